Source: an optimization exercise on an open RTL-to-GDS flow (aim: small area and a short achievable clock period). Production flows keep margins and buffers that such runs may drop. RTL that was checked went through simulation tests only; none was proved equivalent to the original. Runs are listed by start time; runs that overlapped did not see each other's results, and the first one shown may already differ from the original design. The series may have gaps, and a smaller design here may also do less where the tests do not look. Function not checked in runs 5 to 13, 18, 19, 23, 34 and 35: the RTL went through the layout flow alone. The clock cells of runs 9 and 11 to 35 come from the design's own scripts or RTL, not from TritonCTS. No driver is modelled on the clock port, so clock power and skew are understated where the tree is cut down; a real chip needs a root buffer or a tree. No activity file was given, so power comes from the tool's default toggle rates.

==> design/flow/design.v <==
module fifo(input [8-1:0]  data_in,
            input write_enb,
            input read,
            output [8-1:0] data_out,
            output reg full,
            output reg empty,
            input clock,
            input reset
           );
    function integer log2;
      input integer n;
      begin
       log2 = 0;
       while(2**log2 < n)
        begin
         log2=log2+1;
        end
      end
    endfunction
    parameter ADDR_WIDTH = log2(32);
    reg   [ADDR_WIDTH : 0]     rd_ptr;  
    reg   [ADDR_WIDTH : 0]     wr_ptr;  
    wire  [ADDR_WIDTH-1 : 0]  wr_loc;
    wire  [ADDR_WIDTH-1 : 0]  rd_loc;
    reg   [8-1 : 0]  mem[32-1 : 0];
    assign wr_loc = wr_ptr[ADDR_WIDTH-1 : 0];
    assign rd_loc = rd_ptr[ADDR_WIDTH-1 : 0];
    always @(posedge clock)
     begin
      if(~reset)
       begin
        wr_ptr <= 'h0;
        rd_ptr <= 'h0;
       end 
      else
       begin
        if(write_enb & (~full))
         begin
          wr_ptr <= wr_ptr+1;
         end
        if(read & (~empty))
          rd_ptr <= rd_ptr+1;
       end 
     end
    always @(rd_ptr or wr_ptr)
     begin
     empty <= 1'b0;
     full  <= 1'b0;
     if(rd_ptr[ADDR_WIDTH-1:0]==wr_ptr[ADDR_WIDTH-1:0])
      begin
        if(rd_ptr[ADDR_WIDTH]==wr_ptr[ADDR_WIDTH])
          empty <= 1'b1;
        else
          full  <= 1'b1;
      end
     end
    always @(posedge clock)
     begin
      if (write_enb & (~full))
       mem[wr_loc] <= data_in;
     end 
    assign data_out = read ? mem[rd_loc]:'h0;
endmodule
==> design/flow/run.sh <==
#!/bin/bash
# synth_recipe.tcl (not shown) runs the flow's synth.tcl, then flattens the netlist and writes it again
# the make line also repeats each setting of config.mk as NAME=value (left out here)
make -C /OpenROAD-flow-scripts/flow DESIGN_CONFIG=/design/flow/config.mk WORK_HOME=/design/flow/orfs CLKGATE_MAP_FILE= SYNTH_SCRIPT=/design/flow/synth_recipe.tcl finish
==> design/flow/config.mk <==
export PLATFORM = sky130hd
export DESIGN_NAME = fifo
export DESIGN_NICKNAME = fifo
export VERILOG_FILES = /design/flow/design.v
export SDC_FILE = /design/flow/constraint.sdc
export NUM_CORES = 4
export LEC_CHECK = 0
export CAP_MARGIN = 20
export CORE_MARGIN = 2
export CORE_UTILIZATION = 40
export SLEW_MARGIN = 20
==> design/flow/constraint.sdc <==
create_clock -name core_clock -period 3.5 [get_ports {clock}]
set_input_delay 0.7000 -clock core_clock [delete_from_list [all_inputs] [get_ports {clock}]]
set_output_delay 0.7000 -clock core_clock [all_outputs]
set_load 0.01 [all_outputs]
==> qor.yml, run 1 <==
power_and_ir_drop:
  powerDensity_nw_per_um2: 569
  pwr-share-comb_pct: 11.5
  ir_drop_uv: 446
  intPower_uw: 5660
  leakagePower_uw: 0.00406
  seqPwrFrac_pct: 49.8
  swShare_pct: 22.4
  switchingPower_uw: 1630
  power_frac_clock_pct: 38.6
yosys:
  syn_inst: 540
  synth_ff_type: "edfxtp_1"
  ys_ff_latch: 273
  avgSynthCellArea_um2: 20.1
  yosysSeqAreaShare_pct: 74.0
  synth_nets: 557
  synth_area_um2: 10800
  synth_edf_count: 256
  synth_cell_types: 45
  ys_warn_count: 1
  async_reset_ff_share_pct: 0
drt:
  routed-wl-met2_um: 11600
  wl_met1_um: 10400
  wire_per_inst_um: 24.3
  drt-initial-drc-count: 502
  drt-vias-per-instance: 5.55
  firstDrtPassIters: 5
  drc: 0
  highest_layer: "met4"
  wl_met3_um: 1680
  antenna_left: 0
  num_vias: 5459
  route.final.wire_length_um: 23900
timing:
  timing.setup.tns_ps: 0
  setup_viol: 0
  slew_headroom_pct: 41.2
  post-route-period-util_pct: 96.8
  skew_ps: 11.6
  worst_hold_slack_ps: 531
  worstMarginPinSlew_ps: 878
  finalMaxSlewViolations: 0
  finalHoldViolations: 0
  rsz0062_at_grt: "no"
  timing.fmax_mhz: 295
  fin_crit_ps: 3390
worst_setup_path:
  critPathKind: "reg -> out"
  crit_path_max_fanout: 8
  critical_path_required_ps: 2800
  rr_worst_depth: 7
  r2r_setup_slack_ps: 960
  cp-start-kind: "flop"
  worstPathArrival_ps: 2690
  r2r_end: "mem[24][7]$_DFFE_PP_"
  r2r-start: "wr_ptr[2]$_SDFFE_PN0P_"
  endpoint_kind: "output pin"
global_route:
  grt_antenna_before_repair: 0
  grt_pass1_wl_um: 36300
  grt_usage_pct: 17.4
  grt_max_degree: 33
  globalRouteOverflowTotal: 0
  grt_pass1_vias: 5656
layout:
  regArea_um2: 8040
  syn2layout_area_growth_pct: 18.0
  drive_above_1_share_pct: 30.6
  n_antenna_cell: 0
  multi_input_area_um2: 2670
  layout_commonest_cell: "edfxtp_1"
  fin_nets: 640
  nFillCells: 2196
  final_cell_mix: "edfxtp_1 (256), mux4_2 (61), buf_4 (50), nor2_1 (49), clkbuf_16 (29)"
die:
  core_area_um2: 26800
  dieArea_um2: 28400
  initial_utilization_pct: 40.5
  rows: 60
  ioPinCount: 22
  dieWidth_um: 169
  die_h_um: 169
min_path:
  hp-class: "reg -> reg"
  min_delay_path_depth: 2
  hold_path_end: "rd_ptr[5]$_SDFFE_PN0P_"
  min_from: "rd_ptr[5]$_SDFFE_PN0P_"
clock_network:
  clkLatencyLatePin_ps: 530
  path_clk_slew_ps: 60
  cts_buffers: 28
  cts_max_path_buffers: 3
  cts.sinks: 273
  root_buffer: "clkbuf_16"
  cts_hold_buf: 0
  htree_num_levels: 1
  cts_tree: "built"
placement:
  dp_hpwl_um: 14800
  place_congestion: 0.788
  port_buffers: 21
job:
  maxCapViolations: 0
outcome:
  status: "timing/DRC/antenna clean"
[sequential cells by signal, indices dropped and copies added (netlist names), named ones only]
| signal | count |
|---|---|
| wr_ptr | 6 |
| rd_ptr | 6 |
| mem | 256 |
[cell families after synthesis]
logic type	after synthesis	share of synthesized area, %
AO/OA/AOI/OAI	39	3.03
multiplexers	89	15.9
AND/OR/NAND/NOR	90	3.68
buffers and inverters	32	1.79
flip-flops	273	74.0
adder cells (fa/ha/maj)	5	0.577
XOR/XNOR	12	0.969
[per-stage QoR]
stage | cells | cell area (µm²) | util (%) | total power (µW) | setup slack, ps
after floorplan | 540 | 10800 | - | 4160 | 1080
after global placement | 923 | 11700 | 43.7 | 4420 | 243
after detailed placement | 923 | 11700 | 43.7 | 4430 | 212
after CTS | 984 | 12800 | 47.7 | 7360 | 11.7
after global routing | 984 | 12800 | 47.8 | 7530 | 13.4
final | 984 | 12800 | 47.8 | 7290 | 111
[worst max path at each step]
stage	start	endpoint	slack (ps)	cells after the start
3_3_place_gp	read	data_out[4]	240	4
6_report	flop	data_out[2]	110	7
3_5_place_dp	flop	data_out[6]	210	6
2_1_floorplan	flop	data_out[1]	1080	5
5_1_grt	flop	data_out[4]	10	7
4_1_cts	flop	data_out[6]	10	7
[layout make-up]
class                      count  share of cell area, %
clock buffer                  33                   5.79
sequential                   273                   62.8
timing repair buffer          81                   6.06
multi-input combinational    235                   20.9
tap                          341                   3.33
inverter                       4                  0.117
clock inverter                17                   1.01
[Yosys cell counts, types with 2 or more instances]
master	n	share of area, %
ha_1	5	0.58
a21oi_1	7	0.32
a22oi_1	3	0.21
buf_1	2	0.069
inv_1	4	0.14
or3b_2	2	0.16
or4_1	2	0.14
mux4_2	61	13
nand2_1	17	0.59
nand2b_1	2	0.12
buf_6	5	0.52
o21ai_0	2	0.092
mux4_1	3	0.73
nand3b_1	2	0.14
nor2b_1	2	0.12
dfxtp_1	17	3.1
clkbuf_1	8	0.28
edfxtp_1	256	71
a31oi_1	4	0.23
buf_2	10	0.46
o221ai_1	6	0.48
mux2i_1	6	0.55
a221oi_1	5	0.40
o31ai_1	2	0.14
nor2_1	49	1.7
and2_1	2	0.12
xnor2_1	9	0.73
o21a_1	2	0.14
o221ai_2	2	0.28
or2_2	2	0.12
xor2_1	3	0.24
mux2_2	19	2.0
nand3_1	6	0.28
buf_4	2	0.14
[power groups by stage]
stage / Sequential [µW] / Combinational (µW) / Clock [µW]
finish: 3630 / 842 / 2820
detailed placement: 3710 / 729 / 0
global route: 3630 / 895 / 3010
CTS: 3630 / 854 / 2880
global placement: 3700 / 717 / 0
floorplan: 3680 / 476 / 0
[worst max-delay path: stages, from the launching register on]
cell and delay [ps]:
dfxtp_4 390, bufbuf_16 300, buf_4 120, mux4_2 470
mux2_2 340, o221ai_2 180, a21oi_1 90, clkdlybuf4s15_1 270
[routing by layer]
metal	vias to the layer above	track usage, %
met3	31	3.11
met2	192	28.3
met1	2862	25.0
met4	0	3.45
met5	-	0
li1	2374	-
[timing repair]
| action | in CTS | in global routing |
|---|---|---|
| endpoints found under the hold margin | 0 | 0 |
| endpoints found under the setup margin | 8 | 2 |
| resized for setup | 21 | 3 |
| setup buffers | 9 | 0 |
| gates cloned | 2 | 0 |
==> run 2: changes to the inputs <==
==> design/flow/design.v (replaced) <==
module fifo(input [8-1:0]  data_in,
            input write_enb,
            input read,
            output [8-1:0] data_out,
            output reg full,
            output reg empty,
            input clock,
            input reset
           );
    localparam W    = 8;
    localparam ROWS = 32 - 1;            
    localparam AW   = 5;                      
    localparam CW   = 6;                      
    reg  [W-1:0]    head;                    
    reg  [W-1:0]    mem [0:ROWS-1];
    reg  [ROWS-1:0] rsel;                    
    reg  [AW-1:0]   wptr;                    
    reg  [CW-1:0]   count;                   
    wire one  = (count == 1);
    wire le1  = empty | one;                 
    wire w    = write_enb & ~full;
    wire r    = read & ~empty;
    wire w_buf = w & ~empty & ~(one & read);
    wire r_buf = read & ~le1;
    assign data_out = head;
    reg [W-1:0] memout;
    integer i;
    always @* begin
      memout = {W{1'b0}};
      for (i = 0; i < ROWS; i = i + 1)
        memout = memout | (mem[i] & {W{rsel[i]}});
    end
    always @(posedge clock)
      if (read | empty)
        head <= le1 ? data_in : memout;
    always @(posedge clock)
      if (w)
        mem[wptr] <= data_in;
    always @(posedge clock)
     begin
      if (~reset)
       begin
        wptr  <= {AW{1'b0}};
        rsel  <= {{(ROWS-1){1'b0}}, 1'b1};
        count <= {CW{1'b0}};
        empty <= 1'b1;
        full  <= 1'b0;
       end
      else
       begin
        if (w_buf)
          wptr <= (wptr == ROWS-1) ? {AW{1'b0}} : wptr + 1'b1;
        if (r_buf)
          rsel <= {rsel[ROWS-2:0], rsel[ROWS-1]};
        if (w & ~r)
         begin
          count <= count + 1'b1;
          empty <= 1'b0;
          full  <= (count == 32-1);
         end
        else if (r & ~w)
         begin
          count <= count - 1'b1;
          empty <= one;
          full  <= 1'b0;
         end
       end
     end
endmodule
==> run 2 against run 1 <==
Net effect:
- highest routed layer unchanged
- sequential power is 9.6% higher
- first-iteration DRC count is 100% higher
- utilization is 0.80 points lower
- sequential share of layout area is 4.7 points higher
- non-clock buffer count is 34 lower
- combinational power is about 50% lower
- flip-flop and latch count is 27 higher
- area after synthesis is 2.0% higher
- global-route usage is 6.5 points higher
- clock power is 9.6% higher
- synthesized cell count is 35% higher
- worst setup slack better by 990 ps
==> qor.yml, run 2 <==
timing:
  timing.fmax_mhz: 416
  skew_ps: 14.2
  timing.setup.tns_ps: 0
  slew_headroom_pct: 31.8
  setup_viol: 0
  rsz0062_at_grt: "no"
  post-route-period-util_pct: 68.6
  fin_ws_ps: 1100
  finalHoldViolations: 0
  finalMaxSlewViolations: 0
  fin_crit_ps: 2400
  worstMarginPinSlew_ps: 1020
layout:
  multi_input_area_um2: 2300
  final_cell_mix: "edfxtp_1 (256), a22oi_1 (98), nand2_1 (75), nor2_1 (45), dfxtp_1 (44)"
  regMostFlops: "mem"
  layout_commonest_cell: "edfxtp_1"
  nFillCells: 2306
  regArea_um2: 8570
  fin_nets: 783
  drive_above_1_share_pct: 9.41
  n_antenna_cell: 0
  largest_reg_flops: 248
  syn2layout_area_growth_pct: 14.7
  top_regs: "mem x248, rsel x31, head x8"
min_path:
  hp-class: "reg -> reg"
worst_setup_path:
  crit_path_max_fanout: 14
  endpoint_kind: "flop"
  cp-start-kind: "flop"
  worstPathArrival_ps: 2580
  critical_path_required_ps: 3680
  critPathKind: "reg -> reg"
yosys:
  syn_inst: 731
  synth_cell_types: 38
  ys_ff_latch: 300
  yosys.area.top_type_share_pct: 69.5
  yosysMostFrequentCell: "edfxtp_1"
  synth_nets: 751
  ys_top_cells_by_area: "edfxtp_1 (69%), dfxtp_1 (8.0%), a22oi_1 (6.6%)"
  synth_area_um2: 11100
  synth_edf_count: 256
  synth.largest_area_cell: "edfxtp_1"
  avgSynthCellArea_um2: 15.1
  yosysSeqAreaShare_pct: 77.4
  synth_ff_type: "edfxtp_1"
  async_reset_ff_share_pct: 0
  ys_warn_count: 1
  synthTopCellsByCount: "edfxtp_1 (256), a22oi_1 (98), nand2_1 (75)"
global_route:
  grt_max_degree: 32
  grt_pass1_vias: 6813
  grt_antenna_before_repair: 0
  globalRouteOverflowTotal: 0
  grt_usage_pct: 23.8
  grt_pass1_wl_um: 49100
die:
  core_area_um2: 27000
  die_h_um: 170
  dieArea_um2: 29000
  ioPinCount: 22
  rows: 60
  initial_utilization_pct: 40.9
  dieWidth_um: 170
drt:
  antenna_left: 0
  firstDrtPassIters: 6
  drt-vias-per-instance: 6.38
  drc: 0
  wire_per_inst_um: 30.2
  drt-initial-drc-count: 1027
  route.final.wire_length_um: 34100
  num_vias: 7185
clock_network:
  cts_resized: 0
  cts_max_path_buffers: 3
  root_buffer: "clkbuf_16"
  cts_setup_buffers: 0
  clkLatencyLatePin_ps: 550
  path_clk_slew_ps: 60
  cts.sinks: 300
  htree_num_levels: 1
  cts_hold_buf: 0
  cts_buffers: 30
  cts_tree: "built"
placement:
  pre_cts_slack_ps: 636
  dp_hpwl_um: 23300
  place_congestion: 1.04
  port_buffers: 21
outcome:
  status: "timing/DRC/antenna clean"
job:
  maxCapViolations: 0
power_and_ir_drop:
  ir_drop_uv: 453
  leakagePower_uw: 0.00391
  powerDensity_nw_per_um2: 590
==> run 2: layer usage <==
layer / share of wire, % / up-vias / global-route usage, %
met5: 0 / - / 0
met3: 12 / 90 / 4.14
met2: 46 / 557 / 37.8
met1: 38 / 3585 / 33.3
li1: - / 2953 / -
met4: 3.9 / 0 / 8.29
==> run 2: final timing paths <==
check / depth (start not counted) / to / from / slack [ps]
worst min-delay path: 2 / full$_SDFFE_PN0P_ / full$_SDFFE_PN0P_ / 500
worst max-delay path: 2 / mem[16][6]$_DFFE_PP_ / wptr[4]$_SDFFE_PN0P_ / 1100
worst max register to register: 2 / mem[16][6]$_DFFE_PP_ / wptr[4]$_SDFFE_PN0P_ / 1100
worst min register to register: 2 / full$_SDFFE_PN0P_ / full$_SDFFE_PN0P_ / 500
==> run 2: layout make-up <==
class | count | share of cell area, %
sequential | 300 | 67.5
clock inverter | 13 | 0.917
timing repair buffer | 47 | 3.39
inverter | 6 | 0.177
tap | 341 | 3.36
multi-input combinational | 378 | 18.1
clock buffer | 42 | 6.52
==> run 2: cells by family after synthesis <==
family,count (synthesis),share of synthesized area (%)
xor gates and xnor gates,4,0.317
and+or+nand+nor,183,7.79
buffers and inverters,53,1.83
muxes,1,0.0905
adders and majority gates,8,0.905
DFF,300,77.4
AOI/OAI and AO/OA,182,11.6
==> run 2: worst max-delay path, cell delays in order, from the launching register on <==
cell     delay [ps]
dfxtp_1         770
or3b_2          590
nor2_1          670
==> run 2: where the power goes <==
group	internal, µW	switching, µW
Sequential	3930	50.0
Combinational	151	268
Clock	1790	1300
Total	5870	1620
==> run 2: through the flow <==
step / hold slack [ps] / util [%] / power, µW / std cells / instance area (µm²)
floorplan: 490 / - / 4240 / 731 / 11100
global placement: 479 / 43.5 / 4460 / 1072 / 11700
detailed placement: 485 / 43.5 / 4470 / 1072 / 11700
CTS: 496 / 47.0 / 7510 / 1127 / 12700
global route: 518 / 47.0 / 7690 / 1127 / 12700
finish: 496 / 47.0 / 7490 / 1127 / 12700
==> run 3: changes to the inputs <==
--- a/design/flow/config.mk
+++ b/design/flow/config.mk
@@ -5,7 +5,9 @@
 export SDC_FILE = /design/flow/constraint.sdc
 export NUM_CORES = 4
 export LEC_CHECK = 0
+export ABC_CLOCK_PERIOD_IN_PS = 1600
 export CAP_MARGIN = 20
 export CORE_MARGIN = 2
 export CORE_UTILIZATION = 40
+export SETUP_SLACK_MARGIN = 1.9
 export SLEW_MARGIN = 20
==> run 3 against run 2 <==
Net effect:
- highest routed layer unchanged
- critical endpoint is now count[5]$_SDFFE_PN0P_
- worst setup slack improved by 580 ps
- combinational power rose by 55%
- fmax is 32% higher
- sequential power about the same
==> qor.yml, run 3 <==
power_and_ir_drop:
  pwr-share-comb_pct: 8.4
  powerDensity_nw_per_um2: 550
  power_frac_clock_pct: 39.9
  leakagePower_uw: 0.00432
  ir_drop_uv: 378
  fin_total_pwr_uw: 7690
  intPower_uw: 5950
  seqPwrFrac_pct: 51.7
  swShare_pct: 22.6
  switchingPower_uw: 1740
die:
  dieWidth_um: 170
  core_area_um2: 27000
  ioPinCount: 22
  rows: 60
  die_h_um: 170
  initial_utilization_pct: 40.9
  dieArea_um2: 29000
yosys:
  synthTopCellsByCount: "edfxtp_1 (256), a22oi_1 (98), nand2_1 (75)"
  synth_ff_type: "edfxtp_1"
  ys_warn_count: 1
  yosysMostFrequentCell: "edfxtp_1"
  ys_top_cells_by_area: "edfxtp_1 (69%), dfxtp_1 (8.0%), a22oi_1 (6.6%)"
  synth_nets: 751
  synth_area_um2: 11100
  yosysSeqAreaShare_pct: 77.4
  synth_edf_count: 256
  async_reset_ff_share_pct: 0
  avgSynthCellArea_um2: 15.1
  synth.largest_area_cell: "edfxtp_1"
  ys_ff_latch: 300
  yosys.area.top_type_share_pct: 69.5
  synth_cell_types: 38
  syn_inst: 731
layout:
  largest_reg_flops: 248
  n_antenna_cell: 0
  syn2layout_area_growth_pct: 26.5
  fin_nets: 830
  top_regs: "mem x248, rsel x31, head x8"
  layout_commonest_cell: "edfxtp_1"
  final_cell_mix: "edfxtp_1 (256), nand2_1 (69), a22oi_1 (58), buf_4 (41), a22oi_2 (40)"
  regMostFlops: "mem"
  drive_above_1_share_pct: 32.9
clock_network:
  path_clk_slew_ps: 60
  htree_num_levels: 1
  cts_buffers: 29
  cts_max_path_buffers: 3
  root_buffer: "clkbuf_16"
  cts.sinks: 300
  clkLatencyLatePin_ps: 570
  cts_tree: "built"
drt:
  drt-vias-per-instance: 6.24
  antenna_left: 0
  drt-initial-drc-count: 1034
  route.final.wire_length_um: 35900
  wire_per_inst_um: 30.6
  firstDrtPassIters: 5
  drc: 0
  num_vias: 7329
placement:
  dp_hpwl_um: 23000
  port_buffers: 21
  place_congestion: 0.968
timing:
  post-route-period-util_pct: 52.0
  worstMarginPinSlew_ps: 925
  fin_crit_ps: 1820
  rsz0062_at_grt: "yes"
  finalHoldViolations: 0
  timing.setup.tns_ps: 0
  setup_viol: 0
  slew_headroom_pct: 38.4
  timing.fmax_mhz: 549
  worst_hold_slack_ps: 489
  finalMaxSlewViolations: 0
  skew_ps: 11.5
global_route:
  grt_antenna_before_repair: 0
  grt_pass1_vias: 7171
  grt_max_degree: 34
  grt_pass1_wl_um: 50900
  grt_usage_pct: 24.8
  globalRouteOverflowTotal: 0
worst_setup_path:
  cp-start-kind: "flop"
  crit_path_end: "count[5]$_SDFFE_PN0P_"
  critPathLaunch: "full$_SDFFE_PN0P_"
  rr_worst_depth: 9
  critical_path_required_ps: 3950
  r2r_setup_slack_ps: 1680
  crit_path_max_fanout: 3
  worstPathArrival_ps: 2270
  r2r_end: "count[5]$_SDFFE_PN0P_"
  critPathKind: "reg -> reg"
  r2r-start: "full$_SDFFE_PN0P_"
  endpoint_kind: "flop"
job:
  maxCapViolations: 0
outcome:
  status: "timing/DRC/antenna clean"
min_path:
  hp-class: "reg -> reg"
run 3: cell type report:
type	count	area (µm²)
Clock buffer	49	863
Clock inverter	5	53.8
Fill cell	2143	13000
Inverter	6	30.0
Multi-Input combinational cell	379	3020
Sequential cell	300	8650
Tap cell	341	427
Timing Repair Buffer	94	958
run 3: metal layers:
layer  share of wire, %  global-route usage (%)
met5                  0                       0
met4                3.6                    9.22
met3                 11                    4.33
met2                 47                    40.3
met1                 38                    33.6
run 3: through the flow:
stage / cells / instance area [µm²] / utilization (%) / worst slack (ps)
after floorplan: 731 / 11300 / - / 1510
after global placement: 1070 / 12000 / 44.3 / 749
after detailed placement: 1070 / 12000 / 44.3 / 703
after CTS: 1159 / 13600 / 50.5 / 1680
after global routing: 1174 / 14000 / 51.8 / 1640
final: 1174 / 14000 / 51.8 / 1680
run 3: timing repair:
action,CTS,global route
buffers inserted,34,13
pin swaps,44,38
endpoints found under the hold margin,0,0
gates cloned,1,2
gates resized for setup,183,45
setup endpoints to repair,347,291
hold buffers,0,0
run 3: how the worst min path moves through the flow:
stage	from	to	slack, ps	cells past startpoint
after floorplan	wptr[1]$_SDFFE_PN0P_	wptr[1]$_SDFFE_PN0P_	490	2
after global placement	full$_SDFFE_PN0P_	full$_SDFFE_PN0P_	490	2
after detailed placement	full$_SDFFE_PN0P_	full$_SDFFE_PN0P_	490	2
after CTS	full$_SDFFE_PN0P_	full$_SDFFE_PN0P_	490	2
after global routing	full$_SDFFE_PN0P_	full$_SDFFE_PN0P_	520	2
final	full$_SDFFE_PN0P_	full$_SDFFE_PN0P_	490	2
run 3: logic make-up (layout without fill, tap and decap cells):
logic type	after synthesis	count (layout)	share of synthesized area [%]
flops	300	300	77.4
simple gates	183	183	7.79
buf+inv	53	154	1.83
compound gates	182	183	11.6
xor+xnor	4	4	0.317
mux	1	1	0.0905
fa+ha+maj	8	8	0.905
run 3: power groups by stage:
| stage | registers (µW) | logic (µW) | clock network, µW |
|---|---|---|---|
| after floorplan | 4060 | 217 | 0 |
| after global placement | 4060 | 430 | 0 |
| after detailed placement | 4060 | 438 | 0 |
| after CTS | 3970 | 581 | 3070 |
| after global routing | 3980 | 681 | 3220 |
| final | 3970 | 650 | 3070 |
run 3: critical path, stage by stage (launching register included):
cell and delay (ps):
dfxtp_2 330, nand2b_4 170, inv_8 70, ha_4 150, buf_6 100, buf_4 110
nand4_1 160, nor3_1 370, o21a_1 190, nor3_1 50
==> run 4: changes to the inputs <==
--- a/design/flow/config.mk
+++ b/design/flow/config.mk
@@ -9,5 +9,5 @@
 export CAP_MARGIN = 20
 export CORE_MARGIN = 2
 export CORE_UTILIZATION = 40
-export SETUP_SLACK_MARGIN = 1.9
+export SETUP_SLACK_MARGIN = 1.5
 export SLEW_MARGIN = 20
==> run 4 against run 3 <==
Net effect:
- utilization shrank 3.0 points
- via count shrank 2.4%
- sequential share of layout area grew 3.3 points
- final area shrank 5.9%
- synthesized cell count is the same
==> qor.yml, run 4 <==
yosys:
  synth_nets: 751
  synthTopCellsByCount: "edfxtp_1 (256), a22oi_1 (98), nand2_1 (75)"
  async_reset_ff_share_pct: 0
  yosys.area.top_type_share_pct: 69.5
  synth_cell_types: 38
  ys_top_cells_by_area: "edfxtp_1 (69%), dfxtp_1 (8.0%), a22oi_1 (6.6%)"
  syn_inst: 731
  synth_ff_type: "edfxtp_1"
  avgSynthCellArea_um2: 15.1
  synth.largest_area_cell: "edfxtp_1"
  yosysMostFrequentCell: "edfxtp_1"
  ys_warn_count: 1
  synth_edf_count: 256
  ys_ff_latch: 300
  yosysSeqAreaShare_pct: 77.4
  synth_area_um2: 11100
global_route:
  grt_usage_pct: 24.1
  use_met3_pct: 7.02
  use_met2_pct: 37.0
  met1_usage_pct: 32.9
  grt_antenna_before_repair: 1
  grt_pass1_vias: 6838
  globalRouteOverflowTotal: 0
  grt-busiest-layer: "met2"
  grt_pass1_wl_um: 49400
  grt_max_degree: 33
clock_network:
  cts_max_path_buffers: 3
  path_clk_slew_ps: 60
  clkLatencyLatePin_ps: 580
  root_buffer: "clkbuf_16"
  cts_tree: "built"
  cts.sinks: 300
  cts_buffers: 31
  htree_num_levels: 1
  cts_hold_buf: 0
drt:
  num_vias: 7156
  drc: 0
  drt-vias-per-instance: 6.33
  route.final.wire_length_um: 34600
  firstDrtPassIters: 6
  antenna_left: 0
  drt-initial-drc-count: 1179
  wire_per_inst_um: 30.6
die:
  ioPinCount: 22
  dieWidth_um: 170
  rows: 60
  die_h_um: 170
  initial_utilization_pct: 40.9
  core_area_um2: 27000
  dieArea_um2: 29000
layout:
  fin_nets: 784
  top_regs: "mem x248, rsel x31, head x8"
  final_cell_mix: "edfxtp_1 (256), a22oi_1 (97), nand2_1 (73), dfxtp_1 (42), a21oi_1 (37)"
  regMostFlops: "mem"
  syn2layout_area_growth_pct: 19.1
  layout_commonest_cell: "edfxtp_1"
  final_cells: 1130
  n_antenna_cell: 0
  drive_above_1_share_pct: 17.5
  largest_reg_flops: 248
timing:
  rsz0062_at_grt: "yes"
  setup_viol: 0
  finalHoldViolations: 0
  finalMaxSlewViolations: 0
  worstMarginPinSlew_ps: 832
  post-route-period-util_pct: 62.6
  slew_headroom_pct: 44.3
  timing.setup.tns_ps: 0
  timing.fmax_mhz: 457
  skew_ps: 15.1
  fin_crit_ps: 2190
placement:
  numPlacedInstances: 1067
  port_buffers: 21
  dp_hpwl_um: 23100
  place_congestion: 0.988
min_path:
  hp-class: "reg -> reg"
worst_setup_path:
  endpoint_kind: "flop"
  cp-start-kind: "input pin"
  worstPathCellList: "clkdlybuf4s50_1 -> nand2b_4 -> inv_2 -> nand2_1 -> nor2_2"
  critPathKind: "in -> reg"
  slowest_stage: "nor2_2"
  max_stage_delay_ps: 580
  crit_path_max_fanout: 8
  critical_path_required_ps: 3720
  worstPathArrival_ps: 2410
outcome:
  status: "timing/DRC/antenna clean"
power_and_ir_drop:
  fin_total_pwr_uw: 8120
  powerDensity_nw_per_um2: 616
  leakagePower_uw: 0.00403
  ir_drop_uv: 525
job:
  maxCapViolations: 0
-- run 4: cell count changes in the layout (fill, tap and decap cells not counted), moves of 12 or more --
cell / change
dfxtp_2: -29
dfxtp_1: +39
buf_6: -17
clkbuf_1: -14
a22oi_1: +39
a22oi_2: -39
buf_4: -15
buf_12: -12
-- run 4: worst paths after layout --
kind	from	endpoint	slack [ps]	cells after the start
setup / recovery	write_enb	mem[28][2]$_DFFE_PP_	1310	5
hold / removal	full$_SDFFE_PN0P_	full$_SDFFE_PN0P_	500	2
setup reg to reg	wptr[0]$_SDFFE_PN0P_	mem[15][5]$_DFFE_PP_	1450	4
hold reg to reg	full$_SDFFE_PN0P_	full$_SDFFE_PN0P_	500	2
-- run 4: worst max-delay path: cells and delay by family --
family	cells	cell delay (ps)
buffers and inverters	2	610
AND/OR/NAND/NOR	3	1090
-- run 4: timing repair --
item / CTS / global route
endpoints found under the setup margin: 277 / 267
buffers inserted: 2 / 3
pin swaps: 1 / 3
resized for setup: 42 / 36
-- run 4: kinds of logic after synthesis --
kind of cell               after synthesis  synth area share [%]
AOI/OAI and AO/OA                      182                  11.6
xor gates and xnor gates                 4                 0.317
adders and majority gates                8                 0.905
buffers and inverters                   53                  1.83
DFF                                    300                  77.4
muxes                                    1                0.0905
and+or+nand+nor                        183                  7.79
-- run 4: area by class of cell --
type	count	area [µm²]
Fill cell	2242	13800
Sequential cell	300	8570
Multi-Input combinational cell	378	2620
Clock buffer	33	783
Tap cell	341	427
Timing Repair Buffer	47	394
Clock inverter	25	360
Inverter	6	22.5
-- run 4: stage by stage --
stage / setup WS, ps / util (%) / hold WS (ps) / cell area, µm²
finish: 1310 / 48.8 / 496 / 13200
global route: 1240 / 48.8 / 529 / 13200
CTS: 1280 / 48.1 / 490 / 13000
detailed placement: 650 / 43.4 / 479 / 11700
global placement: 766 / 43.4 / 472 / 11700
floorplan: 1500 / - / 490 / 11100
-- run 4: power breakdown --
group          internal [µW]  switching [µW]  leakage [µW]
logic                    179             303      0.000806
registers               3930            53.8       0.00267
clock network           2180            1470      0.000552
total                   6290            1830       0.00403
-- run 4: routing by layer --
metal,share of wire (%),up-vias
met4,3.6,2
li1,-,2964
met3,13,90
met1,38,3585
met2,46,515
met5,0.038,-
==> run 5: changes to the inputs <==
--- a/design/flow/design.v
+++ b/design/flow/design.v
@@ -9,17 +9,24 @@
            );
     localparam W    = 8;
     localparam ROWS = 32 - 1;            
-    localparam AW   = 5;                      
-    localparam CW   = 6;                      
+    localparam AW   = 5;                     
+    localparam CW   = 6;                     
     reg  [W-1:0]    head;                    
     reg  [W-1:0]    mem [0:ROWS-1];
     reg  [ROWS-1:0] rsel;                    
     reg  [AW-1:0]   wptr;                    
     reg  [CW-1:0]   count;                   
-    wire one  = (count == 1);
-    wire le1  = empty | one;                 
+    reg             one;                     
+    wire two    = (count == 2);
+    wire near   = (count == 32-1);
+    wire le1    = empty | one;               
+    wire [CW-1:0] count_up = count + 1'b1;
+    wire [CW-1:0] count_dn = count - 1'b1;
+    wire [AW-1:0] wptr_up  = (wptr == ROWS-1) ? {AW{1'b0}} : wptr + 1'b1;
     wire w    = write_enb & ~full;
     wire r    = read & ~empty;
+    wire up   = w & ~r;
+    wire dn   = r & ~w;
     wire w_buf = w & ~empty & ~(one & read);
     wire r_buf = read & ~le1;
     assign data_out = head;
@@ -44,26 +51,22 @@
         rsel  <= {{(ROWS-1){1'b0}}, 1'b1};
         count <= {CW{1'b0}};
         empty <= 1'b1;
+        one   <= 1'b0;
         full  <= 1'b0;
        end
       else
        begin
         if (w_buf)
-          wptr <= (wptr == ROWS-1) ? {AW{1'b0}} : wptr + 1'b1;
+          wptr <= wptr_up;
         if (r_buf)
           rsel <= {rsel[ROWS-2:0], rsel[ROWS-1]};
-        if (w & ~r)
-         begin
-          count <= count + 1'b1;
-          empty <= 1'b0;
-          full  <= (count == 32-1);
-         end
-        else if (r & ~w)
-         begin
-          count <= count - 1'b1;
-          empty <= one;
-          full  <= 1'b0;
-         end
+        if (up)
+          count <= count_up;
+        else if (dn)
+          count <= count_dn;
+        empty <= (empty & ~write_enb) | (one & read & ~write_enb);
+        one   <= (empty & write_enb) | (one & ~(read ^ write_enb)) | (two & read & ~write_enb);
+        full  <= (full & ~read) | (near & write_enb & ~read);
        end
      end
 endmodule
==> design/flow/config.mk (replaced) <==
export PLATFORM = sky130hd
export DESIGN_NAME = fifo
export DESIGN_NICKNAME = fifo
export VERILOG_FILES = /design/flow/design.v
export SDC_FILE = /design/flow/constraint.sdc
export NUM_CORES = 4
export LEC_CHECK = 0
export CAP_MARGIN = 20
export CORE_MARGIN = 2
export CORE_UTILIZATION = 40
export SETUP_SLACK_MARGIN = 1.9
export SLEW_MARGIN = 20
==> run 5 against run 4 <==
Net effect:
- still clean
- utilization increased by 2.5 points
- fmax increased by 11%
- final area increased by 11%
- hold slack worse by 26 ps
- clock skew shrank 0.71 ps
- flip-flop and latch count grew 1
- register-to-register slack better by 80 ps
- largest cell class unchanged
==> qor.yml, run 5 <==
power_and_ir_drop:
  fin_total_pwr_uw: 7600
  powerDensity_nw_per_um2: 520
  leakagePower_uw: 0.00464
  ir_drop_uv: 398
layout:
  nFillCells: 2330
  largest_reg_flops: 248
  layout_commonest_cell: "edfxtp_1"
  drive_above_1_share_pct: 33.3
  regMostFlops: "mem"
  syn2layout_area_growth_pct: 26.9
  fin_nets: 850
  top_regs: "mem x248, rsel x31, head x8"
  n_antenna_cell: 0
  final_cell_mix: "edfxtp_1 (256), nand2_1 (78), buf_4 (48), a22o_1 (39), a22oi_1 (38)"
clock_network:
  clkLatencyLatePin_ps: 570
  cts.sinks: 301
  cts_tree: "built"
  cts_max_path_buffers: 3
  cts_hold_buf: 0
  root_buffer: "clkbuf_16"
  htree_num_levels: 1
  cts_buffers: 30
  path_clk_slew_ps: 60
worst_setup_path:
  cp-start-kind: "flop"
  critPathLaunch: "rsel[19]$_SDFFE_PN0P_"
  slowest_stage: "o32a_1"
  crit_path_max_fanout: 5
  worstPathCellList: "a22o_1 -> a221oi_2 -> nand4_1 -> o32a_1"
  critPathKind: "reg -> reg"
  worstPathArrival_ps: 2270
  critical_path_required_ps: 3790
  endpoint_kind: "flop"
  max_stage_delay_ps: 430
  r2r-start: "rsel[19]$_SDFFE_PN0P_"
yosys:
  synth_area_um2: 11500
  ys_ff_latch: 301
  yosys.area.top_type_share_pct: 66.7
  synth_edf_count: 256
  synth_nets: 753
  synthTopCellsByCount: "edfxtp_1 (256), nand2_1 (82), dfxtp_1 (45)"
  synth.largest_area_cell: "edfxtp_1"
  ys_top_cells_by_area: "edfxtp_1 (67%), dfxtp_1 (7.8%), buf_6 (3.1%)"
  synth_cell_types: 46
  ys_warn_count: 1
  yosysSeqAreaShare_pct: 74.5
  avgSynthCellArea_um2: 15.8
  yosysMostFrequentCell: "edfxtp_1"
  synth_ff_type: "edfxtp_1"
  syn_inst: 731
  async_reset_ff_share_pct: 0
die:
  dieArea_um2: 30200
  core_area_um2: 28500
  dieWidth_um: 174
  rows: 62
  die_h_um: 174
  initial_utilization_pct: 40.4
  ioPinCount: 22
placement:
  port_buffers: 21
  place_congestion: 0.939
  dp_hpwl_um: 21500
timing:
  finalMaxSlewViolations: 0
  rsz0062_at_grt: "yes"
  skew_ps: 14.4
  worstMarginPinSlew_ps: 1120
  timing.setup.tns_ps: 0
  slew_headroom_pct: 25.3
  post-route-period-util_pct: 56.4
  fin_crit_ps: 1970
  finalHoldViolations: 0
  timing.fmax_mhz: 507
  setup_viol: 0
global_route:
  globalRouteOverflowTotal: 0
  grt_antenna_before_repair: 0
  grt_usage_pct: 23.1
  grt_max_degree: 33
  grt_pass1_vias: 7305
  grt_pass1_wl_um: 50700
job:
  maxCapViolations: 0
min_path:
  hp-class: "in -> reg"
  min_from: "read"
drt:
  num_vias: 7428
  antenna_left: 0
  firstDrtPassIters: 5
  drt-vias-per-instance: 6.01
  drt-initial-drc-count: 899
  drc: 0
  wire_per_inst_um: 28.3
  route.final.wire_length_um: 34900
outcome:
  status: "timing/DRC/antenna clean"
-- run 5: cell count changes in the layout (fill, tap and decap cells not counted), sizes merged, moves of 9 or more --
| cell | delta |
|---|---|
| buf | +76 |
| a22oi | -60 |
| a22o | +34 |
| clkbuf | +9 |
| a221oi | +34 |
| nand2 | +9 |
-- run 5: power breakdown --
part	switching (µW)	internal (µW)	total, µW
Combinational	267	190	457
Clock	1340	1850	3190
Sequential	43.6	3910	3950
Total	1650	5950	7600
-- run 5: cell families after synthesis --
kind of cell / count (synthesis) / synth area share (%)
compound gates: 179 / 12.5
fa+ha+maj: 10 / 1.15
xor+xnor: 5 / 0.380
mux: 2 / 0.174
simple gates: 180 / 7.28
buf+inv: 54 / 3.99
flops: 301 / 74.5
-- run 5: area by class of cell --
class                      count  area, µm²  area share (%)
clock buffer                  42        857            5.86
timing repair buffer         112       1260            8.64
multi-input combinational    377       3170            21.7
inverter                       6       33.8           0.231
tap                          384        480            3.29
sequential                   301       8700            59.5
clock inverter                14        124           0.847
-- run 5: per-stage QoR --
step / instances / instance area (µm²) / hold slack, ps / setup slack [ps] / util, %
final: 1236 / 14600 / 470 / 1530 / 51.2
after global routing: 1236 / 14600 / 484 / 1540 / 51.2
after CTS: 1226 / 14400 / 464 / 1620 / 50.3
after detailed placement: 1104 / 12200 / 475 / 588 / 42.8
after global placement: 1104 / 12200 / 471 / 661 / 42.8
after floorplan: 731 / 11800 / 443 / 1300 / -
-- run 5: path summary, 6_finish.rpt --
kind	depth (start not counted)	endpoint	slack, ps
setup / recovery	4	head[3]$_DFFE_PP_	1530
hold / removal	2	full$_SDFF_PN0_	470
setup reg to reg	4	head[3]$_DFFE_PP_	1530
hold reg to reg	2	count[5]$_SDFFE_PN0P_	480
-- run 5: critical path, delay by kind of cell, from the launching register on --
kind / cells / cell delay [ps]
AO/OA/AOI/OAI: 3 / 1010
flip-flops: 1 / 370
AND/OR/NAND/NOR: 1 / 330
-- run 5: timing repair --
action,CTS,global route
setup buffers,65,10
endpoints found under the setup margin,407,282
hold endpoints to repair,0,0
gates resized for setup,163,44
cloned,1,0
pin swaps,56,45
-- run 5: metal layers --
layer | track usage [%] | share of wire [%] | up-vias
met1 | 31.1 | 39 | 3769
met2 | 37.7 | 48 | 448
li1 | - | - | 3105
met5 | 0 | 0 | -
met4 | 8.54 | 4.3 | 0
met3 | 3.88 | 9.3 | 106
==> run 6: changes to the inputs <==
--- a/design/flow/config.mk
+++ b/design/flow/config.mk
@@ -8,5 +8,7 @@
 export CAP_MARGIN = 20
 export CORE_MARGIN = 2
 export CORE_UTILIZATION = 40
+export CTS_CLUSTER_DIAMETER = 100
+export CTS_CLUSTER_SIZE = 30
 export SETUP_SLACK_MARGIN = 1.9
 export SLEW_MARGIN = 20
==> run 6 against run 5 <==
Net effect:
- final area down 3.9%
- worst setup slack improved by 33 ps
- clock-buffer cell count fell by 21
- sequential share of layout area is 2.5 points higher
- critical path depth is the same
- fmax grew 1.7%
- global-route usage fell by 0.39 points
- hold slack got worse by 5.6 ps
- clock power is about 40% lower
- flip-flop and latch count stayed put
- power is 17% lower
- utilization decreased by 2.0 points
- largest power group unchanged
==> qor.yml, run 6 <==
worst_setup_path:
  critPathKind: "reg -> reg"
  critical_path.top_delay_family: "compound AO/OA/AOI/OAI gates"
  worstPathArrival_ps: 2180
  cp-start-kind: "flop"
  r2r_setup_slack_ps: 1560
  endpoint_kind: "flop"
  worstPathCellList: "a22o_1 -> a221oi_2 -> nand4_1 -> o32a_1"
  critical_path_required_ps: 3740
  max_stage_delay_ps: 420
  crit_path_max_fanout: 1
  slowest_stage: "o32a_1"
  critical_path_buf_inv_count: 0
timing:
  post-route-period-util_pct: 55.5
  timing.fmax_mhz: 515
  timing.setup.tns_ps: 0
  fin_ws_ps: 1560
  finalHoldViolations: 0
  skew_ps: 22.8
  worstMarginPinSlew_ps: 954
  worst_hold_slack_ps: 465
  slew_headroom_pct: 36.4
  finalMaxSlewViolations: 0
  rsz0062_at_grt: "yes"
  fin_crit_ps: 1940
  setup_viol: 0
yosys:
  synth_ff_type: "edfxtp_1"
  ys_top_cells_by_area: "edfxtp_1 (67%), dfxtp_1 (7.8%), buf_6 (3.1%)"
  async_reset_ff_share_pct: 0
  ys_ff_latch: 301
  synth_edf_count: 256
  yosys.area.top_type_share_pct: 66.7
  synth_cell_types: 46
  avgSynthCellArea_um2: 15.8
  yosysSeqAreaShare_pct: 74.5
  ys_warn_count: 1
  synth.largest_area_cell: "edfxtp_1"
  synth_area_um2: 11500
  yosysMostFrequentCell: "edfxtp_1"
  synthTopCellsByCount: "edfxtp_1 (256), nand2_1 (82), dfxtp_1 (45)"
  syn_inst: 731
  synth_nets: 753
layout:
  utilization_pct: 49.2
  syn2layout_area_growth_pct: 21.9
  drive_above_1_share_pct: 31.0
  largest_reg_flops: 248
  regMostFlops: "mem"
  final_cell_mix: "edfxtp_1 (256), nand2_1 (79), buf_4 (46), a22o_1 (40), a22oi_1 (36)"
  top_regs: "mem x248, rsel x31, head x8"
  layout_commonest_cell: "edfxtp_1"
  fin_nets: 834
drt:
  drc: 0
  firstDrtPassIters: 6
  wire_per_inst_um: 28.7
  drt-initial-drc-count: 916
  drt-vias-per-instance: 6.06
  antenna_left: 0
  num_vias: 7296
  route.final.wire_length_um: 34500
power_and_ir_drop:
  ir_drop_uv: 283
  leakagePower_uw: 0.00436
  fin_total_pwr_uw: 6320
  powerDensity_nw_per_um2: 450
placement:
  port_buffers: 21
  pre_cts_slack_ps: 588
  dp_hpwl_um: 21500
  place_congestion: 0.939
clock_network:
  htree_num_levels: 1
  cts_hold_buf: 0
  root_buffer: "clkbuf_16"
  clkLatencyLatePin_ps: 510
  cts_max_path_buffers: 3
  cts.sinks: 301
  path_clk_slew_ps: 110
  cts_tree: "built"
  cts_buffers: 14
job:
  maxCapViolations: 0
global_route:
  grt_pass1_wl_um: 49900
  grt_max_degree: 33
  grt_usage_pct: 22.7
  globalRouteOverflowTotal: 0
  grt_pass1_vias: 7144
  grt_antenna_before_repair: 0
outcome:
  status: "timing/DRC/antenna clean"
die:
  rows: 62
  die_h_um: 174
  initial_utilization_pct: 40.4
  dieWidth_um: 174
  dieArea_um2: 30200
  core_area_um2: 28500
  ioPinCount: 22
min_path:
  hp-class: "in -> reg"
## run 6: cell counts after synthesis
No cell type changed its count.
## run 6: kinds of logic (layout without fill, tap and decap cells)
group	Yosys count	after routing	share of synthesized area, %
XOR/XNOR	5	5	0.380
flip-flops	301	301	74.5
other	0	1	0
buffers and inverters	54	141	3.99
AND/OR/NAND/NOR	180	181	7.28
adder cells (fa/ha/maj)	10	10	1.15
AO/OA/AOI/OAI	179	179	12.5
multiplexers	2	2	0.174
## run 6: where the power goes
part	switching [µW]	internal, µW	total (µW)
clock	1090	823	1910
sequential	41.6	3900	3940
combinational	269	191	460
total	1400	4920	6320
## run 6: path summary, 6_finish.rpt
path | from | endpoint | cells after the start
worst max-delay path | mem[19][3]$_DFFE_PP_ | head[3]$_DFFE_PP_ | 4
worst max register to register | mem[19][3]$_DFFE_PP_ | head[3]$_DFFE_PP_ | 4
worst min-delay path | write_enb | one$_SDFF_PN0_ | 2
worst min register to register | count[5]$_SDFFE_PN0P_ | count[5]$_SDFFE_PN0P_ | 2
## run 6: layer usage
metal  wire length (µm)  part of all wire [%]  vias up  global-route usage, %
met2              16500                    48      484                   37.2
met4               1570                   4.5        0                   7.91
met1              12900                    37     3654                   30.2
met5                  0                     0        -                      0
li1                   -                     -     3069                      -
met3               3520                    10       89                   4.47
## run 6: through the flow
| step | instance area [µm²] | instances |
|---|---|---|
| detailed placement | 12200 | 1104 |
| global route | 14000 | 1203 |
| floorplan | 11800 | 731 |
| CTS | 13700 | 1183 |
| global placement | 12200 | 1104 |
| finish | 14000 | 1204 |
## run 6: layout make-up
| class | instances | area [µm²] |
|---|---|---|
| clock buffer | 21 | 398 |
| antenna | 1 | 2.50 |
| clock inverter | 2 | 32.5 |
| sequential | 301 | 8710 |
| timing repair buffer | 112 | 1250 |
| fill | 2398 | 14500 |
| inverter | 6 | 33.8 |
| multi-input combinational | 377 | 3140 |
| tap | 384 | 480 |
## run 6: what timing repair did
action,4_1_cts,5_1_grt
pin swaps,49,40
gates cloned,1,0
resized for setup,165,43
setup buffers,55,20
setup endpoints to repair,420,265
==> run 7: changes to the inputs <==
--- a/design/flow/design.v
+++ b/design/flow/design.v
@@ -17,17 +17,29 @@
     reg  [AW-1:0]   wptr;                    
     reg  [CW-1:0]   count;                   
     reg             one;                     
-    wire two    = (count == 2);
-    wire near   = (count == 32-1);
-    wire le1    = empty | one;               
-    wire [CW-1:0] count_up = count + 1'b1;
-    wire [CW-1:0] count_dn = count - 1'b1;
-    wire [AW-1:0] wptr_up  = (wptr == ROWS-1) ? {AW{1'b0}} : wptr + 1'b1;
-    wire w    = write_enb & ~full;
-    wire r    = read & ~empty;
-    wire up   = w & ~r;
-    wire dn   = r & ~w;
-    wire w_buf = w & ~empty & ~(one & read);
+    wire le1  = empty | one;                 
+    wire two  = (count == 2);
+    wire near = (count == 32-1);
+    wire mid  = ~le1 & ~full;                
+    wire [CW-1:0] cu = count + 1'b1;
+    wire [CW-1:0] cd = count - 1'b1;
+    wire [CW-1:0] c_w  = full  ? count : cu;
+    wire [CW-1:0] c_r  = empty ? count : cd;
+    wire [CW-1:0] c_wr = empty ? cu : full ? cd : count;
+    wire [AW-1:0] wptr_up = (wptr == ROWS-1) ? {AW{1'b0}} : wptr + 1'b1;
+    reg [CW-1:0] count_n;
+    reg          one_n;
+    always @* begin
+      case ({write_enb, read})
+        2'b10:   begin count_n = c_w;  one_n = empty; end
+        2'b01:   begin count_n = c_r;  one_n = two;   end
+        2'b11:   begin count_n = c_wr; one_n = le1;   end
+        default: begin count_n = count; one_n = one;  end
+      endcase
+    end
+    wire empty_n = ~write_enb & (empty | (read & one));
+    wire full_n  = ~read & (full | (write_enb & near));
+    wire w_buf = write_enb & (mid | (one & ~read));
     wire r_buf = read & ~le1;
     assign data_out = head;
     reg [W-1:0] memout;
@@ -41,7 +53,7 @@
       if (read | empty)
         head <= le1 ? data_in : memout;
     always @(posedge clock)
-      if (w)
+      if (write_enb & ~full)
         mem[wptr] <= data_in;
     always @(posedge clock)
      begin
@@ -60,13 +72,10 @@
           wptr <= wptr_up;
         if (r_buf)
           rsel <= {rsel[ROWS-2:0], rsel[ROWS-1]};
-        if (up)
-          count <= count_up;
-        else if (dn)
-          count <= count_dn;
-        empty <= (empty & ~write_enb) | (one & read & ~write_enb);
-        one   <= (empty & write_enb) | (one & ~(read ^ write_enb)) | (two & read & ~write_enb);
-        full  <= (full & ~read) | (near & write_enb & ~read);
+        count <= count_n;
+        empty <= empty_n;
+        one   <= one_n;
+        full  <= full_n;
        end
      end
 endmodule
--- a/design/flow/config.mk
+++ b/design/flow/config.mk
@@ -8,7 +8,7 @@
 export CAP_MARGIN = 20
 export CORE_MARGIN = 2
 export CORE_UTILIZATION = 40
-export CTS_CLUSTER_DIAMETER = 100
-export CTS_CLUSTER_SIZE = 30
-export SETUP_SLACK_MARGIN = 1.9
+export CTS_CLUSTER_DIAMETER = 60
+export CTS_CLUSTER_SIZE = 20
+export SETUP_SLACK_MARGIN = 1.7
 export SLEW_MARGIN = 20
==> run 7 against run 6 <==
Net effect:
- clock-buffer cell count grew 9
- hold slack gained 54 ps
- clock power grew 37%
- die area shrank 2.1%
- first-iteration DRC count grew 21%
- non-clock buffer count shrank 58
- largest cell class unchanged
- largest power group unchanged
==> qor.yml, run 7 <==
outcome:
  status: "timing/DRC/antenna clean"
placement:
  numPlacedInstances: 1106
  dp_hpwl_um: 23200
  pre_cts_slack_ps: 883
  placed_area_um2: 12100
  port_buffers: 21
  place_congestion: 0.953
layout:
  final_cell_mix: "edfxtp_1 (256), nand2_1 (78), a22o_1 (38), a21oi_1 (38), a22oi_1 (37)"
  regArea_um2: 8660
  layout_commonest_cell: "edfxtp_1"
  regMostFlops: "mem"
  largest_reg_flops: 248
  syn2layout_area_growth_pct: 18.8
  utilization_pct: 48.2
  multi_input_area_um2: 3000
  fin_nets: 788
  top_regs: "mem x248, rsel x31, head x8"
  n_antenna_cell: 0
  final_cells: 1164
  drive_above_1_share_pct: 23.7
  fin_area_um2: 13400
  nFillCells: 2345
yosys:
  ys_ff_latch: 301
  avgSynthCellArea_um2: 15.2
  yosys.area.top_type_share_pct: 68.2
  async_reset_ff_share_pct: 0
  synth_cell_types: 50
  synth_edf_count: 256
  syn_inst: 742
  synth_area_um2: 11300
  synth_ff_type: "edfxtp_1"
  yosysSeqAreaShare_pct: 76.2
  synth.largest_area_cell: "edfxtp_1"
  synth_nets: 761
  ys_warn_count: 1
  ys_top_cells_by_area: "edfxtp_1 (68%), dfxtp_1 (8.0%), a221oi_1 (3.2%)"
  yosysMostFrequentCell: "edfxtp_1"
  synthTopCellsByCount: "edfxtp_1 (256), nand2_1 (83), dfxtp_1 (45)"
timing:
  fin_crit_ps: 1930
  fin_ws_ps: 1570
  finalMaxSlewViolations: 0
  timing.setup.tns_ps: 0
  finalHoldViolations: 0
  post-route-period-util_pct: 55.1
  skew_ps: 31.2
  slew_headroom_pct: 30.3
  rsz0062_at_grt: "yes"
  worstMarginPinSlew_ps: 1040
  setup_viol: 0
  timing.fmax_mhz: 518
drt:
  antenna_left: 0
  route.final.wire_length_um: 34100
  num_vias: 7141
  firstDrtPassIters: 5
  drc: 0
  drt-vias-per-instance: 6.13
  wire_per_inst_um: 29.3
  drt-initial-drc-count: 1110
clock_network:
  cts_buffers: 23
  clkLatencyLatePin_ps: 540
  cts_tree: "built"
  path_clk_slew_ps: 80
  cts_max_path_buffers: 3
  cts.sinks: 301
  htree_num_levels: 1
  root_buffer: "clkbuf_16"
  cts_hold_buf: 0
global_route:
  grt_antenna_before_repair: 0
  grt_pass1_vias: 6858
  grt_max_degree: 33
  grt_pass1_wl_um: 49200
  grt_usage_pct: 23.5
  globalRouteOverflowTotal: 0
worst_setup_path:
  slowest_stage: "dfxtp_4"
  max_stage_delay_ps: 370
  worstPathCellList: "buf_8 -> a22o_4 -> a221oi_4 -> nand4_1 -> o32a_1"
  critPathKind: "reg -> reg"
  endpoint_kind: "flop"
  crit_path_max_fanout: 7
  cp-start-kind: "flop"
  critical_path_required_ps: 3780
  worstPathArrival_ps: 2210
die:
  ioPinCount: 22
  die_h_um: 172
  dieWidth_um: 172
  core_area_um2: 27800
  dieArea_um2: 29500
  rows: 61
  initial_utilization_pct: 40.6
min_path:
  hp-class: "reg -> reg"
power_and_ir_drop:
  leakagePower_uw: 0.00407
  ir_drop_uv: 249
  powerDensity_nw_per_um2: 513
job:
  maxCapViolations: 0
==> run 7: cell types whose count changed after synthesis, moves of 4 or more <==
cell,delta
clkbuf_1,+39
buf_6,-31
xor2_1,-5
nor3_1,+6
o31ai_1,-4
a221oi_2,-10
a221oi_1,+10
==> run 7: kinds of logic after synthesis <==
kind of cell / count (synthesis) / share of synthesized area [%]
flip-flops: 301 / 76.2
AO/OA/AOI/OAI: 185 / 12.8
AND/OR/NAND/NOR: 182 / 7.48
buffers and inverters: 60 / 2.16
adder cells (fa/ha/maj): 7 / 0.777
multiplexers: 4 / 0.355
XOR/XNOR: 3 / 0.233
==> run 7: layout make-up <==
class | count | area share (%)
Tap cell | 378 | 3.53
Inverter | 8 | 0.224
Clock buffer | 30 | 4.49
Timing Repair Buffer | 54 | 3.67
Clock inverter | 12 | 1.05
Sequential cell | 301 | 64.6
Multi-Input combinational cell | 381 | 22.4
==> run 7: stage by stage <==
| stage | total power, µW | hold slack (ps) |
|---|---|---|
| 3_3_place_gp | 4340 | 491 |
| 5_1_grt | 7070 | 539 |
| 6_report | 6870 | 518 |
| 4_1_cts | 6900 | 513 |
| 2_1_floorplan | 4170 | 456 |
| 3_5_place_dp | 4340 | 504 |
==> run 7: metal layers <==
layer  part of all wire (%)  up-vias  global-route usage (%)
met4                    2.5        0                    6.43
met3                     10       46                    3.62
met1                     40     3634                    33.9
li1                       -     3000                       -
met5                      0        -                       0
met2                     47      461                    37.1
==> run 7: power breakdown <==
part	internal, µW	switching (µW)
Sequential	3910	36.7
Combinational	110	208
Clock	1280	1330
==> run 7: timing repair <==
item                                    in CTS  in global routing
pin swaps                                    8                  6
endpoints found under the setup margin     314                 30
resized for setup                          103                 33
gates cloned                                 0                  0
setup buffers                               10                  6
==> run 7: final timing paths <==
kind	startpoint	endpoint	slack, ps	depth (start not counted)
max	rsel[21]$_SDFFE_PN0P_	head[3]$_DFFE_PP_	1570	5
min	count[5]$_SDFFE_PN0P_	count[5]$_SDFFE_PN0P_	520	2
max reg2reg	rsel[21]$_SDFFE_PN0P_	head[3]$_DFFE_PP_	1570	5
min reg2reg	count[5]$_SDFFE_PN0P_	count[5]$_SDFFE_PN0P_	520	2
==> run 7: critical path, delay by kind of cell, from the launching register on <==
family | cells | cell delay [ps]
flip-flops | 1 | 370
buffers and inverters | 1 | 140
AO/OA/AOI/OAI | 3 | 870
AND/OR/NAND/NOR | 1 | 290
==> run 8: changes to the inputs <==
--- a/design/flow/config.mk
+++ b/design/flow/config.mk
@@ -7,7 +7,7 @@
 export LEC_CHECK = 0
 export CAP_MARGIN = 20
 export CORE_MARGIN = 2
-export CORE_UTILIZATION = 40
+export CORE_UTILIZATION = 60
 export CTS_CLUSTER_DIAMETER = 60
 export CTS_CLUSTER_SIZE = 20
 export SETUP_SLACK_MARGIN = 1.7
==> run 8 against run 7 <==
Net effect:
- clock-buffer cell count fell by 3
- worst setup slack better by 69 ps
- die area down 33%
- routed wire length is 0.25% higher
- critical path type unchanged
- global-route usage is 11 points higher
- combinational power about the same
- first-iteration DRC count increased by 2.4%
==> qor.yml, run 8 <==
timing:
  setup_viol: 0
  timing.fmax_mhz: 538
  worstMarginPinSlew_ps: 1050
  post-route-period-util_pct: 53.1
  slew_headroom_pct: 30.1
  finalMaxSlewViolations: 0
  timing.setup.tns_ps: 0
  finalHoldViolations: 0
  skew_ps: 28.1
  fin_crit_ps: 1860
  rsz0062_at_grt: "yes"
clock_network:
  clkLatencyLatePin_ps: 530
  htree_num_levels: 1
  root_buffer: "clkbuf_16"
  cts.sinks: 301
  path_clk_slew_ps: 80
  cts_buffers: 22
  cts_max_path_buffers: 3
  cts_tree: "built"
power_and_ir_drop:
  leakagePower_uw: 0.00422
  powerDensity_nw_per_um2: 513
  ir_drop_uv: 479
drt:
  route.final.wire_length_um: 34100
  wl_met3_um: 4540
  drt-initial-drc-count: 1137
  routed-wl-met2_um: 15700
  wire_per_inst_um: 32.8
  drc: 0
  firstDrtPassIters: 7
  num_vias: 7382
  drt-vias-per-instance: 7.10
  wl_met1_um: 12400
  highest_layer: "met4"
  antenna_left: 0
layout:
  largest_reg_flops: 248
  n_antenna_cell: 0
  final_cell_mix: "edfxtp_1 (256), nand2_1 (77), buf_4 (44), a22o_1 (39)"
  layout_commonest_cell: "edfxtp_1"
  top_regs: "mem x248, rsel x31, head x8"
  syn2layout_area_growth_pct: 19.2
  nFillCells: 1156
  fin_nets: 812
  drive_above_1_share_pct: 26.2
  final_cells: 1040
  regMostFlops: "mem"
placement:
  place_congestion: 0.972
  port_buffers: 21
  dp_hpwl_um: 22700
  numPlacedInstances: 964
worst_setup_path:
  slowest_stage: "o32a_1"
  crit_path_max_fanout: 4
  r2r_setup_slack_ps: 1640
  worstPathArrival_ps: 2120
  max_stage_delay_ps: 360
  worstPathCellList: "buf_6 -> a22o_1 -> a221oi_2 -> nand4_1 -> o32a_1"
  rr_worst_depth: 5
  r2r-start: "rsel[21]$_SDFFE_PN0P_"
  r2r_end: "head[3]$_DFFE_PP_"
  critPathKind: "reg -> reg"
  endpoint_kind: "flop"
  critical_path_required_ps: 3760
  cp-start-kind: "flop"
global_route:
  grt_pass1_wl_um: 48600
  grt_max_degree: 36
  grt_pass1_vias: 6957
  grt_usage_pct: 34.5
  grt_antenna_before_repair: 0
  globalRouteOverflowTotal: 0
die:
  dieWidth_um: 141
  dieArea_um2: 19900
  initial_utilization_pct: 60.7
  rows: 50
  ioPinCount: 22
  die_h_um: 141
  core_area_um2: 18600
yosys:
  synthAdderAreaFrac_pct: 0.777
  avgSynthCellArea_um2: 15.2
  synth_ff_type: "edfxtp_1"
  synth-simple-area-share_pct: 7.48
  synth.area.mux_share_pct: 0.355
  async_reset_ff_share_pct: 0
  synth-xor-area-share_pct: 0.233
  ys_top_cells_by_area: "edfxtp_1 (68%), dfxtp_1 (8.0%), a221oi_1 (3.2%)"
  syn_inst: 742
  synth_top_family_by_area: "compound AO/OA/AOI/OAI gates"
  yosys.area.top_type_share_pct: 68.2
  synth_edf_count: 256
  synth_area_um2: 11300
  synth_compound_area_share_pct: 12.8
  synth_nets: 761
  synth.largest_area_cell: "edfxtp_1"
  yosysSeqAreaShare_pct: 76.2
  ys_ff_latch: 301
  yosysMostFrequentCell: "edfxtp_1"
  synthTopCellsByCount: "edfxtp_1 (256), nand2_1 (83), dfxtp_1 (45)"
  ys_warn_count: 1
  synth_cell_types: 50
min_path:
  hp-class: "reg -> reg"
  min_delay_path_depth: 2
  min_from: "count[5]$_SDFFE_PN0P_"
  hold_path_end: "count[5]$_SDFFE_PN0P_"
outcome:
  status: "timing/DRC/antenna clean"
job:
  maxCapViolations: 0
[run 8: layout make-up]
type	count	area, µm²	share of cell area, %
timing repair buffer	79	704	5.24
clock buffer	27	612	4.55
sequential	301	8670	64.5
tap	234	293	2.18
clock inverter	10	119	0.884
multi-input combinational	381	3010	22.4
inverter	8	30.0	0.223
[run 8: cells by family (layout without fill, tap and decap cells)]
| group | after synthesis | after routing |
|---|---|---|
| buffers and inverters | 60 | 124 |
| adder cells (fa/ha/maj) | 7 | 7 |
| AND/OR/NAND/NOR | 182 | 182 |
| flip-flops | 301 | 301 |
| XOR/XNOR | 3 | 3 |
| multiplexers | 4 | 4 |
| AO/OA/AOI/OAI | 185 | 185 |
[run 8: per-stage QoR]
| stage | total power [µW] | hold WS, ps | instance area (µm²) | setup WS [ps] | util [%] |
|---|---|---|---|---|---|
| final | 6890 | 493 | 13400 | 1640 | 72.4 |
| after floorplan | 4170 | 456 | 11500 | 1620 | - |
| after CTS | 6890 | 498 | 13200 | 1600 | 71.1 |
| after global placement | 4330 | 473 | 12000 | 835 | 64.4 |
| after detailed placement | 4330 | 486 | 12000 | 760 | 64.4 |
| after global routing | 7050 | 552 | 13400 | 1620 | 72.4 |
[run 8: power breakdown]
part / leakage [µW] / total [µW] / internal, µW / switching (µW)
combinational: 0.00116 / 315 / 107 / 208
clock: 0.000356 / 2640 / 1360 / 1280
sequential: 0.00270 / 3940 / 3910 / 31.8
total: 0.00422 / 6890 / 5370 / 1520
[run 8: how the worst max path moves through the flow]
stage / end / slack (ps) / from / depth (start not counted)
2_1_floorplan: mem[13][0]$_DFFE_PP_ / 1620 / write_enb / 4
3_3_place_gp: mem[14][2]$_DFFE_PP_ / 840 / write_enb / 5
3_5_place_dp: mem[14][0]$_DFFE_PP_ / 760 / write_enb / 5
4_1_cts: empty / 1600 / empty$_SDFF_PN1_ / 1
5_1_grt: head[2]$_DFFE_PP_ / 1620 / rsel[3]$_SDFFE_PN0P_ / 5
6_report: head[3]$_DFFE_PP_ / 1640 / rsel[21]$_SDFFE_PN0P_ / 5
[run 8: metal layers]
layer  global-route usage (%)  vias up
li1                         -     3044
met2                     53.9      594
met5                        0        -
met3                     8.22       92
met4                     11.9        0
met1                     48.5     3652
[run 8: worst max-delay path, delay by kind of cell, from the launching register on]
family | cells | cell delay (ps)
AOI/OAI and AO/OA | 3 | 900
buffers and inverters | 1 | 130
DFF | 1 | 320
and+or+nand+nor | 1 | 260
[run 8: repair_timing]
item | 4_1_cts | 5_1_grt
setup buffers | 24 | 15
cloned | 0 | 0
hold endpoints to repair | 0 | 0
hold buffers | 0 | 0
resized for setup | 121 | 28
pin swaps | 18 | 19
endpoints found under the setup margin | 355 | 104
==> run 9: changes to the inputs <==
==> design/flow/design.v (replaced) <==
module fifo(input [8-1:0]  data_in,
            input write_enb,
            input read,
            output [8-1:0] data_out,
            output reg full,
            output reg empty,
            input clock,
            input reset
           );
    localparam W    = 8;
    localparam ROWS = 32 - 1;            
    localparam AW   = 5;                     
    localparam CW   = 6;                     
    localparam G3   = ROWS / 3;              
    reg  [W-1:0]    head;                    
    reg  [W-1:0]    mem [0:ROWS-1];
    reg  [3:0]      ran;                     
    reg  [7:0]      rbn;                     
    reg  [AW-1:0]   wptr;                    
    reg  [CW-1:0]   count;                   
    reg             one;                     
    reg             two;                     
    wire le1   = empty | one;                
    wire three = (count == 3);
    wire near  = (count == 32-1);
    wire mid   = ~le1 & ~full;               
    wire [CW-1:0] cu = count + 1'b1;
    wire [CW-1:0] cd = count - 1'b1;
    wire [CW-1:0] c_w  = full  ? 32     : cu;
    wire [CW-1:0] c_r  = empty ? 0          : cd;
    wire [CW-1:0] c_wr = empty ? 1 : full ? 32 - 1 : count;
    wire [AW-1:0] wptr_up = (wptr == ROWS-1) ? {AW{1'b0}} : wptr + 1'b1;
    wire [3:0] wa = 4'b0001 << wptr[1:0];
    wire [7:0] wb = 8'b00000001 << wptr[4:2];
    wire [ROWS-1:0] wdec;
    genvar g;
    generate
      for (g = 0; g < ROWS; g = g + 1) begin : dec
        assign wdec[g] = wa[g % 4] & wb[g / 4];
      end
    endgenerate
    wire [3:0] ra = ~ran;
    wire [7:0] rb = ~rbn;
    wire       rwrap = ra[2] & rb[7];
    wire [3:0] ra_up = rwrap ? 4'b0001 : {ra[2:0], ra[3]};
    wire [7:0] rb_up = rwrap ? 8'b00000001 : ra[3] ? {rb[6:0], rb[7]} : rb;
    wire [ROWS-1:0] rsel;
    generate
      for (g = 0; g < ROWS; g = g + 1) begin : rs
        assign rsel[g] = ~(ran[g % 4] | rbn[g / 4]);
      end
    endgenerate
    wire [CW-1:0] count_n;
    wire          one_n, two_n;
    fifo_sel4 #(.W(CW+2)) u_cnt_n (
      .d00({count, one,   two}),
      .d10({c_w,   empty, one}),
      .d01({c_r,   two,   three}),
      .d11({c_wr,  le1,   two}),
      .s1(write_enb), .s0(read),
      .y({count_n, one_n, two_n}));
    wire empty_n = ~write_enb & (empty | (read & one));
    wire full_n  = ~read & (full | (write_enb & near));
    wire w_buf = write_enb & (mid | (one & ~read));
    wire rs_hold  = reset & ~read & ~le1;
    wire rs_shift = reset & read & ~le1 & (~two | write_enb);
    wire rs_load  = reset & one & write_enb & ~read;
    wire [3:0] ran_n = ~(({4{rs_hold}} & ra) | ({4{rs_shift}} & ra_up) | ({4{rs_load}} & wa));
    wire [7:0] rbn_n = rs_shift ? ~rb_up : rs_load ? ~wb : rbn;
    assign data_out = head;
    wire [W-1:0] grp_n [0:G3];
    generate
      for (g = 0; g < G3; g = g + 1) begin : grp
        fifo_aoi3 #(.W(W)) u_aoi (
          .a0(mem[3*g]),   .s0(rsel[3*g]),
          .a1(mem[3*g+1]), .s1(rsel[3*g+1]),
          .a2(mem[3*g+2]), .s2(rsel[3*g+2]),
          .y(grp_n[g]));
      end
    endgenerate
    fifo_aoi2 #(.W(W)) u_aoi_last (
      .a0(mem[ROWS-1]), .s0(rsel[ROWS-1]),
      .a1(data_in),     .s1(le1),
      .y(grp_n[G3]));
    reg [W-1:0] head_d;
    integer k;
    always @* begin
      head_d = {W{1'b0}};
      for (k = 0; k <= G3; k = k + 1)
        head_d = head_d | ~grp_n[k];
    end
    always @(posedge clock)
      if (read | empty)
        head <= head_d;
    always @(posedge clock)
      if (write_enb & ~full)
        mem[wptr] <= data_in;
    always @(posedge clock)
     begin
      ran <= ran_n;
      rbn <= rbn_n;
     end
    always @(posedge clock)
     begin
      if (~reset)
       begin
        wptr  <= {AW{1'b0}};
        count <= {CW{1'b0}};
        empty <= 1'b1;
        one   <= 1'b0;
        two   <= 1'b0;
        full  <= 1'b0;
       end
      else
       begin
        if (w_buf)
          wptr <= wptr_up;
        count <= count_n;
        empty <= empty_n;
        one   <= one_n;
        two   <= two_n;
        full  <= full_n;
       end
     end
endmodule
module fifo_aoi3 #(parameter W = 8)
  (input [W-1:0] a0, input [W-1:0] a1, input [W-1:0] a2,
   input s0, input s1, input s2, output [W-1:0] y);
    assign y = ~((a0 & {W{s0}}) | (a1 & {W{s1}}) | (a2 & {W{s2}}));
endmodule
module fifo_aoi2 #(parameter W = 8)
  (input [W-1:0] a0, input [W-1:0] a1,
   input s0, input s1, output [W-1:0] y);
    assign y = ~((a0 & {W{s0}}) | (a1 & {W{s1}}));
endmodule
module fifo_sel4 #(parameter W = 8)
  (input [W-1:0] d00, input [W-1:0] d01, input [W-1:0] d10, input [W-1:0] d11,
   input s1, input s0, output [W-1:0] y);
    assign y = s1 ? (s0 ? d11 : d10) : (s0 ? d01 : d00);
endmodule
==> design/flow/flow/run.sh (new file) <==
#!/bin/bash
# Standard layout except the clock tree: synthesis, floorplan and placement
# by standard.sh, the clock tree by flow/my_cts.tcl (a two-level tree of
# leaf buffers over register clusters), then standard.sh again for routing
# and finishing. Each step's full output goes to its own log here.
set -euo pipefail
here=$(pwd)
res=$here/orfs/results/sky130hd/fifo/base
bash standard.sh place > place.log 2>&1
bash standard.sh run RUN_SCRIPT=$here/flow/my_cts.tcl RUN_LOG_NAME_STEM=4_1_cts_custom > cts.log 2>&1
test -f $res/4_1_cts.odb
cp $res/4_1_cts.odb $res/4_cts.odb
touch $res/4_cts.sdc
bash standard.sh finish > finish.log 2>&1
==> design/flow/flow/my_cts.tcl (new file) <==
# Clock tree built here instead of TritonCTS: the clock port drives one root
# buffer in the middle of the registers, which drives one leaf buffer per
# cluster of registers (clusters from k-means on the clock-pin locations).
# Two buffer levels, balanced by construction. The rest follows ORFS cts.tcl.
source $::env(SCRIPTS_DIR)/load.tcl
erase_non_stage_variables cts
load_design 3_place.odb 3_place.sdc

set K        [expr {[info exists ::env(MY_CTS_K)] ? $::env(MY_CTS_K) : 12}]
set LEAF     [expr {[info exists ::env(MY_CTS_LEAF)] ? $::env(MY_CTS_LEAF) : "sky130_fd_sc_hd__clkbuf_16"}]
set ROOT     [expr {[info exists ::env(MY_CTS_ROOT)] ? $::env(MY_CTS_ROOT) : "sky130_fd_sc_hd__clkbuf_16"}]

set block [ord::get_db_block]
set clk_net [$block findNet clock]

# register clock pins on the clock net
set sinks {}
foreach it [$clk_net getITerms] {
  set inst [$it getInst]
  set box [$inst getBBox]
  set x [expr {([$box xMin] + [$box xMax]) / 2.0}]
  set y [expr {([$box yMin] + [$box yMax]) / 2.0}]
  lappend sinks [list $it $x $y]
}
set n [llength $sinks]
puts "my_cts: $n sinks, $K clusters"

# k-means, seeded with sinks spread along the sorted-by-x order
set sorted [lsort -real -index 1 $sinks]
set cent {}
for {set k 0} {$k < $K} {incr k} {
  set s [lindex $sorted [expr {int(($k + 0.5) * $n / $K)}]]
  lappend cent [list [lindex $s 1] [lindex $s 2]]
}
set cap [expr {int(ceil(1.15 * $n / $K))}]
for {set iter 0} {$iter < 40} {incr iter} {
  # capacity-limited assignment: sinks in order of best distance
  set cand {}
  set si 0
  foreach s $sinks {
    set k 0
    foreach c $cent {
      set d [expr {abs([lindex $s 1] - [lindex $c 0]) + abs([lindex $s 2] - [lindex $c 1])}]
      lappend cand [list $d $si $k]
      incr k
    }
    incr si
  }
  set cand [lsort -real -index 0 $cand]
  array unset asg
  array unset cnt
  for {set k 0} {$k < $K} {incr k} { set cnt($k) 0 }
  foreach c $cand {
    lassign $c d si k
    if {[info exists asg($si)]} continue
    if {$cnt($k) >= $cap} continue
    set asg($si) $k
    incr cnt($k)
  }
  set newc {}
  for {set k 0} {$k < $K} {incr k} { set sx($k) 0.0; set sy($k) 0.0 }
  for {set si 0} {$si < $n} {incr si} {
    set k $asg($si)
    set s [lindex $sinks $si]
    set sx($k) [expr {$sx($k) + [lindex $s 1]}]
    set sy($k) [expr {$sy($k) + [lindex $s 2]}]
  }
  for {set k 0} {$k < $K} {incr k} {
    if {$cnt($k) > 0} {
      lappend newc [list [expr {$sx($k) / $cnt($k)}] [expr {$sy($k) / $cnt($k)}]]
    } else {
      lappend newc [lindex $cent $k]
    }
  }
  set cent $newc
}

set lib_root [get_lib_cells $ROOT]
set lib_leaf [get_lib_cells $LEAF]
set db [ord::get_db]
set m_root [$db findMaster $ROOT]
set m_leaf [$db findMaster $LEAF]

# root buffer at the centre of the leaf buffers
set rx 0.0; set ry 0.0
foreach c $cent { set rx [expr {$rx + [lindex $c 0]}]; set ry [expr {$ry + [lindex $c 1]}] }
set rx [expr {int($rx / $K)}]; set ry [expr {int($ry / $K)}]

set root [odb::dbInst_create $block $m_root clkbuf_root]
$root setLocation $rx $ry
$root setPlacementStatus PLACED
set root_net [odb::dbNet_create $block clknet_root]
$root_net setSigType CLOCK
[$root findITerm A] connect $clk_net
[$root findITerm X] connect $root_net

for {set k 0} {$k < $K} {incr k} {
  set c [lindex $cent $k]
  set leaf [odb::dbInst_create $block $m_leaf clkbuf_leaf_$k]
  $leaf setLocation [expr {int([lindex $c 0])}] [expr {int([lindex $c 1])}]
  $leaf setPlacementStatus PLACED
  set net [odb::dbNet_create $block clknet_leaf_$k]
  $net setSigType CLOCK
  [$leaf findITerm A] connect $root_net
  [$leaf findITerm X] connect $net
  set leafnet($k) $net
}
for {set si 0} {$si < $n} {incr si} {
  set it [lindex [lindex $sinks $si] 0]
  $it disconnect
  $it connect $leafnet($asg($si))
}
for {set k 0} {$k < $K} {incr k} { puts "my_cts: leaf $k: $cnt($k) sinks at [lindex $cent $k]" }

set_propagated_clock [all_clocks]
estimate_parasitics -placement
report_clock_skew
report_clock_latency

set_placement_padding -global \
  -left $::env(CELL_PAD_IN_SITES_DETAIL_PLACEMENT) \
  -right $::env(CELL_PAD_IN_SITES_DETAIL_PLACEMENT)
detailed_placement
estimate_parasitics -placement

if { !$::env(SKIP_CTS_REPAIR_TIMING) } {
  repair_timing_helper
  detailed_placement
  check_placement -verbose
}
estimate_parasitics -placement
report_clock_skew
report_clock_latency
report_worst_slack

orfs_write_db $::env(RESULTS_DIR)/4_1_cts.odb
orfs_write_sdc $::env(RESULTS_DIR)/4_cts.sdc
==> design/flow/standard.sh (new file) <==
#!/bin/bash
# synth_recipe.tcl (not shown) runs the flow's synth.tcl, then flattens the netlist and writes it again
# the make line also repeats each setting of config.mk as NAME=value (left out here)
make -C /OpenROAD-flow-scripts/flow DESIGN_CONFIG=/design/flow/config.mk WORK_HOME=/design/flow/orfs CLKGATE_MAP_FILE= SYNTH_SCRIPT=/design/flow/synth_recipe.tcl "${@:-finish}"
--- a/design/flow/config.mk
+++ b/design/flow/config.mk
@@ -7,8 +7,10 @@
 export LEC_CHECK = 0
 export CAP_MARGIN = 20
 export CORE_MARGIN = 2
-export CORE_UTILIZATION = 60
+export CORE_UTILIZATION = 50
 export CTS_CLUSTER_DIAMETER = 60
 export CTS_CLUSTER_SIZE = 20
-export SETUP_SLACK_MARGIN = 1.7
+export SETUP_SLACK_MARGIN = 1.95
 export SLEW_MARGIN = 20
+export SYNTH_HIERARCHICAL = 1
+export TNS_END_PERCENT = 0
removed: design/flow/run.sh
==> run 9 against run 8 <==
Net effect:
- register-to-register slack got worse by 160 ps
- global-route usage fell by 12 points
- via count is 13% lower
- final area shrank 8.1%
- utilization down 15 points
- routed wire length down 24%
- hold slack improved by 31 ps
- final cell count shrank 6.6%
- largest cell class unchanged
- highest routed layer unchanged
==> qor.yml, run 9 <==
outcome:
  status: "timing/DRC/antenna clean"
timing:
  worstMarginPinSlew_ps: 670
  timing.fmax_mhz: 496
  post-route-period-util_pct: 57.6
  fin_crit_ps: 2020
  slew_headroom_pct: 55.3
  finalMaxSlewViolations: 0
  finalHoldViolations: 0
  setup_viol: 0
  skew_ps: 27.1
  timing.setup.tns_ps: 0
  rsz0062_at_grt: "yes"
worst_setup_path:
  endpoint_kind: "flop"
  max_stage_delay_ps: 500
  worstPathCellList: "nor2_4 -> a222oi_1 -> nand4_1 -> nor2_2 -> nand4_1"
  slowest_stage: "a222oi_1"
  crit_path_max_fanout: 8
  worstPathArrival_ps: 2200
  path_common_cell: "nand4_1"
  cp-start-kind: "flop"
  critPathKind: "reg -> reg"
  critical_path_required_ps: 3680
yosys:
  avgSynthCellArea_um2: 16.7
  synth_ff_type: "edfxtp_1"
  ys_warn_count: 7
  ys_top_cells_by_area: "edfxtp_1 (72%), a222oi_1 (7.3%), dfxtp_1 (3.5%)"
  synthTopCellsByCount: "edfxtp_1 (264), nor2_1 (89), a222oi_1 (80)"
  ys_ff_latch: 283
  synth.largest_area_cell: "edfxtp_1"
  syn_inst: 658
  yosysSeqAreaShare_pct: 75.6
  synth_edf_count: 264
  yosysMostFrequentCell: "edfxtp_1"
  async_reset_ff_share_pct: 0
  synth_nets: 676
  synth_cell_types: 51
  yosys.area.top_type_share_pct: 72.2
  synth_area_um2: 11000
global_route:
  grt_max_degree: 32
  grt_pass1_wl_um: 39900
  grt_usage_pct: 22.2
  grt_antenna_before_repair: 0
  grt_pass1_vias: 6395
  globalRouteOverflowTotal: 0
power_and_ir_drop:
  leakagePower_uw: 0.00373
  pwr-share-comb_pct: 5.0
  power_frac_clock_pct: 28.3
  seqPwrFrac_pct: 66.7
  intPower_uw: 4480
  ir_drop_uv: 316
  swShare_pct: 20.2
  switchingPower_uw: 1130
  powerDensity_nw_per_um2: 454
layout:
  final_cell_mix: "edfxtp_1 (264), a222oi_1 (80), nor2_1 (36), nor2_4 (33), buf_4 (33)"
  syn2layout_area_growth_pct: 12.5
  fin_nets: 711
  n_antenna_cell: 0
  layout_commonest_cell: "edfxtp_1"
  regMostFlops: "mem"
  top_regs: "mem x248, head x8, rbn x8"
  largest_reg_flops: 248
  fin_area_um2: 12400
  drive_above_1_share_pct: 21.1
die:
  dieArea_um2: 23200
  core_area_um2: 21700
  die_h_um: 152
  rows: 54
  dieWidth_um: 152
  initial_utilization_pct: 50.6
  ioPinCount: 22
min_path:
  hp-class: "reg -> reg"
drt:
  firstDrtPassIters: 9
  num_vias: 6401
  drc: 0
  wire_per_inst_um: 26.9
  drt-vias-per-instance: 6.59
  antenna_left: 0
  route.final.wire_length_um: 26100
  drt-initial-drc-count: 1038
placement:
  dp_hpwl_um: 17100
  place_congestion: 0.823
  port_buffers: 21
  placed_area_um2: 11700
job:
  maxCapViolations: 0
clock_network:
  path_clk_slew_ps: 100
  clkLatencyLatePin_ps: 450
-- run 9: changes by cell type in the layout (fill, tap and decap cells not counted), moves of 15 or more --
cell,before,now
a222oi_1,0,80
nand2_1,77,5
a22o_1,39,0
a22oi_1,38,0
a21oi_1,38,4
nor2_1,9,36
a221oi_2,21,1
nor2_2,1,20
dfxtp_2,15,0
-- run 9: final cells by class --
class | count | area, µm²
Multi-Input combinational cell | 326 | 2780
Timing Repair Buffer | 59 | 534
Inverter | 10 | 40.0
Sequential cell | 283 | 8330
Tap cell | 280 | 350
Buffer | 13 | 325
Fill cell | 1631 | 9330
-- run 9: worst paths after layout --
check | start | endpoint | slack (ps) | depth (start not counted)
setup / recovery | ran[1]$_DFF_P_ | head[7]$_DFFE_PP_ | 1480 | 5
hold / removal | wptr[1]$_SDFFE_PN0P_ | wptr[1]$_SDFFE_PN0P_ | 520 | 2
setup reg to reg | ran[1]$_DFF_P_ | head[7]$_DFFE_PP_ | 1480 | 5
hold reg to reg | wptr[1]$_SDFFE_PN0P_ | wptr[1]$_SDFFE_PN0P_ | 520 | 2
-- run 9: worst max-delay path: cells and delay by family (launching register included) --
| kind | cells | cell delay [ps] |
|---|---|---|
| AOI/OAI and AO/OA | 1 | 500 |
| DFF | 1 | 450 |
| and+or+nand+nor | 4 | 810 |
-- run 9: through the flow --
| stage | util (%) | total power, µW | setup WS (ps) | cells | hold slack, ps |
|---|---|---|---|---|---|
| floorplan | - | 3950 | 1720 | 658 | 485 |
| global placement | 54.0 | 4090 | 865 | 933 | 507 |
| detailed placement | 54.0 | 4100 | 806 | 933 | 518 |
| global route | 57.0 | 5800 | 1440 | 971 | 543 |
| finish | 57.0 | 5610 | 1480 | 971 | 524 |
-- run 9: routing by layer --
metal,track usage [%],up-vias,share of wire (%)
li1,-,2813,-
met1,32.8,3274,43
met2,36.9,275,48
met3,1.99,39,6.6
met4,4.23,0,2.4
met5,0,-,0
-- run 9: power groups by stage --
stage	Sequential (µW)	Combinational, µW	Clock (µW)
floorplan	3820	130	0
finish	3740	280	1590
global placement	3820	266	0
detailed placement	3830	271	0
global route	3750	301	1750
-- run 9: kinds of logic after synthesis --
logic type | after synthesis | share of synthesized area (%)
and+or+nand+nor | 177 | 7.97
DFF | 283 | 75.6
xor gates and xnor gates | 6 | 0.478
buffers and inverters | 49 | 2.28
adders and majority gates | 6 | 0.683
AOI/OAI and AO/OA | 120 | 10.4
muxes | 17 | 2.55
==> run 10: changes to the inputs <==
==> design/flow/run.sh (new file) <==
#!/bin/bash
# synth_recipe.tcl (not shown) runs the flow's synth.tcl, then flattens the netlist and writes it again
# the make line also repeats each setting of config.mk as NAME=value (left out here)
make -C /OpenROAD-flow-scripts/flow DESIGN_CONFIG=/design/flow/config.mk WORK_HOME=/design/flow/orfs CLKGATE_MAP_FILE= SYNTH_SCRIPT=/design/flow/synth_recipe.tcl finish
removed: design/flow/flow/run.sh
removed: design/flow/flow/my_cts.tcl
removed: design/flow/standard.sh
==> run 10 against run 9 <==
Net effect:
- still clean
- via count increased by 0.95%
- critical path depth did not move
- first-iteration DRC count is 0.67% higher
==> qor.yml, run 10 <==
layout:
  top_regs: "mem x248, head x8, rbn x8"
  regMostFlops: "mem"
  largest_reg_flops: 248
  syn2layout_area_growth_pct: 15.6
  layout_commonest_cell: "edfxtp_1"
  nFillCells: 1607
  final_cell_mix: "edfxtp_1 (264), a222oi_1 (80), nor2_1 (39), nor2_4 (35), buf_4 (29)"
  utilization_pct: 58.5
  drive_above_1_share_pct: 22.4
  fin_nets: 717
  n_antenna_cell: 0
yosys:
  ys_warn_count: 7
  synth_top_family_by_area: "compound AO/OA/AOI/OAI gates"
  synthAdderAreaFrac_pct: 0.683
  synth-simple-area-share_pct: 7.97
  synthTopCellsByCount: "edfxtp_1 (264), nor2_1 (89), a222oi_1 (80)"
  synth_ff_type: "edfxtp_1"
  ys_ff_latch: 283
  async_reset_ff_share_pct: 0
  yosys.area.top_type_share_pct: 72.2
  synth_compound_area_share_pct: 10.4
  ys_top_cells_by_area: "edfxtp_1 (72%), a222oi_1 (7.3%), dfxtp_1 (3.5%)"
  avgSynthCellArea_um2: 16.7
  synth_cell_types: 51
  synth_nets: 676
  synth.area.mux_share_pct: 2.55
  yosysSeqAreaShare_pct: 75.6
  yosysMostFrequentCell: "edfxtp_1"
  synth-xor-area-share_pct: 0.478
  synth.largest_area_cell: "edfxtp_1"
  synth_edf_count: 264
  synth_area_um2: 11000
  syn_inst: 658
die:
  dieArea_um2: 23200
  rows: 54
  dieWidth_um: 152
  initial_utilization_pct: 50.6
  die_h_um: 152
  ioPinCount: 22
  core_area_um2: 21700
job:
  maxCapViolations: 0
drt:
  drc: 0
  wire_per_inst_um: 26.8
  firstDrtPassIters: 6
  num_vias: 6462
  drt-initial-drc-count: 1045
  drt-vias-per-instance: 6.53
  route.final.wire_length_um: 26600
  antenna_left: 0
worst_setup_path:
  slowest_stage: "dfxtp_4"
  endpoint_kind: "flop"
  max_stage_delay_ps: 480
  worstPathCellList: "nor2_2 -> a222oi_1 -> nand4_1 -> nor2_2 -> nand4_1"
  crit_path_max_fanout: 17
  critPathKind: "reg -> reg"
  critical_path_required_ps: 3750
  worstPathArrival_ps: 2280
  r2r-start: "ran[3]$_DFF_P_"
  cp-start-kind: "flop"
  critical_path_buf_inv_count: 0
  critical_path.top_delay_family: "simple AND/OR/NAND/NOR gates"
  critPathLaunch: "ran[3]$_DFF_P_"
timing:
  skew_ps: 27.4
  post-route-period-util_pct: 58.0
  timing.fmax_mhz: 492
  finalHoldViolations: 0
  rsz0062_at_grt: "yes"
  fin_crit_ps: 2030
  worstMarginPinSlew_ps: 670
  finalMaxSlewViolations: 0
  setup_viol: 0
  timing.setup.tns_ps: 0
  slew_headroom_pct: 55.3
clock_network:
  cts_tree: "built"
  cts_max_path_buffers: 3
  path_clk_slew_ps: 80
  root_buffer: "clkbuf_16"
  cts_buffers: 21
  cts.sinks: 283
  htree_num_levels: 1
  clkLatencyLatePin_ps: 530
  cts_hold_buf: 0
global_route:
  grt_usage_pct: 22.9
  globalRouteOverflowTotal: 0
  grt_pass1_wl_um: 40300
  grt_max_degree: 32
  grt_antenna_before_repair: 0
  grt_pass1_vias: 6434
min_path:
  hp-class: "reg -> reg"
  min_from: "wptr[1]$_SDFFE_PN0P_"
placement:
  place_congestion: 0.823
  port_buffers: 21
  dp_hpwl_um: 17100
power_and_ir_drop:
  leakagePower_uw: 0.00388
  powerDensity_nw_per_um2: 507
  ir_drop_uv: 362
outcome:
  status: "timing/DRC/antenna clean"
-- run 10: cell counts after synthesis --
Identical to the previous run, type by type.
-- run 10: layout make-up --
class                           count  area (µm²)  share of cell area, %
Multi-Input combinational cell    326        2780                   21.9
Clock buffer                       23         533                   4.20
Sequential cell                   283        8330                   65.6
Timing Repair Buffer               57         538                   4.24
Tap cell                          280         350                   2.76
Inverter                           10        37.5                  0.296
Clock inverter                     11         126                  0.996
-- run 10: where the power goes --
| part | internal, µW | switching [µW] | total, µW |
|---|---|---|---|
| sequential | 3720 | 21.3 | 3740 |
| combinational | 102 | 181 | 283 |
| clock | 1220 | 1190 | 2410 |
-- run 10: worst min-delay path: stages (launching register included) --
cell     delay, ps
dfxtp_1        340
nand3_1         80
a21oi_1         60
-- run 10: logic make-up after synthesis --
logic type      count (synthesis)
flops                         283
compound gates                120
buf+inv                        49
fa+ha+maj                       6
simple gates                  177
xor+xnor                        6
mux                            17
-- run 10: timing repair --
action,in CTS,in global routing
gates resized for setup,47,4
setup buffers,21,2
cloned,0,0
pin swaps,24,10
endpoints found under the setup margin,309,333
-- run 10: metrics by stage --
step | cells | hold slack [ps] | instance area (µm²) | setup WS [ps] | total power, µW
6_report | 990 | 523 | 12700 | 1470 | 6430
5_1_grt | 990 | 541 | 12700 | 1440 | 6620
4_1_cts | 988 | 528 | 12700 | 1520 | 6470
3_5_place_dp | 933 | 518 | 11700 | 806 | 4100
3_3_place_gp | 933 | 507 | 11700 | 865 | 4090
2_1_floorplan | 658 | 485 | 11300 | 1720 | 3950
-- run 10: final timing paths --
path,to,slack (ps),cells after the start
setup / recovery,head[4]$_DFFE_PP_,1470,5
hold / removal,wptr[1]$_SDFFE_PN0P_,520,2
setup reg to reg,head[4]$_DFFE_PP_,1470,5
hold reg to reg,wptr[1]$_SDFFE_PN0P_,520,2
-- run 10: per-layer routing --
layer  track usage [%]  part of all wire (%)
met3              2.53                   6.0
met5                 0                     0
met1              33.7                    43
met4              6.76                   2.6
met2              36.7                    48
==> run 11: changes to the inputs <==
==> design/flow/flow/run.sh (new file) <==
#!/bin/bash
# Standard layout except the clock tree: synthesis, floorplan and placement
# by standard.sh, the clock tree by flow/my_cts.tcl (a two-level tree of
# leaf buffers over register clusters), then standard.sh again for routing
# and finishing. Each step's full output goes to its own log here.
set -euo pipefail
here=$(pwd)
res=$here/orfs/results/sky130hd/fifo/base
bash standard.sh place > place.log 2>&1
bash standard.sh run RUN_SCRIPT=$here/flow/my_cts.tcl RUN_LOG_NAME_STEM=4_1_cts_custom > cts.log 2>&1
test -f $res/4_1_cts.odb
cp $res/4_1_cts.odb $res/4_cts.odb
touch $res/4_cts.sdc
bash standard.sh finish > finish.log 2>&1
==> design/flow/flow/my_cts.tcl (new file) <==
source $::env(SCRIPTS_DIR)/load.tcl
erase_non_stage_variables cts
load_design 3_place.odb 3_place.sdc

set K        [expr {[info exists ::env(MY_CTS_K)] ? $::env(MY_CTS_K) : 12}]
set LEAF     [expr {[info exists ::env(MY_CTS_LEAF)] ? $::env(MY_CTS_LEAF) : "sky130_fd_sc_hd__clkbuf_16"}]
set R        [expr {[info exists ::env(MY_CTS_R)] ? $::env(MY_CTS_R) : 4}]
set ROOT     [expr {[info exists ::env(MY_CTS_ROOT)] ? $::env(MY_CTS_ROOT) : "sky130_fd_sc_hd__clkbuf_16"}]

set block [ord::get_db_block]
set clk_net [$block findNet clock]

# register clock pins on the clock net
set sinks {}
foreach it [$clk_net getITerms] {
  set inst [$it getInst]
  set box [$inst getBBox]
  set x [expr {([$box xMin] + [$box xMax]) / 2.0}]
  set y [expr {([$box yMin] + [$box yMax]) / 2.0}]
  lappend sinks [list $it $x $y]
}
set n [llength $sinks]
puts "my_cts: $n sinks, $K clusters"

# k-means, seeded with sinks spread along the sorted-by-x order
set sorted [lsort -real -index 1 $sinks]
set cent {}
for {set k 0} {$k < $K} {incr k} {
  set s [lindex $sorted [expr {int(($k + 0.5) * $n / $K)}]]
  lappend cent [list [lindex $s 1] [lindex $s 2]]
}
set cap [expr {int(ceil(1.15 * $n / $K))}]
for {set iter 0} {$iter < 40} {incr iter} {
  # capacity-limited assignment: sinks in order of best distance
  set cand {}
  set si 0
  foreach s $sinks {
    set k 0
    foreach c $cent {
      set d [expr {abs([lindex $s 1] - [lindex $c 0]) + abs([lindex $s 2] - [lindex $c 1])}]
      lappend cand [list $d $si $k]
      incr k
    }
    incr si
  }
  set cand [lsort -real -index 0 $cand]
  array unset asg
  array unset cnt
  for {set k 0} {$k < $K} {incr k} { set cnt($k) 0 }
  foreach c $cand {
    lassign $c d si k
    if {[info exists asg($si)]} continue
    if {$cnt($k) >= $cap} continue
    set asg($si) $k
    incr cnt($k)
  }
  set newc {}
  for {set k 0} {$k < $K} {incr k} { set sx($k) 0.0; set sy($k) 0.0 }
  for {set si 0} {$si < $n} {incr si} {
    set k $asg($si)
    set s [lindex $sinks $si]
    set sx($k) [expr {$sx($k) + [lindex $s 1]}]
    set sy($k) [expr {$sy($k) + [lindex $s 2]}]
  }
  for {set k 0} {$k < $K} {incr k} {
    if {$cnt($k) > 0} {
      lappend newc [list [expr {$sx($k) / $cnt($k)}] [expr {$sy($k) / $cnt($k)}]]
    } else {
      lappend newc [lindex $cent $k]
    }
  }
  set cent $newc
}

set lib_root [get_lib_cells $ROOT]
set lib_leaf [get_lib_cells $LEAF]
set db [ord::get_db]
set m_root [$db findMaster $ROOT]
set m_leaf [$db findMaster $LEAF]

# group the leaf buffers: k-means on the leaf positions, R groups
set lsorted {}
for {set k 0} {$k < $K} {incr k} { lappend lsorted [list $k {*}[lindex $cent $k]] }
set lsorted [lsort -real -index 1 $lsorted]
set rcent {}
for {set r 0} {$r < $R} {incr r} {
  set s [lindex $lsorted [expr {int(($r + 0.5) * $K / $R)}]]
  lappend rcent [list [lindex $s 1] [lindex $s 2]]
}
set rcap [expr {int(ceil(1.0 * $K / $R))}]
for {set iter 0} {$iter < 30} {incr iter} {
  set cand {}
  for {set k 0} {$k < $K} {incr k} {
    set c [lindex $cent $k]
    set r 0
    foreach rc $rcent {
      lappend cand [list [expr {abs([lindex $c 0] - [lindex $rc 0]) + abs([lindex $c 1] - [lindex $rc 1])}] $k $r]
      incr r
    }
  }
  set cand [lsort -real -index 0 $cand]
  array unset rasg
  array unset rcnt
  for {set r 0} {$r < $R} {incr r} { set rcnt($r) 0; set rsx($r) 0.0; set rsy($r) 0.0 }
  foreach c $cand {
    lassign $c d k r
    if {[info exists rasg($k)]} continue
    if {$rcnt($r) >= $rcap} continue
    set rasg($k) $r
    incr rcnt($r)
  }
  for {set k 0} {$k < $K} {incr k} {
    set r $rasg($k)
    set rsx($r) [expr {$rsx($r) + [lindex [lindex $cent $k] 0]}]
    set rsy($r) [expr {$rsy($r) + [lindex [lindex $cent $k] 1]}]
  }
  set newr {}
  for {set r 0} {$r < $R} {incr r} {
    if {$rcnt($r) > 0} {
      lappend newr [list [expr {$rsx($r) / $rcnt($r)}] [expr {$rsy($r) / $rcnt($r)}]]
    } else {
      lappend newr [lindex $rcent $r]
    }
  }
  set rcent $newr
}

for {set r 0} {$r < $R} {incr r} {
  set rc [lindex $rcent $r]
  set root [odb::dbInst_create $block $m_root clkbuf_root_$r]
  $root setLocation [expr {int([lindex $rc 0])}] [expr {int([lindex $rc 1])}]
  $root setPlacementStatus PLACED
  set rnet [odb::dbNet_create $block clknet_root_$r]
  $rnet setSigType CLOCK
  [$root findITerm A] connect $clk_net
  [$root findITerm X] connect $rnet
  set rootnet($r) $rnet
  puts "my_cts: root $r: $rcnt($r) leaves at $rc"
}

for {set k 0} {$k < $K} {incr k} {
  set c [lindex $cent $k]
  set leaf [odb::dbInst_create $block $m_leaf clkbuf_leaf_$k]
  $leaf setLocation [expr {int([lindex $c 0])}] [expr {int([lindex $c 1])}]
  $leaf setPlacementStatus PLACED
  set net [odb::dbNet_create $block clknet_leaf_$k]
  $net setSigType CLOCK
  [$leaf findITerm A] connect $rootnet($rasg($k))
  [$leaf findITerm X] connect $net
  set leafnet($k) $net
}
for {set si 0} {$si < $n} {incr si} {
  set it [lindex [lindex $sinks $si] 0]
  $it disconnect
  $it connect $leafnet($asg($si))
}
for {set k 0} {$k < $K} {incr k} { puts "my_cts: leaf $k: $cnt($k) sinks at [lindex $cent $k]" }

set_propagated_clock [all_clocks]
estimate_parasitics -placement
report_clock_skew
report_clock_latency

set_placement_padding -global \
  -left $::env(CELL_PAD_IN_SITES_DETAIL_PLACEMENT) \
  -right $::env(CELL_PAD_IN_SITES_DETAIL_PLACEMENT)
detailed_placement
estimate_parasitics -placement

if { !$::env(SKIP_CTS_REPAIR_TIMING) } {
  repair_timing_helper
  detailed_placement
  check_placement -verbose
}
estimate_parasitics -placement
report_clock_skew
report_clock_latency
report_worst_slack

orfs_write_db $::env(RESULTS_DIR)/4_1_cts.odb
orfs_write_sdc $::env(RESULTS_DIR)/4_cts.sdc
==> design/flow/standard.sh (new file) <==
#!/bin/bash
# synth_recipe.tcl (not shown) runs the flow's synth.tcl, then flattens the netlist and writes it again
# the make line also repeats each setting of config.mk as NAME=value (left out here)
make -C /OpenROAD-flow-scripts/flow DESIGN_CONFIG=/design/flow/config.mk WORK_HOME=/design/flow/orfs CLKGATE_MAP_FILE= SYNTH_SCRIPT=/design/flow/synth_recipe.tcl "${@:-finish}"
removed: design/flow/run.sh
==> run 11 against run 10 <==
Net effect:
- final cell count down 1.4%
- via count up 0.68%
- fmax about the same
- sequential share of layout area up 1.2 points
- critical path depth up 1
- global-route usage down 0.50 points
- worst setup slack better by 0.90 ps
- clock skew up 0.59 ps
- final area down 1.8%
==> qor.yml, run 11 <==
placement:
  place_congestion: 0.823
  port_buffers: 21
  dp_hpwl_um: 17100
  pre_cts_slack_ps: 806
  numPlacedInstances: 933
layout:
  regArea_um2: 8330
  regMostFlops: "mem"
  multi_input_area_um2: 2790
  final_cells: 976
  nFillCells: 1613
  top_regs: "mem x248, head x8, rbn x8"
  syn2layout_area_growth_pct: 13.5
  fin_nets: 716
  layout_commonest_cell: "edfxtp_1"
  largest_reg_flops: 248
  final_cell_mix: "edfxtp_1 (264), a222oi_1 (80), nor2_1 (36), nor2_4 (33), buf_4 (32)"
  n_antenna_cell: 0
  drive_above_1_share_pct: 21.8
worst_setup_path:
  worstPathArrival_ps: 2060
  path_common_cell: "nand4_1"
  worstPathCellList: "buf_6 -> nor2_4 -> a222oi_1 -> nand4_1 -> nor2_2 -> nand4_1"
  critical_path_required_ps: 3530
  crit_path_max_fanout: 8
  endpoint_kind: "flop"
  max_stage_delay_ps: 470
  critPathKind: "reg -> reg"
  critical_path.top_delay_family: "simple AND/OR/NAND/NOR gates"
  critical_path_buf_inv_count: 1
  slowest_stage: "a222oi_1"
  cp-start-kind: "flop"
drt:
  drt-initial-drc-count: 985
  drt-vias-per-instance: 6.67
  wire_per_inst_um: 27.0
  num_vias: 6506
  route.final.wire_length_um: 26400
  antenna_left: 0
  drc: 0
  firstDrtPassIters: 7
global_route:
  grt_pass1_wl_um: 40300
  grt_usage_pct: 22.4
  grt_antenna_before_repair: 0
  globalRouteOverflowTotal: 0
  grt_pass1_vias: 6462
  grt_max_degree: 32
yosys:
  synth_edf_count: 264
  ys_ff_latch: 283
  synthTopCellsByCount: "edfxtp_1 (264), nor2_1 (89), a222oi_1 (80)"
  ys_top_cells_by_area: "edfxtp_1 (72%), a222oi_1 (7.3%), dfxtp_1 (3.5%)"
  yosys.area.top_type_share_pct: 72.2
  yosysMostFrequentCell: "edfxtp_1"
  async_reset_ff_share_pct: 0
  synth_area_um2: 11000
  yosysSeqAreaShare_pct: 75.6
  synth_nets: 676
  syn_inst: 658
  ys_warn_count: 7
  synth_ff_type: "edfxtp_1"
  avgSynthCellArea_um2: 16.7
  synth.largest_area_cell: "edfxtp_1"
  synth_cell_types: 51
timing:
  fin_crit_ps: 2030
  rsz0062_at_grt: "yes"
  fin_ws_ps: 1470
  skew_ps: 28.0
  finalHoldViolations: 0
  worst_hold_slack_ps: 524
  slew_headroom_pct: 53.5
  post-route-period-util_pct: 58.0
  timing.setup.tns_ps: 0
  setup_viol: 0
  timing.fmax_mhz: 492
  finalMaxSlewViolations: 0
  worstMarginPinSlew_ps: 697
power_and_ir_drop:
  powerDensity_nw_per_um2: 463
  ir_drop_uv: 316
  fin_total_pwr_uw: 5770
  leakagePower_uw: 0.00376
die:
  core_area_um2: 21700
  dieArea_um2: 23200
  rows: 54
  dieWidth_um: 152
  ioPinCount: 22
  initial_utilization_pct: 50.6
  die_h_um: 152
min_path:
  hp-class: "reg -> reg"
job:
  maxCapViolations: 0
clock_network:
  path_clk_slew_ps: 100
  clkLatencyLatePin_ps: 310
outcome:
  status: "timing/DRC/antenna clean"
==> run 11: cell counts after synthesis <==
No cell type changed its count.
==> run 11: where the power goes <==
part | switching (µW) | internal (µW) | total [µW]
Sequential | 23.4 | 3720 | 3740
Combinational | 182 | 107 | 289
Clock | 913 | 823 | 1740
Total | 1120 | 4650 | 5770
==> run 11: layer usage <==
layer	GRT usage (%)	share of wire, %	vias up
met5	0	0	-
met4	4.36	2.3	0
met3	2.56	7.3	40
met2	37.0	47	309
met1	33.0	43	3332
li1	-	-	2825
==> run 11: per-stage QoR <==
| stage | cell area (µm²) | utilization [%] |
|---|---|---|
| floorplan | 11300 | - |
| finish | 12500 | 57.5 |
| global route | 12500 | 57.5 |
| detailed placement | 11700 | 54.0 |
| global placement | 11700 | 54.0 |
==> run 11: final cells by class <==
class,instances,share of cell area (%)
inverter,10,0.301
timing repair buffer,60,4.50
sequential,283,66.8
tap,280,2.81
multi-input combinational,327,22.4
buffer,16,3.21
==> run 11: worst min-delay path, stage by stage (launching register included) <==
cell and delay (ps):
dfxtp_1 350, nand3_1 80, a21oi_1 60
==> run 11: path summary, 6_finish.rpt <==
| check | startpoint | cells after the start | endpoint | slack [ps] |
|---|---|---|---|---|
| hold reg to reg | wptr[1]$_SDFFE_PN0P_ | 2 | wptr[1]$_SDFFE_PN0P_ | 520 |
| setup reg to reg | rbn[2]$_DFFE_PP_ | 6 | head[4]$_DFFE_PP_ | 1470 |
| setup / recovery | rbn[2]$_DFFE_PP_ | 6 | head[4]$_DFFE_PP_ | 1470 |
| hold / removal | wptr[1]$_SDFFE_PN0P_ | 2 | wptr[1]$_SDFFE_PN0P_ | 520 |
==> run 11: cell families (layout without fill, tap and decap cells) <==
family | Yosys count | in the layout | share of synthesized area (%)
AOI/OAI and AO/OA | 120 | 120 | 10.4
xor gates and xnor gates | 6 | 6 | 0.478
adders and majority gates | 6 | 6 | 0.683
buffers and inverters | 49 | 86 | 2.28
DFF | 283 | 283 | 75.6
muxes | 17 | 17 | 2.55
and+or+nand+nor | 177 | 178 | 7.97
==> run 12: changes to the inputs <==
--- a/design/flow/design.v
+++ b/design/flow/design.v
@@ -11,7 +11,7 @@
     localparam ROWS = 32 - 1;            
     localparam AW   = 5;                     
     localparam CW   = 6;                     
-    localparam G3   = ROWS / 3;              
+    localparam G2   = (ROWS + 1) / 2;        
     reg  [W-1:0]    head;                    
     reg  [W-1:0]    mem [0:ROWS-1];
     reg  [3:0]      ran;                     
@@ -68,26 +68,25 @@
     wire [3:0] ran_n = ~(({4{rs_hold}} & ra) | ({4{rs_shift}} & ra_up) | ({4{rs_load}} & wa));
     wire [7:0] rbn_n = rs_shift ? ~rb_up : rs_load ? ~wb : rbn;
     assign data_out = head;
-    wire [W-1:0] grp_n [0:G3];
+    wire [W-1:0] pair_n [0:G2-1];
     generate
-      for (g = 0; g < G3; g = g + 1) begin : grp
-        fifo_aoi3 #(.W(W)) u_aoi (
-          .a0(mem[3*g]),   .s0(rsel[3*g]),
-          .a1(mem[3*g+1]), .s1(rsel[3*g+1]),
-          .a2(mem[3*g+2]), .s2(rsel[3*g+2]),
-          .y(grp_n[g]));
+      for (g = 0; g < G2 - 1; g = g + 1) begin : grp
+        fifo_aoi2 #(.W(W)) u_aoi (
+          .a0(mem[2*g]),   .s0(rsel[2*g]),
+          .a1(mem[2*g+1]), .s1(rsel[2*g+1]),
+          .y(pair_n[g]));
       end
     endgenerate
     fifo_aoi2 #(.W(W)) u_aoi_last (
       .a0(mem[ROWS-1]), .s0(rsel[ROWS-1]),
       .a1(data_in),     .s1(le1),
-      .y(grp_n[G3]));
+      .y(pair_n[G2-1]));
     reg [W-1:0] head_d;
     integer k;
     always @* begin
       head_d = {W{1'b0}};
-      for (k = 0; k <= G3; k = k + 1)
-        head_d = head_d | ~grp_n[k];
+      for (k = 0; k < G2; k = k + 1)
+        head_d = head_d | ~pair_n[k];
     end
     always @(posedge clock)
       if (read | empty)
@@ -123,11 +122,6 @@
        end
      end
 endmodule
-module fifo_aoi3 #(parameter W = 8)
-  (input [W-1:0] a0, input [W-1:0] a1, input [W-1:0] a2,
-   input s0, input s1, input s2, output [W-1:0] y);
-    assign y = ~((a0 & {W{s0}}) | (a1 & {W{s1}}) | (a2 & {W{s2}}));
-endmodule
 module fifo_aoi2 #(parameter W = 8)
   (input [W-1:0] a0, input [W-1:0] a1,
    input s0, input s1, output [W-1:0] y);
==> run 12 against run 11 <==
Net effect:
- flip-flop and latch count is the same
- critical endpoint is now head[2]$_DFFE_PP_
- via count grew 1.1%
- final area up 8.2%
- routed wire length increased by 6.1%
- still clean on timing, DRC and antenna
- combinational power about the same
- register-to-register slack better by 40 ps
- clock power hardly changed
- critical path depth is the same
- first-iteration DRC count fell by 39%
==> qor.yml, run 12 <==
timing:
  timing.setup.tns_ps: 0
  setup_viol: 0
  finalMaxSlewViolations: 0
  skew_ps: 23.1
  timing.fmax_mhz: 504
  worstMarginPinSlew_ps: 792
  slew_headroom_pct: 47.0
  fin_crit_ps: 1990
  finalHoldViolations: 0
  post-route-period-util_pct: 56.7
  rsz0062_at_grt: "yes"
  fin_ws_ps: 1510
layout:
  regMostFlops: "mem"
  final_cell_mix: "edfxtp_1 (264), a22oi_2 (128), nor2_4 (46), nand4_1 (34), buf_4 (33)"
  top_regs: "mem x248, head x8, rbn x8"
  layout_commonest_cell: "edfxtp_1"
  n_antenna_cell: 0
  largest_reg_flops: 248
  fin_nets: 771
  final_cells: 1070
  fin_area_um2: 13500
  drive_above_1_share_pct: 38.9
  syn2layout_area_growth_pct: 12.4
die:
  ioPinCount: 22
  rows: 56
  die_h_um: 159
  initial_utilization_pct: 51.0
  core_area_um2: 23500
  dieArea_um2: 25300
  dieWidth_um: 159
global_route:
  grt_antenna_before_repair: 1
  grt_usage_pct: 22.0
  grt_pass1_wl_um: 42300
  grt_pass1_vias: 6453
  globalRouteOverflowTotal: 0
  grt_max_degree: 32
clock_network:
  clkLatencyLatePin_ps: 310
  path_clk_slew_ps: 90
yosys:
  synthTopCellsByCount: "edfxtp_1 (264), a22oi_2 (128), nor2_1 (81)"
  synth.largest_area_cell: "edfxtp_1"
  async_reset_ff_share_pct: 0
  ys_warn_count: 7
  synth_nets: 734
  yosysSeqAreaShare_pct: 69.2
  ys_ff_latch: 283
  avgSynthCellArea_um2: 16.8
  ys_top_cells_by_area: "edfxtp_1 (66%), a22oi_2 (13%), buf_6 (3.3%)"
  synth_edf_count: 264
  syn_inst: 716
  yosys.area.top_type_share_pct: 66.0
  synth_ff_type: "edfxtp_1"
  synth_area_um2: 12000
  synth_cell_types: 50
  yosysMostFrequentCell: "edfxtp_1"
placement:
  placed_area_um2: 12500
  place_congestion: 0.866
  dp_hpwl_um: 18500
  numPlacedInstances: 1021
  port_buffers: 21
  pre_cts_slack_ps: 698
worst_setup_path:
  critical_path_required_ps: 3530
  endpoint_kind: "flop"
  cp-start-kind: "flop"
  crit_path_max_fanout: 6
  critPathKind: "reg -> reg"
  worstPathArrival_ps: 2010
drt:
  firstDrtPassIters: 5
  antenna_left: 0
  route.final.wire_length_um: 28000
  num_vias: 6580
  wire_per_inst_um: 26.2
  drc: 0
  drt-vias-per-instance: 6.15
  drt-initial-drc-count: 600
power_and_ir_drop:
  ir_drop_uv: 350
  leakagePower_uw: 0.00392
  powerDensity_nw_per_um2: 430
min_path:
  hp-class: "reg -> reg"
job:
  maxCapViolations: 0
outcome:
  status: "timing/DRC/antenna clean"
run 12: changes by cell type in the layout (fill, tap and decap cells not counted), sizes merged:
cell	previous run	this run
a222oi	80	0
a22oi	8	128
buf	39	46
clkdlybuf4s15	0	1
clkdlybuf4s50	18	8
dlygate4sd2	3	12
nand4	26	34
nor2	89	81
or4	1	9
run 12: cell families (layout without fill, tap and decap cells):
logic type,after synthesis,count (layout),synth area share (%)
flops,283,283,69.2
simple gates,185,186,7.96
compound gates,160,160,15.4
mux,17,17,2.34
buf+inv,59,93,4.07
fa+ha+maj,6,6,0.625
xor+xnor,6,6,0.438
run 12: metrics by stage:
step	total power (µW)	utilization [%]	hold WS, ps
3_5_place_dp	4100	53.3	522
6_report	5790	57.3	539
5_1_grt	5970	57.3	587
2_1_floorplan	3950	-	485
3_3_place_gp	4100	53.3	513
run 12: final cells by class:
class	instances	area, µm²
Buffer	16	400
Fill cell	1830	10100
Inverter	10	40.0
Multi-Input combinational cell	375	3670
Sequential cell	283	8330
Tap cell	319	399
Timing Repair Buffer	67	651
run 12: final timing paths:
check	to	cells after the start	from	slack, ps
max	head[2]$_DFFE_PP_	6	ran[2]$_DFF_P_	1510
min	wptr[1]$_SDFFE_PN0P_	2	wptr[1]$_SDFFE_PN0P_	540
max reg2reg	head[2]$_DFFE_PP_	6	ran[2]$_DFF_P_	1510
min reg2reg	wptr[1]$_SDFFE_PN0P_	2	wptr[1]$_SDFFE_PN0P_	540
run 12: worst max-delay path: stages, from the launching register on:
cell,delay (ps)
dfxtp_2,340
buf_8,110
nor2_2,70
buf_6,150
a22oi_2,200
nand4_1,280
or4_4,570
run 12: routing by layer:
metal  up-vias  routed length, µm  track usage, %
li1       2934                  -               -
met1      3422              12700            32.6
met2       179              13000            35.2
met3        43               1430            3.18
met4         2                771            4.88
met5         -                 10               0
run 12: where the power goes:
group	internal (µW)	leakage, µW	total, µW	switching [µW]
combinational	108	0.00120	291	183
sequential	3720	0.00253	3750	27.8
clock	824	0.000197	1750	931
==> run 13: changes to the inputs <==
--- a/design/flow/design.v
+++ b/design/flow/design.v
@@ -14,8 +14,7 @@
     localparam G2   = (ROWS + 1) / 2;        
     reg  [W-1:0]    head;                    
     reg  [W-1:0]    mem [0:ROWS-1];
-    reg  [3:0]      ran;                     
-    reg  [7:0]      rbn;                     
+    reg  [ROWS-1:0] rsel;                    
     reg  [AW-1:0]   wptr;                    
     reg  [CW-1:0]   count;                   
     reg             one;                     
@@ -39,17 +38,6 @@
         assign wdec[g] = wa[g % 4] & wb[g / 4];
       end
     endgenerate
-    wire [3:0] ra = ~ran;
-    wire [7:0] rb = ~rbn;
-    wire       rwrap = ra[2] & rb[7];
-    wire [3:0] ra_up = rwrap ? 4'b0001 : {ra[2:0], ra[3]};
-    wire [7:0] rb_up = rwrap ? 8'b00000001 : ra[3] ? {rb[6:0], rb[7]} : rb;
-    wire [ROWS-1:0] rsel;
-    generate
-      for (g = 0; g < ROWS; g = g + 1) begin : rs
-        assign rsel[g] = ~(ran[g % 4] | rbn[g / 4]);
-      end
-    endgenerate
     wire [CW-1:0] count_n;
     wire          one_n, two_n;
     fifo_sel4 #(.W(CW+2)) u_cnt_n (
@@ -65,8 +53,12 @@
     wire rs_hold  = reset & ~read & ~le1;
     wire rs_shift = reset & read & ~le1 & (~two | write_enb);
     wire rs_load  = reset & one & write_enb & ~read;
-    wire [3:0] ran_n = ~(({4{rs_hold}} & ra) | ({4{rs_shift}} & ra_up) | ({4{rs_load}} & wa));
-    wire [7:0] rbn_n = rs_shift ? ~rb_up : rs_load ? ~wb : rbn;
+    wire [ROWS-1:0] rsel_n;
+    fifo_ao3 #(.W(ROWS)) u_rsel_n (
+      .a0(rsel), .s0(rs_hold),
+      .a1({rsel[ROWS-2:0], rsel[ROWS-1]}), .s1(rs_shift),
+      .a2(wdec), .s2(rs_load),
+      .y(rsel_n));
     assign data_out = head;
     wire [W-1:0] pair_n [0:G2-1];
     generate
@@ -81,13 +73,19 @@
       .a0(mem[ROWS-1]), .s0(rsel[ROWS-1]),
       .a1(data_in),     .s1(le1),
       .y(pair_n[G2-1]));
-    reg [W-1:0] head_d;
-    integer k;
-    always @* begin
-      head_d = {W{1'b0}};
-      for (k = 0; k < G2; k = k + 1)
-        head_d = head_d | ~pair_n[k];
-    end
+    wire [W-1:0] quad [0:3];
+    wire [W-1:0] half_n [0:1];
+    wire [W-1:0] head_d;
+    generate
+      for (g = 0; g < 4; g = g + 1) begin : q4
+        fifo_nand4 #(.W(W)) u_q (.a(pair_n[4*g]), .b(pair_n[4*g+1]),
+          .c(pair_n[4*g+2]), .d(pair_n[4*g+3]), .y(quad[g]));
+      end
+      for (g = 0; g < 2; g = g + 1) begin : h2
+        fifo_nor2 #(.W(W)) u_h (.a(quad[2*g]), .b(quad[2*g+1]), .y(half_n[g]));
+      end
+    endgenerate
+    fifo_nand2 #(.W(W)) u_or (.a(half_n[0]), .b(half_n[1]), .y(head_d));
     always @(posedge clock)
       if (read | empty)
         head <= head_d;
@@ -96,8 +94,7 @@
         mem[wptr] <= data_in;
     always @(posedge clock)
      begin
-      ran <= ran_n;
-      rbn <= rbn_n;
+      rsel <= rsel_n;
      end
     always @(posedge clock)
      begin
@@ -132,3 +129,21 @@
    input s1, input s0, output [W-1:0] y);
     assign y = s1 ? (s0 ? d11 : d10) : (s0 ? d01 : d00);
 endmodule
+module fifo_nand4 #(parameter W = 8)
+  (input [W-1:0] a, input [W-1:0] b, input [W-1:0] c, input [W-1:0] d,
+   output [W-1:0] y);
+    assign y = ~(a & b & c & d);
+endmodule
+module fifo_nor2 #(parameter W = 8)
+  (input [W-1:0] a, input [W-1:0] b, output [W-1:0] y);
+    assign y = ~(a | b);
+endmodule
+module fifo_nand2 #(parameter W = 8)
+  (input [W-1:0] a, input [W-1:0] b, output [W-1:0] y);
+    assign y = ~(a & b);
+endmodule
+module fifo_ao3 #(parameter W = 8)
+  (input [W-1:0] a0, input [W-1:0] a1, input [W-1:0] a2,
+   input s0, input s1, input s2, output [W-1:0] y);
+    assign y = (a0 & {W{s0}}) | (a1 & {W{s1}}) | (a2 & {W{s2}});
+endmodule
==> design/flow/flow/run.sh (replaced) <==
#!/bin/bash
set -euo pipefail
here=$(pwd)
res=$here/orfs/results/sky130hd/fifo/base
export BUFFER_PORTS_ARGS="-buffer_cell sky130_fd_sc_hd__buf_2"
bash standard.sh place > place.log 2>&1
bash standard.sh run RUN_SCRIPT=$here/flow/my_cts.tcl RUN_LOG_NAME_STEM=4_1_cts_custom > cts.log 2>&1
test -f $res/4_1_cts.odb
cp $res/4_1_cts.odb $res/4_cts.odb
touch $res/4_cts.sdc
bash standard.sh finish > finish.log 2>&1
--- a/design/flow/config.mk
+++ b/design/flow/config.mk
@@ -8,9 +8,7 @@
 export CAP_MARGIN = 20
 export CORE_MARGIN = 2
 export CORE_UTILIZATION = 50
-export CTS_CLUSTER_DIAMETER = 60
-export CTS_CLUSTER_SIZE = 20
 export SETUP_SLACK_MARGIN = 1.95
 export SLEW_MARGIN = 20
 export SYNTH_HIERARCHICAL = 1
-export TNS_END_PERCENT = 0
+export TNS_END_PERCENT = 10
==> run 13 against run 12 <==
Net effect:
- final area is 4.5% higher
- die area is 5.0% higher
- global-route usage is 0.33 points lower
- largest cell class unchanged
- still clean on timing, DRC and antenna
- highest routed layer is now met4
- critical endpoint is now head[1]$_DFFE_PP_
- critical path depth down 1
- critical path type is now in -> reg
- via count up 7.7%
- first-iteration DRC count is 47% higher
==> qor.yml, run 13 <==
outcome:
  status: "timing/DRC/antenna clean"
global_route:
  globalRouteOverflowTotal: 0
  grt_pass1_vias: 6935
  grt_pass1_wl_um: 43200
  grt_usage_pct: 21.7
  grt_max_degree: 33
  grt_antenna_before_repair: 0
min_path:
  hp-class: "reg -> reg"
  min_from: "wptr[1]$_SDFFE_PN0P_"
  hold_path_end: "wptr[1]$_SDFFE_PN0P_"
  min_delay_path_depth: 2
yosys:
  ys_top_cells_by_area: "edfxtp_1 (61%), a22oi_2 (13%), dfxtp_1 (7.3%)"
  synth_edf_count: 256
  syn_inst: 795
  synth_nets: 813
  synthTopCellsByCount: "edfxtp_1 (256), a22oi_2 (128), nor2_1 (81)"
  ys_ff_latch: 302
  synthAdderAreaFrac_pct: 0.595
  avgSynthCellArea_um2: 15.9
  synth-simple-area-share_pct: 7.85
  async_reset_ff_share_pct: 0
  yosysSeqAreaShare_pct: 68.2
  yosysMostFrequentCell: "edfxtp_1"
  synth_top_family_by_area: "compound AO/OA/AOI/OAI gates"
  synth-xor-area-share_pct: 0.416
  synth_cell_types: 43
  synth_compound_area_share_pct: 16.3
  synth.area.mux_share_pct: 1.43
  synth.largest_area_cell: "edfxtp_1"
  yosys.area.top_type_share_pct: 60.9
  ys_warn_count: 7
  synth_area_um2: 12600
  synth_ff_type: "edfxtp_1"
die:
  ioPinCount: 22
  initial_utilization_pct: 50.6
  dieArea_um2: 26500
  dieWidth_um: 163
  die_h_um: 163
  rows: 58
  core_area_um2: 25000
timing:
  setup_viol: 0
  skew_ps: 30.0
  slew_headroom_pct: 52.7
  finalMaxSlewViolations: 0
  fin_crit_ps: 1750
  finalHoldViolations: 0
  post-route-period-util_pct: 49.9
  worstMarginPinSlew_ps: 709
  timing.fmax_mhz: 572
  rsz0062_at_grt: "yes"
  worst_hold_slack_ps: 553
  timing.setup.tns_ps: 0
clock_network:
  clkLatencyLatePin_ps: 320
  path_clk_slew_ps: 90
layout:
  layout_commonest_cell: "edfxtp_1"
  top_regs: "mem x248, rsel x31, head x8"
  syn2layout_area_growth_pct: 11.6
  regMostFlops: "mem"
  final_cells: 1153
  final_cell_mix: "edfxtp_1 (256), a22oi_2 (128), nor2_1 (41), inv_1 (36), buf_4 (35)"
  largest_reg_flops: 248
  drive_above_1_share_pct: 37.8
  fin_nets: 843
  n_antenna_cell: 0
placement:
  port_buffers: 21
  dp_hpwl_um: 18700
  numPlacedInstances: 1093
  place_congestion: 0.846
power_and_ir_drop:
  leakagePower_uw: 0.00449
  powerDensity_nw_per_um2: 434
  ir_drop_uv: 329
  fin_total_pwr_uw: 6120
drt:
  num_vias: 7088
  drt-vias-per-instance: 6.15
  wire_per_inst_um: 25.3
  route.final.wire_length_um: 29200
  antenna_left: 0
  drc: 0
  drt-initial-drc-count: 883
  firstDrtPassIters: 8
worst_setup_path:
  critPathKind: "in -> reg"
  worstPathArrival_ps: 1810
  critical_path_required_ps: 3560
  cp-start-kind: "input pin"
  rr_worst_depth: 7
  r2r_end: "count[4]$_SDFF_PN0_"
  r2r-start: "count[1]$_SDFF_PN0_"
  crit_path_max_fanout: 32
  r2r_setup_slack_ps: 1790
  endpoint_kind: "flop"
job:
  maxCapViolations: 0
run 13: cell type report:
class | count | area [µm²]
Fill cell | 1923 | 10900
Sequential cell | 302 | 8650
Multi-Input combinational cell | 395 | 3830
Timing Repair Buffer | 69 | 643
Tap cell | 330 | 413
Buffer | 16 | 400
Inverter | 41 | 159
run 13: kinds of logic after synthesis:
logic type,count (synthesis)
flip-flops,302
AND/OR/NAND/NOR,196
AO/OA/AOI/OAI,177
buffers and inverters,100
multiplexers,8
XOR/XNOR,6
adder cells (fa/ha/maj),6
run 13: how the worst max path moves through the flow:
| stage | from | end | slack [ps] | depth (start not counted) |
|---|---|---|---|---|
| after global routing | count[0]$_SDFF_PN0_ | count[3]$_SDFF_PN0_ | 1720 | 6 |
| after floorplan | write_enb | wptr[3]$_SDFFE_PN0P_ | 1710 | 4 |
| after global placement | read | rsel[29]$_DFF_P_ | 1010 | 5 |
| final | data_in[1] | head[1]$_DFFE_PP_ | 1750 | 5 |
| after detailed placement | write_enb | mem[12][3]$_DFFE_PP_ | 1130 | 4 |
run 13: critical path, cell delays in order:
cell	delay (ps)
buf_2	300
a22oi_2	220
nand4_1	240
nor2_2	240
nand2_1	100
run 13: through the flow:
step	worst slack (ps)	instance area (µm²)	utilization, %
6_report	1750	14100	56.4
3_3_place_gp	1010	13000	51.9
3_5_place_dp	1130	13000	52.0
2_1_floorplan	1710	12900	-
5_1_grt	1720	14100	56.4
run 13: report_power, final:
group          total [µW]  switching, µW  internal [µW]
sequential           3950           24.0           3920
clock                1820            995            827
combinational         349            220            130
run 13: metal layers:
layer  GRT usage (%)  vias up  wire (µm)
met1            29.8     3629      12100
li1                -     3172          -
met4            6.72        0       1070
met2            36.6      243      14400
met5               0        -          0
met3            2.44       44       1670
==> run 14: changes to the inputs <==
--- a/design/flow/design.v
+++ b/design/flow/design.v
@@ -14,7 +14,8 @@
     localparam G2   = (ROWS + 1) / 2;        
     reg  [W-1:0]    head;                    
     reg  [W-1:0]    mem [0:ROWS-1];
-    reg  [ROWS-1:0] rsel;                    
+    reg  [3:0]      ran;                     
+    reg  [7:0]      rbn;                     
     reg  [AW-1:0]   wptr;                    
     reg  [CW-1:0]   count;                   
     reg             one;                     
@@ -38,6 +39,17 @@
         assign wdec[g] = wa[g % 4] & wb[g / 4];
       end
     endgenerate
+    wire [3:0] ra = ~ran;
+    wire [7:0] rb = ~rbn;
+    wire       rwrap = ra[2] & rb[7];
+    wire [3:0] ra_up = rwrap ? 4'b0001 : {ra[2:0], ra[3]};
+    wire [7:0] rb_up = rwrap ? 8'b00000001 : ra[3] ? {rb[6:0], rb[7]} : rb;
+    wire [ROWS-1:0] rsel;
+    generate
+      for (g = 0; g < ROWS; g = g + 1) begin : rs
+        assign rsel[g] = ~(ran[g % 4] | rbn[g / 4]);
+      end
+    endgenerate
     wire [CW-1:0] count_n;
     wire          one_n, two_n;
     fifo_sel4 #(.W(CW+2)) u_cnt_n (
@@ -53,12 +65,8 @@
     wire rs_hold  = reset & ~read & ~le1;
     wire rs_shift = reset & read & ~le1 & (~two | write_enb);
     wire rs_load  = reset & one & write_enb & ~read;
-    wire [ROWS-1:0] rsel_n;
-    fifo_ao3 #(.W(ROWS)) u_rsel_n (
-      .a0(rsel), .s0(rs_hold),
-      .a1({rsel[ROWS-2:0], rsel[ROWS-1]}), .s1(rs_shift),
-      .a2(wdec), .s2(rs_load),
-      .y(rsel_n));
+    wire [3:0] ran_n = ~(({4{rs_hold}} & ra) | ({4{rs_shift}} & ra_up) | ({4{rs_load}} & wa));
+    wire [7:0] rbn_n = rs_shift ? ~rb_up : rs_load ? ~wb : rbn;
     assign data_out = head;
     wire [W-1:0] pair_n [0:G2-1];
     generate
@@ -94,7 +102,8 @@
         mem[wptr] <= data_in;
     always @(posedge clock)
      begin
-      rsel <= rsel_n;
+      ran <= ran_n;
+      rbn <= rbn_n;
      end
     always @(posedge clock)
      begin
@@ -142,8 +151,3 @@
   (input [W-1:0] a, input [W-1:0] b, output [W-1:0] y);
     assign y = ~(a & b);
 endmodule
-module fifo_ao3 #(parameter W = 8)
-  (input [W-1:0] a0, input [W-1:0] a1, input [W-1:0] a2,
-   input s0, input s1, input s2, output [W-1:0] y);
-    assign y = (a0 & {W{s0}}) | (a1 & {W{s1}}) | (a2 & {W{s2}});
-endmodule
==> run 14 against run 13 <==
Net effect:
- combinational power decreased by 8.0%
- highest routed layer unchanged
- still clean
- critical path depth did not move
- power fell by 4.8%
- synthesized cell count is 7.5% lower
- flip-flop and latch count is 19 lower
- fmax grew 1.2%
- final cell count down 4.1%
==> qor.yml, run 14 <==
yosys:
  syn_inst: 735
  synth-simple-area-share_pct: 8.03
  ys_ff_latch: 283
  yosys.area.top_type_share_pct: 65.7
  synth_edf_count: 264
  synth_ff_type: "edfxtp_1"
  ys_top_cells_by_area: "edfxtp_1 (66%), a22oi_2 (13%), buf_6 (3.3%)"
  synthTopCellsByCount: "edfxtp_1 (264), a22oi_2 (128), nor2_1 (100)"
  synth_cell_types: 49
  yosysSeqAreaShare_pct: 68.9
  synth_area_um2: 12100
  synth_top_family_by_area: "compound AO/OA/AOI/OAI gates"
  ys_warn_count: 7
  async_reset_ff_share_pct: 0
  synth_nets: 753
  synth_compound_area_share_pct: 15.6
  synth.largest_area_cell: "edfxtp_1"
  yosysMostFrequentCell: "edfxtp_1"
  synthAdderAreaFrac_pct: 0.623
  synth.area.mux_share_pct: 2.32
  avgSynthCellArea_um2: 16.4
  synth-xor-area-share_pct: 0.436
clock_network:
  clkLatencyLatePin_ps: 320
  path_clk_slew_ps: 100
layout:
  regMostFlops: "mem"
  top_regs: "mem x248, head x8, rbn x8"
  nFillCells: 1796
  final_cells: 1106
  layout_commonest_cell: "edfxtp_1"
  fin_nets: 807
  largest_reg_flops: 248
  drive_above_1_share_pct: 44.9
  n_antenna_cell: 0
  syn2layout_area_growth_pct: 15.0
  final_cell_mix: "edfxtp_1 (264), a22oi_2 (128), buf_4 (59), nor2_4 (58), nand4_1 (33)"
  utilization_pct: 58.9
timing:
  worstMarginPinSlew_ps: 568
  fin_crit_ps: 1730
  finalHoldViolations: 0
  post-route-period-util_pct: 49.3
  rsz0062_at_grt: "yes"
  setup_viol: 0
  skew_ps: 32.7
  slew_headroom_pct: 62.1
  finalMaxSlewViolations: 0
  fin_ws_ps: 1770
  timing.setup.tns_ps: 0
  timing.fmax_mhz: 579
global_route:
  met1_usage_pct: 35.0
  grt-busiest-layer: "met2"
  use_met2_pct: 37.3
  grt_pass1_vias: 6719
  grt_max_degree: 33
  grt_usage_pct: 23.3
  grt_pass1_wl_um: 44400
  globalRouteOverflowTotal: 0
  grt_antenna_before_repair: 0
  use_met3_pct: 1.85
power_and_ir_drop:
  powerDensity_nw_per_um2: 420
  seqPwrFrac_pct: 64.3
  power_frac_clock_pct: 30.2
  swShare_pct: 20.0
  pwr-share-comb_pct: 5.5
  intPower_uw: 4660
  switchingPower_uw: 1170
  leakagePower_uw: 0.00401
  ir_drop_uv: 447
placement:
  place_congestion: 0.833
  dp_hpwl_um: 18900
  port_buffers: 21
  pre_cts_slack_ps: 1170
  numPlacedInstances: 1029
job:
  maxCapViolations: 0
drt:
  antenna_left: 0
  drt-vias-per-instance: 6.12
  drc: 0
  firstDrtPassIters: 5
  num_vias: 6764
  route.final.wire_length_um: 30000
  drt-initial-drc-count: 637
  wire_per_inst_um: 27.1
die:
  ioPinCount: 22
  rows: 56
  die_h_um: 159
  dieWidth_um: 159
  initial_utilization_pct: 51.2
  core_area_um2: 23500
  dieArea_um2: 25400
worst_setup_path:
  critical_path_required_ps: 3720
  endpoint_kind: "flop"
  crit_path_max_fanout: 4
  critPathKind: "reg -> reg"
  cp-start-kind: "flop"
  worstPathArrival_ps: 1950
outcome:
  status: "timing/DRC/antenna clean"
min_path:
  hp-class: "reg -> reg"
-- run 14: power by group through the flow --
stage	Combinational (µW)	Sequential [µW]	Clock, µW
3_3_place_gp	242	3830	0
2_1_floorplan	128	3820	0
5_1_grt	342	3750	1890
3_5_place_dp	247	3830	0
6_report	321	3750	1760
-- run 14: cell type report --
cell class	instances	area (µm²)	share of cell area (%)
Multi-Input combinational cell	391	3910	28.2
Tap cell	319	399	2.88
Timing Repair Buffer	88	773	5.58
Sequential cell	283	8350	60.3
Inverter	9	33.8	0.244
Buffer	16	400	2.89
-- run 14: cells by family (layout without fill, tap and decap cells) --
family                   after synthesis  in the layout
flip-flops                           283            283
AND/OR/NAND/NOR                      198            198
AO/OA/AOI/OAI                        164            164
buffers and inverters                 61            113
multiplexers                          17             17
adder cells (fa/ha/maj)                6              6
XOR/XNOR                               6              6
-- run 14: worst paths after layout --
check,cells past startpoint,start,to,slack (ps)
max,5,count[3]$_SDFF_PN0_,count[5]$_SDFF_PN0_,1770
min,2,wptr[2]$_SDFFE_PN0P_,wptr[2]$_SDFFE_PN0P_,610
max reg2reg,5,count[3]$_SDFF_PN0_,count[5]$_SDFF_PN0_,1770
min reg2reg,2,wptr[2]$_SDFFE_PN0P_,wptr[2]$_SDFFE_PN0P_,610
-- run 14: critical path: stages, from the launching register on --
cell,delay [ps]
dfxtp_4,370
or3_4,410
o31ai_4,190
a21oi_2,80
mux4_2,430
and2_1,160
-- run 14: per-stage QoR --
stage | power [µW] | cell area [µm²] | hold WS, ps
floorplan | 3950 | 12400 | 489
global route | 5980 | 13900 | 635
global placement | 4070 | 12400 | 519
finish | 5830 | 13900 | 606
detailed placement | 4080 | 12400 | 565
-- run 14: routing by layer --
metal,vias up,routed length [µm]
li1,3018,-
met1,3473,13500
met2,229,14000
met3,44,1560
met4,0,886
met5,-,0
==> run 15: changes to the inputs <==
--- a/design/flow/design.v
+++ b/design/flow/design.v
@@ -11,24 +11,29 @@
     localparam ROWS = 32 - 1;            
     localparam AW   = 5;                     
     localparam CW   = 6;                     
+    localparam [CW-1:0] L0  = 6'b000001;
+    localparam [CW-1:0] L1  = 6'b000010;
+    localparam [CW-1:0] L3  = 6'b001000;
+    localparam [CW-1:0] L31 = 6'b100100;
+    localparam [CW-1:0] L32 = 6'b001001;
     localparam G2   = (ROWS + 1) / 2;        
     reg  [W-1:0]    head;                    
     reg  [W-1:0]    mem [0:ROWS-1];
     reg  [3:0]      ran;                     
     reg  [7:0]      rbn;                     
     reg  [AW-1:0]   wptr;                    
-    reg  [CW-1:0]   count;                   
+    reg  [CW-1:0]   lfsr;                    
     reg             one;                     
     reg             two;                     
     wire le1   = empty | one;                
-    wire three = (count == 3);
-    wire near  = (count == 32-1);
+    wire three = (lfsr == L3);
+    wire near  = (lfsr == L31);
     wire mid   = ~le1 & ~full;               
-    wire [CW-1:0] cu = count + 1'b1;
-    wire [CW-1:0] cd = count - 1'b1;
-    wire [CW-1:0] c_w  = full  ? 32     : cu;
-    wire [CW-1:0] c_r  = empty ? 0          : cd;
-    wire [CW-1:0] c_wr = empty ? 1 : full ? 32 - 1 : count;
+    wire [CW-1:0] cu = {lfsr[CW-2:0], lfsr[5] ^ lfsr[4]};    
+    wire [CW-1:0] cd = {lfsr[0] ^ lfsr[5], lfsr[CW-1:1]};    
+    wire [CW-1:0] c_w  = full  ? L32 : cu;
+    wire [CW-1:0] c_r  = empty ? L0  : cd;
+    wire [CW-1:0] c_wr = empty ? L1 : full ? L31 : lfsr;
     wire [AW-1:0] wptr_up = (wptr == ROWS-1) ? {AW{1'b0}} : wptr + 1'b1;
     wire [3:0] wa = 4'b0001 << wptr[1:0];
     wire [7:0] wb = 8'b00000001 << wptr[4:2];
@@ -53,7 +58,7 @@
     wire [CW-1:0] count_n;
     wire          one_n, two_n;
     fifo_sel4 #(.W(CW+2)) u_cnt_n (
-      .d00({count, one,   two}),
+      .d00({lfsr,  one,   two}),
       .d10({c_w,   empty, one}),
       .d01({c_r,   two,   three}),
       .d11({c_wr,  le1,   two}),
@@ -110,7 +115,7 @@
       if (~reset)
        begin
         wptr  <= {AW{1'b0}};
-        count <= {CW{1'b0}};
+        lfsr  <= L0;
         empty <= 1'b1;
         one   <= 1'b0;
         two   <= 1'b0;
@@ -120,7 +125,7 @@
        begin
         if (w_buf)
           wptr <= wptr_up;
-        count <= count_n;
+        lfsr  <= count_n;
         empty <= empty_n;
         one   <= one_n;
         two   <= two_n;
--- a/design/flow/flow/run.sh
+++ b/design/flow/flow/run.sh
@@ -3,6 +3,10 @@
 here=$(pwd)
 res=$here/orfs/results/sky130hd/fifo/base
 export BUFFER_PORTS_ARGS="-buffer_cell sky130_fd_sc_hd__buf_2"
+bash standard.sh synth > synth.log 2>&1
+bash standard.sh run RUN_SCRIPT=$here/flow/downsize.tcl RUN_LOG_NAME_STEM=1_4_downsize > downsize.log 2>&1
+grep -q "^downsize:" downsize.log
+touch $res/1_synth.sdc
 bash standard.sh place > place.log 2>&1
 bash standard.sh run RUN_SCRIPT=$here/flow/my_cts.tcl RUN_LOG_NAME_STEM=4_1_cts_custom > cts.log 2>&1
 test -f $res/4_1_cts.odb
==> design/flow/flow/downsize.tcl (new file) <==
# Sets every combinational cell of the synthesized netlist to drive strength
# 1 (where the library has it); the flow's timing repair sizes up the cells
# on critical paths again. Registers are left as synthesis made them.
source $::env(SCRIPTS_DIR)/load.tcl
load_design 1_synth.odb 1_synth.sdc
set n 0
foreach inst [get_cells *] {
  set cell [get_property $inst ref_name]
  if {![regexp {^(sky130_fd_sc_hd__[a-z0-9]+)_([0-9]+)$} $cell -> base size]} continue
  if {$size == 1} continue
  set lc [get_lib_cells -quiet ${base}_1]
  if {[llength $lc] == 0} continue
  if {[regexp {__(s?e?df|dl|sdl)} $base]} continue
  replace_cell $inst [lindex $lc 0]
  incr n
}
puts "downsize: $n cells set to drive strength 1"
write_db $::env(RESULTS_DIR)/1_synth.odb
==> run 15 against run 14 <==
Net effect:
- combinational power decreased by 14%
- critical path depth is the same
- power shrank 1.5%
- clock skew decreased by 11 ps
- sequential power barely moved
- flip-flop and latch count did not move
- final area shrank 5.2%
- via count is 1.8% lower
- hold slack worse by 84 ps
- largest cell class unchanged
==> qor.yml, run 15 <==
timing:
  finalHoldViolations: 0
  timing.setup.tns_ps: 0
  finalMaxSlewViolations: 0
  setup_viol: 0
  fin_crit_ps: 1640
  worstMarginPinSlew_ps: 534
  timing.fmax_mhz: 609
  worst_hold_slack_ps: 522
  fin_ws_ps: 1860
  slew_headroom_pct: 64.4
  skew_ps: 21.7
  post-route-period-util_pct: 47.0
  rsz0062_at_grt: "yes"
yosys:
  synth_area_um2: 11100
  synth_nets: 733
  ys_warn_count: 7
  avgSynthCellArea_um2: 15.5
  syn_inst: 715
min_path:
  min_delay_path_depth: 2
  hp-class: "reg -> reg"
  min_from: "wptr[0]$_SDFFE_PN0P_"
  hold_path_end: "wptr[0]$_SDFFE_PN0P_"
worst_setup_path:
  critPathKind: "in -> reg"
  worstPathCellList: "buf_2 -> a22oi_2 -> nand4_1 -> nor2_2 -> nand2_1"
  slowest_stage: "nor2_2"
  cp-start-kind: "input pin"
  critical_path_buf_inv_count: 1
  worstPathArrival_ps: 1700
  critical_path.top_delay_family: "simple AND/OR/NAND/NOR gates"
  critical_path_required_ps: 3560
  r2r_end: "head[4]$_DFFE_PP_"
  r2r_setup_slack_ps: 1860
  rr_worst_depth: 6
  r2r-start: "ran[0]$_DFF_P_"
  max_stage_delay_ps: 260
  crit_path_max_fanout: 11
  endpoint_kind: "flop"
outcome:
  status: "timing/DRC/antenna clean"
drt:
  drc: 0
  drt-initial-drc-count: 609
  num_vias: 6642
  drt-vias-per-instance: 6.36
  route.final.wire_length_um: 27800
  firstDrtPassIters: 5
  antenna_left: 0
  wire_per_inst_um: 26.6
clock_network:
  path_clk_slew_ps: 90
  clkLatencyLatePin_ps: 310
global_route:
  grt_pass1_vias: 6466
  globalRouteOverflowTotal: 0
  grt_antenna_before_repair: 0
  grt_max_degree: 33
  grt_pass1_wl_um: 40400
  grt_usage_pct: 23.0
layout:
  multi_input_area_um2: 3330
  regArea_um2: 8340
  nFillCells: 1576
  largest_reg_flops: 248
  layout_commonest_cell: "edfxtp_1"
  drive_above_1_share_pct: 32.5
  final_cell_mix: "edfxtp_1 (264), a22oi_1 (95), buf_4 (57), nor2_4 (54)"
  top_regs: "mem x248, head x8, rbn x8"
  n_antenna_cell: 0
  syn2layout_area_growth_pct: 18.9
  fin_nets: 784
  regMostFlops: "mem"
placement:
  place_congestion: 0.908
  dp_hpwl_um: 17400
  pre_cts_slack_ps: 1060
  port_buffers: 21
die:
  die_h_um: 153
  dieWidth_um: 153
  core_area_um2: 21800
  ioPinCount: 22
  dieArea_um2: 23300
  initial_utilization_pct: 50.8
  rows: 54
job:
  maxCapViolations: 0
power_and_ir_drop:
  leakagePower_uw: 0.00396
  ir_drop_uv: 250
  powerDensity_nw_per_um2: 437
## run 15: worst max-delay path by stage
stage	to	start	slack [ps]	cells past startpoint
after global placement	rbn[7]$_DFFE_PP_	write_enb	1130	4
after floorplan	wptr[3]$_SDFFE_PN0P_	write_enb	1640	5
after global routing	data_out[5]	head[5]$_DFFE_PP_	1870	1
final	head[4]$_DFFE_PP_	data_in[4]	1860	5
after detailed placement	rbn[7]$_DFFE_PP_	write_enb	1060	4
## run 15: area by class of cell
type | count | share of cell area (%)
Tap cell | 280 | 2.67
Inverter | 9 | 0.295
Multi-Input combinational cell | 375 | 25.4
Buffer | 16 | 3.05
Sequential cell | 283 | 63.5
Timing Repair Buffer | 81 | 5.15
## run 15: power by group
group	leakage (µW)	switching [µW]	internal (µW)	total [µW]
clock	0.000197	908	823	1730
sequential	0.00253	20.1	3720	3740
combinational	0.00123	184	91.0	275
total	0.00396	1110	4630	5740
## run 15: tightest hold or removal path, delay by kind of cell (launching register included)
family | cells | cell delay (ps)
simple gates | 1 | 70
flops | 1 | 360
compound gates | 1 | 60
## run 15: per-layer routing
metal / share of wire, % / vias up / wire length (µm) / GRT usage [%]
met2: 47 / 290 / 13200 / 37.1
met1: 42 / 3338 / 11800 / 32.8
met4: 4.4 / 0 / 1220 / 8.42
met3: 5.8 / 67 / 1610 / 2.59
li1: - / 2947 / - / -
met5: 0 / - / 0 / 0
## run 15: per-stage QoR
step / power (µW) / utilization (%) / cell area (µm²) / std cells
after floorplan: 3910 / - / 11400 / 715
after global placement: 4040 / 53.8 / 11700 / 974
after detailed placement: 4040 / 53.8 / 11700 / 974
after global routing: 5910 / 60.4 / 13100 / 1044
final: 5740 / 60.4 / 13100 / 1044
==> run 16: changes to the inputs <==
--- a/design/flow/config.mk
+++ b/design/flow/config.mk
@@ -8,7 +8,7 @@
 export CAP_MARGIN = 20
 export CORE_MARGIN = 2
 export CORE_UTILIZATION = 50
-export SETUP_SLACK_MARGIN = 1.95
+export SETUP_SLACK_MARGIN = 1.85
 export SLEW_MARGIN = 20
 export SYNTH_HIERARCHICAL = 1
 export TNS_END_PERCENT = 10
==> run 16 against run 15 <==
Net effect:
- die area unchanged
- flip-flop and latch count unchanged
- first-iteration DRC count decreased by 4.3%
- hold slack improved by 36 ps
- critical path type is now reg -> reg
- critical endpoint is now head[6]$_DFFE_PP_
- largest power group unchanged
- highest routed layer unchanged
==> qor.yml, run 16 <==
outcome:
  status: "timing/DRC/antenna clean"
global_route:
  grt_max_degree: 33
  grt_usage_pct: 22.4
  grt_pass1_wl_um: 39400
  globalRouteOverflowTotal: 0
  grt_pass1_vias: 6299
  grt_antenna_before_repair: 0
drt:
  num_vias: 6518
  route.final.wire_length_um: 27600
  firstDrtPassIters: 4
  drc: 0
  wire_per_inst_um: 26.7
  drt-initial-drc-count: 583
  drt-vias-per-instance: 6.30
  antenna_left: 0
layout:
  layout_commonest_cell: "edfxtp_1"
  drive_above_1_share_pct: 28.0
  syn2layout_area_growth_pct: 16.6
  top_regs: "mem x248, head x8, rbn x8"
  largest_reg_flops: 248
  final_cell_mix: "edfxtp_1 (264), a22oi_1 (108), nor2_4 (47), buf_4 (47), nand4_1 (34)"
  fin_nets: 774
  regMostFlops: "mem"
  n_antenna_cell: 0
timing:
  finalHoldViolations: 0
  fin_ws_ps: 1820
  setup_viol: 0
  rsz0062_at_grt: "yes"
  fin_crit_ps: 1680
  worstMarginPinSlew_ps: 807
  slew_headroom_pct: 46.2
  finalMaxSlewViolations: 0
  timing.fmax_mhz: 595
  skew_ps: 21.0
  worst_hold_slack_ps: 558
  post-route-period-util_pct: 48.0
  timing.setup.tns_ps: 0
die:
  dieArea_um2: 23300
  rows: 54
  core_area_um2: 21800
  die_h_um: 153
  initial_utilization_pct: 50.8
  dieWidth_um: 153
  ioPinCount: 22
placement:
  pre_cts_slack_ps: 1060
  place_congestion: 0.908
  port_buffers: 21
  dp_hpwl_um: 17400
worst_setup_path:
  worstPathCellList: "nor2_1 -> a22oi_1 -> nand4_1 -> nor2_2 -> nand2_1"
  critical_path_required_ps: 3560
  critical_path_buf_inv_count: 0
  worstPathArrival_ps: 1740
  cp-start-kind: "flop"
  slowest_stage: "edfxtp_1"
  crit_path_max_fanout: 8
  critPathKind: "reg -> reg"
  max_stage_delay_ps: 460
  critical_path.top_delay_family: "simple AND/OR/NAND/NOR gates"
  endpoint_kind: "flop"
power_and_ir_drop:
  leakagePower_uw: 0.00390
  ir_drop_uv: 251
  fin_total_pwr_uw: 5740
  powerDensity_nw_per_um2: 445
yosys:
  avgSynthCellArea_um2: 15.5
  syn_inst: 715
  ys_warn_count: 7
  synth_nets: 733
  synth_area_um2: 11100
job:
  maxCapViolations: 0
min_path:
  hp-class: "reg -> reg"
clock_network:
  path_clk_slew_ps: 90
  clkLatencyLatePin_ps: 310
[run 16: tightest hold or removal path: cells and delay by family, from the launching register on]
| kind | cells | cell delay, ps |
|---|---|---|
| AOI/OAI and AO/OA | 1 | 60 |
| DFF | 1 | 370 |
| and+or+nand+nor | 1 | 90 |
[run 16: worst paths after layout]
| check | from | slack (ps) | cells after the start | to |
|---|---|---|---|---|
| max | rbn[5]$_DFFE_PP_ | 1820 | 5 | head[6]$_DFFE_PP_ |
| min | wptr[1]$_SDFFE_PN0P_ | 560 | 2 | wptr[1]$_SDFFE_PN0P_ |
| max reg2reg | rbn[5]$_DFFE_PP_ | 1820 | 5 | head[6]$_DFFE_PP_ |
| min reg2reg | wptr[1]$_SDFFE_PN0P_ | 560 | 2 | wptr[1]$_SDFFE_PN0P_ |
[run 16: power by group]
group	leakage, µW	internal (µW)	total [µW]	switching (µW)
Clock	0.000197	823	1740	917
Combinational	0.00118	85.6	262	176
Sequential	0.00253	3720	3740	21.8
Total	0.00390	4630	5740	1110
[run 16: per-stage QoR]
step           std cells  area, µm²  util (%)
3_3_place_gp         974      11700      53.8
5_1_grt             1034      12900      59.2
6_report            1034      12900      59.2
3_5_place_dp         974      11700      53.8
2_1_floorplan        715      11400         -
[run 16: per-layer routing]
metal  wire length (µm)  global-route usage, %  vias up
met5                  0                      0        -
met4               1100                   7.80        0
met3               1470                   2.79       61
met2              13000                   36.0      228
met1              12000                   32.1     3304
li1                   -                      -     2925
[run 16: final cells by class]
cell class              count  area [µm²]
flip-flops and latches    283        8340
repair buffers             71         592
well taps                 280         350
multi-input cells         375        3170
inverters                   9        36.3
plain buffers              16         400
fillers                  1625        8870
==> run 17: changes to the inputs <==
--- a/design/flow/flow/my_cts.tcl
+++ b/design/flow/flow/my_cts.tcl
@@ -8,6 +8,27 @@
 set ROOT     [expr {[info exists ::env(MY_CTS_ROOT)] ? $::env(MY_CTS_ROOT) : "sky130_fd_sc_hd__clkbuf_16"}]
 
 set block [ord::get_db_block]
+
+# Output port buffers: move each next to the register that drives it (the
+# buffer then drives the wire to the pin), unless MY_CTS_KEEP_OUTBUF is set.
+if {![info exists ::env(MY_CTS_KEEP_OUTBUF)]} {
+  foreach bt [$block getBTerms] {
+    if {[$bt getIoType] ne "OUTPUT"} continue
+    set net [$bt getNet]
+    set drv ""
+    foreach it [$net getITerms] { if {[$it isOutputSignal]} { set drv [$it getInst] } }
+    if {$drv eq ""} continue
+    set a ""
+    foreach it [$drv getITerms] { if {[$it isInputSignal]} { set a $it } }
+    if {$a eq "" || [$a getNet] eq "NULL"} continue
+    set src ""
+    foreach it [[$a getNet] getITerms] { if {[$it isOutputSignal]} { set src [$it getInst] } }
+    if {$src eq ""} continue
+    set box [$src getBBox]
+    $drv setLocation [$box xMax] [$box yMin]
+    puts "my_cts: output buffer [$drv getName] moved next to [$src getName]"
+  }
+}
 set clk_net [$block findNet clock]
 
 # register clock pins on the clock net
--- a/design/flow/config.mk
+++ b/design/flow/config.mk
@@ -8,7 +8,7 @@
 export CAP_MARGIN = 20
 export CORE_MARGIN = 2
 export CORE_UTILIZATION = 50
-export SETUP_SLACK_MARGIN = 1.85
+export SETUP_SLACK_MARGIN = 1.95
 export SLEW_MARGIN = 20
 export SYNTH_HIERARCHICAL = 1
 export TNS_END_PERCENT = 10
==> run 17 against run 16 <==
Net effect:
- register-to-register slack gained 70 ps
- critical path depth is the same
- hold slack lost 35 ps
- utilization grew 1.0 points
- flip-flop and latch count is the same
- combinational power grew 5%
- sequential power is essentially flat
- sequential share of layout area shrank 1.1 points
- final cell count grew 1.1%
- final area grew 1.7%
- worst setup slack gained 47 ps
- critical path type is now in -> reg
- largest cell class unchanged
==> qor.yml, run 17 <==
drt:
  route.final.wire_length_um: 27700
  drt-initial-drc-count: 594
  drt-vias-per-instance: 6.29
  antenna_left: 0
  num_vias: 6576
  firstDrtPassIters: 4
  wire_per_inst_um: 26.5
  drc: 0
layout:
  regMostFlops: "mem"
  fin_nets: 785
  final_cell_mix: "edfxtp_1 (264), a22oi_1 (98), buf_4 (57), nor2_4 (52), nand4_1 (34)"
  top_regs: "mem x248, head x8, rbn x8"
  utilization_pct: 60.3
  largest_reg_flops: 248
  n_antenna_cell: 0
  syn2layout_area_growth_pct: 18.6
  drive_above_1_share_pct: 31.6
  layout_commonest_cell: "edfxtp_1"
min_path:
  min_from: "wptr[0]$_SDFFE_PN0P_"
  min_delay_path_depth: 2
  hp-class: "reg -> reg"
  hold_path_end: "wptr[0]$_SDFFE_PN0P_"
global_route:
  grt_pass1_vias: 6466
  globalRouteOverflowTotal: 0
  grt_pass1_wl_um: 40500
  grt-busiest-layer: "met2"
  grt_usage_pct: 23.0
  met1_usage_pct: 32.7
  grt_antenna_before_repair: 0
  use_met3_pct: 2.76
  use_met2_pct: 37.3
  grt_max_degree: 33
timing:
  timing.fmax_mhz: 613
  worst_hold_slack_ps: 523
  post-route-period-util_pct: 46.6
  skew_ps: 20.8
  timing.setup.tns_ps: 0
  worstMarginPinSlew_ps: 533
  finalHoldViolations: 0
  slew_headroom_pct: 64.5
  finalMaxSlewViolations: 0
  setup_viol: 0
  fin_crit_ps: 1630
  rsz0062_at_grt: "yes"
clock_network:
  path_clk_slew_ps: 90
  clkLatencyLatePin_ps: 310
worst_setup_path:
  rr_worst_depth: 6
  worstPathArrival_ps: 1690
  r2r_end: "head[7]$_DFFE_PP_"
  endpoint_kind: "flop"
  r2r_setup_slack_ps: 1890
  crit_path_max_fanout: 20
  critPathKind: "in -> reg"
  critical_path_required_ps: 3560
  r2r-start: "ran[3]$_DFF_P_"
  cp-start-kind: "input pin"
die:
  dieWidth_um: 153
  rows: 54
  die_h_um: 153
  dieArea_um2: 23300
  core_area_um2: 21800
  initial_utilization_pct: 50.8
  ioPinCount: 22
power_and_ir_drop:
  ir_drop_uv: 249
  powerDensity_nw_per_um2: 438
  leakagePower_uw: 0.00396
yosys:
  avgSynthCellArea_um2: 15.5
  synth_nets: 733
  synth_area_um2: 11100
  ys_warn_count: 7
  syn_inst: 715
placement:
  dp_hpwl_um: 17400
  port_buffers: 21
  place_congestion: 0.908
outcome:
  status: "timing/DRC/antenna clean"
job:
  maxCapViolations: 0
==> run 17: metrics by stage <==
step | setup slack [ps] | std cells | cell area, µm² | power (µW)
2_1_floorplan | 1640 | 715 | 11400 | 3910
3_3_place_gp | 1130 | 974 | 11700 | 4040
3_5_place_dp | 1060 | 974 | 11700 | 4040
5_1_grt | 1860 | 1045 | 13100 | 5900
6_report | 1870 | 1045 | 13100 | 5740
==> run 17: power breakdown <==
group | total, µW | internal (µW) | switching [µW]
combinational | 275 | 89.3 | 186
clock | 1730 | 823 | 910
sequential | 3730 | 3720 | 17.1
total | 5740 | 4630 | 1110
==> run 17: layout make-up <==
class,instances,area (µm²)
repair buffers,81,683
flip-flops and latches,283,8340
multi-input cells,376,3300
plain buffers,16,400
inverters,9,36.3
well taps,280,350
fillers,1577,8650
==> run 17: worst max-delay path, stage by stage <==
cell	delay (ps)
buf_4	210
a22oi_1	240
nand4_1	200
nor2_2	230
nand2_1	90
==> run 17: worst max path at each step <==
stage,from,end,slack [ps],depth (start not counted)
6_report,data_in[1],head[1]$_DFFE_PP_,1870,5
3_5_place_dp,write_enb,rbn[7]$_DFFE_PP_,1060,4
2_1_floorplan,write_enb,wptr[3]$_SDFFE_PN0P_,1640,5
5_1_grt,lfsr[4]$_SDFF_PN0_,lfsr[0]$_SDFF_PN1_,1860,5
3_3_place_gp,write_enb,rbn[7]$_DFFE_PP_,1130,4
==> run 17: routing by layer <==
layer  routed length, µm  part of all wire, %  vias up
met3                1760                  6.4       67
met1               11700                   42     3295
met2               13000                   47      271
met4                1260                  4.5        0
li1                    -                    -     2943
met5                   0                    0        -
==> run 18: changes to the inputs <==
--- a/design/flow/design.v
+++ b/design/flow/design.v
@@ -82,10 +82,9 @@
           .y(pair_n[g]));
       end
     endgenerate
-    fifo_aoi2 #(.W(W)) u_aoi_last (
-      .a0(mem[ROWS-1]), .s0(rsel[ROWS-1]),
-      .a1(data_in),     .s1(le1),
-      .y(pair_n[G2-1]));
+    fifo_nand2 #(.W(W)) u_last (.a(mem[ROWS-1]), .b({W{rsel[ROWS-1]}}), .y(pair_n[G2-1]));
+    wire [W-1:0] din_n;
+    fifo_nand2 #(.W(W)) u_din (.a(data_in), .b({W{le1}}), .y(din_n));
     wire [W-1:0] quad [0:3];
     wire [W-1:0] half_n [0:1];
     wire [W-1:0] head_d;
@@ -98,7 +97,7 @@
         fifo_nor2 #(.W(W)) u_h (.a(quad[2*g]), .b(quad[2*g+1]), .y(half_n[g]));
       end
     endgenerate
-    fifo_nand2 #(.W(W)) u_or (.a(half_n[0]), .b(half_n[1]), .y(head_d));
+    fifo_nand3 #(.W(W)) u_or (.a(half_n[0]), .b(half_n[1]), .c(din_n), .y(head_d));
     always @(posedge clock)
       if (read | empty)
         head <= head_d;
@@ -156,3 +155,7 @@
   (input [W-1:0] a, input [W-1:0] b, output [W-1:0] y);
     assign y = ~(a & b);
 endmodule
+module fifo_nand3 #(parameter W = 8)
+  (input [W-1:0] a, input [W-1:0] b, input [W-1:0] c, output [W-1:0] y);
+    assign y = ~(a & b & c);
+endmodule
==> run 18 against run 17 <==
Net effect:
- still clean
- final cell count decreased by 0.86%
- global-route usage increased by 0.066 points
- via count increased by 2.3%
- hold slack improved by 20 ps
- critical path type is now reg -> reg
- highest routed layer unchanged
==> qor.yml, run 18 <==
outcome:
  status: "timing/DRC/antenna clean"
timing:
  fin_crit_ps: 1690
  rsz0062_at_grt: "yes"
  setup_viol: 0
  post-route-period-util_pct: 48.2
  finalHoldViolations: 0
  timing.fmax_mhz: 592
  worstMarginPinSlew_ps: 865
  slew_headroom_pct: 42.3
  fin_ws_ps: 1810
  timing.setup.tns_ps: 0
  skew_ps: 30.9
  finalMaxSlewViolations: 0
worst_setup_path:
  crit_path_end: "head[0]$_DFFE_PP_"
  cp-start-kind: "flop"
  r2r-start: "ran[3]$_DFF_P_"
  rr_worst_depth: 7
  crit_path_max_fanout: 9
  critical_path_required_ps: 3560
  r2r_end: "head[0]$_DFFE_PP_"
  endpoint_kind: "flop"
  r2r_setup_slack_ps: 1810
  critPathKind: "reg -> reg"
  critPathLaunch: "ran[3]$_DFF_P_"
  worstPathArrival_ps: 1750
layout:
  regMostFlops: "mem"
  syn2layout_area_growth_pct: 19.1
  fin_nets: 776
  nFillCells: 1607
  largest_reg_flops: 248
  multi_input_area_um2: 3460
  layout_commonest_cell: "edfxtp_1"
  regArea_um2: 8340
  final_cell_mix: "edfxtp_1 (264), a22oi_1 (61), a22oi_2 (60), nor2_4 (54), nand4_1 (34)"
  drive_above_1_share_pct: 34.4
  n_antenna_cell: 0
  top_regs: "mem x248, head x8, rbn x8"
power_and_ir_drop:
  power_frac_clock_pct: 30.6
  ir_drop_uv: 368
  swShare_pct: 19.4
  seqPwrFrac_pct: 65.3
  fin_total_pwr_uw: 5720
  powerDensity_nw_per_um2: 434
  switchingPower_uw: 1110
  leakagePower_uw: 0.00394
  pwr-share-comb_pct: 4.1
  intPower_uw: 4610
placement:
  pre_cts_slack_ps: 1090
  dp_hpwl_um: 16700
  place_congestion: 0.824
  port_buffers: 21
die:
  core_area_um2: 21800
  dieArea_um2: 23300
  initial_utilization_pct: 50.8
  die_h_um: 153
  rows: 54
  ioPinCount: 22
  dieWidth_um: 153
global_route:
  grt_pass1_vias: 6653
  grt_antenna_before_repair: 0
  grt_max_degree: 33
  grt_pass1_wl_um: 41200
  globalRouteOverflowTotal: 0
  grt_usage_pct: 23.1
drt:
  firstDrtPassIters: 5
  drt-initial-drc-count: 784
  route.final.wire_length_um: 27600
  drt-vias-per-instance: 6.49
  wire_per_inst_um: 26.7
  antenna_left: 0
  num_vias: 6726
  drc: 0
yosys:
  ys_warn_count: 7
  avgSynthCellArea_um2: 15.3
  syn_inst: 721
  synth_nets: 739
  synth_area_um2: 11100
clock_network:
  path_clk_slew_ps: 100
  clkLatencyLatePin_ps: 320
min_path:
  hp-class: "reg -> reg"
job:
  maxCapViolations: 0
==> run 18: cell types whose count changed in the layout (fill, tap and decap cells not counted), sizes merged <==
cell / change
nand3: +8
buf: -17
a22oi: -8
nand2: +8
==> run 18: per-layer routing <==
| metal | global-route usage, % | vias up | routed length, µm |
|---|---|---|---|
| met2 | 36.6 | 313 | 12800 |
| met3 | 3.78 | 65 | 2370 |
| met1 | 33.8 | 3420 | 11600 |
| li1 | - | 2928 | - |
| met5 | 0 | - | 0 |
| met4 | 6.13 | 0 | 904 |
==> run 18: final cells by class <==
class / count / area share (%)
sequential: 283 / 63.3
multi-input combinational: 384 / 26.3
timing repair buffer: 64 / 4.42
buffer: 16 / 3.04
tap: 280 / 2.66
inverter: 9 / 0.256
==> run 18: power groups by stage <==
stage | logic, µW | clock network, µW | registers [µW]
after global routing | 249 | 1890 | 3740
after detailed placement | 194 | 0 | 3820
final | 233 | 1750 | 3740
after global placement | 190 | 0 | 3820
after floorplan | 87.7 | 0 | 3820
==> run 18: worst min-delay path by stage <==
stage / startpoint / end / cells past startpoint / slack [ps]
after floorplan: wptr[1]$_SDFFE_PN0P_ / wptr[1]$_SDFFE_PN0P_ / 2 / 490
after global placement: wptr[1]$_SDFFE_PN0P_ / wptr[1]$_SDFFE_PN0P_ / 2 / 520
after detailed placement: wptr[1]$_SDFFE_PN0P_ / wptr[1]$_SDFFE_PN0P_ / 2 / 520
after global routing: wptr[1]$_SDFFE_PN0P_ / wptr[1]$_SDFFE_PN0P_ / 2 / 580
final: wptr[1]$_SDFFE_PN0P_ / wptr[1]$_SDFFE_PN0P_ / 2 / 540
==> run 18: worst max-delay path: stages (launching register included) <==
cell	delay (ps)
dfxtp_4	420
buf_12	140
buf_6	100
nor2_4	60
a22oi_1	180
nand4_1	240
nor2_2	200
nand3_2	110
==> run 18: metrics by stage <==
step / util, % / hold slack (ps) / cell area (µm²) / instances
2_1_floorplan: - / 489 / 11400 / 721
3_3_place_gp: 53.6 / 524 / 11700 / 976
3_5_place_dp: 53.6 / 517 / 11700 / 976
5_1_grt: 60.5 / 582 / 13200 / 1036
6_report: 60.5 / 544 / 13200 / 1036
==> run 19: changes to the inputs <==
--- a/design/flow/config.mk
+++ b/design/flow/config.mk
@@ -11,4 +11,4 @@
 export SETUP_SLACK_MARGIN = 1.95
 export SLEW_MARGIN = 20
 export SYNTH_HIERARCHICAL = 1
-export TNS_END_PERCENT = 10
+export TNS_END_PERCENT = 0
==> run 19 against run 18 <==
Net effect:
- still clean
- flip-flop and latch count stayed put
- clock power about the same
- final area decreased by 2.7%
- sequential share of layout area grew 1.7 points
- final cell count shrank 1.3%
- worst setup slack worse by 17 ps
- die area is the same
- register-to-register slack worse by 20 ps
- hold slack improved by 6.9 ps
- critical path type unchanged
- largest cell class unchanged
- highest routed layer unchanged
==> qor.yml, run 19 <==
global_route:
  use_met3_pct: 3.44
  use_met2_pct: 37.0
  grt_pass1_wl_um: 39800
  grt_usage_pct: 22.4
  grt_max_degree: 33
  met1_usage_pct: 31.8
  grt_pass1_vias: 6539
  grt_antenna_before_repair: 0
  grt-busiest-layer: "met2"
  globalRouteOverflowTotal: 0
die:
  dieWidth_um: 153
  dieArea_um2: 23300
  initial_utilization_pct: 50.8
  core_area_um2: 21800
  die_h_um: 153
  ioPinCount: 22
  rows: 54
worst_setup_path:
  worstPathArrival_ps: 1750
  cp-start-kind: "flop"
  r2r_end: "head[7]$_DFFE_PP_"
  critical_path_required_ps: 3540
  r2r_setup_slack_ps: 1790
  r2r-start: "ran[0]$_DFF_P_"
  rr_worst_depth: 5
  endpoint_kind: "flop"
  critPathKind: "reg -> reg"
  crit_path_max_fanout: 8
power_and_ir_drop:
  ir_drop_uv: 298
  powerDensity_nw_per_um2: 444
  leakagePower_uw: 0.00377
timing:
  setup_viol: 0
  timing.fmax_mhz: 586
  slew_headroom_pct: 41.6
  rsz0062_at_grt: "yes"
  finalHoldViolations: 0
  fin_crit_ps: 1710
  post-route-period-util_pct: 48.7
  finalMaxSlewViolations: 0
  timing.setup.tns_ps: 0
  worstMarginPinSlew_ps: 875
  worst_hold_slack_ps: 550
  fin_ws_ps: 1790
  skew_ps: 26.7
layout:
  fin_area_um2: 12800
  layout_commonest_cell: "edfxtp_1"
  fin_nets: 763
  n_antenna_cell: 0
  regMostFlops: "mem"
  utilization_pct: 58.9
  final_cell_mix: "edfxtp_1 (264), a22oi_1 (78), nor2_4 (45), a22oi_2 (43), nand4_1 (34)"
  syn2layout_area_growth_pct: 15.9
  largest_reg_flops: 248
  top_regs: "mem x248, head x8, rbn x8"
  drive_above_1_share_pct: 28.8
  nFillCells: 1642
  regArea_um2: 8340
  multi_input_area_um2: 3280
yosys:
  synth_area_um2: 11100
  syn_inst: 721
  avgSynthCellArea_um2: 15.3
  ys_warn_count: 7
  synth_nets: 739
placement:
  dp_hpwl_um: 16900
  place_congestion: 0.828
  port_buffers: 21
  placed_area_um2: 11600
  pre_cts_slack_ps: 1160
drt:
  firstDrtPassIters: 5
  wire_per_inst_um: 26.5
  num_vias: 6579
  antenna_left: 0
  drc: 0
  route.final.wire_length_um: 27100
  drt-vias-per-instance: 6.43
  drt-initial-drc-count: 616
min_path:
  hold_path_end: "wptr[0]$_SDFFE_PN0P_"
  hp-class: "reg -> reg"
  min_from: "wptr[0]$_SDFFE_PN0P_"
  min_delay_path_depth: 2
outcome:
  status: "timing/DRC/antenna clean"
job:
  maxCapViolations: 0
clock_network:
  path_clk_slew_ps: 100
  clkLatencyLatePin_ps: 310
==> run 19: layout make-up <==
| type | count | share of cell area [%] |
|---|---|---|
| Sequential cell | 283 | 65.1 |
| Multi-Input combinational cell | 382 | 25.6 |
| Timing Repair Buffer | 53 | 3.27 |
| Buffer | 16 | 3.12 |
| Tap cell | 280 | 2.73 |
| Inverter | 9 | 0.264 |
==> run 19: where the power goes <==
group	internal (µW)	leakage (µW)	switching, µW
Sequential	3720	0.00253	18.6
Combinational	61.5	0.00105	159
Clock	823	0.000197	907
==> run 19: per-stage QoR <==
step | power (µW) | std cells
global route | 5840 | 1023
floorplan | 3900 | 721
finish | 5690 | 1023
global placement | 4010 | 976
detailed placement | 4020 | 976
==> run 19: layer usage <==
layer  vias up  wire [µm]
met5         -          0
met4         0        714
met3        43       1900
met2       262      13200
met1      3372      11400
li1       2902          -
==> run 19: worst max-delay path by stage <==
stage | from | endpoint | slack (ps) | cells past startpoint
floorplan | write_enb | wptr[3]$_SDFFE_PN0P_ | 1630 | 5
global placement | write_enb | rbn[3]$_DFFE_PP_ | 1230 | 4
detailed placement | write_enb | rbn[3]$_DFFE_PP_ | 1160 | 4
global route | ran[1]$_DFF_P_ | head[1]$_DFFE_PP_ | 1780 | 6
finish | ran[0]$_DFF_P_ | head[7]$_DFFE_PP_ | 1790 | 5
==> run 19: critical path, stage by stage (launching register included) <==
cell     delay (ps)
dfxtp_4         520
nor2_4          110
a22oi_2         210
nand4_1         280
nor2_2          210
nand3_1         100
==> run 20: changes to the inputs <==
--- a/design/flow/design.v
+++ b/design/flow/design.v
@@ -82,9 +82,10 @@
           .y(pair_n[g]));
       end
     endgenerate
-    fifo_nand2 #(.W(W)) u_last (.a(mem[ROWS-1]), .b({W{rsel[ROWS-1]}}), .y(pair_n[G2-1]));
-    wire [W-1:0] din_n;
-    fifo_nand2 #(.W(W)) u_din (.a(data_in), .b({W{le1}}), .y(din_n));
+    fifo_aoi2 #(.W(W)) u_aoi_last (
+      .a0(mem[ROWS-1]), .s0(rsel[ROWS-1]),
+      .a1(data_in),     .s1(le1),
+      .y(pair_n[G2-1]));
     wire [W-1:0] quad [0:3];
     wire [W-1:0] half_n [0:1];
     wire [W-1:0] head_d;
@@ -97,7 +98,7 @@
         fifo_nor2 #(.W(W)) u_h (.a(quad[2*g]), .b(quad[2*g+1]), .y(half_n[g]));
       end
     endgenerate
-    fifo_nand3 #(.W(W)) u_or (.a(half_n[0]), .b(half_n[1]), .c(din_n), .y(head_d));
+    fifo_nand2 #(.W(W)) u_or (.a(half_n[0]), .b(half_n[1]), .y(head_d));
     always @(posedge clock)
       if (read | empty)
         head <= head_d;
@@ -155,7 +156,3 @@
   (input [W-1:0] a, input [W-1:0] b, output [W-1:0] y);
     assign y = ~(a & b);
 endmodule
-module fifo_nand3 #(parameter W = 8)
-  (input [W-1:0] a, input [W-1:0] b, input [W-1:0] c, output [W-1:0] y);
-    assign y = ~(a & b & c);
-endmodule
--- a/design/flow/flow/my_cts.tcl
+++ b/design/flow/flow/my_cts.tcl
@@ -8,27 +8,6 @@
 set ROOT     [expr {[info exists ::env(MY_CTS_ROOT)] ? $::env(MY_CTS_ROOT) : "sky130_fd_sc_hd__clkbuf_16"}]
 
 set block [ord::get_db_block]
-
-# Output port buffers: move each next to the register that drives it (the
-# buffer then drives the wire to the pin), unless MY_CTS_KEEP_OUTBUF is set.
-if {![info exists ::env(MY_CTS_KEEP_OUTBUF)]} {
-  foreach bt [$block getBTerms] {
-    if {[$bt getIoType] ne "OUTPUT"} continue
-    set net [$bt getNet]
-    set drv ""
-    foreach it [$net getITerms] { if {[$it isOutputSignal]} { set drv [$it getInst] } }
-    if {$drv eq ""} continue
-    set a ""
-    foreach it [$drv getITerms] { if {[$it isInputSignal]} { set a $it } }
-    if {$a eq "" || [$a getNet] eq "NULL"} continue
-    set src ""
-    foreach it [[$a getNet] getITerms] { if {[$it isOutputSignal]} { set src [$it getInst] } }
-    if {$src eq ""} continue
-    set box [$src getBBox]
-    $drv setLocation [$box xMax] [$box yMin]
-    puts "my_cts: output buffer [$drv getName] moved next to [$src getName]"
-  }
-}
 set clk_net [$block findNet clock]
 
 # register clock pins on the clock net
--- a/design/flow/config.mk
+++ b/design/flow/config.mk
@@ -7,8 +7,8 @@
 export LEC_CHECK = 0
 export CAP_MARGIN = 20
 export CORE_MARGIN = 2
-export CORE_UTILIZATION = 50
+export CORE_UTILIZATION = 60
 export SETUP_SLACK_MARGIN = 1.95
 export SLEW_MARGIN = 20
 export SYNTH_HIERARCHICAL = 1
-export TNS_END_PERCENT = 0
+export TNS_END_PERCENT = 10
==> run 20 against run 19 <==
Net effect:
- sequential share of layout area shrank 0.38 points
- still clean
- routed wire length grew 0.18%
- clock skew shrank 3.5 ps
- critical path depth is the same
- register-to-register slack gained 30 ps
- flip-flop and latch count is the same
- largest power group unchanged
- combinational power grew 17%
- first-iteration DRC count grew 53%
- synthesized cell count shrank 0.83%
- fmax grew 1.8%
==> qor.yml, run 20 <==
global_route:
  grt_pass1_vias: 6644
  use_met2_pct: 44.4
  globalRouteOverflowTotal: 0
  grt_pass1_wl_um: 40800
  grt_usage_pct: 27.8
  grt_antenna_before_repair: 0
  grt-busiest-layer: "met2"
  grt_max_degree: 33
  met1_usage_pct: 41.6
  use_met3_pct: 3.48
layout:
  fin_area_um2: 12900
  syn2layout_area_growth_pct: 16.6
  final_cell_mix: "edfxtp_1 (264), a22oi_1 (91), nor2_4 (42), a22oi_2 (38), nand4_1 (34)"
  drive_above_1_share_pct: 30.7
  nFillCells: 1171
  n_antenna_cell: 0
  regMostFlops: "mem"
  fin_nets: 765
  top_regs: "mem x248, head x8, rbn x8"
  largest_reg_flops: 248
  layout_commonest_cell: "edfxtp_1"
drt:
  drt-vias-per-instance: 6.93
  firstDrtPassIters: 7
  route.final.wire_length_um: 27200
  wire_per_inst_um: 27.9
  antenna_left: 0
  drt-initial-drc-count: 941
  drc: 0
  num_vias: 6753
yosys:
  synth_nets: 733
  avgSynthCellArea_um2: 15.5
  synth_area_um2: 11100
  ys_warn_count: 7
  syn_inst: 715
worst_setup_path:
  max_stage_delay_ps: 520
  critical_path.top_delay_family: "simple AND/OR/NAND/NOR gates"
  r2r-start: "rbn[7]$_DFFE_PP_"
  r2r_end: "head[3]$_DFFE_PP_"
  endpoint_kind: "flop"
  critical_path_buf_inv_count: 0
  cp-start-kind: "flop"
  worstPathCellList: "nor2_2 -> a22oi_1 -> nand4_1 -> nor2_1 -> nand2_1"
  crit_path_end: "head[3]$_DFFE_PP_"
  r2r_setup_slack_ps: 1830
  crit_path_max_fanout: 8
  cp_num_cells: 5
  worstPathArrival_ps: 1730
  rr_worst_depth: 5
  critPathLaunch: "rbn[7]$_DFFE_PP_"
  slowest_stage: "edfxtp_1"
  critPathKind: "reg -> reg"
  critical_path_required_ps: 3550
timing:
  rsz0062_at_grt: "yes"
  setup_viol: 0
  timing.setup.tns_ps: 0
  finalMaxSlewViolations: 0
  post-route-period-util_pct: 47.8
  worstMarginPinSlew_ps: 494
  timing.fmax_mhz: 597
  finalHoldViolations: 0
  fin_crit_ps: 1670
  skew_ps: 23.2
  slew_headroom_pct: 67.0
  worst_hold_slack_ps: 547
power_and_ir_drop:
  leakagePower_uw: 0.00388
  fin_total_pwr_uw: 5730
  powerDensity_nw_per_um2: 444
  ir_drop_uv: 697
placement:
  dp_hpwl_um: 16600
  placed_area_um2: 11600
  port_buffers: 21
  place_congestion: 0.904
outcome:
  status: "timing/DRC/antenna clean"
die:
  rows: 49
  dieWidth_um: 140
  initial_utilization_pct: 61.3
  ioPinCount: 22
  core_area_um2: 18000
  dieArea_um2: 19500
  die_h_um: 140
clock_network:
  clkLatencyLatePin_ps: 310
  path_clk_slew_ps: 90
min_path:
  hp-class: "reg -> reg"
  min_delay_path_depth: 2
job:
  maxCapViolations: 0
==> run 20: area by class of cell <==
cell class / instances / area, µm² / share of cell area [%]
Buffer: 16 / 400 / 3.10
Inverter: 9 / 36.3 / 0.281
Multi-Input combinational cell: 375 / 3280 / 25.4
Tap cell: 229 / 287 / 2.22
Timing Repair Buffer: 62 / 553 / 4.29
Sequential cell: 283 / 8340 / 64.7
==> run 20: routing by layer <==
layer	routed length, µm	share of wire [%]
met3	2430	8.9
met1	11000	41
met5	0	0
met2	12900	47
met4	806	3.0
==> run 20: power by group <==
| group | internal (µW) | total (µW) | leakage [µW] | switching, µW |
|---|---|---|---|---|
| Sequential | 3720 | 3740 | 0.00253 | 20.9 |
| Combinational | 84.9 | 258 | 0.00115 | 173 |
| Clock | 823 | 1730 | 0.000197 | 907 |
==> run 20: worst min path at each step <==
stage,start,to,slack (ps)
5_1_grt,wptr[1]$_SDFFE_PN0P_,wptr[1]$_SDFFE_PN0P_,600
3_5_place_dp,wptr[1]$_SDFFE_PN0P_,wptr[1]$_SDFFE_PN0P_,520
6_report,wptr[1]$_SDFFE_PN0P_,wptr[1]$_SDFFE_PN0P_,550
3_3_place_gp,wptr[1]$_SDFFE_PN0P_,wptr[1]$_SDFFE_PN0P_,520
2_1_floorplan,wptr[1]$_SDFFE_PN0P_,wptr[1]$_SDFFE_PN0P_,490
==> run 20: worst min-delay path: cells and delay by family, from the launching register on <==
family / cells / cell delay (ps)
AND/OR/NAND/NOR: 1 / 80
AO/OA/AOI/OAI: 1 / 60
flip-flops: 1 / 360
==> run 20: stage by stage <==
step                      utilization (%)  instances  worst slack (ps)
after floorplan                         -        715              1640
after detailed placement             64.3        918              1080
final                                71.5        974              1830
after global routing                 71.5        974              1800
after global placement               64.3        918              1160
==> run 21: changes to the inputs <==
--- a/design/flow/design.v
+++ b/design/flow/design.v
@@ -9,7 +9,6 @@
            );
     localparam W    = 8;
     localparam ROWS = 32 - 1;            
-    localparam AW   = 5;                     
     localparam CW   = 6;                     
     localparam [CW-1:0] L0  = 6'b000001;
     localparam [CW-1:0] L1  = 6'b000010;
@@ -21,34 +20,25 @@
     reg  [W-1:0]    mem [0:ROWS-1];
     reg  [3:0]      ran;                     
     reg  [7:0]      rbn;                     
-    reg  [AW-1:0]   wptr;                    
     reg  [CW-1:0]   lfsr;                    
     reg             one;                     
     reg             two;                     
     wire le1   = empty | one;                
     wire three = (lfsr == L3);
     wire near  = (lfsr == L31);
-    wire mid   = ~le1 & ~full;               
     wire [CW-1:0] cu = {lfsr[CW-2:0], lfsr[5] ^ lfsr[4]};    
     wire [CW-1:0] cd = {lfsr[0] ^ lfsr[5], lfsr[CW-1:1]};    
     wire [CW-1:0] c_w  = full  ? L32 : cu;
     wire [CW-1:0] c_r  = empty ? L0  : cd;
     wire [CW-1:0] c_wr = empty ? L1 : full ? L31 : lfsr;
-    wire [AW-1:0] wptr_up = (wptr == ROWS-1) ? {AW{1'b0}} : wptr + 1'b1;
-    wire [3:0] wa = 4'b0001 << wptr[1:0];
-    wire [7:0] wb = 8'b00000001 << wptr[4:2];
-    wire [ROWS-1:0] wdec;
     genvar g;
-    generate
-      for (g = 0; g < ROWS; g = g + 1) begin : dec
-        assign wdec[g] = wa[g % 4] & wb[g / 4];
-      end
-    endgenerate
+    integer k;
     wire [3:0] ra = ~ran;
     wire [7:0] rb = ~rbn;
-    wire       rwrap = ra[2] & rb[7];
-    wire [3:0] ra_up = rwrap ? 4'b0001 : {ra[2:0], ra[3]};
-    wire [7:0] rb_up = rwrap ? 8'b00000001 : ra[3] ? {rb[6:0], rb[7]} : rb;
+    wire [3:0] ra_up = {ra[2:0], ra[3]};
+    wire [7:0] rb_up = ra[3] ? {rb[6:0], rb[7]} : rb;
+    wire [3:0] ra_dn = {ra[0], ra[3:1]};
+    wire [7:0] rb_dn = ra[0] ? {rb[0], rb[7:1]} : rb;
     wire [ROWS-1:0] rsel;
     generate
       for (g = 0; g < ROWS; g = g + 1) begin : rs
@@ -66,12 +56,15 @@
       .y({count_n, one_n, two_n}));
     wire empty_n = ~write_enb & (empty | (read & one));
     wire full_n  = ~read & (full | (write_enb & near));
-    wire w_buf = write_enb & (mid | (one & ~read));
-    wire rs_hold  = reset & ~read & ~le1;
-    wire rs_shift = reset & read & ~le1 & (~two | write_enb);
+    wire w        = write_enb & ~full;
+    wire rs_keep  = reset & ~le1 & (read ~^ w);
+    wire rs_up    = reset & ~le1 & w & ~read;
+    wire rs_dn    = reset & ~le1 & read & ~w & ~two;
     wire rs_load  = reset & one & write_enb & ~read;
-    wire [3:0] ran_n = ~(({4{rs_hold}} & ra) | ({4{rs_shift}} & ra_up) | ({4{rs_load}} & wa));
-    wire [7:0] rbn_n = rs_shift ? ~rb_up : rs_load ? ~wb : rbn;
+    wire [3:0] ran_n = ~(({4{rs_keep}} & ra) | ({4{rs_up}} & ra_up) |
+                         ({4{rs_dn}} & ra_dn) | ({4{rs_load}} & 4'b0001));
+    wire [7:0] rbn_n = ~(({8{rs_keep}} & rb) | ({8{rs_up}} & rb_up) |
+                         ({8{rs_dn}} & rb_dn) | ({8{rs_load}} & 8'b00000001));
     assign data_out = head;
     wire [W-1:0] pair_n [0:G2-1];
     generate
@@ -82,10 +75,9 @@
           .y(pair_n[g]));
       end
     endgenerate
-    fifo_aoi2 #(.W(W)) u_aoi_last (
-      .a0(mem[ROWS-1]), .s0(rsel[ROWS-1]),
-      .a1(data_in),     .s1(le1),
-      .y(pair_n[G2-1]));
+    fifo_nand2 #(.W(W)) u_last (.a(mem[ROWS-1]), .b({W{rsel[ROWS-1]}}), .y(pair_n[G2-1]));
+    wire [W-1:0] din_n;
+    fifo_nand2 #(.W(W)) u_din (.a(data_in), .b({W{le1}}), .y(din_n));
     wire [W-1:0] quad [0:3];
     wire [W-1:0] half_n [0:1];
     wire [W-1:0] head_d;
@@ -98,13 +90,17 @@
         fifo_nor2 #(.W(W)) u_h (.a(quad[2*g]), .b(quad[2*g+1]), .y(half_n[g]));
       end
     endgenerate
-    fifo_nand2 #(.W(W)) u_or (.a(half_n[0]), .b(half_n[1]), .y(head_d));
+    fifo_nand3 #(.W(W)) u_or (.a(half_n[0]), .b(half_n[1]), .c(din_n), .y(head_d));
     always @(posedge clock)
       if (read | empty)
         head <= head_d;
     always @(posedge clock)
-      if (write_enb & ~full)
-        mem[wptr] <= data_in;
+      if (w)
+       begin
+        for (k = ROWS - 1; k > 0; k = k - 1)
+          mem[k] <= mem[k-1];
+        mem[0] <= data_in;
+       end
     always @(posedge clock)
      begin
       ran <= ran_n;
@@ -114,7 +110,6 @@
      begin
       if (~reset)
        begin
-        wptr  <= {AW{1'b0}};
         lfsr  <= L0;
         empty <= 1'b1;
         one   <= 1'b0;
@@ -123,8 +118,6 @@
        end
       else
        begin
-        if (w_buf)
-          wptr <= wptr_up;
         lfsr  <= count_n;
         empty <= empty_n;
         one   <= one_n;
@@ -156,3 +149,7 @@
   (input [W-1:0] a, input [W-1:0] b, output [W-1:0] y);
     assign y = ~(a & b);
 endmodule
+module fifo_nand3 #(parameter W = 8)
+  (input [W-1:0] a, input [W-1:0] b, input [W-1:0] c, output [W-1:0] y);
+    assign y = ~(a & b & c);
+endmodule
--- a/design/flow/config.mk
+++ b/design/flow/config.mk
@@ -7,7 +7,7 @@
 export LEC_CHECK = 0
 export CAP_MARGIN = 20
 export CORE_MARGIN = 2
-export CORE_UTILIZATION = 60
+export CORE_UTILIZATION = 50
 export SETUP_SLACK_MARGIN = 1.95
 export SLEW_MARGIN = 20
 export SYNTH_HIERARCHICAL = 1
==> run 21 against run 20 <==
Net effect:
- sequential share of layout area up 3.6 points
- critical endpoint is now data_out[0]
- still clean
- largest cell class unchanged
- first-iteration DRC count down 47%
- register-to-register slack better by 60 ps
==> qor.yml, run 21 <==
layout:
  fin_nets: 683
  layout_commonest_cell: "edfxtp_1"
  syn2layout_area_growth_pct: 14.4
  drive_above_1_share_pct: 24.3
  n_antenna_cell: 0
  top_regs: "mem x248, head x8, rbn x8"
  final_cells: 937
  largest_reg_flops: 248
  regMostFlops: "mem"
  final_cell_mix: "edfxtp_1 (256), a22oi_1 (99), nand4_1 (32), nor2_2 (28)"
  utilization_pct: 58.8
yosys:
  avgSynthCellArea_um2: 16.4
  synth_area_um2: 10500
  ys_warn_count: 9
  synth_nets: 653
  syn_inst: 639
die:
  dieWidth_um: 149
  rows: 52
  initial_utilization_pct: 51.4
  core_area_um2: 20400
  die_h_um: 149
  dieArea_um2: 22100
  ioPinCount: 22
power_and_ir_drop:
  powerDensity_nw_per_um2: 489
  fin_total_pwr_uw: 5860
  pwr-share-comb_pct: 3.3
  switchingPower_uw: 1130
  seqPwrFrac_pct: 67.1
  leakagePower_uw: 0.00386
  intPower_uw: 4730
  ir_drop_uv: 340
  power_frac_clock_pct: 29.6
  swShare_pct: 19.4
drt:
  wire_per_inst_um: 22.3
  drt-vias-per-instance: 6.17
  route.final.wire_length_um: 20900
  antenna_left: 0
  drt-initial-drc-count: 496
  firstDrtPassIters: 5
  num_vias: 5785
  drc: 0
worst_setup_path:
  slowest_stage: "edfxtp_1"
  critical_path.top_delay_family: "flip-flops"
  worstPathArrival_ps: 990
  cp-start-kind: "flop"
  endpoint_kind: "output pin"
  r2r-start: "ran[0]$_DFF_P_"
  worstPathCellList: "buf_6"
  critical_path_buf_inv_count: 1
  critPathKind: "reg -> out"
  critical_path_required_ps: 2800
  critPathLaunch: "head[0]$_DFFE_PP_"
  crit_path_max_fanout: 1
  max_stage_delay_ps: 510
  rr_worst_depth: 6
  cp_num_cells: 1
timing:
  setup_viol: 0
  finalHoldViolations: 0
  finalMaxSlewViolations: 0
  timing.fmax_mhz: 591
  timing.setup.tns_ps: 0
  fin_crit_ps: 1690
  post-route-period-util_pct: 48.4
  skew_ps: 24.5
  rsz0062_at_grt: "yes"
  worstMarginPinSlew_ps: 640
  slew_headroom_pct: 57.3
global_route:
  grt_pass1_wl_um: 31700
  grt_antenna_before_repair: 0
  grt_max_degree: 70
  globalRouteOverflowTotal: 0
  grt_pass1_vias: 5523
  grt_usage_pct: 18.3
min_path:
  hp-class: "reg -> reg"
  min_from: "mem[25][1]$_DFFE_PP_"
  min_delay_path_depth: 0
placement:
  place_congestion: 0.781
  numPlacedInstances: 890
  dp_hpwl_um: 13100
  port_buffers: 21
clock_network:
  path_clk_slew_ps: 90
  clkLatencyLatePin_ps: 310
outcome:
  status: "timing/DRC/antenna clean"
job:
  maxCapViolations: 0
[run 21: stage by stage]
stage,hold WS (ps),worst slack [ps],instance area [µm²]
2_1_floorplan,427,-1360,10500
3_3_place_gp,429,1370,10800
3_5_place_dp,434,1280,10800
5_1_grt,456,1780,12000
6_report,430,1810,12000
[run 21: power groups by stage]
| stage | logic (µW) | clock network (µW) | registers (µW) |
|---|---|---|---|
| floorplan | 88.5 | 0 | 3990 |
| global placement | 144 | 0 | 3990 |
| detailed placement | 151 | 0 | 4010 |
| global route | 211 | 1880 | 3950 |
| finish | 196 | 1730 | 3930 |
[run 21: path summary, 6_finish.rpt]
kind              slack (ps)                   end
setup / recovery        1810           data_out[0]
hold / removal           430  mem[26][1]$_DFFE_PP_
setup reg to reg        1890     head[6]$_DFFE_PP_
hold reg to reg          430  mem[26][1]$_DFFE_PP_
[run 21: area by class of cell]
cell class,instances,area [µm²]
multi-input cells,316,2490
well taps,270,338
fillers,1531,8390
plain buffers,16,400
repair buffers,53,549
inverters,4,21.3
flip-flops and latches,278,8170
[run 21: metal layers]
metal  up-vias  GRT usage [%]  wire, µm
met1      2957           28.3      9620
met2       168           28.4      9700
met5         -              0         0
met3        31           2.06      1130
met4         0           3.81       429
li1       2629              -         -
==> run 22: changes to the inputs <==
--- a/design/flow/flow/my_cts.tcl
+++ b/design/flow/flow/my_cts.tcl
@@ -8,6 +8,27 @@
 set ROOT     [expr {[info exists ::env(MY_CTS_ROOT)] ? $::env(MY_CTS_ROOT) : "sky130_fd_sc_hd__clkbuf_16"}]
 
 set block [ord::get_db_block]
+
+# Output port buffers: move each next to the register that drives it (the
+# buffer then drives the wire to the pin), unless MY_CTS_KEEP_OUTBUF is set.
+if {![info exists ::env(MY_CTS_KEEP_OUTBUF)]} {
+  foreach bt [$block getBTerms] {
+    if {[$bt getIoType] ne "OUTPUT"} continue
+    set net [$bt getNet]
+    set drv ""
+    foreach it [$net getITerms] { if {[$it isOutputSignal]} { set drv [$it getInst] } }
+    if {$drv eq ""} continue
+    set a ""
+    foreach it [$drv getITerms] { if {[$it isInputSignal]} { set a $it } }
+    if {$a eq "" || [$a getNet] eq "NULL"} continue
+    set src ""
+    foreach it [[$a getNet] getITerms] { if {[$it isOutputSignal]} { set src [$it getInst] } }
+    if {$src eq ""} continue
+    set box [$src getBBox]
+    $drv setLocation [$box xMax] [$box yMin]
+    puts "my_cts: output buffer [$drv getName] moved next to [$src getName]"
+  }
+}
 set clk_net [$block findNet clock]
 
 # register clock pins on the clock net
==> run 22 against run 21 <==
Net effect:
- flip-flop and latch count unchanged
- final cell count increased by 0.43%
- critical path depth increased by 5
- utilization increased by 0.29 points
- hold slack about the same
- power about the same
- worst setup slack improved by 110 ps
- global-route usage increased by 0.14 points
- critical path type is now reg -> reg
- still clean
- synthesized cell count unchanged
- clock power about the same
- sequential share of layout area decreased by 0.31 points
- critical endpoint is now head[6]$_DFFE_PP_
- via count decreased by 0.21%
==> qor.yml, run 22 <==
timing:
  timing.fmax_mhz: 633
  worstMarginPinSlew_ps: 648
  finalHoldViolations: 0
  setup_viol: 0
  post-route-period-util_pct: 45.1
  finalMaxSlewViolations: 0
  rsz0062_at_grt: "yes"
  fin_crit_ps: 1580
  skew_ps: 26.5
  slew_headroom_pct: 56.8
drt:
  antenna_left: 0
  drc: 0
  highest_layer: "met4"
  num_vias: 5773
  drt-initial-drc-count: 544
  firstDrtPassIters: 5
  routed-wl-met2_um: 9710
  wire_per_inst_um: 22.2
  route.final.wire_length_um: 20900
  wl_met3_um: 1090
  drt-vias-per-instance: 6.13
  wl_met1_um: 9630
job:
  maxCapViolations: 0
worst_setup_path:
  cp-start-kind: "flop"
  critPathKind: "reg -> reg"
  crit_path_max_fanout: 8
  max_stage_delay_ps: 460
  slowest_stage: "dfxtp_4"
  critical_path.top_delay_family: "simple AND/OR/NAND/NOR gates"
  critical_path_buf_inv_count: 1
  worstPathCellList: "buf_4 -> nor2_4 -> a22oi_1 -> nand4_1 -> nor2_2 -> nand3_1"
  worstPathArrival_ps: 1640
  critical_path_required_ps: 3560
  endpoint_kind: "flop"
yosys:
  syn_inst: 639
  avgSynthCellArea_um2: 16.4
  synth_nets: 653
  ys_warn_count: 9
  synth_area_um2: 10500
die:
  core_area_um2: 20400
  dieWidth_um: 149
  dieArea_um2: 22100
  ioPinCount: 22
  rows: 52
  die_h_um: 149
  initial_utilization_pct: 51.4
placement:
  dp_hpwl_um: 13100
  port_buffers: 21
  place_congestion: 0.781
  numPlacedInstances: 890
  placed_area_um2: 10800
global_route:
  globalRouteOverflowTotal: 0
  grt_usage_pct: 18.4
  grt_pass1_vias: 5525
  grt_antenna_before_repair: 0
  grt_max_degree: 70
  grt_pass1_wl_um: 31900
layout:
  fin_area_um2: 12000
  fin_nets: 687
  syn2layout_area_growth_pct: 15.0
  n_antenna_cell: 0
  final_cells: 941
  nFillCells: 1521
  regMostFlops: "mem"
  largest_reg_flops: 248
  top_regs: "mem x248, head x8, rbn x8"
  layout_commonest_cell: "edfxtp_1"
  drive_above_1_share_pct: 25.3
  final_cell_mix: "edfxtp_1 (256), a22oi_1 (95), nand4_1 (32), nor2_2 (25), a22oi_2 (25)"
power_and_ir_drop:
  powerDensity_nw_per_um2: 487
  leakagePower_uw: 0.00388
  ir_drop_uv: 339
outcome:
  status: "timing/DRC/antenna clean"
clock_network:
  clkLatencyLatePin_ps: 310
  path_clk_slew_ps: 90
min_path:
  hp-class: "reg -> reg"
-- run 22: worst paths after layout --
| path | start | endpoint | slack [ps] | cells past startpoint |
|---|---|---|---|---|
| hold / removal | mem[25][1]$_DFFE_PP_ | mem[26][1]$_DFFE_PP_ | 430 | 0 |
| hold reg to reg | mem[25][1]$_DFFE_PP_ | mem[26][1]$_DFFE_PP_ | 430 | 0 |
| setup reg to reg | ran[0]$_DFF_P_ | head[6]$_DFFE_PP_ | 1920 | 6 |
| setup / recovery | ran[0]$_DFF_P_ | head[6]$_DFFE_PP_ | 1920 | 6 |
-- run 22: metrics by stage --
| stage | setup TNS (ps) | worst slack, ps | hold slack [ps] | total power, µW | utilization [%] |
|---|---|---|---|---|---|
| floorplan | -336450 | -1360 | 427 | 4080 | - |
| global placement | 0 | 1370 | 429 | 4140 | 53.0 |
| detailed placement | 0 | 1280 | 434 | 4160 | 53.0 |
| global route | 0 | 1870 | 456 | 6050 | 59.1 |
| finish | 0 | 1920 | 430 | 5860 | 59.1 |
-- run 22: power breakdown --
| group | switching (µW) | total (µW) | internal (µW) | leakage (µW) |
|---|---|---|---|---|
| Clock | 907 | 1730 | 823 | 0.000197 |
| Sequential | 97.5 | 3920 | 3820 | 0.00269 |
| Combinational | 127 | 204 | 77.1 | 0.000986 |
-- run 22: final cells by class --
| type | instances | area, µm² | share of cell area [%] |
|---|---|---|---|
| flip-flops and latches | 278 | 8180 | 68.0 |
| multi-input cells | 316 | 2520 | 21.0 |
| repair buffers | 57 | 571 | 4.74 |
| plain buffers | 16 | 400 | 3.33 |
| well taps | 270 | 338 | 2.81 |
| inverters | 4 | 21.3 | 0.177 |
-- run 22: layer usage --
metal	vias up	global-route usage [%]
li1	2631	-
met1	2955	28.2
met2	158	28.6
met3	29	2.48
met4	0	3.81
met5	-	0
==> run 23: changes to the inputs <==
--- a/design/flow/design.v
+++ b/design/flow/design.v
@@ -19,6 +19,7 @@
     reg  [W-1:0]    head;                    
     reg  [W-1:0]    mem [0:ROWS-1];
     reg  [3:0]      ran;                     
+    reg  [3:0]      rap;                     
     reg  [7:0]      rbn;                     
     reg  [CW-1:0]   lfsr;                    
     reg             one;                     
@@ -42,7 +43,10 @@
     wire [ROWS-1:0] rsel;
     generate
       for (g = 0; g < ROWS; g = g + 1) begin : rs
-        assign rsel[g] = ~(ran[g % 4] | rbn[g / 4]);
+        if (g < ROWS / 2)
+          assign rsel[g] = ~(ran[g % 4] | rbn[g / 4]);
+        else
+          assign rsel[g] = rap[g % 4] & ~rbn[g / 4];
       end
     endgenerate
     wire [CW-1:0] count_n;
@@ -104,6 +108,7 @@
     always @(posedge clock)
      begin
       ran <= ran_n;
+      rap <= ~ran_n;
       rbn <= rbn_n;
      end
     always @(posedge clock)
--- a/design/flow/flow/run.sh
+++ b/design/flow/flow/run.sh
@@ -3,6 +3,7 @@
 here=$(pwd)
 res=$here/orfs/results/sky130hd/fifo/base
 export BUFFER_PORTS_ARGS="-buffer_cell sky130_fd_sc_hd__buf_2"
+export MY_CTS_K=16 MY_CTS_LEAF=sky130_fd_sc_hd__clkbuf_8 MY_CTS_ROOT=sky130_fd_sc_hd__clkbuf_8
 bash standard.sh synth > synth.log 2>&1
 bash standard.sh run RUN_SCRIPT=$here/flow/downsize.tcl RUN_LOG_NAME_STEM=1_4_downsize > downsize.log 2>&1
 grep -q "^downsize:" downsize.log
==> run 23 against run 22 <==
Net effect:
- utilization is 2.2 points lower
- power is 4.5% lower
- clock power down 17%
- fmax shrank 8.8%
- final area fell by 0.95%
- area after synthesis up 1.8%
- routed wire length increased by 0.60%
- combinational power is 4% lower
- critical path type is now in -> reg
- largest cell class unchanged
- largest power group unchanged
- highest routed layer unchanged
==> qor.yml, run 23 <==
min_path:
  min_delay_path_depth: 0
  min_from: "mem[4][2]$_DFFE_PP_"
  hp-class: "reg -> reg"
  hold_path_end: "mem[5][2]$_DFFE_PP_"
drt:
  num_vias: 5861
  drc: 0
  firstDrtPassIters: 5
  route.final.wire_length_um: 21000
  drt-initial-drc-count: 543
  wire_per_inst_um: 21.7
  drt-vias-per-instance: 6.07
  antenna_left: 0
clock_network:
  clkLatencyLatePin_ps: 340
  path_clk_slew_ps: 110
yosys:
  synth_area_um2: 10600
  avgSynthCellArea_um2: 16.1
  syn_inst: 660
  synth_nets: 674
  ys_warn_count: 9
layout:
  n_antenna_cell: 0
  drive_above_1_share_pct: 22.4
  top_regs: "mem x248, head x8, rbn x8"
  fin_nets: 707
  layout_commonest_cell: "edfxtp_1"
  regMostFlops: "mem"
  largest_reg_flops: 248
  syn2layout_area_growth_pct: 11.9
  final_cell_mix: "edfxtp_1 (256), a22oi_1 (112), nand4_1 (34), nor2_1 (26), buf_4 (26)"
  final_cells: 966
worst_setup_path:
  worstPathCellList: "buf_12 -> nor2b_4 -> or4b_4 -> o32ai_1 -> a21oi_1"
  critical_path.top_delay_family: "simple AND/OR/NAND/NOR gates"
  r2r_end: "rbn[0]$_DFF_P_"
  critPathKind: "in -> reg"
  max_stage_delay_ps: 590
  rr_worst_depth: 4
  critical_path_required_ps: 3690
  r2r_setup_slack_ps: 1810
  slowest_stage: "or4b_4"
  cp-start-kind: "input pin"
  crit_path_max_fanout: 5
  critical_path_buf_inv_count: 1
  worstPathArrival_ps: 1920
  r2r-start: "one$_SDFF_PN0_"
  endpoint_kind: "flop"
die:
  rows: 53
  die_h_um: 150
  initial_utilization_pct: 50.8
  dieWidth_um: 150
  core_area_um2: 21000
  dieArea_um2: 22500
  ioPinCount: 22
power_and_ir_drop:
  fin_total_pwr_uw: 5590
  ir_drop_uv: 315
  powerDensity_nw_per_um2: 469
  leakagePower_uw: 0.00384
timing:
  worst_hold_slack_ps: 436
  rsz0062_at_grt: "yes"
  timing.setup.tns_ps: 0
  worstMarginPinSlew_ps: 575
  slew_headroom_pct: 61.5
  fin_crit_ps: 1730
  skew_ps: 28.9
  post-route-period-util_pct: 49.5
  finalHoldViolations: 0
  timing.fmax_mhz: 577
  fin_ws_ps: 1770
  setup_viol: 0
  finalMaxSlewViolations: 0
global_route:
  globalRouteOverflowTotal: 0
  grt_antenna_before_repair: 0
  grt_max_degree: 85
  grt_usage_pct: 18.1
  grt_pass1_vias: 5795
  grt_pass1_wl_um: 32200
job:
  maxCapViolations: 0
outcome:
  status: "timing/DRC/antenna clean"
placement:
  place_congestion: 0.729
  numPlacedInstances: 914
  port_buffers: 21
  dp_hpwl_um: 12800
  pre_cts_slack_ps: 677
-- run 23: layout make-up --
cell class                      count  area (µm²)
Multi-Input combinational cell    329        2550
Fill cell                        1648        9040
Inverter                            7        31.3
Timing Repair Buffer               53         457
Buffer                             20         275
Tap cell                          275         344
Sequential cell                   282        8260
-- run 23: power by group --
part	internal [µW]	total [µW]	switching, µW
registers	3870	3970	95.4
logic	77.0	195	118
clock network	522	1430	910
-- run 23: how the worst max path moves through the flow --
| stage | startpoint | end | slack, ps | cells past startpoint |
|---|---|---|---|---|
| global route | write_enb | rbn[0]$_DFF_P_ | 1770 | 6 |
| finish | write_enb | rbn[0]$_DFF_P_ | 1770 | 5 |
| detailed placement | write_enb | mem[30][5]$_DFFE_PP_ | 680 | 3 |
| global placement | reset | ran[0]$_DFF_P_ | 790 | 5 |
| floorplan | write_enb | ran[0]$_DFF_P_ | 940 | 6 |
-- run 23: metrics by stage --
step                      cell area (µm²)  utilization, %
after detailed placement            11000            52.5
after floorplan                     10700               -
after global routing                11900            56.9
after global placement              11000            52.5
final                               11900            56.9
-- run 23: routing by layer --
layer  global-route usage (%)  vias to the layer above  routed length (µm)
li1                         -                     2696                   -
met1                     26.4                     3004                9600
met2                     29.6                      136               10200
met4                     3.87                        0                 372
met5                        0                        -                   0
met3                     2.26                       25                 818
==> run 24: changes to the inputs <==
--- a/design/flow/design.v
+++ b/design/flow/design.v
@@ -19,7 +19,6 @@
     reg  [W-1:0]    head;                    
     reg  [W-1:0]    mem [0:ROWS-1];
     reg  [3:0]      ran;                     
-    reg  [3:0]      rap;                     
     reg  [7:0]      rbn;                     
     reg  [CW-1:0]   lfsr;                    
     reg             one;                     
@@ -43,10 +42,7 @@
     wire [ROWS-1:0] rsel;
     generate
       for (g = 0; g < ROWS; g = g + 1) begin : rs
-        if (g < ROWS / 2)
-          assign rsel[g] = ~(ran[g % 4] | rbn[g / 4]);
-        else
-          assign rsel[g] = rap[g % 4] & ~rbn[g / 4];
+        assign rsel[g] = ~(ran[g % 4] | rbn[g / 4]);
       end
     endgenerate
     wire [CW-1:0] count_n;
@@ -108,7 +104,6 @@
     always @(posedge clock)
      begin
       ran <= ran_n;
-      rap <= ~ran_n;
       rbn <= rbn_n;
      end
     always @(posedge clock)
==> run 24 against run 23 <==
Net effect:
- highest routed layer unchanged
- sequential power decreased by 1%
- worst setup slack improved by 140 ps
- hold slack gained 6.3 ps
- via count down 2.4%
- area after synthesis fell by 1.8%
- combinational power is 3% higher
- first-iteration DRC count increased by 1.5%
- sequential share of layout area increased by 0.56 points
- die area down 1.7%
==> qor.yml, run 24 <==
drt:
  firstDrtPassIters: 5
  routed-wl-met2_um: 9680
  wl_met3_um: 1100
  wl_met1_um: 9530
  highest_layer: "met4"
  drt-initial-drc-count: 551
  wire_per_inst_um: 22.1
  drc: 0
  drt-vias-per-instance: 6.11
  antenna_left: 0
  route.final.wire_length_um: 20700
  num_vias: 5723
worst_setup_path:
  slowest_stage: "buf_4"
  endpoint_kind: "flop"
  worstPathArrival_ps: 1610
  worstPathCellList: "buf_4 -> nand2b_4 -> clkinvlp_4 -> buf_4 -> buf_16"
  critPathKind: "in -> reg"
  cp-start-kind: "input pin"
  crit_path_max_fanout: 35
  path_common_cell: "buf_4"
  critical_path_required_ps: 3520
  max_stage_delay_ps: 230
global_route:
  grt_max_degree: 70
  globalRouteOverflowTotal: 0
  grt_usage_pct: 18.2
  grt_antenna_before_repair: 0
  grt_pass1_vias: 5450
  grt_pass1_wl_um: 31600
power_and_ir_drop:
  leakagePower_uw: 0.00376
  fin_total_pwr_uw: 5520
  powerDensity_nw_per_um2: 472
  ir_drop_uv: 339
placement:
  pre_cts_slack_ps: 1280
  place_congestion: 0.781
  dp_hpwl_um: 13100
  placed_area_um2: 10800
  port_buffers: 21
timing:
  worstMarginPinSlew_ps: 532
  slew_headroom_pct: 64.5
  timing.fmax_mhz: 629
  setup_viol: 0
  worst_hold_slack_ps: 442
  finalHoldViolations: 0
  rsz0062_at_grt: "yes"
  fin_ws_ps: 1910
  timing.setup.tns_ps: 0
  post-route-period-util_pct: 45.4
  skew_ps: 39.9
  fin_crit_ps: 1590
  finalMaxSlewViolations: 0
die:
  rows: 52
  dieArea_um2: 22100
  core_area_um2: 20400
  die_h_um: 149
  ioPinCount: 22
  dieWidth_um: 149
  initial_utilization_pct: 51.4
clock_network:
  clkLatencyLatePin_ps: 340
  path_clk_slew_ps: 110
layout:
  largest_reg_flops: 248
  drive_above_1_share_pct: 22.6
  fin_nets: 683
  n_antenna_cell: 0
  layout_commonest_cell: "edfxtp_1"
  nFillCells: 1567
  syn2layout_area_growth_pct: 11.9
  fin_area_um2: 11700
  final_cell_mix: "edfxtp_1 (256), a22oi_1 (108), nor2_2 (34), nand4_1 (32), nand2_1 (21)"
  regMostFlops: "mem"
  top_regs: "mem x248, head x8, rbn x8"
yosys:
  ys_warn_count: 9
  synth_nets: 653
  syn_inst: 639
  synth_area_um2: 10500
  avgSynthCellArea_um2: 16.4
outcome:
  status: "timing/DRC/antenna clean"
min_path:
  hp-class: "reg -> reg"
job:
  maxCapViolations: 0
==> run 24: layout make-up <==
cell class / count / area, µm² / area share [%]
Timing Repair Buffer: 50 / 520 / 4.45
Sequential cell: 278 / 8180 / 69.9
Inverter: 4 / 18.8 / 0.160
Multi-Input combinational cell: 315 / 2370 / 20.3
Tap cell: 270 / 338 / 2.89
Buffer: 20 / 275 / 2.35
==> run 24: per-layer routing <==
layer | track usage (%) | vias up
met2 | 28.6 | 165
li1 | - | 2615
met4 | 3.43 | 0
met3 | 1.93 | 27
met5 | 0 | -
met1 | 28.4 | 2916
==> run 24: where the power goes <==
part           leakage (µW)  switching [µW]  internal, µW
sequential          0.00269            94.1          3820
combinational      0.000926             127          74.9
clock              0.000144             880           522
==> run 24: path summary, 6_finish.rpt <==
kind                        start                   end  slack (ps)  cells after the start
min          mem[12][1]$_DFFE_PP_  mem[13][1]$_DFFE_PP_         440                      0
max                     write_enb   mem[2][3]$_DFFE_PP_        1910                      5
min reg2reg  mem[12][1]$_DFFE_PP_  mem[13][1]$_DFFE_PP_         440                      0
max reg2reg    lfsr[5]$_SDFF_PN0_    lfsr[0]$_SDFF_PN1_        1930                      5
==> run 24: through the flow <==
stage / std cells / utilization (%)
final: 937 / 57.5
after detailed placement: 890 / 53.0
after floorplan: 639 / -
after global routing: 937 / 57.5
after global placement: 890 / 53.0
==> run 24: worst max-delay path, delay by kind of cell <==
family	cells	cell delay, ps
and+or+nand+nor	1	90
buffers and inverters	4	790
==> run 25: changes to the inputs <==
--- a/design/flow/flow/run.sh
+++ b/design/flow/flow/run.sh
@@ -3,7 +3,7 @@
 here=$(pwd)
 res=$here/orfs/results/sky130hd/fifo/base
 export BUFFER_PORTS_ARGS="-buffer_cell sky130_fd_sc_hd__buf_2"
-export MY_CTS_K=16 MY_CTS_LEAF=sky130_fd_sc_hd__clkbuf_8 MY_CTS_ROOT=sky130_fd_sc_hd__clkbuf_8
+export MY_CTS_K=18 MY_CTS_LEAF=sky130_fd_sc_hd__clkbuf_8 MY_CTS_ROOT=sky130_fd_sc_hd__clkbuf_8
 bash standard.sh synth > synth.log 2>&1
 bash standard.sh run RUN_SCRIPT=$here/flow/downsize.tcl RUN_LOG_NAME_STEM=1_4_downsize > downsize.log 2>&1
 grep -q "^downsize:" downsize.log
==> run 25 against run 24 <==
Net effect:
- still clean
- global-route usage is 0.19 points higher
- hold slack worse by 23 ps
- area after synthesis unchanged
- final area shrank 0.81%
- final cell count is 0.11% lower
- utilization fell by 0.47 points
- sequential power about the same
- largest power group unchanged
==> qor.yml, run 25 <==
drt:
  firstDrtPassIters: 5
  num_vias: 5671
  drc: 0
  wire_per_inst_um: 21.8
  drt-vias-per-instance: 6.06
  drt-initial-drc-count: 541
  route.final.wire_length_um: 20400
  antenna_left: 0
power_and_ir_drop:
  seqPwrFrac_pct: 70.2
  powerDensity_nw_per_um2: 481
  pwr-share-comb_pct: 3.5
  intPower_uw: 4470
  ir_drop_uv: 319
  swShare_pct: 19.9
  switchingPower_uw: 1110
  power_frac_clock_pct: 26.3
  fin_total_pwr_uw: 5580
  leakagePower_uw: 0.00374
global_route:
  grt_max_degree: 70
  grt_pass1_wl_um: 32100
  grt_pass1_vias: 5582
  grt_usage_pct: 18.4
  globalRouteOverflowTotal: 0
  grt_antenna_before_repair: 0
worst_setup_path:
  cp-start-kind: "input pin"
  worstPathArrival_ps: 1600
  critical_path_required_ps: 3500
  critPathKind: "in -> reg"
  endpoint_kind: "flop"
  crit_path_max_fanout: 35
yosys:
  ys_warn_count: 9
  syn_inst: 639
  synth_nets: 653
  avgSynthCellArea_um2: 16.4
  synth_area_um2: 10500
timing:
  timing.fmax_mhz: 628
  post-route-period-util_pct: 45.5
  skew_ps: 40.7
  fin_ws_ps: 1910
  setup_viol: 0
  worstMarginPinSlew_ps: 578
  slew_headroom_pct: 61.3
  finalMaxSlewViolations: 0
  fin_crit_ps: 1590
  finalHoldViolations: 0
  timing.setup.tns_ps: 0
  rsz0062_at_grt: "yes"
placement:
  port_buffers: 21
  pre_cts_slack_ps: 1280
  place_congestion: 0.781
  dp_hpwl_um: 13100
layout:
  n_antenna_cell: 0
  syn2layout_area_growth_pct: 11.0
  layout_commonest_cell: "edfxtp_1"
  nFillCells: 1564
  regMostFlops: "mem"
  final_cell_mix: "edfxtp_1 (256), a22oi_1 (114), nor2_2 (37), nand4_1 (32), clkbuf_8 (22)"
  top_regs: "mem x248, head x8, rbn x8"
  largest_reg_flops: 248
  drive_above_1_share_pct: 21.2
  fin_nets: 682
job:
  maxCapViolations: 0
clock_network:
  clkLatencyLatePin_ps: 340
  path_clk_slew_ps: 100
die:
  core_area_um2: 20400
  initial_utilization_pct: 51.4
  die_h_um: 149
  ioPinCount: 22
  rows: 52
  dieWidth_um: 149
  dieArea_um2: 22100
min_path:
  hp-class: "reg -> reg"
outcome:
  status: "timing/DRC/antenna clean"
-- run 25: cell types whose count changed in the layout (fill, tap and decap cells not counted), sizes merged --
cell  before  now
buf       46   45
-- run 25: cell type report --
type	instances	area [µm²]	share of cell area [%]
Buffer	22	303	2.61
Multi-Input combinational cell	315	2330	20.0
Inverter	4	21.3	0.183
Sequential cell	278	8170	70.4
Timing Repair Buffer	47	452	3.89
Tap cell	270	338	2.91
-- run 25: power by group through the flow --
stage	Sequential, µW	Combinational, µW	Clock, µW
floorplan	3990	88.5	0
finish	3920	196	1470
global placement	3990	144	0
global route	3940	213	1610
detailed placement	4010	151	0
-- run 25: worst max-delay path, stage by stage --
cell        delay [ps]
buf_4              190
nand2b_4            90
clkinvlp_4         140
buf_4              230
buf_16             220
-- run 25: path summary, 6_finish.rpt --
| kind | start | to | slack [ps] | cells after the start |
|---|---|---|---|---|
| setup / recovery | write_enb | mem[18][7]$_DFFE_PP_ | 1910 | 5 |
| hold / removal | mem[19][2]$_DFFE_PP_ | mem[20][2]$_DFFE_PP_ | 420 | 0 |
| setup reg to reg | ran[0]$_DFF_P_ | head[3]$_DFFE_PP_ | 1910 | 6 |
| hold reg to reg | mem[19][2]$_DFFE_PP_ | mem[20][2]$_DFFE_PP_ | 420 | 0 |
-- run 25: through the flow --
stage,instance area [µm²],hold WS [ps],utilization (%),std cells
finish,11600,420,57.0,936
global route,11600,435,57.0,936
detailed placement,10800,434,53.0,890
global placement,10800,429,53.0,890
floorplan,10500,427,-,639
-- run 25: per-layer routing --
metal  GRT usage [%]  wire length (µm)
met5               0                 0
met4            3.43               357
met1            28.2              9390
met2            28.6              9420
met3            3.04              1230
==> run 26: changes to the inputs <==
--- a/design/flow/config.mk
+++ b/design/flow/config.mk
@@ -11,4 +11,4 @@
 export SETUP_SLACK_MARGIN = 1.95
 export SLEW_MARGIN = 20
 export SYNTH_HIERARCHICAL = 1
-export TNS_END_PERCENT = 10
+export TNS_END_PERCENT = 20
==> run 26 against run 25 <==
Net effect:
- sequential power barely moved
- routed wire length barely moved
- utilization rose by 0.14 points
- critical path depth rose by 1
- synthesized cell count did not move
- worst setup slack got worse by 19 ps
==> qor.yml, run 26 <==
drt:
  num_vias: 5683
  drc: 0
  antenna_left: 0
  drt-vias-per-instance: 6.07
  firstDrtPassIters: 5
  wire_per_inst_um: 21.8
  route.final.wire_length_um: 20400
  drt-initial-drc-count: 476
timing:
  timing.setup.tns_ps: 0
  skew_ps: 41.6
  finalHoldViolations: 0
  setup_viol: 0
  slew_headroom_pct: 61.8
  timing.fmax_mhz: 620
  fin_ws_ps: 1890
  finalMaxSlewViolations: 0
  worstMarginPinSlew_ps: 571
  worst_hold_slack_ps: 418
  fin_crit_ps: 1610
  rsz0062_at_grt: "yes"
  post-route-period-util_pct: 46.1
worst_setup_path:
  r2r_end: "head[6]$_DFFE_PP_"
  critPathKind: "reg -> reg"
  worstPathArrival_ps: 1680
  crit_path_end: "head[6]$_DFFE_PP_"
  endpoint_kind: "flop"
  r2r-start: "ran[0]$_DFF_P_"
  critical_path_required_ps: 3570
  r2r_setup_slack_ps: 1890
  rr_worst_depth: 6
  critPathLaunch: "ran[0]$_DFF_P_"
  crit_path_max_fanout: 8
  cp-start-kind: "flop"
power_and_ir_drop:
  leakagePower_uw: 0.00375
  ir_drop_uv: 318
  fin_total_pwr_uw: 5580
  powerDensity_nw_per_um2: 480
die:
  ioPinCount: 22
  rows: 52
  core_area_um2: 20400
  initial_utilization_pct: 51.4
  dieArea_um2: 22100
  dieWidth_um: 149
  die_h_um: 149
layout:
  fin_nets: 682
  n_antenna_cell: 0
  regMostFlops: "mem"
  final_cell_mix: "edfxtp_1 (256), a22oi_1 (111), nor2_2 (37), nand4_1 (32), clkbuf_8 (22)"
  top_regs: "mem x248, head x8, rbn x8"
  drive_above_1_share_pct: 21.6
  syn2layout_area_growth_pct: 11.2
  utilization_pct: 57.1
  layout_commonest_cell: "edfxtp_1"
  largest_reg_flops: 248
global_route:
  globalRouteOverflowTotal: 0
  grt_usage_pct: 18.4
  grt_antenna_before_repair: 0
  grt_pass1_vias: 5582
  grt_max_degree: 70
  grt_pass1_wl_um: 32100
min_path:
  min_from: "mem[19][2]$_DFFE_PP_"
  hp-class: "reg -> reg"
  min_delay_path_depth: 0
yosys:
  synth_area_um2: 10500
  synth_nets: 653
  syn_inst: 639
  ys_warn_count: 9
  avgSynthCellArea_um2: 16.4
outcome:
  status: "timing/DRC/antenna clean"
placement:
  dp_hpwl_um: 13100
  place_congestion: 0.781
  port_buffers: 21
  pre_cts_slack_ps: 1280
job:
  maxCapViolations: 0
clock_network:
  path_clk_slew_ps: 100
  clkLatencyLatePin_ps: 340
## run 26: changes by cell type in the layout (fill, tap and decap cells not counted)
cell / before / now
a22oi_1: 114 / 111
a22oi_2: 6 / 9
buf_2: 17 / 15
buf_6: 1 / 3
## run 26: cell type report
cell class / instances / area (µm²)
Fill cell: 1561 / 8730
Multi-Input combinational cell: 315 / 2340
Buffer: 22 / 303
Sequential cell: 278 / 8170
Inverter: 4 / 21.3
Tap cell: 270 / 338
Timing Repair Buffer: 47 / 464
## run 26: critical path: stages, from the launching register on
cell and delay, ps:
dfxtp_4 420, buf_4 190, nor2_2 120, a22oi_2 210, nand4_1 130, nor2_2 200
nand3_1 90
## run 26: worst min path at each step
stage / slack, ps / end
final: 420 / mem[20][2]$_DFFE_PP_
after global routing: 430 / mem[20][2]$_DFFE_PP_
after detailed placement: 430 / mem[7][0]$_DFFE_PP_
after global placement: 430 / mem[15][6]$_DFFE_PP_
after floorplan: 430 / mem[10][0]$_DFFE_PP_
## run 26: metrics by stage
step                instance area [µm²]  std cells
finish                            11600        936
global route                      11600        936
detailed placement                10800        890
global placement                  10800        890
floorplan                         10500        639
## run 26: where the power goes
group          internal [µW]  switching (µW)
logic                   74.7             125
clock network            571             890
registers               3830            93.9
## run 26: layer usage
layer | global-route usage [%] | up-vias | routed length [µm]
li1 | - | 2613 | -
met1 | 28.2 | 2877 | 9380
met2 | 28.6 | 162 | 9390
met3 | 3.04 | 31 | 1260
met4 | 3.43 | 0 | 357
met5 | 0 | - | 0
==> run 27: changes to the inputs <==
--- a/design/flow/config.mk
+++ b/design/flow/config.mk
@@ -8,7 +8,7 @@
 export CAP_MARGIN = 20
 export CORE_MARGIN = 2
 export CORE_UTILIZATION = 50
-export SETUP_SLACK_MARGIN = 1.95
+export SETUP_SLACK_MARGIN = 2.05
 export SLEW_MARGIN = 20
 export SYNTH_HIERARCHICAL = 1
-export TNS_END_PERCENT = 20
+export TNS_END_PERCENT = 10
==> run 27 against run 26 <==
Net effect:
- flip-flop and latch count did not move
- clock power barely moved
- global-route usage rose by 0.80 points
- first-iteration DRC count rose by 9.0%
- sequential power barely moved
- worst setup slack improved by 34 ps
==> qor.yml, run 27 <==
die:
  dieArea_um2: 22100
  dieWidth_um: 149
  rows: 52
  ioPinCount: 22
  die_h_um: 149
  initial_utilization_pct: 51.4
  core_area_um2: 20400
timing:
  fin_crit_ps: 1580
  slew_headroom_pct: 66.3
  worstMarginPinSlew_ps: 505
  skew_ps: 45.2
  fin_ws_ps: 1920
  finalHoldViolations: 0
  timing.setup.tns_ps: 0
  timing.fmax_mhz: 634
  setup_viol: 0
  post-route-period-util_pct: 45.1
  rsz0062_at_grt: "yes"
  finalMaxSlewViolations: 0
layout:
  regArea_um2: 8180
  top_regs: "mem x248, head x8, rbn x8"
  fin_nets: 697
  nFillCells: 1518
  multi_input_area_um2: 2520
  syn2layout_area_growth_pct: 15.3
  final_cell_mix: "edfxtp_1 (256), a22oi_1 (97), nand4_1 (32), nor2_2 (23), a22oi_2 (23)"
  largest_reg_flops: 248
  final_cells: 951
  n_antenna_cell: 0
  utilization_pct: 59.2
  regMostFlops: "mem"
  drive_above_1_share_pct: 26.9
  layout_commonest_cell: "edfxtp_1"
placement:
  place_congestion: 0.781
  port_buffers: 21
  dp_hpwl_um: 13100
  numPlacedInstances: 890
  pre_cts_slack_ps: 1280
drt:
  firstDrtPassIters: 5
  routed-wl-met2_um: 9700
  route.final.wire_length_um: 21000
  wl_met3_um: 1120
  wl_met1_um: 9730
  drt-vias-per-instance: 6.04
  drc: 0
  highest_layer: "met4"
  antenna_left: 0
  drt-initial-drc-count: 519
  num_vias: 5745
  wire_per_inst_um: 22.1
worst_setup_path:
  worstPathCellList: "buf_6"
  endpoint_kind: "output pin"
  critPathKind: "reg -> out"
  worstPathArrival_ps: 880
  critPathLaunch: "head[0]$_DFFE_PP_"
  critical_path_required_ps: 2800
  critical_path.top_delay_family: "flip-flops"
  max_stage_delay_ps: 390
  r2r-start: "empty$_SDFF_PN1_"
  crit_path_max_fanout: 1
  cp-start-kind: "flop"
  slowest_stage: "edfxtp_1"
  critical_path_buf_inv_count: 1
global_route:
  globalRouteOverflowTotal: 0
  grt_pass1_wl_um: 33300
  grt_usage_pct: 19.2
  grt_max_degree: 70
  grt_pass1_vias: 5743
  grt_antenna_before_repair: 0
power_and_ir_drop:
  powerDensity_nw_per_um2: 465
  leakagePower_uw: 0.00388
  ir_drop_uv: 318
yosys:
  synth_area_um2: 10500
  syn_inst: 639
  ys_warn_count: 9
  synth_nets: 653
  avgSynthCellArea_um2: 16.4
min_path:
  min_from: "mem[19][2]$_DFFE_PP_"
  hp-class: "reg -> reg"
outcome:
  status: "timing/DRC/antenna clean"
clock_network:
  path_clk_slew_ps: 100
  clkLatencyLatePin_ps: 340
job:
  maxCapViolations: 0
==> run 27: cell types whose count changed in the layout (fill, tap and decap cells not counted), moves of 3 or more <==
cell     before  now
nor2_4        0   17
a22oi_1     111   97
a22oi_2       9   23
nor2_2       37   23
buf_6         3   12
dfxtp_2       8    4
dfxtp_4       8   12
buf_8         0    3
nor2_1       15   12
==> run 27: final timing paths <==
check                          to  cells after the start  slack, ps
min          mem[20][2]$_DFFE_PP_                      0        420
min reg2reg  mem[20][2]$_DFFE_PP_                      0        420
max                   data_out[0]                      1       1920
max reg2reg    lfsr[3]$_SDFF_PN0_                      6       1970
==> run 27: power breakdown <==
group | switching [µW] | leakage (µW) | internal, µW
combinational | 132 | 0.00103 | 95.8
clock | 892 | 0.000158 | 571
sequential | 97.8 | 0.00269 | 3820
==> run 27: through the flow <==
step / area [µm²] / hold WS, ps / total power (µW)
3_3_place_gp: 10800 / 429 / 4140
3_5_place_dp: 10800 / 434 / 4160
6_report: 12100 / 416 / 5610
5_1_grt: 12100 / 435 / 5800
2_1_floorplan: 10500 / 427 / 4080
==> run 27: area by class of cell <==
class	instances	share of cell area, %
flip-flops and latches	278	67.8
multi-input cells	316	20.9
repair buffers	61	5.79
plain buffers	22	2.51
inverters	4	0.176
well taps	270	2.80
==> run 27: metal layers <==
layer	global-route usage [%]	vias to the layer above
met1	29.6	2897
li1	-	2652
met5	0	-
met4	3.86	0
met2	29.8	162
met3	2.64	34
==> run 28: changes to the inputs <==
--- a/design/flow/design.v
+++ b/design/flow/design.v
@@ -9,62 +9,49 @@
            );
     localparam W    = 8;
     localparam ROWS = 32 - 1;            
-    localparam CW   = 6;                     
-    localparam [CW-1:0] L0  = 6'b000001;
-    localparam [CW-1:0] L1  = 6'b000010;
-    localparam [CW-1:0] L3  = 6'b001000;
-    localparam [CW-1:0] L31 = 6'b100100;
-    localparam [CW-1:0] L32 = 6'b001001;
     localparam G2   = (ROWS + 1) / 2;        
     reg  [W-1:0]    head;                    
     reg  [W-1:0]    mem [0:ROWS-1];
-    reg  [3:0]      ran;                     
-    reg  [7:0]      rbn;                     
-    reg  [CW-1:0]   lfsr;                    
+    reg  [3:0]      can;                     
+    reg  [8:0]      cbn;                     
     reg             one;                     
     reg             two;                     
     wire le1   = empty | one;                
-    wire three = (lfsr == L3);
-    wire near  = (lfsr == L31);
-    wire [CW-1:0] cu = {lfsr[CW-2:0], lfsr[5] ^ lfsr[4]};    
-    wire [CW-1:0] cd = {lfsr[0] ^ lfsr[5], lfsr[CW-1:1]};    
-    wire [CW-1:0] c_w  = full  ? L32 : cu;
-    wire [CW-1:0] c_r  = empty ? L0  : cd;
-    wire [CW-1:0] c_wr = empty ? L1 : full ? L31 : lfsr;
+    wire [3:0] ca = ~can;
+    wire [8:0] cb = ~cbn;
+    wire three = ca[3] & cb[0];              
+    wire near  = ca[3] & cb[7];              
     genvar g;
     integer k;
-    wire [3:0] ra = ~ran;
-    wire [7:0] rb = ~rbn;
-    wire [3:0] ra_up = {ra[2:0], ra[3]};
-    wire [7:0] rb_up = ra[3] ? {rb[6:0], rb[7]} : rb;
-    wire [3:0] ra_dn = {ra[0], ra[3:1]};
-    wire [7:0] rb_dn = ra[0] ? {rb[0], rb[7:1]} : rb;
+    wire [3:0] ca_up = {ca[2:0], ca[3]};
+    wire [8:0] cb_up = ca[3] ? {cb[7:0], cb[8]} : cb;
+    wire [3:0] ca_dn = {ca[0], ca[3:1]};
+    wire [8:0] cb_dn = ca[0] ? {cb[0], cb[8:1]} : cb;
     wire [ROWS-1:0] rsel;
     generate
       for (g = 0; g < ROWS; g = g + 1) begin : rs
-        assign rsel[g] = ~(ran[g % 4] | rbn[g / 4]);
+        assign rsel[g] = ~(can[(g + 2) % 4] | cbn[(g + 2) / 4]);
       end
     endgenerate
-    wire [CW-1:0] count_n;
-    wire          one_n, two_n;
-    fifo_sel4 #(.W(CW+2)) u_cnt_n (
-      .d00({lfsr,  one,   two}),
-      .d10({c_w,   empty, one}),
-      .d01({c_r,   two,   three}),
-      .d11({c_wr,  le1,   two}),
+    wire       one_n, two_n;
+    fifo_sel4 #(.W(2)) u_flags_n (
+      .d00({one,   two}),
+      .d10({empty, one}),
+      .d01({two,   three}),
+      .d11({le1,   two}),
       .s1(write_enb), .s0(read),
-      .y({count_n, one_n, two_n}));
+      .y({one_n, two_n}));
     wire empty_n = ~write_enb & (empty | (read & one));
     wire full_n  = ~read & (full | (write_enb & near));
-    wire w        = write_enb & ~full;
-    wire rs_keep  = reset & ~le1 & (read ~^ w);
-    wire rs_up    = reset & ~le1 & w & ~read;
-    wire rs_dn    = reset & ~le1 & read & ~w & ~two;
-    wire rs_load  = reset & one & write_enb & ~read;
-    wire [3:0] ran_n = ~(({4{rs_keep}} & ra) | ({4{rs_up}} & ra_up) |
-                         ({4{rs_dn}} & ra_dn) | ({4{rs_load}} & 4'b0001));
-    wire [7:0] rbn_n = ~(({8{rs_keep}} & rb) | ({8{rs_up}} & rb_up) |
-                         ({8{rs_dn}} & rb_dn) | ({8{rs_load}} & 8'b00000001));
+    wire w     = write_enb & ~full;
+    wire r     = read & ~empty;
+    wire c_up  = reset & w & ~r;
+    wire c_dn  = reset & r & ~w;
+    wire c_kp  = reset & ~(w ^ r);
+    wire [3:0] can_n = ~(({4{c_kp}} & ca) | ({4{c_up}} & ca_up) |
+                         ({4{c_dn}} & ca_dn) | ({4{~reset}} & 4'b0001));
+    wire [8:0] cbn_n = ~(({9{c_kp}} & cb) | ({9{c_up}} & cb_up) |
+                         ({9{c_dn}} & cb_dn) | ({9{~reset}} & 9'b000000001));
     assign data_out = head;
     wire [W-1:0] pair_n [0:G2-1];
     generate
@@ -103,14 +90,13 @@
        end
     always @(posedge clock)
      begin
-      ran <= ran_n;
-      rbn <= rbn_n;
+      can <= can_n;
+      cbn <= cbn_n;
      end
     always @(posedge clock)
      begin
       if (~reset)
        begin
-        lfsr  <= L0;
         empty <= 1'b1;
         one   <= 1'b0;
         two   <= 1'b0;
@@ -118,7 +104,6 @@
        end
       else
        begin
-        lfsr  <= count_n;
         empty <= empty_n;
         one   <= one_n;
         two   <= two_n;
--- a/design/flow/config.mk
+++ b/design/flow/config.mk
@@ -8,7 +8,7 @@
 export CAP_MARGIN = 20
 export CORE_MARGIN = 2
 export CORE_UTILIZATION = 50
-export SETUP_SLACK_MARGIN = 2.05
+export SETUP_SLACK_MARGIN = 1.95
 export SLEW_MARGIN = 20
 export SYNTH_HIERARCHICAL = 1
 export TNS_END_PERCENT = 10
==> run 28 against run 27 <==
Net effect:
- clock skew is 8.4 ps lower
- global-route usage rose by 1.1 points
- worst setup slack lost 36 ps
- still clean
- hold slack improved by 18 ps
- critical endpoint is now head[6]$_DFFE_PP_
- critical path depth rose by 4
- via count fell by 1.1%
- power decreased by 0.27%
- clock power hardly changed
- final cell count down 6.1%
- utilization fell by 2.3 points
- register-to-register slack worse by 80 ps
- synthesized cell count is 5.5% lower
==> qor.yml, run 28 <==
global_route:
  grt_pass1_vias: 5657
  grt_usage_pct: 20.3
  globalRouteOverflowTotal: 0
  grt_antenna_before_repair: 0
  grt_pass1_wl_um: 34100
  grt_max_degree: 83
timing:
  worstMarginPinSlew_ps: 613
  fin_crit_ps: 1610
  timing.fmax_mhz: 619
  setup_viol: 0
  post-route-period-util_pct: 46.1
  skew_ps: 36.8
  worst_hold_slack_ps: 435
  rsz0062_at_grt: "yes"
  finalMaxSlewViolations: 0
  slew_headroom_pct: 59.1
  finalHoldViolations: 0
power_and_ir_drop:
  pwr-share-comb_pct: 4.5
  swShare_pct: 20.6
  seqPwrFrac_pct: 69.7
  ir_drop_uv: 310
  intPower_uw: 4440
  power_frac_clock_pct: 25.9
  leakagePower_uw: 0.00376
  switchingPower_uw: 1150
  powerDensity_nw_per_um2: 502
job:
  maxCapViolations: 0
min_path:
  min_from: "mem[5][2]$_DFFE_PN_"
  hp-class: "reg -> reg"
layout:
  drive_above_1_share_pct: 20.2
  syn2layout_area_growth_pct: 10.8
  layout_commonest_cell: "edfxtp_1"
  multi_input_area_um2: 2090
  fin_nets: 642
  nFillCells: 1537
  largest_reg_flops: 248
  top_regs: "mem x248, cbn x9, head x8"
  final_cells: 893
  regArea_um2: 8060
  n_antenna_cell: 0
  final_cell_mix: "edfxtp_1 (256), a22oi_1 (116), nand4_1 (32), nor2_2 (26), nand2_1 (23)"
  regMostFlops: "mem"
die:
  dieWidth_um: 146
  initial_utilization_pct: 51.3
  die_h_um: 146
  rows: 51
  ioPinCount: 22
  dieArea_um2: 21300
  core_area_um2: 19600
drt:
  routed-wl-met2_um: 10200
  route.final.wire_length_um: 22000
  drt-vias-per-instance: 6.36
  highest_layer: "met4"
  wire_per_inst_um: 24.6
  antenna_left: 0
  num_vias: 5683
  firstDrtPassIters: 5
  drt-initial-drc-count: 715
  wl_met3_um: 1450
  drc: 0
  wl_met1_um: 9640
placement:
  port_buffers: 21
  numPlacedInstances: 853
  dp_hpwl_um: 13300
  place_congestion: 0.822
clock_network:
  path_clk_slew_ps: 100
  clkLatencyLatePin_ps: 330
worst_setup_path:
  crit_path_max_fanout: 8
  endpoint_kind: "flop"
  critPathKind: "reg -> reg"
  cp-start-kind: "flop"
  worstPathArrival_ps: 1660
  critical_path_required_ps: 3540
  critPathLaunch: "cbn[7]$_DFF_P_"
  r2r-start: "cbn[7]$_DFF_P_"
yosys:
  syn_inst: 604
  synth_nets: 616
  ys_warn_count: 9
  avgSynthCellArea_um2: 16.7
  synth_area_um2: 10100
outcome:
  status: "timing/DRC/antenna clean"
-- run 28: critical path: stages, from the launching register on --
cell and delay (ps):
dfxtp_2 430, nor2_2 160, a22oi_1 190, nand4_1 250
nor2_4 210, nand3_1 100
-- run 28: path summary, 6_finish.rpt --
path / end / slack (ps) / depth (start not counted)
setup reg to reg: head[6]$_DFFE_PP_ / 1890 / 5
setup / recovery: head[6]$_DFFE_PP_ / 1890 / 5
hold / removal: mem[6][2]$_DFFE_PN_ / 430 / 0
hold reg to reg: mem[6][2]$_DFFE_PN_ / 430 / 0
-- run 28: cell type report --
| type | instances | area share (%) |
|---|---|---|
| sequential | 273 | 72.3 |
| multi-input combinational | 284 | 18.7 |
| timing repair buffer | 41 | 3.04 |
| tap | 265 | 2.97 |
| buffer | 22 | 2.72 |
| inverter | 8 | 0.269 |
-- run 28: power by group through the flow --
stage / clock network (µW) / logic (µW) / registers [µW]
2_1_floorplan: 0 / 121 / 3930
3_5_place_dp: 0 / 186 / 3980
3_3_place_gp: 0 / 182 / 3970
5_1_grt: 1590 / 269 / 3920
6_report: 1450 / 250 / 3900
-- run 28: per-stage QoR --
stage	setup slack, ps	total power (µW)	setup TNS (ps)	cell area, µm²	util [%]
finish	1890	5600	0	11100	56.9
global route	1840	5780	0	11100	56.9
detailed placement	1120	4160	0	10400	53.0
global placement	1170	4150	0	10400	53.0
floorplan	-270	4050	-2220	10100	-
-- run 28: layer usage --
layer | GRT usage (%) | up-vias
li1 | - | 2483
met1 | 30.5 | 2904
met2 | 32.1 | 241
met3 | 2.41 | 55
met4 | 5.10 | 0
met5 | 0 | -
==> run 29: changes to the inputs <==
--- a/design/flow/design.v
+++ b/design/flow/design.v
@@ -14,12 +14,10 @@
     reg  [W-1:0]    mem [0:ROWS-1];
     reg  [3:0]      can;                     
     reg  [8:0]      cbn;                     
-    reg             one;                     
-    reg             two;                     
-    wire le1   = empty | one;                
     wire [3:0] ca = ~can;
     wire [8:0] cb = ~cbn;
-    wire three = ca[3] & cb[0];              
+    wire one   = ca[1] & cb[0];              
+    wire le1   = empty | one;                
     wire near  = ca[3] & cb[7];              
     genvar g;
     integer k;
@@ -33,14 +31,6 @@
         assign rsel[g] = ~(can[(g + 2) % 4] | cbn[(g + 2) / 4]);
       end
     endgenerate
-    wire       one_n, two_n;
-    fifo_sel4 #(.W(2)) u_flags_n (
-      .d00({one,   two}),
-      .d10({empty, one}),
-      .d01({two,   three}),
-      .d11({le1,   two}),
-      .s1(write_enb), .s0(read),
-      .y({one_n, two_n}));
     wire empty_n = ~write_enb & (empty | (read & one));
     wire full_n  = ~read & (full | (write_enb & near));
     wire w     = write_enb & ~full;
@@ -98,15 +88,11 @@
       if (~reset)
        begin
         empty <= 1'b1;
-        one   <= 1'b0;
-        two   <= 1'b0;
         full  <= 1'b0;
        end
       else
        begin
         empty <= empty_n;
-        one   <= one_n;
-        two   <= two_n;
         full  <= full_n;
        end
      end
@@ -115,11 +101,6 @@
   (input [W-1:0] a0, input [W-1:0] a1,
    input s0, input s1, output [W-1:0] y);
     assign y = ~((a0 & {W{s0}}) | (a1 & {W{s1}}));
-endmodule
-module fifo_sel4 #(parameter W = 8)
-  (input [W-1:0] d00, input [W-1:0] d01, input [W-1:0] d10, input [W-1:0] d11,
-   input s1, input s0, output [W-1:0] y);
-    assign y = s1 ? (s0 ? d11 : d10) : (s0 ? d01 : d00);
 endmodule
 module fifo_nand4 #(parameter W = 8)
   (input [W-1:0] a, input [W-1:0] b, input [W-1:0] c, input [W-1:0] d,
==> run 29 against run 28 <==
Net effect:
- flip-flop and latch count shrank 2
- sequential power barely moved
- critical endpoint is now data_out[4]
- routed wire length rose by 3.5%
- hold slack got worse by 0.69 ps
- critical path type is now reg -> out
- power grew 0.43%
- clock skew increased by 1.5 ps
- utilization is 0.89 points higher
- highest routed layer unchanged
==> qor.yml, run 29 <==
timing:
  finalMaxSlewViolations: 0
  finalHoldViolations: 0
  timing.fmax_mhz: 629
  post-route-period-util_pct: 45.4
  worstMarginPinSlew_ps: 567
  rsz0062_at_grt: "yes"
  fin_crit_ps: 1590
  slew_headroom_pct: 62.2
  timing.setup.tns_ps: 0
  skew_ps: 38.4
  setup_viol: 0
clock_network:
  clkLatencyLatePin_ps: 340
  path_clk_slew_ps: 100
worst_setup_path:
  slowest_stage: "edfxtp_1"
  r2r_setup_slack_ps: 1920
  endpoint_kind: "output pin"
  r2r_end: "head[7]$_DFFE_PP_"
  r2r-start: "can[3]$_DFF_P_"
  worstPathCellList: "buf_6"
  cp-start-kind: "flop"
  critical_path_buf_inv_count: 1
  critical_path.top_delay_family: "flip-flops"
  worstPathArrival_ps: 890
  crit_path_max_fanout: 1
  critical_path_required_ps: 2800
  critPathKind: "reg -> out"
  max_stage_delay_ps: 400
  rr_worst_depth: 6
min_path:
  hp-class: "reg -> reg"
  hold_path_end: "mem[10][1]$_DFFE_PN_"
  min_from: "mem[9][1]$_DFFE_PN_"
  min_delay_path_depth: 0
global_route:
  grt_max_degree: 95
  grt_antenna_before_repair: 0
  grt_pass1_vias: 5677
  grt_pass1_wl_um: 34000
  globalRouteOverflowTotal: 0
  grt_usage_pct: 20.7
layout:
  fin_nets: 668
  n_antenna_cell: 0
  drive_above_1_share_pct: 23.5
  top_regs: "mem x248, cbn x9, head x8"
  final_cell_mix: "edfxtp_1 (256), a22oi_1 (106), nand4_1 (32), nor2_2 (27), clkbuf_8 (22)"
  regMostFlops: "mem"
  layout_commonest_cell: "edfxtp_1"
  utilization_pct: 57.8
  regArea_um2: 8020
  largest_reg_flops: 248
  syn2layout_area_growth_pct: 13.3
  nFillCells: 1504
  fin_area_um2: 11300
  multi_input_area_um2: 2100
die:
  core_area_um2: 19500
  dieWidth_um: 145
  rows: 51
  ioPinCount: 22
  die_h_um: 145
  dieArea_um2: 21100
  initial_utilization_pct: 51.0
placement:
  placed_area_um2: 10300
  dp_hpwl_um: 13600
  port_buffers: 21
  place_congestion: 0.846
drt:
  firstDrtPassIters: 5
  drc: 0
  antenna_left: 0
  route.final.wire_length_um: 22700
  drt-vias-per-instance: 6.24
  num_vias: 5735
  drt-initial-drc-count: 616
  wire_per_inst_um: 24.7
power_and_ir_drop:
  ir_drop_uv: 297
  fin_total_pwr_uw: 5620
  powerDensity_nw_per_um2: 498
  leakagePower_uw: 0.00370
yosys:
  ys_warn_count: 9
  synth_nets: 625
  synth_area_um2: 9960
  syn_inst: 613
  avgSynthCellArea_um2: 16.2
job:
  maxCapViolations: 0
outcome:
  status: "timing/DRC/antenna clean"
run 29: report_power, final:
part	internal [µW]	switching (µW)	total (µW)
combinational	103	202	305
sequential	3760	110	3870
clock	571	875	1450
run 29: how the worst max path moves through the flow:
stage / from / to / slack (ps) / cells after the start
floorplan: write_enb / can[1]$_DFF_P_ / 1530 / 6
global placement: write_enb / mem[7][7]$_DFFE_PN_ / 1260 / 4
detailed placement: write_enb / mem[24][4]$_DFFE_PN_ / 1200 / 4
global route: can[3]$_DFF_P_ / head[7]$_DFFE_PP_ / 1860 / 6
finish: head[4]$_DFFE_PP_ / data_out[4] / 1910 / 1
run 29: per-layer routing:
layer  vias up  GRT usage [%]  wire [µm]
li1       2516              -          -
met1      2905           29.3       9330
met2       259           33.5      10900
met3        55           3.24       1670
met4         0           6.42        859
met5         -              0          0
run 29: cell type report:
type | count | area share [%]
Inverter | 11 | 0.599
Multi-Input combinational cell | 295 | 18.6
Buffer | 22 | 2.68
Timing Repair inverter | 4 | 0.488
Sequential cell | 271 | 71.0
Tap cell | 265 | 2.94
Timing Repair Buffer | 51 | 3.61
run 29: stage by stage:
stage	instances	hold WS (ps)	setup slack, ps
after floorplan	613	427	1530
after global routing	919	449	1860
final	919	434	1910
after detailed placement	864	434	1200
after global placement	864	431	1260
==> run 30: changes to the inputs <==
--- a/design/flow/config.mk
+++ b/design/flow/config.mk
@@ -7,7 +7,7 @@
 export LEC_CHECK = 0
 export CAP_MARGIN = 20
 export CORE_MARGIN = 2
-export CORE_UTILIZATION = 50
+export CORE_UTILIZATION = 60
 export SETUP_SLACK_MARGIN = 1.95
 export SLEW_MARGIN = 20
 export SYNTH_HIERARCHICAL = 1
==> run 30 against run 29 <==
Net effect:
- combinational power fell by 3%
- hold slack improved by 3.0 ps
- area after synthesis did not move
- largest power group unchanged
- die area fell by 16%
- final cell count is 5.1% lower
- register-to-register slack worse by 60 ps
- clock power barely moved
==> qor.yml, run 30 <==
clock_network:
  clkLatencyLatePin_ps: 330
  path_clk_slew_ps: 100
layout:
  layout_commonest_cell: "edfxtp_1"
  top_regs: "mem x248, cbn x9, head x8"
  fin_area_um2: 11300
  n_antenna_cell: 0
  final_cell_mix: "edfxtp_1 (256), a22oi_1 (100), nand4_1 (32), nor2_2 (23), clkbuf_8 (22)"
  syn2layout_area_growth_pct: 13.3
  nFillCells: 1105
  drive_above_1_share_pct: 24.4
  regMostFlops: "mem"
  largest_reg_flops: 248
  fin_nets: 666
yosys:
  synth_area_um2: 9960
  ys_warn_count: 9
  avgSynthCellArea_um2: 16.2
  synth_nets: 625
  syn_inst: 613
worst_setup_path:
  critical_path_required_ps: 3550
  critPathKind: "reg -> reg"
  r2r_end: "head[2]$_DFFE_PP_"
  cp-start-kind: "flop"
  endpoint_kind: "flop"
  crit_path_max_fanout: 8
  worstPathArrival_ps: 1690
  rr_worst_depth: 6
  r2r-start: "can[2]$_DFF_P_"
  r2r_setup_slack_ps: 1860
timing:
  worstMarginPinSlew_ps: 554
  fin_crit_ps: 1640
  slew_headroom_pct: 63.0
  timing.setup.tns_ps: 0
  skew_ps: 51.3
  finalHoldViolations: 0
  finalMaxSlewViolations: 0
  timing.fmax_mhz: 609
  rsz0062_at_grt: "yes"
  post-route-period-util_pct: 46.9
  setup_viol: 0
global_route:
  use_met3_pct: 2.95
  grt_pass1_vias: 5530
  use_met2_pct: 40.5
  grt_antenna_before_repair: 0
  grt-busiest-layer: "met2"
  globalRouteOverflowTotal: 0
  grt_max_degree: 100
  grt_pass1_wl_um: 33300
  grt_usage_pct: 24.8
  met1_usage_pct: 37.2
die:
  dieArea_um2: 17600
  ioPinCount: 22
  initial_utilization_pct: 60.7
  core_area_um2: 16400
  rows: 47
  die_h_um: 133
  dieWidth_um: 133
min_path:
  hold_path_end: "mem[4][3]$_DFFE_PN_"
  min_from: "mem[3][3]$_DFFE_PN_"
  min_delay_path_depth: 0
  hp-class: "reg -> reg"
placement:
  dp_hpwl_um: 13300
  port_buffers: 21
  placed_area_um2: 10300
  place_congestion: 0.791
drt:
  num_vias: 5651
  antenna_left: 0
  wire_per_inst_um: 25.3
  drt-initial-drc-count: 567
  drt-vias-per-instance: 6.48
  route.final.wire_length_um: 22100
  drc: 0
  firstDrtPassIters: 5
power_and_ir_drop:
  leakagePower_uw: 0.00371
  powerDensity_nw_per_um2: 495
  ir_drop_uv: 317
job:
  maxCapViolations: 0
outcome:
  status: "timing/DRC/antenna clean"
-- run 30: cell types whose count changed in the layout (fill, tap and decap cells not counted), sizes merged --
cell | previous run | this run
clkinv | 3 | 2
inv | 12 | 11
nand2b | 3 | 2
nor2 | 57 | 58
-- run 30: cell type report --
| cell class | instances | area, µm² | area share [%] |
|---|---|---|---|
| multi-input combinational | 295 | 2150 | 19.0 |
| tap | 220 | 275 | 2.44 |
| timing repair inverter | 2 | 36.3 | 0.322 |
| inverter | 11 | 67.6 | 0.599 |
| timing repair buffer | 51 | 424 | 3.76 |
| sequential | 271 | 8030 | 71.2 |
| buffer | 22 | 303 | 2.68 |
-- run 30: power breakdown --
part	switching, µW	internal [µW]	total [µW]	leakage [µW]
combinational	191	104	295	0.000916
clock	852	570	1420	0.000158
sequential	113	3760	3870	0.00263
total	1160	4430	5590	0.00371
-- run 30: routing by layer --
layer / up-vias / wire (µm) / share of wire, %
met5: - / 0 / 0
met4: 0 / 398 / 1.8
met3: 35 / 1120 / 5.1
met2: 193 / 10800 / 49
met1: 2901 / 9740 / 44
li1: 2522 / - / -
-- run 30: worst max-delay path, stage by stage (launching register included) --
cell and delay (ps):
dfxtp_4 370, buf_12 130, nor2_2 100, a22oi_1 210, nand4_1 180, nor2_2 250, nand3_1 110
-- run 30: worst max path at each step --
stage | start | to | slack (ps) | cells after the start
after floorplan | write_enb | can[1]$_DFF_P_ | 1530 | 6
after global placement | write_enb | cbn[0]$_DFF_P_ | 1280 | 6
after detailed placement | write_enb | cbn[0]$_DFF_P_ | 1190 | 6
after global routing | can[0]$_DFF_P_ | head[0]$_DFFE_PP_ | 1810 | 7
final | can[2]$_DFF_P_ | head[2]$_DFFE_PP_ | 1860 | 6
-- run 30: stage by stage --
stage / hold WS, ps / total power, µW / utilization [%] / worst slack (ps) / cells
6_report: 437 / 5590 / 68.8 / 1860 / 872
5_1_grt: 440 / 5790 / 68.8 / 1810 / 872
3_5_place_dp: 433 / 4150 / 62.6 / 1190 / 819
3_3_place_gp: 431 / 4140 / 62.6 / 1280 / 819
2_1_floorplan: 427 / 4020 / - / 1530 / 613
==> run 31: changes to the inputs <==
--- a/design/flow/config.mk
+++ b/design/flow/config.mk
@@ -7,7 +7,8 @@
 export LEC_CHECK = 0
 export CAP_MARGIN = 20
 export CORE_MARGIN = 2
-export CORE_UTILIZATION = 60
+export CORE_UTILIZATION = 50
+export PLACE_DENSITY = 0.8
 export SETUP_SLACK_MARGIN = 1.95
 export SLEW_MARGIN = 20
 export SYNTH_HIERARCHICAL = 1
==> run 31 against run 30 <==
Net effect:
- worst setup slack improved by 32 ps
- fmax increased by 2.0%
- clock power about the same
- flip-flop and latch count unchanged
- clock skew decreased by 7.1 ps
- register-to-register slack improved by 50 ps
- via count increased by 6.3%
- hold slack got worse by 15 ps
- highest routed layer unchanged
- routed wire length increased by 0.27%
==> qor.yml, run 31 <==
yosys:
  syn_inst: 613
  avgSynthCellArea_um2: 16.2
  ys_warn_count: 9
  synth_nets: 625
  synth_area_um2: 9960
placement:
  placed_area_um2: 10300
  port_buffers: 21
  dp_hpwl_um: 12900
  place_congestion: 0.840
clock_network:
  path_clk_slew_ps: 100
  clkLatencyLatePin_ps: 330
timing:
  setup_viol: 0
  slew_headroom_pct: 53.6
  finalHoldViolations: 0
  rsz0062_at_grt: "yes"
  skew_ps: 44.2
  fin_crit_ps: 1610
  worstMarginPinSlew_ps: 697
  finalMaxSlewViolations: 0
  timing.fmax_mhz: 622
  post-route-period-util_pct: 46.0
  timing.setup.tns_ps: 0
outcome:
  status: "timing/DRC/antenna clean"
layout:
  drive_above_1_share_pct: 21.3
  largest_reg_flops: 248
  layout_commonest_cell: "edfxtp_1"
  nFillCells: 1434
  top_regs: "mem x248, cbn x9, head x8"
  syn2layout_area_growth_pct: 12.1
  fin_nets: 658
  regMostFlops: "mem"
  final_cell_mix: "edfxtp_1 (256), a22oi_1 (112), nand4_1 (32), nor2_2 (23), clkbuf_8 (22)"
  n_antenna_cell: 0
  fin_area_um2: 11200
drt:
  drc: 0
  antenna_left: 0
  num_vias: 6005
  wire_per_inst_um: 24.3
  drt-initial-drc-count: 862
  drt-vias-per-instance: 6.61
  firstDrtPassIters: 5
  route.final.wire_length_um: 22100
die:
  ioPinCount: 22
  dieWidth_um: 145
  rows: 51
  core_area_um2: 19500
  die_h_um: 145
  initial_utilization_pct: 51.0
  dieArea_um2: 21100
power_and_ir_drop:
  powerDensity_nw_per_um2: 501
  leakagePower_uw: 0.00365
  ir_drop_uv: 349
min_path:
  hp-class: "reg -> reg"
global_route:
  grt_usage_pct: 19.0
  grt_antenna_before_repair: 0
  grt_max_degree: 111
  grt_pass1_wl_um: 32200
  globalRouteOverflowTotal: 0
  grt_pass1_vias: 5746
job:
  maxCapViolations: 0
worst_setup_path:
  cp-start-kind: "input pin"
  critPathKind: "in -> reg"
  crit_path_max_fanout: 5
  critical_path_required_ps: 3700
  endpoint_kind: "flop"
  worstPathArrival_ps: 1810
==> run 31: cell count changes in the layout (fill, tap and decap cells not counted), sizes merged <==
cell / delta
buf: -8
clkbuf: +2
clkinv: +1
inv: -1
nor2: -2
==> run 31: layout make-up <==
class	count	area, µm²	share of cell area, %
plain buffers	22	303	2.71
multi-input cells	293	2050	18.4
repair buffers	45	350	3.14
flip-flops and latches	271	8020	71.8
inverters	11	67.6	0.605
repair inverters	2	46.3	0.415
well taps	265	332	2.97
==> run 31: metrics by stage <==
stage	std cells	power (µW)	worst slack (ps)	utilization, %	hold WS (ps)
floorplan	613	4020	1530	-	427
global route	909	5750	1880	57.2	415
detailed placement	862	4140	1180	52.8	433
finish	909	5590	1890	57.2	422
global placement	862	4120	1300	52.8	430
==> run 31: per-layer routing <==
layer	vias up	part of all wire, %	track usage, %
met3	91	12	4.40
met1	2975	38	27.5
met4	0	3.6	5.59
met5	-	0	0
met2	443	46	29.3
li1	2496	-	-
==> run 31: worst max-delay path, cell delays in order <==
cell and delay, ps:
buf_2 130, nand2b_4 200, buf_4 220, mux2i_1 300, nand2_1 80, and3_1 180
==> run 31: report_power, final <==
part           leakage, µW  switching (µW)  total [µW]  internal (µW)
logic             0.000858             201         295           93.6
registers          0.00263             106        3870           3760
clock network     0.000158             861        1430            570
==> run 31: final timing paths <==
path,endpoint,slack [ps],startpoint,depth (start not counted)
setup / recovery,can[0]$_DFF_P_,1890,write_enb,6
hold / removal,mem[18][6]$_DFFE_PN_,420,mem[17][6]$_DFFE_PN_,0
setup reg to reg,cbn[1]$_DFF_P_,1910,can[3]$_DFF_P_,7
hold reg to reg,mem[18][6]$_DFFE_PN_,420,mem[17][6]$_DFFE_PN_,0
==> run 32: changes to the inputs <==
--- a/design/flow/design.v
+++ b/design/flow/design.v
@@ -25,12 +25,15 @@
     wire [8:0] cb_up = ca[3] ? {cb[7:0], cb[8]} : cb;
     wire [3:0] ca_dn = {ca[0], ca[3:1]};
     wire [8:0] cb_dn = ca[0] ? {cb[0], cb[8:1]} : cb;
-    wire [ROWS-1:0] rsel;
+    wire [ROWS-1:0] sa, sb, rsel, rsel2;
     generate
       for (g = 0; g < ROWS; g = g + 1) begin : rs
-        assign rsel[g] = ~(can[(g + 2) % 4] | cbn[(g + 2) / 4]);
+        assign sa[g] = can[(g + 2) % 4];
+        assign sb[g] = cbn[(g + 2) / 4];
       end
     endgenerate
+    fifo_nor2 #(.W(ROWS)) u_rsel  (.a(sa), .b(sb), .y(rsel));
+    fifo_nor2 #(.W(ROWS)) u_rsel2 (.a(sa), .b(sb), .y(rsel2));
     wire empty_n = ~write_enb & (empty | (read & one));
     wire full_n  = ~read & (full | (write_enb & near));
     wire w     = write_enb & ~full;
@@ -43,16 +46,22 @@
     wire [8:0] cbn_n = ~(({9{c_kp}} & cb) | ({9{c_up}} & cb_up) |
                          ({9{c_dn}} & cb_dn) | ({9{~reset}} & 9'b000000001));
     assign data_out = head;
+    localparam H = W / 2;
     wire [W-1:0] pair_n [0:G2-1];
     generate
       for (g = 0; g < G2 - 1; g = g + 1) begin : grp
-        fifo_aoi2 #(.W(W)) u_aoi (
-          .a0(mem[2*g]),   .s0(rsel[2*g]),
-          .a1(mem[2*g+1]), .s1(rsel[2*g+1]),
-          .y(pair_n[g]));
+        fifo_aoi2 #(.W(H)) u_aoi_lo (
+          .a0(mem[2*g][H-1:0]),   .s0(rsel[2*g]),
+          .a1(mem[2*g+1][H-1:0]), .s1(rsel[2*g+1]),
+          .y(pair_n[g][H-1:0]));
+        fifo_aoi2 #(.W(W-H)) u_aoi_hi (
+          .a0(mem[2*g][W-1:H]),   .s0(rsel2[2*g]),
+          .a1(mem[2*g+1][W-1:H]), .s1(rsel2[2*g+1]),
+          .y(pair_n[g][W-1:H]));
       end
     endgenerate
-    fifo_nand2 #(.W(W)) u_last (.a(mem[ROWS-1]), .b({W{rsel[ROWS-1]}}), .y(pair_n[G2-1]));
+    fifo_nand2 #(.W(W)) u_last (.a(mem[ROWS-1]),
+      .b({{(W-H){rsel2[ROWS-1]}}, {H{rsel[ROWS-1]}}}), .y(pair_n[G2-1]));
     wire [W-1:0] din_n;
     fifo_nand2 #(.W(W)) u_din (.a(data_in), .b({W{le1}}), .y(din_n));
     wire [W-1:0] quad [0:3];
--- a/design/flow/config.mk
+++ b/design/flow/config.mk
@@ -8,7 +8,6 @@
 export CAP_MARGIN = 20
 export CORE_MARGIN = 2
 export CORE_UTILIZATION = 50
-export PLACE_DENSITY = 0.8
 export SETUP_SLACK_MARGIN = 1.95
 export SLEW_MARGIN = 20
 export SYNTH_HIERARCHICAL = 1
==> run 32 against run 31 <==
Net effect:
- sequential power hardly changed
- utilization up 0.64 points
- clock power about the same
- area after synthesis increased by 0.52%
- sequential share of layout area shrank 0.65 points
- fmax up 3.2%
- critical path depth down 5
- flip-flop and latch count is the same
- register-to-register slack improved by 40 ps
==> qor.yml, run 32 <==
worst_setup_path:
  r2r-start: "can[3]$_DFF_P_"
  r2r_setup_slack_ps: 1950
  critPathLaunch: "head[5]$_DFFE_PP_"
  cp-start-kind: "flop"
  worstPathArrival_ps: 860
  critical_path_required_ps: 2800
  critical_path.top_delay_family: "flip-flops"
  critical_path_buf_inv_count: 1
  worstPathCellList: "buf_2"
  cp_num_cells: 1
  crit_path_end: "data_out[5]"
  crit_path_max_fanout: 1
  critPathKind: "reg -> out"
  max_stage_delay_ps: 370
  endpoint_kind: "output pin"
  slowest_stage: "edfxtp_1"
  r2r_end: "head[3]$_DFFE_PP_"
  rr_worst_depth: 6
timing:
  slew_headroom_pct: 68.2
  skew_ps: 36.5
  fin_crit_ps: 1560
  timing.fmax_mhz: 641
  timing.setup.tns_ps: 0
  finalMaxSlewViolations: 0
  rsz0062_at_grt: "yes"
  worstMarginPinSlew_ps: 477
  finalHoldViolations: 0
  post-route-period-util_pct: 44.6
  setup_viol: 0
drt:
  antenna_left: 0
  firstDrtPassIters: 5
  drt-initial-drc-count: 598
  route.final.wire_length_um: 20600
  drc: 0
  wire_per_inst_um: 22.0
  drt-vias-per-instance: 6.08
  num_vias: 5705
die:
  dieArea_um2: 21200
  dieWidth_um: 146
  rows: 51
  initial_utilization_pct: 51.3
  ioPinCount: 22
  core_area_um2: 19500
  die_h_um: 146
power_and_ir_drop:
  ir_drop_uv: 328
  powerDensity_nw_per_um2: 497
  leakagePower_uw: 0.00366
clock_network:
  clkLatencyLatePin_ps: 340
  path_clk_slew_ps: 100
global_route:
  grt_pass1_wl_um: 32000
  grt_antenna_before_repair: 0
  grt_usage_pct: 18.7
  globalRouteOverflowTotal: 0
  grt_max_degree: 69
  grt_pass1_vias: 5702
yosys:
  syn_inst: 605
  avgSynthCellArea_um2: 16.5
  ys_warn_count: 9
  yosys_area_um2: 10100
  synth_cell_types: 28
  yosys.area.top_type_share_pct: 76.3
  synth_edf_count: 256
  ys_top_cells_by_area: "edfxtp_1 (76%), a22oi_1 (8.9%), nor2_1 (3.3%)"
  synth_nets: 617
  synthTopCellsByCount: "edfxtp_1 (256), a22oi_1 (120), nor2_1 (88)"
  synth.largest_area_cell: "edfxtp_1"
  synth_area_um2: 10000
  yosysSeqAreaShare_pct: 79.3
  yosysMostFrequentCell: "edfxtp_1"
  async_reset_ff_share_pct: 0
  ys_ff_latch: 271
  synth_ff_type: "edfxtp_1"
min_path:
  hp-class: "reg -> reg"
placement:
  dp_hpwl_um: 12700
  port_buffers: 21
  place_congestion: 0.801
outcome:
  status: "timing/DRC/antenna clean"
layout:
  top_regs: "mem x248, cbn x9, head x8"
  largest_reg_flops: 248
  utilization_pct: 57.8
  regMostFlops: "mem"
  nFillCells: 1511
  final_cell_mix: "edfxtp_1 (256), a22oi_1 (110), nor2_1 (70), nand4_1 (32), nand2_1 (23)"
  fin_nets: 687
  layout_commonest_cell: "edfxtp_1"
  n_antenna_cell: 0
  drive_above_1_share_pct: 17.8
  syn2layout_area_growth_pct: 12.8
job:
  maxCapViolations: 0
## run 32: worst min-delay path by stage
stage                                 endpoint  slack (ps)                  from  cells past startpoint
after floorplan           mem[10][0]$_DFFE_PN_         430   mem[9][0]$_DFFE_PN_                      0
after global placement    mem[20][1]$_DFFE_PN_         430  mem[19][1]$_DFFE_PN_                      0
after detailed placement  mem[15][5]$_DFFE_PN_         430  mem[14][5]$_DFFE_PN_                      0
after global routing      mem[20][1]$_DFFE_PN_         440  mem[19][1]$_DFFE_PN_                      0
final                      mem[8][2]$_DFFE_PN_         440   mem[7][2]$_DFFE_PN_                      0
## run 32: per-layer routing
layer	wire [µm]	vias up	track usage [%]
li1	-	2586	-
met1	8930	2944	27.1
met2	10400	144	31.4
met3	909	31	2.13
met4	396	0	3.48
met5	0	-	0
## run 32: cell type report
class                      count  area (µm²)  share of cell area (%)
sequential                   271        8030                    71.1
buffer                        22         303                    2.68
tap                          265         332                    2.94
timing repair buffer          48         434                    3.85
inverter                       4        41.3                   0.366
multi-input combinational    326        2120                    18.8
timing repair inverter         2        32.5                   0.288
## run 32: report_power, final
| part | total [µW] | internal [µW] | switching (µW) | leakage (µW) |
|---|---|---|---|---|
| clock | 1450 | 571 | 881 | 0.000158 |
| sequential | 3870 | 3760 | 113 | 0.00263 |
| combinational | 292 | 110 | 182 | 0.000865 |
## run 32: cells by family (layout without fill, tap and decap cells)
group / after synthesis / in the layout / synth area share (%)
AOI/OAI and AO/OA: 144 / 144 / 10.3
xor gates and xnor gates: 1 / 1 / 0.273
and+or+nand+nor: 159 / 159 / 7.11
muxes: 22 / 22 / 2.39
DFF: 271 / 271 / 79.3
buffers and inverters: 8 / 76 / 0.572
## run 32: through the flow
| step | cells | power, µW | hold WS (ps) | worst slack [ps] | cell area [µm²] |
|---|---|---|---|---|---|
| floorplan | 605 | 4040 | 427 | 1530 | 10100 |
| global placement | 892 | 4160 | 432 | 1150 | 10500 |
| detailed placement | 892 | 4170 | 435 | 1070 | 10500 |
| global route | 938 | 5810 | 445 | 1900 | 11300 |
| finish | 938 | 5620 | 440 | 1940 | 11300 |
==> run 33: changes to the inputs <==
--- a/design/flow/config.mk
+++ b/design/flow/config.mk
@@ -8,7 +8,7 @@
 export CAP_MARGIN = 20
 export CORE_MARGIN = 2
 export CORE_UTILIZATION = 50
-export SETUP_SLACK_MARGIN = 1.95
+export SETUP_SLACK_MARGIN = 2.05
 export SLEW_MARGIN = 20
 export SYNTH_HIERARCHICAL = 1
 export TNS_END_PERCENT = 10
==> run 33 against run 32 <==
Net effect:
- still clean on timing, DRC and antenna
- fmax rose by 0.18%
- sequential share of layout area fell by 2.4 points
- global-route usage rose by 0.52 points
- worst setup slack improved by 2.9 ps
- synthesized cell count did not move
- sequential power barely moved
- area after synthesis did not move
- final cell count rose by 1.5%
- first-iteration DRC count rose by 4.7%
- register-to-register slack barely moved
- highest routed layer unchanged
==> qor.yml, run 33 <==
outcome:
  status: "timing/DRC/antenna clean"
yosys:
  synth_nets: 617
  yosys.area.top_type_share_pct: 76.3
  synth_cell_types: 28
  avgSynthCellArea_um2: 16.5
  async_reset_ff_share_pct: 0
  synth_ff_type: "edfxtp_1"
  synth_area_um2: 10000
  ys_top_cells_by_area: "edfxtp_1 (76%), a22oi_1 (8.9%), nor2_1 (3.3%)"
  yosysSeqAreaShare_pct: 79.3
  yosys_area_um2: 10100
  ys_ff_latch: 271
  ys_warn_count: 9
  synth.largest_area_cell: "edfxtp_1"
  synthTopCellsByCount: "edfxtp_1 (256), a22oi_1 (120), nor2_1 (88)"
  yosysMostFrequentCell: "edfxtp_1"
  syn_inst: 605
  synth_edf_count: 256
layout:
  drive_above_1_share_pct: 25.2
  final_cell_mix: "edfxtp_1 (256), a22oi_1 (91), nor2_1 (54), nand4_1 (32), a22oi_2 (29)"
  syn2layout_area_growth_pct: 16.7
  fin_nets: 701
  top_regs: "mem x248, cbn x9, head x8"
  largest_reg_flops: 248
  layout_commonest_cell: "edfxtp_1"
  regMostFlops: "mem"
  n_antenna_cell: 0
timing:
  finalHoldViolations: 0
  skew_ps: 34.8
  worst_hold_slack_ps: 442
  fin_crit_ps: 1560
  timing.setup.tns_ps: 0
  setup_viol: 0
  rsz0062_at_grt: "yes"
  timing.fmax_mhz: 642
  finalMaxSlewViolations: 0
  post-route-period-util_pct: 44.5
  worstMarginPinSlew_ps: 484
  slew_headroom_pct: 67.6
worst_setup_path:
  r2r_setup_slack_ps: 1950
  critPathLaunch: "write_enb"
  critPathKind: "in -> reg"
  worstPathArrival_ps: 1780
  cp-start-kind: "input pin"
  r2r-start: "can[0]$_DFF_P_"
  critical_path_required_ps: 3720
  endpoint_kind: "flop"
  crit_path_max_fanout: 5
  rr_worst_depth: 7
  r2r_end: "head[6]$_DFFE_PP_"
power_and_ir_drop:
  ir_drop_uv: 327
  leakagePower_uw: 0.00377
  powerDensity_nw_per_um2: 484
die:
  rows: 51
  ioPinCount: 22
  die_h_um: 146
  dieWidth_um: 146
  core_area_um2: 19500
  initial_utilization_pct: 51.3
  dieArea_um2: 21200
global_route:
  grt_max_degree: 69
  globalRouteOverflowTotal: 0
  grt_antenna_before_repair: 0
  grt_pass1_wl_um: 32700
  grt_usage_pct: 19.3
  grt_pass1_vias: 5829
clock_network:
  clkLatencyLatePin_ps: 340
  path_clk_slew_ps: 100
job:
  maxCapViolations: 0
drt:
  num_vias: 5731
  route.final.wire_length_um: 21100
  wire_per_inst_um: 22.2
  drt-initial-drc-count: 626
  firstDrtPassIters: 6
  drt-vias-per-instance: 6.02
  antenna_left: 0
  drc: 0
min_path:
  hp-class: "reg -> reg"
  min_delay_path_depth: 0
  hold_path_end: "mem[8][2]$_DFFE_PN_"
  min_from: "mem[7][2]$_DFFE_PN_"
placement:
  dp_hpwl_um: 12700
  place_congestion: 0.801
  port_buffers: 21
run 33: cell counts after synthesis:
Identical to the previous run, type by type.
run 33: routing by layer:
layer | vias up | global-route usage, % | part of all wire, %
met5 | - | 0 | 0
met4 | 0 | 3.68 | 2.1
met3 | 40 | 2.23 | 4.3
met2 | 135 | 33.3 | 51
met1 | 2946 | 26.8 | 43
li1 | 2610 | - | -
run 33: worst max-delay path by stage:
stage                                 endpoint  slack [ps]  cells past startpoint
after detailed placement  mem[24][0]$_DFFE_PN_        1070                      4
final                           can[0]$_DFF_P_        1940                      6
after global placement     mem[2][0]$_DFFE_PN_        1150                      4
after floorplan                 can[2]$_DFF_P_        1530                      6
after global routing         head[1]$_DFFE_PP_        1900                      5
run 33: cell families (layout without fill, tap and decap cells):
logic type | count (synthesis) | after routing | synth area share, %
simple gates | 159 | 159 | 7.11
buf+inv | 8 | 90 | 0.572
compound gates | 144 | 144 | 10.3
mux | 22 | 22 | 2.39
xor+xnor | 1 | 1 | 0.273
flops | 271 | 271 | 79.3
run 33: stage by stage:
| step | area [µm²] | instances | setup WS (ps) | total power (µW) | utilization, % |
|---|---|---|---|---|---|
| after floorplan | 10100 | 605 | 1530 | 4040 | - |
| after global placement | 10500 | 892 | 1150 | 4160 | 53.8 |
| after detailed placement | 10500 | 892 | 1070 | 4170 | 53.8 |
| after global routing | 11700 | 952 | 1900 | 5850 | 59.8 |
| final | 11700 | 952 | 1940 | 5650 | 59.8 |
run 33: area by class of cell:
type | instances | area (µm²)
sequential | 271 | 8040
timing repair inverter | 2 | 32.5
tap | 265 | 332
buffer | 22 | 303
fill | 1480 | 7840
timing repair buffer | 62 | 622
multi-input combinational | 326 | 2320
inverter | 4 | 41.3
run 33: power breakdown:
part	switching (µW)	internal [µW]
Clock	883	571
Combinational	194	129
Sequential	119	3760
run 33: critical path: stages:
cell	delay, ps
buf_2	130
nand2b_4	180
buf_4	200
mux2i_1	280
nand2_1	100
and3_1	190
==> run 34: changes to the inputs <==
--- a/design/flow/design.v
+++ b/design/flow/design.v
@@ -14,6 +14,7 @@
     reg  [W-1:0]    mem [0:ROWS-1];
     reg  [3:0]      can;                     
     reg  [8:0]      cbn;                     
+    reg             c3, c0;                  
     wire [3:0] ca = ~can;
     wire [8:0] cb = ~cbn;
     wire one   = ca[1] & cb[0];              
@@ -22,9 +23,9 @@
     genvar g;
     integer k;
     wire [3:0] ca_up = {ca[2:0], ca[3]};
-    wire [8:0] cb_up = ca[3] ? {cb[7:0], cb[8]} : cb;
+    wire [8:0] cb_up = c3 ? {cb[7:0], cb[8]} : cb;
     wire [3:0] ca_dn = {ca[0], ca[3:1]};
-    wire [8:0] cb_dn = ca[0] ? {cb[0], cb[8:1]} : cb;
+    wire [8:0] cb_dn = c0 ? {cb[0], cb[8:1]} : cb;
     wire [ROWS-1:0] sa, sb, rsel, rsel2;
     generate
       for (g = 0; g < ROWS; g = g + 1) begin : rs
@@ -91,6 +92,8 @@
      begin
       can <= can_n;
       cbn <= cbn_n;
+      c3  <= ~can_n[3];
+      c0  <= ~can_n[0];
      end
     always @(posedge clock)
      begin
--- a/design/flow/config.mk
+++ b/design/flow/config.mk
@@ -8,7 +8,7 @@
 export CAP_MARGIN = 20
 export CORE_MARGIN = 2
 export CORE_UTILIZATION = 50
-export SETUP_SLACK_MARGIN = 2.05
+export SETUP_SLACK_MARGIN = 1.95
 export SLEW_MARGIN = 20
 export SYNTH_HIERARCHICAL = 1
 export TNS_END_PERCENT = 10
==> run 34 against run 33 <==
Net effect:
- register-to-register slack barely moved
- power fell by 0.61%
- die area rose by 0.57%
- fmax fell by 2.3%
- routed wire length fell by 8.5%
- final cell count fell by 2.5%
- highest routed layer unchanged
- hold slack improved by 0.69 ps
- critical endpoint is now mem[12][6]$_DFFE_PN_
- area after synthesis rose by 0.59%
- utilization fell by 2.4 points
==> qor.yml, run 34 <==
min_path:
  min_delay_path_depth: 0
  hp-class: "reg -> reg"
drt:
  wire_per_inst_um: 20.8
  drt-initial-drc-count: 481
  firstDrtPassIters: 5
  num_vias: 5516
  drc: 0
  antenna_left: 0
  route.final.wire_length_um: 19300
  drt-vias-per-instance: 5.94
outcome:
  status: "timing/DRC/antenna clean"
clock_network:
  path_clk_slew_ps: 100
  clkLatencyLatePin_ps: 330
layout:
  regMostFlops: "mem"
  syn2layout_area_growth_pct: 11.8
  top_regs: "mem x248, cbn x9, head x8"
  largest_reg_flops: 248
  layout_commonest_cell: "edfxtp_1"
  fin_nets: 677
  n_antenna_cell: 0
  drive_above_1_share_pct: 13.9
  final_cell_mix: "edfxtp_1 (256), a22oi_1 (115), nor2_1 (82), nand4_1 (32), clkbuf_8 (22)"
yosys:
  async_reset_ff_share_pct: 0
  avgSynthCellArea_um2: 16.6
  syn_inst: 606
  ys_top_cells_by_area: "edfxtp_1 (76%), a22oi_1 (8.9%), dfxtp_1 (3.4%)"
  synth_cell_types: 30
  synth_edf_count: 256
  synthTopCellsByCount: "edfxtp_1 (256), a22oi_1 (120), nor2_1 (90)"
  synth_area_um2: 10100
  synth_ff_type: "edfxtp_1"
  yosysSeqAreaShare_pct: 79.3
  synth_nets: 618
  synth.largest_area_cell: "edfxtp_1"
  yosysMostFrequentCell: "edfxtp_1"
  ys_ff_latch: 273
  ys_warn_count: 9
  yosys.area.top_type_share_pct: 76.0
  yosys_area_um2: 10100
placement:
  dp_hpwl_um: 12300
  place_congestion: 0.840
  port_buffers: 21
timing:
  finalHoldViolations: 0
  finalMaxSlewViolations: 0
  rsz0062_at_grt: "yes"
  slew_headroom_pct: 62.8
  timing.setup.tns_ps: 0
  worstMarginPinSlew_ps: 558
  post-route-period-util_pct: 45.5
  fin_crit_ps: 1590
  timing.fmax_mhz: 628
  worst_hold_slack_ps: 443
  skew_ps: 37.9
  setup_viol: 0
global_route:
  grt_pass1_wl_um: 30400
  grt_antenna_before_repair: 0
  grt_pass1_vias: 5392
  globalRouteOverflowTotal: 0
  grt_usage_pct: 17.8
  grt_max_degree: 63
worst_setup_path:
  r2r_end: "head[3]$_DFFE_PP_"
  cp-start-kind: "input pin"
  critical_path_required_ps: 3530
  crit_path_max_fanout: 31
  rr_worst_depth: 6
  worstPathArrival_ps: 1620
  crit_path_end: "mem[12][6]$_DFFE_PN_"
  endpoint_kind: "flop"
  r2r_setup_slack_ps: 1940
  critPathKind: "in -> reg"
  critPathLaunch: "write_enb"
  r2r-start: "can[2]$_DFF_P_"
power_and_ir_drop:
  powerDensity_nw_per_um2: 499
  leakagePower_uw: 0.00362
  ir_drop_uv: 314
die:
  dieArea_um2: 21300
  ioPinCount: 22
  dieWidth_um: 146
  rows: 51
  initial_utilization_pct: 51.4
  die_h_um: 146
  core_area_um2: 19600
job:
  maxCapViolations: 0
==> run 34: worst max-delay path, stage by stage <==
cell and delay [ps]:
buf_2 130, nand2b_4 100, clkinvlp_4 150, buf_4 180, bufbuf_16 350
==> run 34: how the worst min path moves through the flow <==
stage,slack [ps],startpoint,to
detailed placement,430,mem[1][2]$_DFFE_PN_,mem[2][2]$_DFFE_PN_
finish,440,mem[20][3]$_DFFE_PN_,mem[21][3]$_DFFE_PN_
global route,460,mem[28][6]$_DFFE_PN_,mem[29][6]$_DFFE_PN_
global placement,430,mem[5][6]$_DFFE_PN_,mem[6][6]$_DFFE_PN_
floorplan,430,mem[9][0]$_DFFE_PN_,mem[10][0]$_DFFE_PN_
==> run 34: where the power goes <==
| part | total, µW | switching (µW) | leakage (µW) | internal [µW] |
|---|---|---|---|---|
| logic | 277 | 173 | 0.000813 | 104 |
| clock network | 1450 | 880 | 0.000158 | 571 |
| registers | 3890 | 108 | 0.00265 | 3780 |
| total | 5620 | 1160 | 0.00362 | 4460 |
==> run 34: final cells by class <==
class                      count  area [µm²]
buffer                        22         303
fill                        1529        8340
inverter                       3        15.0
multi-input combinational    326        2100
sequential                   273        8070
tap                          265         332
timing repair buffer          39         437
==> run 34: per-layer routing <==
layer	wire [µm]	global-route usage, %	vias up
li1	-	-	2576
met1	9140	27.7	2762
met2	8790	27.1	146
met3	997	2.38	32
met4	420	3.68	0
met5	0	0	-
==> run 34: cells by family (layout without fill, tap and decap cells) <==
kind of cell,count (synthesis),after routing,share of synthesized area [%]
flip-flops,273,273,79.3
AO/OA/AOI/OAI,143,143,10.3
multiplexers,25,25,2.70
AND/OR/NAND/NOR,157,157,6.99
XOR/XNOR,1,1,0.272
buffers and inverters,7,64,0.433
==> run 34: through the flow <==
stage	instance area, µm²	total power [µW]	utilization [%]	setup WS, ps	instances
after floorplan	10100	4080	-	-1930	606
after global placement	10600	4170	53.9	1300	891
after detailed placement	10600	4190	53.9	1250	891
after global routing	11300	5820	57.4	1860	928
final	11300	5620	57.4	1910	928
==> run 35: changes to the inputs <==
--- a/design/flow/design.v
+++ b/design/flow/design.v
@@ -14,7 +14,7 @@
     reg  [W-1:0]    mem [0:ROWS-1];
     reg  [3:0]      can;                     
     reg  [8:0]      cbn;                     
-    reg             c3, c0;                  
+    reg  [3:0]      cap;                     
     wire [3:0] ca = ~can;
     wire [8:0] cb = ~cbn;
     wire one   = ca[1] & cb[0];              
@@ -23,18 +23,19 @@
     genvar g;
     integer k;
     wire [3:0] ca_up = {ca[2:0], ca[3]};
-    wire [8:0] cb_up = c3 ? {cb[7:0], cb[8]} : cb;
+    wire [8:0] cb_up = ca[3] ? {cb[7:0], cb[8]} : cb;
     wire [3:0] ca_dn = {ca[0], ca[3:1]};
-    wire [8:0] cb_dn = c0 ? {cb[0], cb[8:1]} : cb;
-    wire [ROWS-1:0] sa, sb, rsel, rsel2;
+    wire [8:0] cb_dn = ca[0] ? {cb[0], cb[8:1]} : cb;
+    wire [ROWS-1:0] sa, sp, sb, rsel, rsel2;
     generate
       for (g = 0; g < ROWS; g = g + 1) begin : rs
         assign sa[g] = can[(g + 2) % 4];
+        assign sp[g] = cap[(g + 2) % 4];
         assign sb[g] = cbn[(g + 2) / 4];
       end
     endgenerate
     fifo_nor2 #(.W(ROWS)) u_rsel  (.a(sa), .b(sb), .y(rsel));
-    fifo_nor2 #(.W(ROWS)) u_rsel2 (.a(sa), .b(sb), .y(rsel2));
+    fifo_andn #(.W(ROWS)) u_rsel2 (.a(sp), .b(sb), .y(rsel2));
     wire empty_n = ~write_enb & (empty | (read & one));
     wire full_n  = ~read & (full | (write_enb & near));
     wire w     = write_enb & ~full;
@@ -91,9 +92,8 @@
     always @(posedge clock)
      begin
       can <= can_n;
+      cap <= ~can_n;
       cbn <= cbn_n;
-      c3  <= ~can_n[3];
-      c0  <= ~can_n[0];
      end
     always @(posedge clock)
      begin
@@ -131,3 +131,7 @@
   (input [W-1:0] a, input [W-1:0] b, input [W-1:0] c, output [W-1:0] y);
     assign y = ~(a & b & c);
 endmodule
+module fifo_andn #(parameter W = 8)
+  (input [W-1:0] a, input [W-1:0] b, output [W-1:0] y);
+    assign y = a & ~b;
+endmodule
==> run 35 against run 34 <==
Net effect:
- sequential share of layout area is 0.15 points lower
- worst setup slack better by 11 ps
- final area is 0.93% higher
- die area is 1.2% higher
- via count is 2.6% higher
- flip-flop and latch count is 2 higher
- global-route usage is 0.069 points lower
- hold slack better by 2.3 ps
- critical path depth is 1 higher
- area after synthesis is 1.2% higher
- register-to-register slack hardly changed
- clock skew is 4.2 ps lower
- largest cell class unchanged
==> qor.yml, run 35 <==
worst_setup_path:
  r2r_setup_slack_ps: 1940
  worstPathArrival_ps: 1800
  r2r-start: "cbn[7]$_DFF_P_"
  path_common_cell: "mux2i_1"
  cp-start-kind: "input pin"
  slowest_stage: "mux2i_1"
  crit_path_max_fanout: 6
  max_stage_delay_ps: 290
  worstPathCellList: "buf_2 -> nand2b_4 -> clkinvlp_4 -> mux2i_1 -> mux2i_1 -> nand2b_1"
  rr_worst_depth: 6
  r2r_end: "head[2]$_DFFE_PP_"
  critPathKind: "in -> reg"
  critical_path_required_ps: 3720
  endpoint_kind: "flop"
timing:
  worstMarginPinSlew_ps: 692
  finalHoldViolations: 0
  skew_ps: 33.7
  timing.fmax_mhz: 632
  slew_headroom_pct: 53.8
  setup_viol: 0
  fin_crit_ps: 1580
  timing.setup.tns_ps: 0
  rsz0062_at_grt: "yes"
  post-route-period-util_pct: 45.2
  finalMaxSlewViolations: 0
  worst_hold_slack_ps: 445
global_route:
  grt_pass1_wl_um: 30800
  grt_max_degree: 100
  grt_pass1_vias: 5636
  globalRouteOverflowTotal: 0
  grt_antenna_before_repair: 0
  grt_usage_pct: 17.7
die:
  core_area_um2: 20100
  dieWidth_um: 147
  ioPinCount: 22
  die_h_um: 147
  rows: 52
  initial_utilization_pct: 50.7
  dieArea_um2: 21500
layout:
  top_regs: "mem x248, cbn x9, head x8"
  layout_commonest_cell: "edfxtp_1"
  fin_nets: 690
  final_cell_mix: "edfxtp_1 (256), a22oi_1 (114), nor2_1 (53), nand4_1 (32), nor2b_1 (27)"
  regMostFlops: "mem"
  syn2layout_area_growth_pct: 11.5
  n_antenna_cell: 0
  nFillCells: 1600
  drive_above_1_share_pct: 16.0
  largest_reg_flops: 248
  multi_input_area_um2: 2190
  utilization_pct: 56.5
  regArea_um2: 8120
  final_cells: 946
placement:
  numPlacedInstances: 906
  port_buffers: 21
  dp_hpwl_um: 13000
  place_congestion: 0.804
yosys:
  synth_nets: 625
  ys_warn_count: 9
  syn_inst: 613
  synth_area_um2: 10200
  avgSynthCellArea_um2: 16.6
min_path:
  hp-class: "reg -> reg"
  min_delay_path_depth: 0
  min_from: "mem[3][4]$_DFFE_PN_"
  hold_path_end: "mem[4][4]$_DFFE_PN_"
drt:
  drt-initial-drc-count: 487
  drc: 0
  wire_per_inst_um: 20.9
  firstDrtPassIters: 4
  antenna_left: 0
  num_vias: 5657
  drt-vias-per-instance: 5.98
  route.final.wire_length_um: 19800
job:
  maxCapViolations: 0
power_and_ir_drop:
  fin_total_pwr_uw: 5640
  leakagePower_uw: 0.00365
  ir_drop_uv: 356
  powerDensity_nw_per_um2: 496
outcome:
  status: "timing/DRC/antenna clean"
clock_network:
  path_clk_slew_ps: 100
  clkLatencyLatePin_ps: 330
## run 35: layer usage
metal  share of wire [%]  wire (µm)  GRT usage, %  up-vias
li1                    -          -             -     2603
met1                  45       8900          26.3     2863
met2                  48       9590          28.8      159
met3                 4.6        909          1.89       32
met4                 2.1        426          3.79        0
met5                   0          0             0        -
## run 35: worst max-delay path by stage
stage	start	end	cells past startpoint
floorplan	write_enb	cbn[0]$_DFF_P_	6
detailed placement	write_enb	mem[23][0]$_DFFE_PN_	4
finish	write_enb	can[2]$_DFF_P_	6
global route	cap[3]$_DFF_P_	head[4]$_DFFE_PP_	5
global placement	write_enb	mem[23][1]$_DFFE_PN_	4
## run 35: report_power, final
group / total [µW] / switching, µW / internal [µW] / leakage [µW]
combinational: 259 / 164 / 94.4 / 0.000827
sequential: 3930 / 118 / 3810 / 0.00267
clock: 1450 / 884 / 571 / 0.000158
total: 5640 / 1170 / 4470 / 0.00365
## run 35: final cells by class
class                   instances  share of cell area [%]
inverters                       4                   0.165
repair inverters                1                  0.0441
repair buffers                 44                    3.35
well taps                     270                    2.97
multi-input cells             330                    19.3
flip-flops and latches        275                    71.5
plain buffers                  22                    2.67
## run 35: critical path: cells and delay by family
family        cells  cell delay [ps]
simple gates      2              280
buf+inv           2              350
mux               2              460
## run 35: per-stage QoR
step | cell area (µm²) | setup WS, ps
after floorplan | 10200 | -1930
after global placement | 10700 | 1470
after detailed placement | 10700 | 1420
after global routing | 11400 | 1880
final | 11400 | 1920

[separate check: timing with driven ports]
Ports are ideal in the flow. The routed layouts listed here were re-timed in OpenROAD. Step 1: set_driving_cell puts a clkbuf_16 on clock and a buf_2 on each other input, an assumption about the parent block. Step 2 moves the port delays by t, midway between the first and last clock arrival at a register: inputs arrive t later, outputs are due t later. That takes back most of the time a late clock gives input paths. Three values: ideal, step 1, step 2; two values: the first two.
run | t (ns) | setup WS [ns] | clock arrival spread, ns | worst register clock-pin slew, ns
run 1 | 0.573 | 0.111 / 0.066 / 0.442 | 0.013 / 0.012 | 0.06 / 0.06
run 2 | 0.597 | 1.098 / 1.098 / 0.561 | 0.014 / 0.015 | 0.06 / 0.06
run 3 | 0.609 | 1.680 / 1.678 / 1.123 | 0.016 / 0.017 | 0.07 / 0.07
run 4 | 0.618 | 1.310 / 1.333 / 0.715 | 0.017 / 0.016 | 0.07 / 0.07
run 5 | 0.605 | 1.526 / 1.526 / 1.045 | 0.014 / 0.015 | 0.06 / 0.06
run 6 | 0.542 | 1.559 / 1.559 / 1.132 | 0.025 / 0.025 | 0.11 / 0.11
run 7 | 0.580 | 1.571 / 1.571 / 1.139 | 0.034 / 0.034 | 0.09 / 0.09
run 8 | 0.569 | 1.640 / 1.640 / 1.276 | 0.029 / 0.030 | 0.09 / 0.09
run 9 | 0.486 | 1.483 / 1.483 / 1.142 | 0.027 / 0.027 | 0.10 / 0.10
run 10 | 0.566 | 1.469 / 1.469 / 0.939 | 0.028 / 0.027 | 0.08 / 0.08
run 11 | 0.398 | 1.469 / 1.470 / 1.170 | 0.028 / 0.028 | 0.10 / 0.10
run 12 | 0.404 | 1.514 / 1.494 / 1.200 | 0.024 / 0.023 | 0.10 / 0.10
run 13 | 0.393 | 1.753 / 1.712 / 1.427 | 0.031 / 0.031 | 0.10 / 0.10
run 14 | 0.398 | 1.773 / 1.742 / 1.552 | 0.034 / 0.034 | 0.10 / 0.10
run 15 | 0.394 | 1.857 / 1.774 / 1.532 | 0.024 / 0.025 | 0.10 / 0.10
run 16 | 0.394 | 1.820 / 1.783 / 1.473 | 0.025 / 0.025 | 0.10 / 0.10
run 17 | 0.396 | 1.868 / 1.812 / 1.534 | 0.024 / 0.024 | 0.10 / 0.10
run 18 | 0.398 | 1.811 / 1.787 / 1.525 | 0.033 / 0.033 | 0.10 / 0.10
run 19 | 0.388 | 1.795 / 1.779 / 1.520 | 0.030 / 0.031 | 0.10 / 0.10
run 20 | 0.393 | 1.825 / 1.825 / 1.546 | 0.023 / 0.024 | 0.10 / 0.10
run 21 | 0.385 | 1.808 / 1.717 / 1.607 | 0.027 / 0.026 | 0.09 / 0.09
run 22 | 0.387 | 1.920 / 1.864 / 1.603 | 0.027 / 0.027 | 0.09 / 0.09
run 23 | 0.390 | 1.767 / 1.774 / 1.384 | 0.029 / 0.030 | 0.12 / 0.12
run 24 | 0.392 | 1.910 / 1.860 / 1.565 | 0.049 / 0.049 | 0.12 / 0.12
run 25 | 0.392 | 1.907 / 1.847 / 1.564 | 0.042 / 0.042 | 0.10 / 0.10
run 26 | 0.391 | 1.888 / 1.846 / 1.573 | 0.043 / 0.043 | 0.10 / 0.10
run 27 | 0.393 | 1.921 / 1.846 / 1.596 | 0.046 / 0.046 | 0.10 / 0.10
run 28 | 0.397 | 1.885 / 1.830 / 1.557 | 0.038 / 0.038 | 0.10 / 0.10
run 29 | 0.393 | 1.911 / 1.835 / 1.576 | 0.041 / 0.040 | 0.11 / 0.11
run 30 | 0.397 | 1.859 / 1.831 / 1.610 | 0.064 / 0.064 | 0.10 / 0.10
run 31 | 0.384 | 1.891 / 1.852 / 1.562 | 0.050 / 0.049 | 0.10 / 0.10
run 32 | 0.402 | 1.940 / 1.861 / 1.618 | 0.038 / 0.038 | 0.10 / 0.10
run 33 | 0.401 | 1.943 / 1.870 / 1.601 | 0.036 / 0.037 | 0.10 / 0.10
run 34 | 0.390 | 1.907 / 1.869 / 1.569 | 0.042 / 0.042 | 0.10 / 0.10
run 35 | 0.388 | 1.918 / 1.862 / 1.565 | 0.048 / 0.048 | 0.11 / 0.11
After both steps setup and hold are still met in every run listed. For run 4, which loses most, drivers alone change the setup slack by +0.023 ns; drivers and shift together by -0.595 ns.
